Source: an optimization exercise on an open RTL-to-GDS flow (aim: small area, a short achievable clock period and few clock cycles per item). Production flows keep margins and buffers that such runs may drop.
RTL that was checked went through simulation tests only; none was proved equivalent to the original.
Order is by start time. A run may have started before the one above it ended, and the first run may already hold edits.
Not every run is shown, and edits may drop behaviour that the tests do not exercise.
No functional check of the RTL was part of runs 7 and 8.
Power figures rest on the tool's default switching activity, not on a simulated workload.

[design/flow/design.v]
`timescale 1ns / 1ps
module reg_shift
    #(parameter WIDTH = 16,
      parameter SIZE = 32)
      (input   logic   signed     [WIDTH-1:0] sh_in,
       input   logic   [SIZE-1:0][WIDTH-1:0] p_in,
       output  logic   signed     [WIDTH-1:0] sh_out,
       output  logic   [SIZE-1:0][WIDTH-1:0] p_out,
       input   logic   unsigned   sh_en,
       input   logic   unsigned   pi_en,
       input   logic   unsigned   rst,
       input   logic   unsigned   clk
      );
    localparam [WIDTH-1:0] RESET_VAL = 'd0;
    logic   [SIZE-1:0][WIDTH-1:0] internal_data;
    always_ff @(posedge(clk) or posedge(rst)) begin : SEQ
        integer idx;
        if(rst == 1'b1) begin
           for (idx = 0; idx < SIZE; idx++) begin
              internal_data[idx] <= RESET_VAL;
           end
       end else begin
           if(pi_en == 1'b1) begin
               for (idx = 0; idx < SIZE; idx++) begin
                  internal_data[idx] <= p_in[idx];
               end
           end else if(sh_en == 1'b1) begin
               internal_data[SIZE-1] <= sh_in;
               for(idx = 1; idx < SIZE; idx++) begin
                   internal_data[SIZE-1-idx] <= internal_data[SIZE-idx];
               end
           end
       end 
    end
    assign sh_out = internal_data[0];
    assign p_out = internal_data;
endmodule
`timescale 1ns / 1ps
module mul_fix
    #(parameter w=4)
    (input   logic   signed  [w-1:0]   a,
     input   logic   signed  [w-1:0]   b,
     output  logic   signed  [w-1:0]   o
    );
    localparam  ARG_WIDTH = w;
    localparam  MUL_WIDTH = w*2-1;
    always_comb begin : COMB
        logic   signed  [MUL_WIDTH-1:0]   buffer;
        buffer  =  a*b;
        o = buffer[MUL_WIDTH-1:ARG_WIDTH-1];
    end
endmodule
`timescale 1ns / 1ps
module add_fix
    #(parameter w=4)
    (input   logic   signed  [w-1:0]   a,
     input   logic   signed  [w-1:0]   b,
     output  logic   signed  [w-1:0]   o
    );
    localparam logic signed [w*2-1:0] MIN_EXT = -(2**(w-1)) + 1;
    localparam logic signed [w*2-1:0] MAX_EXT = (2**(w-1)) - 1;
    localparam logic signed [w-1:0]   MIN_V   = -(2**(w-1)) + 1;
    localparam logic signed [w-1:0]   MAX_V   = (2**(w-1)) - 1;
    always_comb begin : COMB
        logic   signed  [w*2-1:0]   buffer;
        logic   signed  [w-1:0]   result;
        buffer  =  a+b;
        if(buffer < MIN_EXT) begin
            result = MIN_V;
        end else if(buffer > MAX_EXT) begin
            result = MAX_V;
        end else begin
            result = buffer;
        end
        o = result;
    end
endmodule
`timescale 1ns / 1ps
module mac_fix
    #(parameter w=4)
    (input   logic   clk,
     input   logic   en,
     input   logic   rst,
     input   logic   clr,
     input   logic   signed  [w-1:0]   x,
     input   logic   signed  [w-1:0]   c,
     output  logic   signed  [w-1:0]   o
    );
logic   signed  [w-1:0]   mem;
logic   signed  [w-1:0]   U0_o;
mul_fix     #(.w(w)) U0(.a(x),
           .b(c),
           .o(U0_o));
logic   signed  [w-1:0]   U1_o;
add_fix     #(.w(w)) U1(.a(mem),
           .b(U0_o),
           .o(U1_o));
always_ff @(posedge(clk) or posedge(rst)) begin : SEQ
    if( rst == 1'b1) begin
        mem <= 'd0;
    end else begin
        if(clr == 1'b1) begin
            mem <= 'd0;
        end else  if(en == 1'b1) begin
            mem <= U1_o;
        end else begin
            mem <= mem;
        end
    end
end
assign o = mem;
endmodule
`timescale 1ns / 1ps
module scaler_mul_fix
    #(parameter WIDTH = 16,
      parameter SCALE = 2)
    (input  logic   signed  [WIDTH-1:0] in,
     output logic   signed  [WIDTH-1:0] out
    );
    localparam IN_MSB_IDX = WIDTH-1;
    localparam SHAMT = $clog2(SCALE);
    localparam IN_LSB_IDX = ((IN_MSB_IDX - SHAMT) < 0) ? 0 : (IN_MSB_IDX - SHAMT);
    localparam logic signed [WIDTH-1:0] MAX_POS = (2**(WIDTH-1)) - 1;
    logic   signed  [WIDTH-1:0] sig_out;
    always_comb begin : COMB
        automatic logic unsigned [WIDTH-1:0] tmp;
        if ( in == 0 ) begin
            sig_out = in;
        end else begin
            if ( in[IN_MSB_IDX] == 1'b1) begin
                tmp = -in;
            end else begin
                tmp = in;
            end
           if ((WIDTH-1) <= SHAMT) begin
               if (tmp == 0) begin
                   tmp = 0;
               end else begin
                   tmp = MAX_POS;
               end
           end else if ( tmp[IN_MSB_IDX:IN_LSB_IDX] == 0) begin
               tmp = tmp << SHAMT;
           end else begin
               tmp = MAX_POS;
           end
           if (tmp == 0 || in[IN_MSB_IDX] == 1'b0) begin
                tmp = tmp;  
           end else begin  
                tmp = -tmp;
           end
           sig_out = tmp;
        end
    end
    assign out = sig_out;
endmodule
`timescale 1ns / 1ps
module scaler_div_fix
    #(parameter WIDTH = 16,
      parameter SCALE = 2)
    (input  logic   signed  [WIDTH-1:0] in,
     output logic   signed  [WIDTH-1:0] out
    );
    localparam IN_MSB_IDX = WIDTH-1;
    localparam SHAMT = $clog2(SCALE);
    localparam logic signed [WIDTH-1:0] MAX_POS = (2**(WIDTH-1)) - 1;
    logic   signed  [WIDTH-1:0] sig_out;
    always_comb begin : COMB
        automatic logic unsigned [WIDTH-1:0] tmp;
        if ( in == 0 ) begin
            sig_out = in;
        end else begin
            if ( in[IN_MSB_IDX] == 1'b1) begin
                tmp = -in;
            end else begin
                tmp = in;
            end
            if(((WIDTH-1) <= SHAMT)) begin
                if (tmp == 0) begin
                    tmp = 0;
                end else begin
                    tmp = 1;
                end
            end else begin
                tmp = tmp >> SHAMT;
                if(tmp == 0) begin
                    tmp = 1;
                end
            end
            if (in[IN_MSB_IDX] == 1'b0) begin
                tmp = tmp;  
            end else begin  
                tmp = -tmp;
            end
            sig_out = tmp;
        end
    end
    assign out = sig_out;
endmodule
`timescale 1ns / 1ps
module relu_fix
    #(WIDTH = 16)
    (input  logic   signed  [WIDTH-1:0] in,
     output logic   signed  [WIDTH-1:0] out
    );
    localparam [WIDTH-1:0] ZERO_VAL = 'd0;
    logic   signed  [WIDTH-1:0] sig_out;
    always_comb begin : COMB
        if(in[WIDTH-1] == 1'b0) begin
            sig_out = in;
        end else begin
            sig_out = ZERO_VAL;
        end
    end
    assign out = sig_out;
endmodule
`timescale 1ns / 1ps
module sm_relu
    #(parameter DATA_WIDTH = 8,
      parameter ADDR_WIDTH = 16,
      parameter ADDR_BASE_A = 0,
      parameter ADDR_BASE_W = 0,
      parameter ADDR_BASE_REG = 0)
    (input  logic   clk,
     input  logic   rst,
     input  logic                                   start,
     input  logic                                   reset,
     output logic   unsigned                        done,
     output logic   unsigned    [ADDR_WIDTH-1:0]    mem_addr,
     output logic   unsigned    [2:0]               r_sh_en,
     input  logic                                   arg_zero,
     output logic   unsigned    [1:0]               mac_en,
     output logic   unsigned    [1:0]               mac_clr);
    typedef enum integer {
                SI_IDLE          = 0,
                S1_L1_LD_A       = 1,
                S2_L1_LD_W       = 2,
                S3_L1_MAC_CYCLE  = 3,
                S4_L2_LA_W       = 4,
                S5_L2_MAC_CYCLE  = 5,
                S6_FINISHED      = 6
               } state_t;
    localparam  L1_NEURON_COUNT = 25;
    localparam  L2_NEURON_COUNT = 10;
    localparam  L1_A_COUNT = 401;
    localparam  L2_A_COUNT = 26;
    state_t state;
    integer a_counter;
    integer w_counter;
    logic   unsigned    [ADDR_WIDTH-1:0]     a_addr_offset;
    logic   unsigned    [ADDR_WIDTH-1:0]     w_addr_offset;
    state_t state_next;
    integer a_counter_next;
    integer w_counter_next;
    logic   unsigned    [ADDR_WIDTH-1:0]     a_addr_offset_next;
    logic   unsigned    [ADDR_WIDTH-1:0]     w_addr_offset_next;
    always_ff @(posedge(clk) or posedge(rst)) begin: SM_SEQ
        if(rst == 1'b1) begin
            a_counter <= 0;
            a_addr_offset <= 0;
            w_counter <= 0;
            w_addr_offset <= 0;
            state <= SI_IDLE;
        end else begin
            a_counter <= a_counter_next;
            a_addr_offset <= a_addr_offset_next;
            w_counter <= w_counter_next;
            w_addr_offset <= w_addr_offset_next;
            state <= state_next;
        end
    end
    always_comb begin: SM_NEXT
        a_counter_next = a_counter;
        w_counter_next = w_counter;
        a_addr_offset_next = a_addr_offset;
        w_addr_offset_next = w_addr_offset;
        state_next = state;
        case(state)
            SI_IDLE: begin
                if(start == 1'b1) begin
                   a_counter_next = 0;
                   w_counter_next = 0;
                   a_addr_offset_next = 0;
                   w_addr_offset_next = 0;
                   state_next = S1_L1_LD_A;
                end else begin 
                   state_next = SI_IDLE;
                end
            end
            S1_L1_LD_A: begin
                a_counter_next = a_counter + 1;
                a_addr_offset_next = a_addr_offset + 1;
                w_counter_next = 0;
                if(a_counter < L1_A_COUNT) begin
                    state_next = S2_L1_LD_W;
                end else begin
                    state_next = S4_L2_LA_W;
                    a_counter_next = 0;
                end
            end
            S2_L1_LD_W: begin
                if(arg_zero == 1'b1) begin
                    w_counter_next = w_counter + L1_NEURON_COUNT;
                    w_addr_offset_next = w_addr_offset_next + L1_NEURON_COUNT;
                    state_next = S1_L1_LD_A;
                end else if(w_counter < L1_NEURON_COUNT) begin
                    w_counter_next = w_counter + 1;
                    w_addr_offset_next = w_addr_offset + 1;
                    state_next = S2_L1_LD_W;
                end else begin
                    state_next = S3_L1_MAC_CYCLE;
                end
            end
            S3_L1_MAC_CYCLE: begin
                state_next = S1_L1_LD_A;
            end
            S4_L2_LA_W: begin
                if(w_counter < L2_NEURON_COUNT) begin
                    w_counter_next = w_counter + 1;
                    w_addr_offset_next = w_addr_offset + 1;
                    state_next = S4_L2_LA_W;
                end else begin
                    state_next = S5_L2_MAC_CYCLE;
                end
            end
            S5_L2_MAC_CYCLE: begin
                a_counter_next = a_counter + 1;
                if(a_counter_next < L2_A_COUNT) begin
                    w_counter_next = 0;
                    state_next = S4_L2_LA_W;
                end else begin
                    state_next = S6_FINISHED;
                end
            end
            S6_FINISHED: begin
                if(reset == 1'b0) begin
                    state_next = S6_FINISHED;
                end else begin
                    state_next = SI_IDLE;
                end
            end
        endcase
    end
    always_comb begin: SM_OUT
        done = 1'b0;
        mem_addr = {ADDR_WIDTH{1'b0}};
        r_sh_en = 3'b000;
        mac_en = 2'b00;
        mac_clr = 2'b00;
        case(state)
            SI_IDLE: begin
                mac_clr = 2'b11;
            end
            S1_L1_LD_A: begin
                mem_addr = ADDR_BASE_A + a_addr_offset;
                r_sh_en = 3'b001;
            end
            S2_L1_LD_W: begin
                mem_addr = ADDR_BASE_W + w_addr_offset;
                if(w_counter < L1_NEURON_COUNT) begin
                    r_sh_en = 3'b010;
                end
            end
            S3_L1_MAC_CYCLE: begin
                mac_en = 2'b01;
            end
            S4_L2_LA_W: begin
                mem_addr = ADDR_BASE_W + w_addr_offset;
                if(w_counter < L2_NEURON_COUNT) begin
                    r_sh_en = 3'b100;
                end
            end
            S5_L2_MAC_CYCLE: begin
                    mac_en = 2'b10;
                    mem_addr = ADDR_BASE_REG + a_counter;
            end
            S6_FINISHED: begin
                done = 1'b1;
            end
        endcase
    end
endmodule
`timescale 1ns / 1ps
module datapath_relu_fix
    #(parameter WIDTH=8,
      parameter ADDR_WIDTH = 16,
      parameter SM1_SCALE = 1,
      parameter SD1_SCALE = 1,
      parameter SM2_SCALE = 1,
      parameter L2_ONE_BIAS_VAL = 0)
    (input  logic   clk,
     input  logic   rst,
     input  logic   signed      [WIDTH-1:0]         mem_data,
     input  logic   unsigned    [ADDR_WIDTH-1:0]    l2_src_addr,
     input  logic   unsigned    [2:0]               r_sh_en,
     input  logic   unsigned    [1:0]               mac_en,
     input  logic   unsigned    [1:0]               mac_clr,
     output logic                                   arg_zero,
     output logic   [9:0][WIDTH-1:0]                out);
    logic   [0:0][WIDTH-1:0] R_ARG_p_out;
    reg_shift   #(.WIDTH(WIDTH),
                  .SIZE(1))
    R_ARG   (.sh_in(mem_data),
             .p_out(R_ARG_p_out),
             .p_in(R_ARG_p_out),
             .pi_en(1'b0),
             .sh_en(r_sh_en[0]),
             .rst(rst),
             .clk(clk));
    assign arg_zero = R_ARG_p_out[0] == 0;
    logic   [24:0][WIDTH-1:0] R1_p_out;
    reg_shift   #(.WIDTH(WIDTH),
                  .SIZE(25))
    R1  (.sh_in(mem_data),
         .p_out(R1_p_out),
         .p_in(R1_p_out),
         .pi_en(1'b0),
         .sh_en(r_sh_en[1]),
         .rst(rst),
         .clk(clk));
    logic   [24:0][WIDTH-1:0] M1_o;
    logic   [24:0][WIDTH-1:0] SM1_out;
    logic   [24:0][WIDTH-1:0] RELU1_out;
    logic   [24:0][WIDTH-1:0] SD1_out;
    generate begin : GEN_L1
        genvar gi;
        for(gi = 0; gi<25; gi=gi+1) begin
            mac_fix #(.w(WIDTH))
            MAC (.clk(clk),
                 .en(mac_en[0]),
                 .rst(rst),
                 .clr(mac_clr[0]),
                 .x(R_ARG_p_out[0]),
                 .c(R1_p_out[gi]),
                 .o(M1_o[gi]));
            scaler_mul_fix  #(.WIDTH(WIDTH),
                              .SCALE(SM1_SCALE))
            SCALER_MUL (.in(M1_o[gi]),
                 .out(SM1_out[gi]));
            relu_fix  #(.WIDTH(WIDTH))
            RELU (.in(SM1_out[gi]),
                 .out(RELU1_out[gi]));
            scaler_div_fix  #(.WIDTH(WIDTH),
                              .SCALE(SD1_SCALE))
            SCALER_DIV (.in(RELU1_out[gi]),
                 .out(SD1_out[gi]));
        end
    end
    endgenerate
    logic   [9:0][WIDTH-1:0] R2_p_out;
    reg_shift   #(.WIDTH(WIDTH),
                  .SIZE(10))
    R2  (.sh_in(mem_data),
         .p_out(R2_p_out),
         .p_in(R2_p_out),
         .pi_en(1'b0),
         .sh_en(r_sh_en[2]),
         .rst(rst),
         .clk(clk));
    logic   signed  [WIDTH-1:0] mac2_a;
    always_comb begin : MAC2_INPUT
        if(l2_src_addr == 0) begin
            mac2_a = L2_ONE_BIAS_VAL;
        end else if(l2_src_addr > 25) begin
            mac2_a = 0;
        end else begin
            mac2_a = SD1_out[l2_src_addr-1];
        end 
    end
    logic   [9:0][WIDTH-1:0] M2_o;
    logic   [9:0][WIDTH-1:0] SM2_out;
    logic   [9:0][WIDTH-1:0] RELU2_out;
    logic   [9:0][WIDTH-1:0] SD2_out;
    generate begin : GEN_L2
        genvar gi;
        for(gi = 0; gi<10; gi=gi+1)begin
            mac_fix #(.w(WIDTH))
            MAC    (.clk(clk),
                 .en(mac_en[1]),
                 .rst(rst),
                 .clr(mac_clr[1]),
                 .x(mac2_a),
                 .c(R2_p_out[gi]),
                 .o(M2_o[gi]));
            scaler_mul_fix  #(.WIDTH(WIDTH),
                              .SCALE(SM2_SCALE))
            SCALER_MUL    (.in(M2_o[gi]),
                 .out(SM2_out[gi]));
            relu_fix  #(.WIDTH(WIDTH))
            RELU    (.in(SM2_out[gi]),
                 .out(out[gi]));
        end
    end
    endgenerate
 endmodule
`timescale 1ns / 1ps
module dnn_relu_fix
    #(parameter DATA_WIDTH = 8,
      parameter ADDR_WIDTH = 16,
      parameter ADDR_BASE_A = 0,
      parameter ADDR_BASE_W = 0,
      parameter SM1_SCALE = 1,
      parameter SD1_SCALE = 1,
      parameter SM2_SCALE = 1,
      parameter L2_ONE_BIAS_VAL = 0)
     (input     logic   clk,
      input     logic   rst,
      input     logic   start,
      input     logic   reset,
      output    logic   done,
      output    logic   unsigned    [ADDR_WIDTH-1:0]    mem_addr,
      input     logic   signed      [DATA_WIDTH-1:0]    mem_data,
      output    logic   [9:0][DATA_WIDTH-1:0]    out);
    localparam ADDR_BASE_REG = 0;
    logic   unsigned    [ADDR_WIDTH-1:0]    SM_mem_addr;
    logic   unsigned    [2:0]               SM_r_sh_en;
    logic   unsigned    [1:0]               SM_mac_en;
    logic   unsigned    [1:0]               SM_mac_clr;
    logic                                   D_PATH_arg_zero;
    sm_relu #(.DATA_WIDTH(DATA_WIDTH),
              .ADDR_WIDTH(ADDR_WIDTH),
              .ADDR_BASE_A(ADDR_BASE_A),
              .ADDR_BASE_W(ADDR_BASE_W),
              .ADDR_BASE_REG(ADDR_BASE_REG))
        SM (.clk(clk),
            .rst(rst),
            .start(start),
            .reset(reset),
            .done(done),
            .mem_addr(SM_mem_addr),
            .r_sh_en(SM_r_sh_en),
            .arg_zero(D_PATH_arg_zero),
            .mac_en(SM_mac_en),
            .mac_clr(SM_mac_clr));
    assign mem_addr = SM_mem_addr;
    datapath_relu_fix   #(.WIDTH(DATA_WIDTH),
                          .ADDR_WIDTH(ADDR_WIDTH),
                          .SM1_SCALE(SM1_SCALE),
                          .SD1_SCALE(SD1_SCALE),
                          .SM2_SCALE(SM2_SCALE),
                          .L2_ONE_BIAS_VAL(L2_ONE_BIAS_VAL))
        D_PATH (.clk(clk),
                .rst(rst),
                .mem_data(mem_data),
                .l2_src_addr(SM_mem_addr),
                .r_sh_en(SM_r_sh_en),
                .arg_zero(D_PATH_arg_zero),
                .mac_en(SM_mac_en),
                .mac_clr(SM_mac_clr),
                .out(out));
 endmodule
`timescale 1ns / 1ps
module dnn_relu_fix12
     (input     logic                       clk,
      input     logic                       rst,
      input     logic                       start,
      input     logic                       reset,
      input     logic   signed      [11:0]  mem_data,
      output    logic   unsigned    [15:0]  mem_addr,
      output    logic                       done,
      output    logic               [119:0] out);
    logic   [9:0][11:0]  out_arr;
    assign out = out_arr;
    dnn_relu_fix   #(.DATA_WIDTH(12),
                     .ADDR_WIDTH(16),
                     .ADDR_BASE_A(16'h0000),
                     .ADDR_BASE_W(16'h0191),
                     .SM1_SCALE(4),
                     .SD1_SCALE(2),
                     .SM2_SCALE(16),
                     .L2_ONE_BIAS_VAL(12'b010000000000))
    DNN             (.clk(clk),
                     .rst(rst),
                     .start(start),
                     .reset(reset),
                     .done(done),
                     .mem_addr(mem_addr),
                     .mem_data(mem_data),
                     .out(out_arr)
                    );
endmodule
[design/flow/run.sh]
#!/bin/bash
# synth_recipe.tcl (not shown) runs the flow's synth.tcl, then flattens the netlist and writes it again
# the make line also repeats each setting of config.mk as NAME=value (left out here)
make -C /OpenROAD-flow-scripts/flow DESIGN_CONFIG=/design/flow/config.mk WORK_HOME=/design/flow/orfs CLKGATE_MAP_FILE= SYNTH_SCRIPT=/design/flow/synth_recipe.tcl finish
[design/flow/config.mk]
export PLATFORM = sky130hd
export DESIGN_NAME = dnn_relu_fix12
export DESIGN_NICKNAME = dnn_relu_fix12
export VERILOG_FILES = /design/flow/design.v
export SDC_FILE = /design/flow/constraint.sdc
export NUM_CORES = 4
export LEC_CHECK = 0
export CAP_MARGIN = 20
export CORE_MARGIN = 2
export CORE_UTILIZATION = 40
export SLEW_MARGIN = 20
[design/flow/constraint.sdc]
create_clock -name core_clock -period 14.0 [get_ports {clk}]
set_input_delay 2.8000 -clock core_clock [delete_from_list [all_inputs] [get_ports {clk}]]
set_output_delay 2.8000 -clock core_clock [all_outputs]
set_load 0.01 [all_outputs]
==> load_flow_metrics.sql, run 1 <==
INSERT INTO impl_metrics (metric_group, metric, value, unit) VALUES
('status', 'run_status', 'complete, no violations', ''),
('setup_path', 'worst-path-max-fanout', '23', ''),
('final_layout', 'fin_area', '0.274', 'sq mm'),
('synth', 'synth_area', '0.257', 'sq mm'),
('floorplanning', 'fp.dieW', '806', 'um'),
('synth', 'yosysWarnings', '12', ''),
('sta', 'worst_hold_check_slack', '0.517', 'ns'),
('grt', 'globalRouteOverflowTotal', '0', ''),
('setup_path', 'critical_path_class', 'reg -> reg', ''),
('min_path', 'hold_class', 'reg -> reg', ''),
('synth', 'synth.ff_latch_count', '951', ''),
('synth', 'post_synth_num_cell_types', '104', ''),
('setup_path', 'critical-path-slowest-cell', 'fa_1', ''),
('placement', 'placement.cell_area', '0.268', 'sq mm'),
('sta', 'remaining_max_slew_budget_at_the_tightest_pin', '24.8', '%'),
('cts', 'cts.sinks', '951', ''),
('detailed_routing', 'via_density_per_instance', '5.42', ''),
('setup_path', 'timing.critical_path.to_type', 'register', ''),
('min_path', 'min_delay_path_depth', '1', ''),
('final_layout', 'commonest_non_fill_non_tap_cell_in_the_layout', 'inv_1', ''),
('placement', 'dpl.cell_count', '37500', ''),
('min_path', 'min-delay-start', 'DNN.SM.w_counter[28]', ''),
('cts', 'clkTransAtPathRegs', '0.05', 'ns'),
('min_path', 'hold_end', 'DNN.SM.w_counter[28]', ''),
('cts', 'clock_insertion_delay_worst_skew', '0.94', 'ns'),
('synth', 'synth_enable_flop_cells', '0', ''),
('run', 'drv.max_cap_violation_count', '0', ''),
('cts', 'cts.htree.levels', '4', ''),
('sta', 'skew', '0.0919', 'ns'),
('setup_path', 'r2r_cells', '57', ''),
('grt', 'grt_util_all_layers', '24.0', '%'),
('setup_path', 'reg_to_reg_end', 'DNN.D_PATH.GEN_L2.genblk1[2].MAC.mem[8]', ''),
('setup_path', 'crit_arrival', '14.29', 'ns'),
('floorplanning', 'floorplan.initialDensity', '40.2', '%'),
('final_layout', 'area.growth.synth_to_final', '6.60', '%'),
('floorplanning', 'floorplan.io_pins', '153', ''),
('sta', 'finalSetupViolations', '0', ''),
('floorplanning', 'core_region_area', '0.641', 'sq mm'),
('floorplanning', 'die_area', '0.650', 'sq mm'),
('synth', 'synthesis.instances', '29900', ''),
('grt', 'grt_first_pass_wirelength', '1240000', 'um'),
('setup_path', 'reg2reg_slack', '0.49', 'ns'),
('cts', 'cts-buffers-inserted', '152', ''),
('detailed_routing', 'remaining_drc_errors', '0', ''),
('synth', 'synthFlopType', 'dfrtp_1', ''),
('detailed_routing', 'drt-initial-drc-count', '15200', ''),
('sta', 'tns', '0', 'ns'),
('setup_path', 'worst_path_required', '14.78', 'ns'),
('floorplanning', 'die_height', '806', 'um'),
('placement', 'routabilityCongestion', '1.00', ''),
('sta', 'final_max_slew_viol_count', '0', ''),
('synth', 'synth_sequential_area_ratio', '9.24', '%'),
('final_layout', 'final_layout_size_suffix_gt1_share', '5.44', '%'),
('placement', 'place_hpwl', '586000', 'um'),
('grt', 'largest_net_degree_at_the_start_of_global_routing', '131', ''),
('detailed_routing', 'drt-total-wl', '778000', 'um'),
('final_layout', 'finalNetCount', '35900', ''),
('detailed_routing', 'detail_route.wl_per_cell', '20.6', 'um'),
('detailed_routing', 'detailedRoute.firstPassIterationCount', '9', ''),
('synth', 'ys_async_sr_fraction', '100', '%'),
('final_layout', 'commonest_non_fill_non_tap_cells_in_the_layout', '5205 x inv_1, 4655 x fa_1, 4147 x nand2_1', ''),
('sta', 'finalHoldViolations', '0', ''),
('floorplanning', 'floorplan.rows', '294', ''),
('sta', 'achievable-frequency', '74.0', 'MHz'),
('setup_path', 'startpoint_type', 'register', ''),
('detailed_routing', 'via_count', '205000', ''),
('cts', 'tritoncts', 'done', ''),
('detailed_routing', 'drt.antenna.violating_nets', '0', ''),
('setup_path', 'regToRegStartpoint', 'DNN.SM.w_addr_offset[0]', ''),
('grt', 'number_of_global_route_vias_before_repair', '215000', ''),
('synth', 'synthesis.area_per_instance', '8.61', 'sq um'),
('setup_path', 'cp_slowest_stage_delay', '0.54', 'ns'),
('grt', 'antenna_violations_before_repair', '43', ''),
('final_layout', 'layout.cells.non_filler', '37800', ''),
('sta', 'post-route-min-period', '13.51', 'ns'),
('placement', 'numPortBuffers', '142', ''),
('sta', 'finalCritPeriodShare', '96.5', '%'),
('cts', 'cts_max_path_buffers', '4', ''),
('cts', 'cts-root-buf', 'clkbuf_16', ''),
('sta', 'worst_max_slew_pin_slew', '1.12', 'ns');
==> kinds of logic after synthesis <==
family | Yosys count | synth area share (%)
fa+ha+maj | 6771 | 46.5
buf+inv | 6844 | 10.1
compound gates | 4047 | 10.2
xor+xnor | 1172 | 3.99
mux | 554 | 2.39
flops | 951 | 9.24
simple gates | 9566 | 17.6
other cells | 1 | 0.00146
==> stage by stage <==
stage	util [%]	setup slack, ns
after floorplan	-	-1.89
after global placement	41.8	-0.485
after detailed placement	41.8	-0.686
after CTS	42.7	0.00139
after global routing	42.8	-0.0250
final	42.8	0.492
==> worst max-delay path by stage <==
stage,startpoint,end,depth (start not counted)
6_report,DNN.SM.w_addr_offset[0],DNN.D_PATH.GEN_L2.genblk1[2].MAC.mem[8],57
5_1_grt,DNN.SM.w_addr_offset[0],DNN.D_PATH.GEN_L2.genblk1[6].MAC.mem[6],55
4_1_cts,DNN.SM.w_addr_offset[0],DNN.D_PATH.GEN_L2.genblk1[9].MAC.mem[10],56
3_5_place_dp,DNN.SM.w_addr_offset[0],DNN.D_PATH.GEN_L2.genblk1[7].MAC.mem[10],58
3_3_place_gp,DNN.SM.w_addr_offset[0],DNN.D_PATH.GEN_L2.genblk1[7].MAC.mem[8],58
2_1_floorplan,rst,DNN.D_PATH.GEN_L1.genblk1[0].MAC.mem[0],1
==> sequential cells by signal, indices dropped and copies added (netlist names) <==
name / flops
DNN.D_PATH.GEN_L1.genblk1.MAC.mem: 300
DNN.D_PATH.R_ARG.internal_data: 12
DNN.D_PATH.R1.internal_data: 300
DNN.SM.state: 3
DNN.SM.a_addr_offset: 16
DNN.SM.w_addr_offset: 16
DNN.SM.a_counter: 32
DNN.D_PATH.GEN_L2.genblk1.MAC.mem: 120
DNN.D_PATH.R2.internal_data: 120
DNN.SM.w_counter: 32
==> Yosys cell counts, types with 105 or more instances <==
library cell / number / area share (%)
ha_1: 2115 / 10
nor3_1: 405 / 0.79
dfrtp_1: 951 / 9.2
o21ai_0: 1198 / 2.3
o21bai_1: 164 / 0.48
inv_1: 5210 / 7.6
and3_1: 182 / 0.44
mux2_2: 444 / 1.9
mux2i_1: 105 / 0.41
nand2_1: 4154 / 6.1
nand3_1: 308 / 0.60
xnor2_1: 842 / 2.9
or3_1: 162 / 0.39
a31oi_1: 149 / 0.36
nand2b_1: 416 / 1.0
o31ai_1: 114 / 0.33
nor2b_1: 178 / 0.43
nor2_1: 1485 / 2.2
fa_1: 4656 / 36
clkbuf_1: 1464 / 2.1
a21o_1: 269 / 0.78
a21oi_1: 812 / 1.6
a21boi_0: 124 / 0.36
a211oi_1: 117 / 0.34
nor4_1: 130 / 0.32
o21a_1: 124 / 0.36
xor2_1: 330 / 1.1
and2_1: 1672 / 4.1
==> cell type report <==
class                   instances  area [sq um]
repair buffers                663          6260
flip-flops and latches        951         23800
well taps                    8584         10700
clock buffers                 193          4140
fillers                     63000        367000
diodes                         17          42.5
multi-input cells           22100        209000
clock inverters                79          1060
inverters                    5222         19600
==> layer usage <==
layer | track usage (%) | vias up | wire length [um] | part of all wire, %
li1 | - | 92700 | - | -
met1 | 33.5 | 105000 | 344000 | 44
met2 | 38.9 | 6043 | 359000 | 46
met3 | 3.86 | 1067 | 54300 | 7.0
met4 | 5.82 | 20 | 21700 | 2.8
met5 | 0 | - | 382 | 0.049
==> repair_timing <==
action,in CTS,in global routing
resized for setup,9,159
hold endpoints to repair,0,0
endpoints found under the setup margin,109,120
pin swaps,2,21
hold buffers,0,0
setup buffers,2,19
cloned,1,6
==> critical path, delay by kind of cell (launching register included) <==
kind | cells | cell delay, ns
compound gates | 22 | 4.42
fa+ha+maj | 10 | 3.72
simple gates | 10 | 1.97
xor+xnor | 5 | 1.00
flops | 1 | 0.38
mux | 1 | 0.27
buf+inv | 9 | 1.48
Testbench counts, summed over its fixed seeds: cycles 172,436, items 48.
Power of run 1 is left out: the tool's default activity adds up to more than one toggle a clock period on the data nets, which glitch-free logic cannot reach.
==> run 2, diff against run 1 <==
--- a/design/flow/design.v
+++ b/design/flow/design.v
@@ -558,23 +558,185 @@
       output    logic   unsigned    [15:0]  mem_addr,
       output    logic                       done,
       output    logic               [119:0] out);
-    logic   [9:0][11:0]  out_arr;
-    assign out = out_arr;
-    dnn_relu_fix   #(.DATA_WIDTH(12),
-                     .ADDR_WIDTH(16),
-                     .ADDR_BASE_A(16'h0000),
-                     .ADDR_BASE_W(16'h0191),
-                     .SM1_SCALE(4),
-                     .SD1_SCALE(2),
-                     .SM2_SCALE(16),
-                     .L2_ONE_BIAS_VAL(12'b010000000000))
-    DNN             (.clk(clk),
-                     .rst(rst),
-                     .start(start),
-                     .reset(reset),
-                     .done(done),
-                     .mem_addr(mem_addr),
-                     .mem_data(mem_data),
-                     .out(out_arr)
-                    );
+    localparam logic [15:0] BASE_W2 = 16'd10426;
+    localparam logic [2:0] M_IDLE  = 3'd0,
+                           M_L1A   = 3'd1,
+                           M_L1W   = 3'd2,
+                           M_BIAS  = 3'd3,
+                           M_L2    = 3'd4,
+                           M_FLUSH = 3'd5,
+                           M_DONE  = 3'd6;
+    function automatic logic signed [11:0] f_mul(input logic signed [11:0] a,
+                                                 input logic signed [11:0] b);
+        logic signed [23:0] p;
+        p = a * b;
+        f_mul = p[22:11];
+    endfunction
+    function automatic logic signed [11:0] f_add(input logic signed [11:0] a,
+                                                 input logic signed [11:0] b);
+        logic signed [12:0] s;
+        s = a + b;
+        if (s < -13'sd2047)     f_add = -12'sd2047;
+        else if (s > 13'sd2047) f_add = 12'sd2047;
+        else                    f_add = s[11:0];
+    endfunction
+    function automatic logic [11:0] f_hid(input logic [11:0] v);
+        if (v[11])              f_hid = 12'd0;
+        else if (v[10] | v[9])  f_hid = 12'd1023;
+        else                    f_hid = {v[10:0], 1'b0};
+    endfunction
+    function automatic logic [11:0] f_out(input logic [11:0] v);
+        if (v[11])              f_out = 12'd0;
+        else if (v[10:7] != 0)  f_out = 12'd2047;
+        else                    f_out = {v[7:0], 4'b0};
+    endfunction
+    logic [2:0]  mode;
+    logic [8:0]  n;         
+    logic [13:0] wrow;      
+    logic [4:0]  wcnt;      
+    logic [4:0]  ph;        
+    logic [4:0]  jn;        
+    logic        clr;       
+    logic [3:0]  kcnt;      
+    logic [15:0] addr_q;
+    logic        wv_d, wv_p;           
+    logic        bv_d;                 
+    logic        l2v_d, l2v_p;         
+    logic        l2f_d, l2f_p;         
+    logic        fin_d, fin_p, fin_a;  
+    logic signed [11:0] d_q;     
+    logic signed [11:0] na;      
+    logic signed [11:0] cur_a;   
+    logic signed [11:0] p_q;     
+    logic signed [11:0] acc2;
+    logic [24:0][11:0]  ring;
+    logic [9:0][11:0]   ob;
+    assign mem_addr = addr_q;
+    assign out = ob;
+    wire        pend   = (n != 9'd0) && (na != 12'sd0);
+    wire [4:0]  ph_inc = (ph == 5'd24) ? 5'd0 : ph + 5'd1;
+    wire [4:0]  jn_inc = (jn == 5'd24) ? 5'd0 : jn + 5'd1;
+    wire [15:0] waddr  = {2'b00, wrow} + {11'd0, jn};
+    always_ff @(posedge clk or posedge rst) begin : CTRL
+        if (rst) begin
+            mode  <= M_IDLE;
+            done  <= 1'b0;
+            wv_d  <= 1'b0;
+            wv_p  <= 1'b0;
+            bv_d  <= 1'b0;
+            l2v_d <= 1'b0;
+            l2v_p <= 1'b0;
+            l2f_d <= 1'b0;
+            l2f_p <= 1'b0;
+            fin_d <= 1'b0;
+            fin_p <= 1'b0;
+            fin_a <= 1'b0;
+        end else begin
+            wv_d  <= (mode == M_L1W);
+            wv_p  <= wv_d;
+            bv_d  <= (mode == M_BIAS) && (wcnt < 5'd10);
+            l2v_d <= (mode == M_L2);
+            l2v_p <= l2v_d;
+            l2f_d <= (mode == M_L2) && (ph == 5'd0);
+            l2f_p <= l2f_d;
+            fin_d <= (mode == M_L2) && (ph == 5'd24) && (kcnt == 4'd9);
+            fin_p <= fin_d;
+            fin_a <= fin_p;
+            case (mode)
+                M_IDLE:  if (start) mode <= M_L1A;
+                M_L1A:   if (pend) mode <= M_L1W;
+                         else if (n == 9'd401) mode <= M_BIAS;
+                M_L1W:   if (wcnt == 5'd24) mode <= (n == 9'd401) ? M_BIAS : M_L1A;
+                M_BIAS:  if (wcnt >= 5'd9 && ph == 5'd24) mode <= M_L2;
+                M_L2:    if (ph == 5'd24 && kcnt == 4'd9) mode <= M_FLUSH;
+                M_FLUSH: if (fin_a) begin
+                             mode <= M_DONE;
+                             done <= 1'b1;
+                         end
+                M_DONE:  if (reset) begin
+                             mode <= M_IDLE;
+                             done <= 1'b0;
+                         end
+                default: mode <= M_IDLE;
+            endcase
+        end
+    end
+    always_ff @(posedge clk) begin : CNT
+        ph <= ph_inc;
+        jn <= jn_inc;
+        if (ph == 5'd24) clr <= 1'b0;
+        case (mode)
+            M_IDLE: begin
+                n      <= 9'd0;
+                wrow   <= 14'd376;
+                addr_q <= 16'd0;
+                ph     <= 5'd0;
+                jn     <= 5'd3;
+                clr    <= 1'b1;
+            end
+            M_L1A: begin
+                wcnt <= 5'd0;
+                if (pend) begin
+                    addr_q <= waddr;
+                end else if (n == 9'd401) begin
+                    addr_q <= BASE_W2;
+                end else begin
+                    n      <= n + 9'd1;
+                    wrow   <= wrow + 14'd25;
+                    addr_q <= {7'd0, n + 9'd1};
+                end
+            end
+            M_L1W: begin
+                wcnt <= wcnt + 5'd1;
+                if (wcnt == 5'd24) begin
+                    wcnt <= 5'd0;
+                    if (n == 9'd401) begin
+                        addr_q <= BASE_W2;
+                    end else begin
+                        n      <= n + 9'd1;
+                        wrow   <= wrow + 14'd25;
+                        addr_q <= {7'd0, n + 9'd1};
+                    end
+                end else begin
+                    addr_q <= waddr;
+                end
+            end
+            M_BIAS: begin
+                kcnt <= 4'd0;
+                if (wcnt < 5'd10) wcnt <= wcnt + 5'd1;
+                if (wcnt >= 5'd9 && ph == 5'd24) addr_q <= BASE_W2 + 16'd10;
+                else if (wcnt < 5'd9) addr_q <= addr_q + 16'd1;
+            end
+            M_L2: begin
+                if (ph == 5'd24) begin
+                    kcnt   <= kcnt + 4'd1;
+                    addr_q <= addr_q - 16'd239;
+                end else begin
+                    addr_q <= addr_q + 16'd10;
+                end
+            end
+            default: ;
+        endcase
+    end
+    wire signed [11:0] prod = f_mul(cur_a, d_q);
+    wire signed [11:0] head = ring[0];
+    wire signed [11:0] ring_in = f_add(clr ? 12'sd0 : head, wv_p ? p_q : 12'sd0);
+    wire signed [11:0] acc2_in = f_add(l2f_p ? ob[0] : acc2, p_q);
+    always_ff @(posedge clk) begin : DP
+        d_q <= mem_data;
+        if (mode == M_L1A) na <= mem_data;
+        if (mode == M_L1A && pend) cur_a <= na;
+        else if (mode == M_L2) cur_a <= f_hid(head);
+        p_q <= prod;
+        ring[23:0] <= ring[24:1];
+        ring[24]   <= ring_in;
+        if (l2v_p) acc2 <= acc2_in;
+        if (bv_d) begin
+            ob[8:0] <= ob[9:1];
+            ob[9]   <= {d_q[11], d_q[11:1]};
+        end else if ((l2v_p && l2f_p) || fin_a) begin
+            ob[8:0] <= ob[9:1];
+            ob[9]   <= f_out(acc2);
+        end
+    end
 endmodule
==> run 2 against run 1 <==
  * First-iteration DRC count is 94% lower
  * Flip-flop and latch count is 398 lower
  * Fmax is 130% higher
  * Count of clock-buffer cells in the layout is 123 lower
  * Cell count is 93% lower
  * Sequential share of layout area is 40 points higher
  * Utilization is 5.0 points higher
  * Highest routed layer is now met4
==> load_flow_metrics.sql, run 2 <==
INSERT INTO impl_metrics (metric_group, metric, value, unit) VALUES
('grt', 'largest_net_degree_at_the_start_of_global_routing', '74', ''),
('placement', 'placement.cell_area', '0.0252', 'sq mm'),
('cts', 'cts-buffers-inserted', '55', ''),
('min_path', 'min-delay-start', 'ring[96]', ''),
('final_layout', 'largest_register_ff_count', '300', ''),
('final_layout', 'reg.largest.list', 'ring: 300 flops, ob: 120 flops, addr_q: 16 flops', ''),
('final_layout', 'commonest_non_fill_non_tap_cell_in_the_layout', 'dfxtp_1', ''),
('synth', 'synth_top_cells_by_area', 'dfxtp_1 29%, edfxtp_1 27%, fa_1 12%, ha_1 5.0%, inv_1 3.2%', ''),
('final_layout', 'footprint_of_the_multi_input_gates', '0.00874', 'sq mm'),
('synth', 'synth.ff_latch_count', '553', ''),
('detailed_routing', 'drt-initial-drc-count', '904', ''),
('final_layout', 'commonest_non_fill_non_tap_cells_in_the_layout', '335 x dfxtp_1, 204 x edfxtp_1, 197 x inv_1', ''),
('setup_path', 'worst_path_required', '14.47', 'ns'),
('power', 'pwr_density_cell', '131', 'mW/mm^2'),
('grt', 'number_of_global_route_vias_before_repair', '13900', ''),
('synth', 'yosysWarnings', '1', ''),
('synth', 'synthFlopType', 'dfxtp_1', ''),
('floorplanning', 'floorplan.io_pins', '153', ''),
('synth', 'synthesis.area_per_instance', '12.4', 'sq um'),
('setup_path', 'regToRegStartpoint', 'd_q[11]', ''),
('placement', 'place_hpwl', '35000', 'um'),
('setup_path', 'reg_to_reg_end', 'p_q[11]', ''),
('grt', 'grt_util_all_layers', '16.2', '%'),
('cts', 'tritoncts', 'done', ''),
('detailed_routing', 'wire_length_on_met3', '2890', 'um'),
('detailed_routing', 'remaining_drc_errors', '0', ''),
('floorplanning', 'core_region_area', '0.0565', 'sq mm'),
('cts', 'setup_fix_bufs_post_cts', '0', ''),
('sta', 'final_max_slew_viol_count', '0', ''),
('sta', 'post-route-min-period', '5.91', 'ns'),
('setup_path', 'crit_arrival', '6.38', 'ns'),
('cts', 'clkTransAtPathRegs', '0.06', 'ns'),
('cts', 'cts.sinks', '553', ''),
('final_layout', 'sequential_area', '0.0132', 'sq mm'),
('sta', 'remaining_max_slew_budget_at_the_tightest_pin', '35.1', '%'),
('setup_path', 'startpoint_type', 'register', ''),
('detailed_routing', 'dr_wl_met2', '21700', 'um'),
('placement', 'numPortBuffers', '152', ''),
('synth', 'synth_top_family_by_area', 'adder cells', ''),
('sta', 'achievable-frequency', '169', 'MHz'),
('cts', 'cts.htree.levels', '2', ''),
('final_layout', 'antenna_cells', '0', ''),
('grt', 'antenna_violations_before_repair', '1', ''),
('floorplanning', 'die_area', '0.0591', 'sq mm'),
('sta', 'finalHoldViolations', '0', ''),
('final_layout', 'final_layout_size_suffix_gt1_share', '6.15', '%'),
('detailed_routing', 'detailedRoute.firstPassIterationCount', '7', ''),
('synth', 'xor_xnor_share_of_the_synthesized_area', '3.06', '%'),
('synth', 'netlist.top_cell.by_area', 'dfxtp_1', ''),
('detailed_routing', 'via_density_per_instance', '4.91', ''),
('synth', 'synthesis.instances', '1852', ''),
('final_layout', 'n_fill_cell', '4960', ''),
('synth', 'synth_mux_area_share', '0.591', '%'),
('grt', 'grt_first_pass_wirelength', '75800', 'um'),
('cts', 'cts_resized', '0', ''),
('final_layout', 'finalNetCount', '2248', ''),
('synth', 'synth_sequential_area_ratio', '57.6', '%'),
('sta', 'finalCritPeriodShare', '42.2', '%'),
('final_layout', 'max_flop_register', 'ring', ''),
('setup_path', 'critical_path_class', 'reg -> reg', ''),
('synth', 'synthDominantCellAreaShare', '29.3', '%'),
('setup_path', 'reg2reg_slack', '8.09', 'ns'),
('synth', 'synth.top_cells.by_count', '335 x dfxtp_1, 204 x edfxtp_1, 197 x inv_1, 148 x nand2_1, 135 x fa_1', ''),
('synth', 'ys_async_sr_fraction', '2.53', '%'),
('sta', 'tns', '0', 'ns'),
('final_layout', 'final_core_util', '47.8', '%'),
('detailed_routing', 'via_count', '13800', ''),
('detailed_routing', 'drt.antenna.violating_nets', '0', ''),
('sta', 'finalSetupViolations', '0', ''),
('cts', 'postCtsHoldBufs', '0', ''),
('setup_path', 'timing.critical_path.to_type', 'register', ''),
('run', 'drv.max_cap_violation_count', '0', ''),
('synth', 'synth_area', '0.0229', 'sq mm'),
('floorplanning', 'fp.dieW', '243', 'um'),
('cts', 'cts_max_path_buffers', '3', ''),
('setup_path', 'worst-path-max-fanout', '9', ''),
('synth', 'post_synthesis_adder_cell_area_fraction', '17.3', '%'),
('sta', 'skew', '0.0442', 'ns'),
('synth', 'post_synth_and_or_nand_nor_area_fraction', '9.81', '%'),
('power', 'cellLeakagePower', '11.0', 'nW'),
('cts', 'clock_insertion_delay_worst_skew', '0.61', 'ns'),
('min_path', 'hold_end', 'ring[84]', ''),
('detailed_routing', 'highest_layer', 'met4', ''),
('synth', 'post_synthesis_compound_gate_area_fraction', '7.37', '%'),
('sta', 'unrepaired_setup_endpoints_after_global_routing', 'no', ''),
('power', 'irDropWorstVdd', '104', 'uV'),
('synth', 'synthMostInstantiatedCell', 'dfxtp_1', ''),
('floorplanning', 'floorplan.initialDensity', '40.5', '%'),
('detailed_routing', 'met1_length', '22000', 'um'),
('grt', 'globalRouteOverflowTotal', '0', ''),
('final_layout', 'fin_area', '0.0270', 'sq mm'),
('floorplanning', 'die_height', '243', 'um'),
('sta', 'worst_max_slew_pin_slew', '0.972', 'ns'),
('cts', 'cts-root-buf', 'clkbuf_16', ''),
('min_path', 'min_delay_path_depth', '0', ''),
('synth', 'post_synth_num_cell_types', '68', ''),
('min_path', 'hold_class', 'reg -> reg', ''),
('setup_path', 'r2r_cells', '17', ''),
('synth', 'synth_enable_flop_cells', '204', ''),
('detailed_routing', 'detail_route.wl_per_cell', '17.0', 'um'),
('floorplanning', 'floorplan.rows', '87', ''),
('final_layout', 'area.growth.synth_to_final', '18.1', '%'),
('detailed_routing', 'drt-total-wl', '47700', 'um'),
('status', 'run_status', 'complete, no violations', ''),
('placement', 'routabilityCongestion', '0.842', '');
-- run 2: final cells by class --
cell class / instances / area share, %
clock buffer: 70 / 5.68
clock inverter: 29 / 1.13
inverter: 198 / 2.75
multi-input combinational: 1041 / 32.4
sequential: 553 / 48.8
tap: 756 / 3.50
timing repair buffer: 157 / 5.77
-- run 2: stage by stage --
stage,std cells,hold WS (ns),total power [mW],worst slack [ns]
global route,2804,0.308,3.68,7.86
floorplan,1852,0.310,2.01,8.86
CTS,2804,0.306,3.58,8.10
finish,2804,0.304,3.54,8.09
detailed placement,2705,0.312,2.10,8.17
global placement,2705,0.310,2.10,8.32
-- run 2: worst max path at each step --
stage,from,to,slack [ns],cells past startpoint
after floorplan,cur_a[11],p_q[11],8.86,20
after global placement,d_q[11],p_q[11],8.32,17
after detailed placement,d_q[11],p_q[11],8.17,17
after CTS,d_q[11],p_q[11],8.10,17
after global routing,d_q[11],p_q[11],7.86,17
final,d_q[11],p_q[11],8.09,17
-- run 2: kinds of logic after synthesis --
group                    after synthesis
AO/OA/AOI/OAI                        254
XOR/XNOR                              80
adder cells (fa/ha/maj)              238
buffers and inverters                258
flip-flops                           553
multiplexers                          12
AND/OR/NAND/NOR                      457
-- run 2: where the power goes --
part / internal (mW) / switching [mW]
Clock: 0.853 / 0.617
Sequential: 1.72 / 0.0285
Combinational: 0.138 / 0.181
-- run 2: worst max-delay path, cell delays in order (launching register included) --
cell and delay (ns):
dfxtp_1 0.50, clkinv_1 0.40, nor2_1 0.26, fa_1 0.45, fa_1 0.55, fa_1 0.53
fa_1 0.55, inv_1 0.05, fa_1 0.53, inv_1 0.04, ha_1 0.33, a21o_1 0.20
o21ai_0 0.17, or3_1 0.16, nand3_1 0.18, o31a_1 0.36, a311oi_1 0.37, xnor2_1 0.13
-- run 2: layer usage --
metal  GRT usage, %  vias up
li1               -     6533
met4           5.21        0
met3           3.14       72
met2           25.6      383
met1           22.4     6777
met5              0        -
Testbench counts for the RTL of run 2, summed over its fixed seeds: cycles 146,890, items 48.
==> run 3, diff against run 2 <==
--- a/design/flow/design.v
+++ b/design/flow/design.v
@@ -566,12 +566,6 @@
                            M_L2    = 3'd4,
                            M_FLUSH = 3'd5,
                            M_DONE  = 3'd6;
-    function automatic logic signed [11:0] f_mul(input logic signed [11:0] a,
-                                                 input logic signed [11:0] b);
-        logic signed [23:0] p;
-        p = a * b;
-        f_mul = p[22:11];
-    endfunction
     function automatic logic signed [11:0] f_add(input logic signed [11:0] a,
                                                  input logic signed [11:0] b);
         logic signed [12:0] s;
@@ -599,11 +593,11 @@
     logic        clr;       
     logic [3:0]  kcnt;      
     logic [15:0] addr_q;
-    logic        wv_d, wv_p;           
-    logic        bv_d;                 
-    logic        l2v_d, l2v_p;         
-    logic        l2f_d, l2f_p;         
-    logic        fin_d, fin_p, fin_a;  
+    logic        wv_d, wv_m, wv_p;             
+    logic        bv_d;                         
+    logic        l2v_d, l2v_m, l2v_p;          
+    logic        l2f_d, l2f_m, l2f_p;          
+    logic        fin_d, fin_m, fin_p, fin_a;   
     logic signed [11:0] d_q;     
     logic signed [11:0] na;      
     logic signed [11:0] cur_a;   
@@ -622,25 +616,33 @@
             mode  <= M_IDLE;
             done  <= 1'b0;
             wv_d  <= 1'b0;
+            wv_m  <= 1'b0;
             wv_p  <= 1'b0;
             bv_d  <= 1'b0;
             l2v_d <= 1'b0;
+            l2v_m <= 1'b0;
             l2v_p <= 1'b0;
             l2f_d <= 1'b0;
+            l2f_m <= 1'b0;
             l2f_p <= 1'b0;
             fin_d <= 1'b0;
+            fin_m <= 1'b0;
             fin_p <= 1'b0;
             fin_a <= 1'b0;
         end else begin
             wv_d  <= (mode == M_L1W);
-            wv_p  <= wv_d;
+            wv_m  <= wv_d;
+            wv_p  <= wv_m;
             bv_d  <= (mode == M_BIAS) && (wcnt < 5'd10);
             l2v_d <= (mode == M_L2);
-            l2v_p <= l2v_d;
+            l2v_m <= l2v_d;
+            l2v_p <= l2v_m;
             l2f_d <= (mode == M_L2) && (ph == 5'd0);
-            l2f_p <= l2f_d;
+            l2f_m <= l2f_d;
+            l2f_p <= l2f_m;
             fin_d <= (mode == M_L2) && (ph == 5'd24) && (kcnt == 4'd9);
-            fin_p <= fin_d;
+            fin_m <= fin_d;
+            fin_p <= fin_m;
             fin_a <= fin_p;
             case (mode)
                 M_IDLE:  if (start) mode <= M_L1A;
@@ -662,6 +664,7 @@
         end
     end
     always_ff @(posedge clk) begin : CNT
+        addr_q <= addr_q + 16'd1;
         ph <= ph_inc;
         jn <= jn_inc;
         if (ph == 5'd24) clr <= 1'b0;
@@ -671,7 +674,7 @@
                 wrow   <= 14'd376;
                 addr_q <= 16'd0;
                 ph     <= 5'd0;
-                jn     <= 5'd3;
+                jn     <= 5'd4;
                 clr    <= 1'b1;
             end
             M_L1A: begin
@@ -705,7 +708,6 @@
                 kcnt <= 4'd0;
                 if (wcnt < 5'd10) wcnt <= wcnt + 5'd1;
                 if (wcnt >= 5'd9 && ph == 5'd24) addr_q <= BASE_W2 + 16'd10;
-                else if (wcnt < 5'd9) addr_q <= addr_q + 16'd1;
             end
             M_L2: begin
                 if (ph == 5'd24) begin
@@ -718,7 +720,13 @@
             default: ;
         endcase
     end
-    wire signed [11:0] prod = f_mul(cur_a, d_q);
+    wire signed [5:0]  w_hi = d_q[11:6];
+    wire signed [6:0]  w_lo = {1'b0, d_q[5:0]};
+    wire signed [17:0] pm_hi = cur_a * w_hi;
+    wire signed [17:0] pm_lo = cur_a * w_lo;
+    logic signed [16:0] m_hi;
+    logic signed [11:0] m_lo;
+    wire signed [16:0] m_sum = m_hi + {{5{m_lo[11]}}, m_lo};
     wire signed [11:0] head = ring[0];
     wire signed [11:0] ring_in = f_add(clr ? 12'sd0 : head, wv_p ? p_q : 12'sd0);
     wire signed [11:0] acc2_in = f_add(l2f_p ? ob[0] : acc2, p_q);
@@ -727,7 +735,9 @@
         if (mode == M_L1A) na <= mem_data;
         if (mode == M_L1A && pend) cur_a <= na;
         else if (mode == M_L2) cur_a <= f_hid(head);
-        p_q <= prod;
+        m_hi <= pm_hi[16:0];
+        m_lo <= pm_lo[17:6];
+        p_q  <= m_sum[16:5];
         ring[23:0] <= ring[24:1];
         ring[24]   <= ring_in;
         if (l2v_p) acc2 <= acc2_in;
==> run 3 against run 2 <==
  * Still clean
  * Flip-flop and latch count up 33
  * Worst hold slack better by 0.0075 ns
  * Via count up 2.9%
  * Setup slack better by 0.84 ns
  * First-iteration DRC count down 7.3%
  * Sequential power up 3%
  * Clock skew down 0.0046 ns
  * Combinational power up 1%
  * Wire length about the same
  * Register-to-register slack better by 0.84 ns
  * Utilization down 0.10 points
  * Cell count up 2.7%
  * Largest power group unchanged
  * Highest routed layer unchanged
==> load_flow_metrics.sql, run 3 <==
INSERT INTO impl_metrics (metric_group, metric, value, unit) VALUES
('synth', 'post_synth_num_cell_types', '75', ''),
('detailed_routing', 'via_density_per_instance', '4.92', ''),
('floorplanning', 'die_height', '247', 'um'),
('placement', 'numPortBuffers', '152', ''),
('sta', 'post-route-min-period', '5.08', 'ns'),
('synth', 'post_synth_and_or_nand_nor_area_fraction', '10.9', '%'),
('synth', 'ys_async_sr_fraction', '3.07', '%'),
('cts', 'clkTransAtPathRegs', '0.06', 'ns'),
('synth', 'synth_area', '0.0236', 'sq mm'),
('power', 'cellLeakagePower', '11.4', 'nW'),
('synth', 'synthesis.instances', '1896', ''),
('power', 'cell_internal_pwr', '2.88', 'mW'),
('synth', 'synthMostInstantiatedCell', 'dfxtp_1', ''),
('detailed_routing', 'remaining_drc_errors', '0', ''),
('synth', 'synth_top_cells_by_area', 'dfxtp_1 32%, edfxtp_1 24%, fa_1 8.4%, ha_1 6.5%, and2_1 3.3%', ''),
('placement', 'place_hpwl', '34900', 'um'),
('setup_path', 'crit_arrival', '5.56', 'ns'),
('synth', 'synth.ff_latch_count', '586', ''),
('setup_path', 'critical_path_class', 'reg -> reg', ''),
('cts', 'cts.htree.levels', '2', ''),
('power', 'sequentialPowerShare', '48.5', '%'),
('grt', 'largest_net_degree_at_the_start_of_global_routing', '70', ''),
('final_layout', 'commonest_non_fill_non_tap_cell_in_the_layout', 'dfxtp_1', ''),
('setup_path', 'worst-path-max-fanout', '13', ''),
('placement', 'routabilityCongestion', '0.875', ''),
('final_layout', 'commonest_non_fill_non_tap_cells_in_the_layout', '379 x dfxtp_1, 189 x edfxtp_1, 152 x clkdlybuf4s50_1', ''),
('cts', 'cts-root-buf', 'clkbuf_16', ''),
('synth', 'synthFlopType', 'dfxtp_1', ''),
('sta', 'unrepaired_setup_endpoints_after_global_routing', 'no', ''),
('sta', 'finalSetupViolations', '0', ''),
('grt', 'globalRouteOverflowTotal', '0', ''),
('cts', 'setup_fix_bufs_post_cts', '0', ''),
('final_layout', 'finalNetCount', '2297', ''),
('detailed_routing', 'via_count', '14200', ''),
('status', 'run_status', 'complete, no violations', ''),
('synth', 'post_synthesis_adder_cell_area_fraction', '15.5', '%'),
('power', 'swShare', '23.0', '%'),
('sta', 'tns', '0', 'ns'),
('floorplanning', 'floorplan.io_pins', '153', ''),
('detailed_routing', 'detail_route.wl_per_cell', '16.6', 'um'),
('synth', 'synth_enable_flop_cells', '189', ''),
('setup_path', 'startpoint_type', 'register', ''),
('final_layout', 'final_layout_size_suffix_gt1_share', '6.45', '%'),
('detailed_routing', 'drt-total-wl', '47700', 'um'),
('synth', 'post_synthesis_compound_gate_area_fraction', '7.71', '%'),
('detailed_routing', 'drt-initial-drc-count', '838', ''),
('final_layout', 'area.growth.synth_to_final', '18.5', '%'),
('grt', 'number_of_global_route_vias_before_repair', '14200', ''),
('min_path', 'hold_class', 'reg -> reg', ''),
('synth', 'netlist.top_cell.by_area', 'dfxtp_1', ''),
('setup_path', 'worst_path_required', '14.48', 'ns'),
('power', 'power.share.clock', '42.9', '%'),
('floorplanning', 'floorplan.initialDensity', '40.2', '%'),
('run', 'drv.max_cap_violation_count', '0', ''),
('power', 'pwr_density_cell', '133', 'mW/mm^2'),
('synth', 'synth_mux_area_share', '0.789', '%'),
('cts', 'cts_resized', '0', ''),
('final_layout', 'reg.largest.list', 'ring: 300 flops, ob: 120 flops, m_hi: 17 flops', ''),
('power', 'p_switching', '0.859', 'mW'),
('synth', 'xor_xnor_share_of_the_synthesized_area', '4.08', '%'),
('grt', 'antenna_violations_before_repair', '0', ''),
('placement', 'dpl.cell_count', '2771', ''),
('cts', 'clock_insertion_delay_worst_skew', '0.63', 'ns'),
('grt', 'grt_first_pass_wirelength', '75900', 'um'),
('cts', 'cts_max_path_buffers', '3', ''),
('final_layout', 'max_flop_register', 'ring', ''),
('floorplanning', 'floorplan.rows', '89', ''),
('sta', 'remaining_max_slew_budget_at_the_tightest_pin', '34.6', '%'),
('synth', 'synthDominantCellAreaShare', '32.1', '%'),
('grt', 'grt_util_all_layers', '15.8', '%'),
('sta', 'worst_max_slew_pin_slew', '0.971', 'ns'),
('sta', 'finalCritPeriodShare', '36.3', '%'),
('sta', 'skew', '0.0396', 'ns'),
('synth', 'synth.top_cells.by_count', '379 x dfxtp_1, 189 x edfxtp_1, 129 x inv_1, 125 x and2_1, 123 x ha_1', ''),
('floorplanning', 'die_area', '0.0610', 'sq mm'),
('final_layout', 'antenna_cells', '0', ''),
('sta', 'worst_hold_check_slack', '0.311', 'ns'),
('power', 'combinational_fraction_of_design_power', '8.6', '%'),
('cts', 'cts.sinks', '586', ''),
('final_layout', 'layout.cells.non_filler', '2881', ''),
('detailed_routing', 'detailedRoute.firstPassIterationCount', '5', ''),
('synth', 'synth_sequential_area_ratio', '58.1', '%'),
('cts', 'cts-buffers-inserted', '59', ''),
('cts', 'tritoncts', 'done', ''),
('power', 'irDropWorstVdd', '122', 'uV'),
('detailed_routing', 'drt.antenna.violating_nets', '0', ''),
('floorplanning', 'core_region_area', '0.0587', 'sq mm'),
('sta', 'finalHoldViolations', '0', ''),
('synth', 'synthesis.area_per_instance', '12.5', 'sq um'),
('power', 'design_power_total', '3.74', 'mW'),
('final_layout', 'largest_register_ff_count', '300', ''),
('synth', 'yosysWarnings', '1', ''),
('floorplanning', 'fp.dieW', '247', 'um'),
('synth', 'synth_top_family_by_area', 'adder cells', ''),
('sta', 'achievable-frequency', '197', 'MHz'),
('sta', 'final_max_slew_viol_count', '0', ''),
('cts', 'postCtsHoldBufs', '0', ''),
('setup_path', 'timing.critical_path.to_type', 'register', '');
run 3: metal layers:
metal | wire length [um] | share of wire [%] | vias to the layer above | global-route usage, %
met1 | 21600 | 45 | 6904 | 20.8
met5 | 0 | 0 | - | 0
li1 | - | - | 6844 | -
met3 | 2570 | 5.4 | 71 | 3.01
met4 | 1200 | 2.5 | 0 | 4.91
met2 | 22400 | 47 | 350 | 26.3
run 3: final timing paths:
kind | startpoint | slack [ns] | end | cells past startpoint
setup / recovery | d_q[3] | 8.92 | m_lo[11] | 16
hold / removal | ring[170] | 0.31 | ring[158] | 0
setup reg to reg | d_q[3] | 8.92 | m_lo[11] | 16
hold reg to reg | ring[170] | 0.31 | ring[158] | 0
max in group asynchronous | rst | 10.94 | wv_m | 2
min in group asynchronous | rst | 2.60 | fin_d | 2
run 3: worst max-delay path, stage by stage, from the launching register on:
cell,delay [ns]
dfxtp_1,0.57
nand2_1,0.14
fa_1,0.56
inv_1,0.05
fa_1,0.46
fa_1,0.54
inv_1,0.06
fa_1,0.52
inv_1,0.04
ha_1,0.21
or3_1,0.40
or4_1,0.43
a21oi_2,0.18
o31ai_2,0.14
o31ai_4,0.25
mux2i_1,0.11
a221o_1,0.26
run 3: stage by stage:
step / util [%] / worst slack, ns / area (sq um)
6_report: 47.7 / 8.92 / 28000
5_1_grt: 47.7 / 8.67 / 28000
4_1_cts: 47.7 / 8.93 / 28000
3_5_place_dp: 44.2 / 8.98 / 26000
3_3_place_gp: 44.2 / 9.06 / 26000
2_1_floorplan: - / 9.23 / 23600
run 3: logic make-up after synthesis:
group	count (synthesis)
AO/OA/AOI/OAI	273
XOR/XNOR	110
adder cells (fa/ha/maj)	236
buffers and inverters	185
flip-flops	586
multiplexers	17
AND/OR/NAND/NOR	489
run 3: final cells by class:
| cell class | instances | area, sq um |
|---|---|---|
| clock buffer | 82 | 1760 |
| clock inverter | 28 | 285 |
| fill | 5122 | 30700 |
| tap | 773 | 967 |
| multi-input combinational | 1125 | 9230 |
| sequential | 586 | 13700 |
| timing repair buffer | 157 | 1560 |
| inverter | 130 | 488 |
run 3: power by group through the flow:
stage / clock (mW) / sequential, mW / combinational (mW)
final: 1.60 / 1.81 / 0.322
after CTS: 1.65 / 1.81 / 0.322
after global placement: 0 / 1.85 / 0.316
after global routing: 1.72 / 1.81 / 0.354
after detailed placement: 0 / 1.85 / 0.319
after floorplan: 0 / 1.84 / 0.250
Testbench counts for the RTL of run 3, summed over its fixed seeds: cycles 146,938, items 48.
==> run 4, diff against run 3 <==
==> design/flow/flow/run.sh (new file) <==
#!/bin/bash
set -euo pipefail
export BUFFER_PORTS_ARGS="-buffer_cell sky130_fd_sc_hd__buf_2"
bash standard.sh finish > flow_make.log 2>&1
==> design/flow/standard.sh (new file) <==
#!/bin/bash
# synth_recipe.tcl (not shown) runs the flow's synth.tcl, then flattens the netlist and writes it again
# the make line also repeats each setting of config.mk as NAME=value (left out here)
make -C /OpenROAD-flow-scripts/flow DESIGN_CONFIG=/design/flow/config.mk WORK_HOME=/design/flow/orfs CLKGATE_MAP_FILE= SYNTH_SCRIPT=/design/flow/synth_recipe.tcl "${@:-finish}"
removed: design/flow/run.sh
==> run 4 against run 3 <==
  * Still clean on timing, DRC and antenna
  * Sequential share of layout area up 1.6 points
  * Clock skew shrank 0.022 ns
  * Count of clock-buffer cells in the layout is 1 lower
  * Synthesized cell count stayed put
  * Global-route usage decreased by 0.14 points
  * Critical path depth unchanged
  * Sequential power hardly changed
  * Cell count about the same
  * Fmax barely moved
  * Largest power group unchanged
==> load_flow_metrics.sql, run 4 <==
INSERT INTO impl_metrics (metric_group, metric, value, unit) VALUES
('floorplanning', 'fp.dieW', '247', 'um'),
('grt', 'number_of_global_route_vias_before_repair', '14100', ''),
('power', 'cellLeakagePower', '11.3', 'nW'),
('cts', 'cts_resized', '0', ''),
('setup_path', 'critical-path-slowest-cell', 'dfxtp_1', ''),
('floorplanning', 'die_height', '247', 'um'),
('min_path', 'min-delay-start', 'ring[62]', ''),
('setup_path', 'timing.critical_path.to_type', 'register', ''),
('sta', 'tns', '0', 'ns'),
('placement', 'routabilityCongestion', '0.861', ''),
('cts', 'cts_max_path_buffers', '3', ''),
('setup_path', 'reg_to_reg_end', 'm_lo[11]', ''),
('grt', 'grt_util_all_layers', '15.7', '%'),
('synth', 'synth_sequential_area_ratio', '58.1', '%'),
('cts', 'tritoncts', 'done', ''),
('synth', 'synth_enable_flop_cells', '189', ''),
('placement', 'numPortBuffers', '152', ''),
('final_layout', 'fin_area', '0.0271', 'sq mm'),
('final_layout', 'reg.largest.list', 'ring: 300 flops, ob: 120 flops, m_hi: 17 flops', ''),
('sta', 'post-route-min-period', '5.08', 'ns'),
('detailed_routing', 'detail_route.wl_per_cell', '16.5', 'um'),
('power', 'design_power_total', '3.66', 'mW'),
('synth', 'synth_top_cells_by_area', 'dfxtp_1 32%, edfxtp_1 24%, fa_1 8.4%, ha_1 6.5%, and2_1 3.3%', ''),
('cts', 'clock_insertion_delay_worst_skew', '0.62', 'ns'),
('detailed_routing', 'drt-initial-drc-count', '820', ''),
('synth', 'netlist.top_cell.by_area', 'dfxtp_1', ''),
('setup_path', 'critical_path.cell_chain', 'nand2_1 -> fa_1 -> inv_1 -> fa_1 -> fa_1 -> inv_1 -> fa_1 -> inv_1 -> ha_1 -> or3_1 -> or4_1 -> a21oi_2 -> o31ai_2 -> o31ai_4 -> mux2i_1 -> a221o_1', ''),
('setup_path', 'cp_slowest_stage_delay', '0.63', 'ns'),
('final_layout', 'commonest_non_fill_non_tap_cells_in_the_layout', '379 x dfxtp_1, 189 x edfxtp_1, 152 x buf_2', ''),
('cts', 'cts-buffers-inserted', '58', ''),
('floorplanning', 'die_area', '0.0610', 'sq mm'),
('setup_path', 'cp_common_cell', 'fa_1', ''),
('sta', 'remaining_max_slew_budget_at_the_tightest_pin', '28.4', '%'),
('grt', 'grt_first_pass_wirelength', '75600', 'um'),
('setup_path', 'r2r_cells', '16', ''),
('final_layout', 'commonest_non_fill_non_tap_cell_in_the_layout', 'dfxtp_1', ''),
('cts', 'cts.sinks', '586', ''),
('setup_path', 'critical_path_class', 'reg -> reg', ''),
('sta', 'worst_slack', '8.92', 'ns'),
('run', 'drv.max_cap_violation_count', '0', ''),
('setup_path', 'crit_arrival', '5.58', 'ns'),
('sta', 'worst_hold_check_slack', '0.316', 'ns'),
('sta', 'worst_max_slew_pin_slew', '1.06', 'ns'),
('floorplanning', 'floorplan.initialDensity', '40.2', '%'),
('detailed_routing', 'remaining_drc_errors', '0', ''),
('sta', 'finalCritPeriodShare', '36.3', '%'),
('floorplanning', 'floorplan.rows', '89', ''),
('cts', 'clkTransAtPathRegs', '0.06', 'ns'),
('setup_path', 'startpoint_type', 'register', ''),
('synth', 'ys_async_sr_fraction', '3.07', '%'),
('setup_path', 'regToRegStartpoint', 'd_q[2]', ''),
('synth', 'synthesis.area_per_instance', '12.5', 'sq um'),
('grt', 'largest_net_degree_at_the_start_of_global_routing', '70', ''),
('sta', 'finalHoldViolations', '0', ''),
('grt', 'antenna_violations_before_repair', '2', ''),
('min_path', 'min_delay_path_depth', '0', ''),
('setup_path', 'reg2reg_slack', '8.92', 'ns'),
('sta', 'skew', '0.0177', 'ns'),
('placement', 'post-place-ws', '8.94', 'ns'),
('floorplanning', 'core_region_area', '0.0587', 'sq mm'),
('status', 'run_status', 'complete, no violations', ''),
('detailed_routing', 'drt.antenna.violating_nets', '0', ''),
('sta', 'finalSetupViolations', '0', ''),
('synth', 'synth.top_cells.by_count', '379 x dfxtp_1, 189 x edfxtp_1, 129 x inv_1, 125 x and2_1, 123 x ha_1', ''),
('cts', 'cts.htree.levels', '2', ''),
('synth', 'post_synth_num_cell_types', '75', ''),
('final_layout', 'largest_register_ff_count', '300', ''),
('sta', 'unrepaired_setup_endpoints_after_global_routing', 'no', ''),
('final_layout', 'max_flop_register', 'ring', ''),
('synth', 'synth.ff_latch_count', '586', ''),
('final_layout', 'finalNetCount', '2295', ''),
('power', 'irDropWorstVdd', '113', 'uV'),
('synth', 'synthesis.instances', '1896', ''),
('setup_path', 'worst-path-max-fanout', '13', ''),
('min_path', 'hold_end', 'ring[50]', ''),
('final_layout', 'antenna_cells', '0', ''),
('floorplanning', 'floorplan.io_pins', '153', ''),
('cts', 'postCtsHoldBufs', '0', ''),
('detailed_routing', 'via_count', '14200', ''),
('cts', 'cts-root-buf', 'clkbuf_16', ''),
('synth', 'synthFlopType', 'dfxtp_1', ''),
('sta', 'final_max_slew_viol_count', '0', ''),
('final_layout', 'final_layout_size_suffix_gt1_share', '13.5', '%'),
('min_path', 'hold_class', 'reg -> reg', ''),
('placement', 'placement.cell_area', '0.0252', 'sq mm'),
('cts', 'setup_fix_bufs_post_cts', '0', ''),
('final_layout', 'area.growth.synth_to_final', '14.9', '%'),
('setup_path', 'worst_path_required', '14.50', 'ns'),
('grt', 'globalRouteOverflowTotal', '0', ''),
('detailed_routing', 'detailedRoute.firstPassIterationCount', '5', ''),
('synth', 'synthDominantCellAreaShare', '32.1', '%'),
('synth', 'synthMostInstantiatedCell', 'dfxtp_1', ''),
('placement', 'place_hpwl', '34900', 'um'),
('synth', 'yosysWarnings', '1', ''),
('sta', 'achievable-frequency', '197', 'MHz'),
('synth', 'synth_area', '0.0236', 'sq mm'),
('power', 'pwr_density_cell', '135', 'mW/mm^2'),
('detailed_routing', 'via_density_per_instance', '4.93', ''),
('detailed_routing', 'drt-total-wl', '47500', 'um');
==> run 4: cell counts after synthesis <==
No cell type changed its count.
==> run 4: worst max-delay path, delay by kind of cell, from the launching register on <==
kind	cells	cell delay [ns]
compound gates	4	0.85
fa+ha+maj	5	2.26
buf+inv	3	0.14
flops	1	0.63
mux	1	0.12
simple gates	3	0.96
==> run 4: worst max path at each step <==
stage	startpoint	endpoint	slack [ns]	cells past startpoint
2_1_floorplan	cur_a[6]	m_lo[11]	9.23	17
5_1_grt	d_q[2]	m_lo[11]	8.70	16
6_report	d_q[2]	m_lo[11]	8.92	16
3_5_place_dp	d_q[2]	m_lo[11]	8.94	16
4_1_cts	d_q[2]	m_lo[11]	8.92	16
3_3_place_gp	d_q[3]	m_lo[11]	9.00	16
==> run 4: cell families after synthesis <==
kind of cell / share of synthesized area [%]
muxes: 0.789
and+or+nand+nor: 10.9
DFF: 58.1
AOI/OAI and AO/OA: 7.71
buffers and inverters: 2.95
xor gates and xnor gates: 4.08
adders and majority gates: 15.5
==> run 4: layer usage <==
layer	wire (um)	part of all wire [%]	global-route usage (%)
met3	2490	5.2	3.39
met2	22400	47	26.1
met1	21500	45	20.6
met5	11	0.023	0
met4	1170	2.5	4.25
==> run 4: metrics by stage <==
step | std cells | util [%]
6_report | 2879 | 46.2
2_1_floorplan | 1896 | -
3_5_place_dp | 2770 | 42.9
4_1_cts | 2879 | 46.2
3_3_place_gp | 2770 | 42.9
5_1_grt | 2879 | 46.2
==> run 4: final cells by class <==
type,count,area [sq um]
fillers,5269,31600
well taps,773,967
multi-input cells,1125,9230
clock inverters,28,262
repair buffers,156,791
inverters,130,488
clock buffers,81,1680
flip-flops and latches,586,13700
==> run 4: power by group <==
group,total [mW],internal [mW],switching [mW]
logic,0.315,0.141,0.173
registers,1.81,1.79,0.0223
clock network,1.53,0.883,0.651
==> run 5, diff against run 4 <==
--- a/design/flow/design.v
+++ b/design/flow/design.v
@@ -593,6 +593,7 @@
     logic        clr;       
     logic [3:0]  kcnt;      
     logic [15:0] addr_q;
+    logic        start_q, reset_q;
     logic        wv_d, wv_m, wv_p;             
     logic        bv_d;                         
     logic        l2v_d, l2v_m, l2v_p;          
@@ -615,6 +616,8 @@
         if (rst) begin
             mode  <= M_IDLE;
             done  <= 1'b0;
+            start_q <= 1'b0;
+            reset_q <= 1'b0;
             wv_d  <= 1'b0;
             wv_m  <= 1'b0;
             wv_p  <= 1'b0;
@@ -630,6 +633,9 @@
             fin_p <= 1'b0;
             fin_a <= 1'b0;
         end else begin
+            start_q <= start;
+            reset_q <= reset;
+            if (reset) done <= 1'b0;
             wv_d  <= (mode == M_L1W);
             wv_m  <= wv_d;
             wv_p  <= wv_m;
@@ -645,7 +651,7 @@
             fin_p <= fin_m;
             fin_a <= fin_p;
             case (mode)
-                M_IDLE:  if (start) mode <= M_L1A;
+                M_IDLE:  if (start_q) mode <= M_L1A;
                 M_L1A:   if (pend) mode <= M_L1W;
                          else if (n == 9'd401) mode <= M_BIAS;
                 M_L1W:   if (wcnt == 5'd24) mode <= (n == 9'd401) ? M_BIAS : M_L1A;
@@ -655,10 +661,7 @@
                              mode <= M_DONE;
                              done <= 1'b1;
                          end
-                M_DONE:  if (reset) begin
-                             mode <= M_IDLE;
-                             done <= 1'b0;
-                         end
+                M_DONE:  if (reset_q) mode <= M_IDLE;
                 default: mode <= M_IDLE;
             endcase
         end
@@ -720,13 +723,16 @@
             default: ;
         endcase
     end
-    wire signed [5:0]  w_hi = d_q[11:6];
-    wire signed [6:0]  w_lo = {1'b0, d_q[5:0]};
-    wire signed [17:0] pm_hi = cur_a * w_hi;
-    wire signed [17:0] pm_lo = cur_a * w_lo;
-    logic signed [16:0] m_hi;
-    logic signed [11:0] m_lo;
-    wire signed [16:0] m_sum = m_hi + {{5{m_lo[11]}}, m_lo};
+    wire signed [4:0]  w_0 = {1'b0, d_q[3:0]};
+    wire signed [4:0]  w_1 = {1'b0, d_q[7:4]};
+    wire signed [3:0]  w_2 = d_q[11:8];
+    wire signed [15:0] pm_0 = cur_a * w_0;
+    wire signed [15:0] pm_1 = cur_a * w_1;
+    wire signed [15:0] pm_2 = cur_a * w_2;
+    logic signed [11:0] m_0;
+    logic signed [15:0] m_1;
+    logic signed [14:0] m_2;
+    wire signed [18:0] m_sum = {{7{m_0[11]}}, m_0} + {{3{m_1[15]}}, m_1} + {m_2, 4'b0};
     wire signed [11:0] head = ring[0];
     wire signed [11:0] ring_in = f_add(clr ? 12'sd0 : head, wv_p ? p_q : 12'sd0);
     wire signed [11:0] acc2_in = f_add(l2f_p ? ob[0] : acc2, p_q);
@@ -735,9 +741,10 @@
         if (mode == M_L1A) na <= mem_data;
         if (mode == M_L1A && pend) cur_a <= na;
         else if (mode == M_L2) cur_a <= f_hid(head);
-        m_hi <= pm_hi[16:0];
-        m_lo <= pm_lo[17:6];
-        p_q  <= m_sum[16:5];
+        m_0  <= pm_0[15:4];
+        m_1  <= pm_1;
+        m_2  <= pm_2[14:0];
+        p_q  <= m_sum[18:7];
         ring[23:0] <= ring[24:1];
         ring[24]   <= ring_in;
         if (l2v_p) acc2 <= acc2_in;
==> run 5 against run 4 <==
  * Fmax increased by 16%
  * Critical path type unchanged
  * First-iteration DRC count decreased by 6.1%
  * Setup slack improved by 0.68 ns
==> load_flow_metrics.sql, run 5 <==
INSERT INTO impl_metrics (metric_group, metric, value, unit) VALUES
('final_layout', 'n_fill_cell', '5437', ''),
('status', 'run_status', 'complete, no violations', ''),
('min_path', 'hold_class', 'reg -> reg', ''),
('detailed_routing', 'remaining_drc_errors', '0', ''),
('cts', 'cts_resized', '0', ''),
('cts', 'cts-buffers-inserted', '60', ''),
('min_path', 'min-delay-start', 'ring[230]', ''),
('sta', 'final_max_slew_viol_count', '0', ''),
('floorplanning', 'die_height', '252', 'um'),
('detailed_routing', 'wire_length_on_met3', '2450', 'um'),
('floorplanning', 'core_region_area', '0.0605', 'sq mm'),
('detailed_routing', 'drt.antenna.violating_nets', '0', ''),
('sta', 'worst_hold_check_slack', '0.312', 'ns'),
('grt', 'globalRouteOverflowTotal', '0', ''),
('final_layout', 'sequential_area', '0.0140', 'sq mm'),
('detailed_routing', 'via_count', '15100', ''),
('synth', 'synth_top_cells_by_area', 'dfxtp_1 32%, edfxtp_1 23%, ha_1 8.0%, fa_1 6.0%, and2_1 3.1%', ''),
('setup_path', 'timing.critical_path.to_type', 'register', ''),
('sta', 'unrepaired_setup_endpoints_after_global_routing', 'no', ''),
('synth', 'synthDominantCellAreaShare', '32.1', '%'),
('detailed_routing', 'met1_length', '23100', 'um'),
('final_layout', 'reg.largest.list', 'ring: 300 flops, ob: 120 flops', ''),
('grt', 'grt_first_pass_wirelength', '81300', 'um'),
('grt', 'antenna_violations_before_repair', '1', ''),
('cts', 'cts-root-buf', 'clkbuf_16', ''),
('final_layout', 'finalNetCount', '2446', ''),
('cts', 'postCtsHoldBufs', '0', ''),
('final_layout', 'antenna_cells', '0', ''),
('synth', 'post_synthesis_compound_gate_area_fraction', '8.90', '%'),
('final_layout', 'area.growth.synth_to_final', '15.2', '%'),
('placement', 'place_hpwl', '36700', 'um'),
('final_layout', 'commonest_non_fill_non_tap_cell_in_the_layout', 'dfxtp_1', ''),
('placement', 'numPortBuffers', '152', ''),
('grt', 'largest_net_degree_at_the_start_of_global_routing', '74', ''),
('grt', 'number_of_global_route_vias_before_repair', '15500', ''),
('synth', 'synthesis.area_per_instance', '12.1', 'sq um'),
('synth', 'synth_enable_flop_cells', '189', ''),
('cts', 'setup_fix_bufs_post_cts', '0', ''),
('synth', 'synth_area', '0.0245', 'sq mm'),
('detailed_routing', 'drt-total-wl', '50100', 'um'),
('sta', 'skew', '0.0233', 'ns'),
('sta', 'tns', '0', 'ns'),
('setup_path', 'critical_path_class', 'reg -> reg', ''),
('detailed_routing', 'via_density_per_instance', '4.98', ''),
('detailed_routing', 'detail_route.wl_per_cell', '16.5', 'um'),
('detailed_routing', 'highest_layer', 'met5', ''),
('final_layout', 'footprint_of_the_multi_input_gates', '0.00969', 'sq mm'),
('floorplanning', 'floorplan.io_pins', '153', ''),
('detailed_routing', 'drt-initial-drc-count', '770', ''),
('sta', 'finalHoldViolations', '0', ''),
('floorplanning', 'fp.dieW', '252', 'um'),
('final_layout', 'final_layout_size_suffix_gt1_share', '13.6', '%'),
('synth', 'netlist.top_cell.by_area', 'dfxtp_1', ''),
('synth', 'ys_async_sr_fraction', '3.32', '%'),
('synth', 'synthesis.instances', '2035', ''),
('sta', 'finalSetupViolations', '0', ''),
('setup_path', 'startpoint_type', 'register', ''),
('sta', 'finalCritPeriodShare', '31.4', '%'),
('synth', 'synth.ff_latch_count', '602', ''),
('grt', 'grt_util_all_layers', '16.0', '%'),
('setup_path', 'regToRegStartpoint', 'd_q[10]', ''),
('cts', 'cts.htree.levels', '2', ''),
('setup_path', 'worst_setup_path_startpoint', 'd_q[10]', ''),
('cts', 'cts_max_path_buffers', '3', ''),
('cts', 'clock_insertion_delay_worst_skew', '0.63', 'ns'),
('cts', 'cts.sinks', '602', ''),
('synth', 'synth_top_family_by_area', 'adder cells', ''),
('setup_path', 'worst_path_required', '14.50', 'ns'),
('final_layout', 'commonest_non_fill_non_tap_cells_in_the_layout', '393 x dfxtp_1, 189 x edfxtp_1, 160 x inv_1', ''),
('cts', 'clkTransAtPathRegs', '0.06', 'ns'),
('synth', 'synthMostInstantiatedCell', 'dfxtp_1', ''),
('sta', 'achievable-frequency', '227', 'MHz'),
('floorplanning', 'die_area', '0.0633', 'sq mm'),
('synth', 'post_synth_num_cell_types', '78', ''),
('setup_path', 'worst-path-max-fanout', '14', ''),
('floorplanning', 'floorplan.rows', '90', ''),
('floorplanning', 'floorplan.initialDensity', '40.6', '%'),
('synth', 'post_synthesis_adder_cell_area_fraction', '14.3', '%'),
('run', 'drv.max_cap_violation_count', '0', ''),
('setup_path', 'crit_arrival', '4.90', 'ns'),
('detailed_routing', 'detailedRoute.firstPassIterationCount', '5', ''),
('synth', 'yosysWarnings', '1', ''),
('synth', 'synthFlopType', 'dfxtp_1', ''),
('synth', 'xor_xnor_share_of_the_synthesized_area', '4.59', '%'),
('cts', 'tritoncts', 'done', ''),
('placement', 'routabilityCongestion', '0.863', ''),
('sta', 'remaining_max_slew_budget_at_the_tightest_pin', '34.6', '%'),
('final_layout', 'largest_register_ff_count', '300', ''),
('synth', 'synth.top_cells.by_count', '393 x dfxtp_1, 189 x edfxtp_1, 160 x inv_1, 156 x ha_1, 120 x and2_1', ''),
('detailed_routing', 'dr_wl_met2', '23000', 'um'),
('synth', 'post_synth_and_or_nand_nor_area_fraction', '11.0', '%'),
('sta', 'post-route-min-period', '4.40', 'ns'),
('synth', 'synth_sequential_area_ratio', '57.3', '%'),
('final_layout', 'max_flop_register', 'ring', ''),
('sta', 'worst_max_slew_pin_slew', '0.977', 'ns'),
('synth', 'synth_mux_area_share', '0.638', '%');
[run 5: cell type report]
class,count,area share [%]
well taps,782,3.46
multi-input cells,1218,34.3
inverters,161,2.14
clock inverters,36,1.46
flip-flops and latches,602,49.7
repair buffers,157,2.83
clock buffers,77,6.12
[run 5: kinds of logic (layout without fill, tap and decap cells)]
kind of cell	Yosys count	after routing
muxes	14	14
AOI/OAI and AO/OA	323	323
and+or+nand+nor	516	516
adders and majority gates	238	238
buffers and inverters	215	431
DFF	602	602
xor gates and xnor gates	127	127
[run 5: worst max-delay path, cell delays in order (launching register included)]
cell and delay (ns):
dfxtp_1 0.62, nand2_1 0.14, fa_1 0.52, fa_1 0.53, fa_1 0.53, inv_1 0.05
ha_1 0.21, fa_1 0.40, a21o_1 0.17, a21oi_1 0.21, o21bai_1 0.09, a21oi_1 0.22
o21bai_1 0.09, a21oi_1 0.25, nand4b_1 0.16, nand3_1 0.07
[run 5: worst paths after layout]
kind / endpoint / slack (ns) / cells after the start
max: m_2[13] / 9.60 / 15
min: ring[218] / 0.31 / 0
max reg2reg: m_2[13] / 9.60 / 15
min reg2reg: ring[218] / 0.31 / 0
max in group asynchronous: fin_a / 11.19 / 2
min in group asynchronous: done / 2.31 / 2
[run 5: per-layer routing]
| metal | track usage, % | vias to the layer above |
|---|---|---|
| met2 | 26.4 | 321 |
| met5 | 0 | - |
| met1 | 21.0 | 7312 |
| met4 | 5.73 | 2 |
| met3 | 3.04 | 92 |
| li1 | - | 7379 |
[run 5: through the flow]
stage                     std cells  utilization (%)  cell area (sq um)  worst slack [ns]
after floorplan                2035                -              24500              9.92
after global placement         2919             43.2              26100              9.70
after detailed placement       2920             43.2              26100              9.62
after CTS                      3033             46.7              28300              9.62
after global routing           3033             46.7              28300              9.39
final                          3033             46.7              28300              9.60
Testbench counts for the RTL of run 5, summed over its fixed seeds: cycles 146,986, items 48.
Power of run 5 is not shown: the default activity estimate is doubtful for this run.
==> run 6, diff against run 5 <==
--- a/design/flow/design.v
+++ b/design/flow/design.v
@@ -723,16 +723,41 @@
             default: ;
         endcase
     end
-    wire signed [4:0]  w_0 = {1'b0, d_q[3:0]};
-    wire signed [4:0]  w_1 = {1'b0, d_q[7:4]};
-    wire signed [3:0]  w_2 = d_q[11:8];
-    wire signed [15:0] pm_0 = cur_a * w_0;
-    wire signed [15:0] pm_1 = cur_a * w_1;
-    wire signed [15:0] pm_2 = cur_a * w_2;
-    logic signed [11:0] m_0;
-    logic signed [15:0] m_1;
-    logic signed [14:0] m_2;
-    wire signed [18:0] m_sum = {{7{m_0[11]}}, m_0} + {{3{m_1[15]}}, m_1} + {m_2, 4'b0};
+    logic [22:0] pp [0:12];
+    always_comb begin : PPGEN
+        integer r, c;
+        for (r = 0; r < 13; r = r + 1) pp[r] = 23'd0;
+        for (r = 0; r < 11; r = r + 1) begin
+            for (c = 0; c < 11; c = c + 1) pp[r][r + c] = cur_a[c] & d_q[r];
+            pp[r][r + 11] = ~(cur_a[11] & d_q[r]);
+        end
+        for (c = 0; c < 11; c = c + 1) pp[11][11 + c] = ~(cur_a[c] & d_q[11]);
+        pp[11][22] = cur_a[11] & d_q[11];
+        pp[12][12] = 1'b1;
+    end
+    function automatic logic [22:0] csa_s(input logic [22:0] x, input logic [22:0] y,
+                                          input logic [22:0] z);
+        csa_s = x ^ y ^ z;
+    endfunction
+    function automatic logic [22:0] csa_c(input logic [22:0] x, input logic [22:0] y,
+                                          input logic [22:0] z);
+        logic [22:0] m;
+        m = (x & y) | (x & z) | (y & z);
+        csa_c = {m[21:0], 1'b0};
+    endfunction
+    wire [22:0] l1s0 = csa_s(pp[0], pp[1], pp[2]),  l1c0 = csa_c(pp[0], pp[1], pp[2]);
+    wire [22:0] l1s1 = csa_s(pp[3], pp[4], pp[5]),  l1c1 = csa_c(pp[3], pp[4], pp[5]);
+    wire [22:0] l1s2 = csa_s(pp[6], pp[7], pp[8]),  l1c2 = csa_c(pp[6], pp[7], pp[8]);
+    wire [22:0] l1s3 = csa_s(pp[9], pp[10], pp[11]), l1c3 = csa_c(pp[9], pp[10], pp[11]);
+    wire [22:0] l2s0 = csa_s(l1s0, l1c0, l1s1),  l2c0 = csa_c(l1s0, l1c0, l1s1);
+    wire [22:0] l2s1 = csa_s(l1c1, l1s2, l1c2),  l2c1 = csa_c(l1c1, l1s2, l1c2);
+    wire [22:0] l2s2 = csa_s(l1s3, l1c3, pp[12]), l2c2 = csa_c(l1s3, l1c3, pp[12]);
+    wire [22:0] l3s0 = csa_s(l2s0, l2c0, l2s1),  l3c0 = csa_c(l2s0, l2c0, l2s1);
+    wire [22:0] l3s1 = csa_s(l2c1, l2s2, l2c2),  l3c1 = csa_c(l2c1, l2s2, l2c2);
+    wire [22:0] l4s0 = csa_s(l3s0, l3c0, l3s1),  l4c0 = csa_c(l3s0, l3c0, l3s1);
+    wire [22:0] l5s0 = csa_s(l4s0, l4c0, l3c1),  l5c0 = csa_c(l4s0, l4c0, l3c1);
+    logic [22:0] m_a, m_b;
+    wire  [22:0] m_sum = m_a + m_b;
     wire signed [11:0] head = ring[0];
     wire signed [11:0] ring_in = f_add(clr ? 12'sd0 : head, wv_p ? p_q : 12'sd0);
     wire signed [11:0] acc2_in = f_add(l2f_p ? ob[0] : acc2, p_q);
@@ -741,10 +766,9 @@
         if (mode == M_L1A) na <= mem_data;
         if (mode == M_L1A && pend) cur_a <= na;
         else if (mode == M_L2) cur_a <= f_hid(head);
-        m_0  <= pm_0[15:4];
-        m_1  <= pm_1;
-        m_2  <= pm_2[14:0];
-        p_q  <= m_sum[18:7];
+        m_a  <= l5s0;
+        m_b  <= l5c0;
+        p_q  <= m_sum[22:11];
         ring[23:0] <= ring[24:1];
         ring[24]   <= ring_in;
         if (l2v_p) acc2 <= acc2_in;
==> run 6 against run 5 <==
  * Setup slack improved by 0.18 ns
  * Synthesized cell count fell by 9.3%
  * Area after synthesis fell by 5.4%
  * Critical path depth fell by 14
  * Highest routed layer unchanged
==> load_flow_metrics.sql, run 6 <==
INSERT INTO impl_metrics (metric_group, metric, value, unit) VALUES
('grt', 'grt_util_all_layers', '15.3', '%'),
('detailed_routing', 'highest_layer', 'met5', ''),
('sta', 'remaining_max_slew_budget_at_the_tightest_pin', '36.5', '%'),
('synth', 'yosysWarnings', '2', ''),
('run', 'drv.max_cap_violation_count', '0', ''),
('floorplanning', 'die_area', '0.0599', 'sq mm'),
('grt', 'largest_net_degree_at_the_start_of_global_routing', '64', ''),
('sta', 'final_max_slew_viol_count', '0', ''),
('floorplanning', 'floorplan.initialDensity', '40.4', '%'),
('final_layout', 'final_layout_size_suffix_gt1_share', '14.5', '%'),
('cts', 'clkTransAtPathRegs', '0.06', 'ns'),
('synth', 'synth_top_cells_by_area', 'dfxtp_1 33%, edfxtp_1 24%, fa_1 9.0%, ha_1 5.3%, and2_1 2.8%', ''),
('min_path', 'hold_class', 'reg -> reg', ''),
('cts', 'tritoncts', 'done', ''),
('status', 'run_status', 'complete, no violations', ''),
('final_layout', 'final_core_util', '46.7', '%'),
('grt', 'number_of_global_route_vias_before_repair', '13900', ''),
('detailed_routing', 'drt-initial-drc-count', '755', ''),
('detailed_routing', 'detail_route.wl_per_cell', '16.1', 'um'),
('placement', 'place_hpwl', '32600', 'um'),
('sta', 'finalCritPeriodShare', '30.1', '%'),
('final_layout', 'finalNetCount', '2225', ''),
('setup_path', 'path_depth', '1', ''),
('final_layout', 'max_flop_register', 'ring', ''),
('floorplanning', 'fp.dieW', '245', 'um'),
('cts', 'cts-buffers-inserted', '59', ''),
('detailed_routing', 'drt.antenna.violating_nets', '0', ''),
('synth', 'synthMostInstantiatedCell', 'dfxtp_1', ''),
('setup_path', 'critical_path.cell_chain', 'buf_2', ''),
('sta', 'skew', '0.0376', 'ns'),
('sta', 'worst_slack', '9.78', 'ns'),
('detailed_routing', 'remaining_drc_errors', '0', ''),
('synth', 'synth.top_cells.by_count', '384 x dfxtp_1, 189 x edfxtp_1, 166 x inv_1, 112 x nand2_1, 104 x fa_1', ''),
('setup_path', 'cp_slowest_stage_delay', '0.57', 'ns'),
('setup_path', 'crit_arrival', '1.42', 'ns'),
('floorplanning', 'core_region_area', '0.0575', 'sq mm'),
('grt', 'globalRouteOverflowTotal', '0', ''),
('cts', 'clock_insertion_delay_worst_skew', '0.63', 'ns'),
('sta', 'unrepaired_setup_endpoints_after_global_routing', 'no', ''),
('placement', 'numPortBuffers', '152', ''),
('synth', 'synth.ff_latch_count', '593', ''),
('synth', 'synthFlopType', 'dfxtp_1', ''),
('final_layout', 'fin_area', '0.0269', 'sq mm'),
('sta', 'achievable-frequency', '237', 'MHz'),
('detailed_routing', 'detailedRoute.firstPassIterationCount', '5', ''),
('min_path', 'min-delay-start', 'ring[277]', ''),
('detailed_routing', 'met1_length', '21100', 'um'),
('cts', 'cts.htree.levels', '2', ''),
('synth', 'post_synth_num_cell_types', '87', ''),
('synth', 'synth_enable_flop_cells', '189', ''),
('detailed_routing', 'dr_wl_met2', '20700', 'um'),
('cts', 'cts_max_path_buffers', '3', ''),
('synth', 'synth_area', '0.0232', 'sq mm'),
('final_layout', 'area.growth.synth_to_final', '15.8', '%'),
('floorplanning', 'floorplan.io_pins', '153', ''),
('sta', 'finalHoldViolations', '0', ''),
('cts', 'cts.sinks', '593', ''),
('sta', 'tns', '0', 'ns'),
('synth', 'synthesis.instances', '1845', ''),
('setup_path', 'critical_path_class', 'reg -> out', ''),
('floorplanning', 'die_height', '245', 'um'),
('synth', 'synthesis.area_per_instance', '12.6', 'sq um'),
('final_layout', 'commonest_non_fill_non_tap_cells_in_the_layout', '384 x dfxtp_1, 189 x edfxtp_1, 166 x inv_1', ''),
('detailed_routing', 'wire_length_on_met3', '2420', 'um'),
('synth', 'synthDominantCellAreaShare', '33.1', '%'),
('synth', 'ys_async_sr_fraction', '3.37', '%'),
('setup_path', 'worst_path_required', '11.20', 'ns'),
('setup_path', 'worst_path_dominant_cell_family', 'flip-flops', ''),
('sta', 'worst_max_slew_pin_slew', '0.949', 'ns'),
('detailed_routing', 'via_density_per_instance', '4.88', ''),
('sta', 'post-route-min-period', '4.22', 'ns'),
('final_layout', 'reg.largest.list', 'ring: 300 flops, ob: 120 flops', ''),
('setup_path', 'worst-path-buf-inv', '1', ''),
('floorplanning', 'floorplan.rows', '88', ''),
('placement', 'post-place-ws', '10.20', 'ns'),
('setup_path', 'worst-path-max-fanout', '13', ''),
('setup_path', 'r2r_cells', '9', ''),
('grt', 'grt_first_pass_wirelength', '73700', 'um'),
('min_path', 'min_delay_path_depth', '0', ''),
('setup_path', 'timing.critical_path.to_type', 'output port', ''),
('cts', 'setup_fix_bufs_post_cts', '0', ''),
('sta', 'finalSetupViolations', '0', ''),
('setup_path', 'critical-path-slowest-cell', 'dfxtp_1', ''),
('final_layout', 'commonest_non_fill_non_tap_cell_in_the_layout', 'dfxtp_1', ''),
('placement', 'placement.cell_area', '0.0247', 'sq mm'),
('cts', 'postCtsHoldBufs', '0', ''),
('setup_path', 'startpoint_type', 'register', ''),
('setup_path', 'regToRegStartpoint', 'l2f_p', ''),
('final_layout', 'largest_register_ff_count', '300', ''),
('placement', 'routabilityCongestion', '0.828', ''),
('synth', 'synth_sequential_area_ratio', '59.8', '%'),
('grt', 'antenna_violations_before_repair', '4', ''),
('synth', 'netlist.top_cell.by_area', 'dfxtp_1', ''),
('cts', 'cts-root-buf', 'clkbuf_16', ''),
('cts', 'cts_resized', '0', ''),
('detailed_routing', 'via_count', '13800', ''),
('detailed_routing', 'drt-total-wl', '45500', 'um'),
('setup_path', 'worst_setup_path_startpoint', 'addr_q[4]', '');
==> run 6: cell types whose count changed after synthesis, sizes merged, moves of 7 or more <==
cell and delta:
ha -57, xnor2 -43, a21oi -30, fa +30, nand2 +25, and2 -18
nor2 -14, o21ai -11, dfxtp -9, and3 -8, xor2 -8, nor2b -7
nor3 -7
==> run 6: path summary, 6_finish.rpt <==
kind	slack (ns)	endpoint
worst min-delay path	0.30	ring[265]
max in group asynchronous	11.10	l2f_m
worst min register to register	0.30	ring[265]
worst max register to register	10.12	acc2[0]
worst max-delay path	9.78	mem_addr[4]
min in group asynchronous	2.35	fin_m
==> run 6: routing by layer <==
layer | vias up | track usage [%]
li1 | 6631 | -
met1 | 6766 | 20.8
met2 | 288 | 24.5
met3 | 74 | 3.33
met4 | 4 | 4.82
met5 | - | 0
==> run 6: kinds of logic after synthesis <==
logic type	Yosys count	synth area share, %
adder cells (fa/ha/maj)	209	14.6
AO/OA/AOI/OAI	254	7.76
multiplexers	16	0.755
AND/OR/NAND/NOR	474	10.6
flip-flops	593	59.8
buffers and inverters	224	3.68
XOR/XNOR	75	2.83
==> run 6: area by class of cell <==
class	count	area, sq um
fill	5205	30600
sequential	593	13900
multi-input combinational	1028	8490
clock buffer	80	1760
tap	765	957
timing repair buffer	157	798
inverter	167	627
clock inverter	31	360
antenna	1	2.50
==> run 6: through the flow <==
stage,cells,hold WS (ns)
6_report,2822,0.302
5_1_grt,2821,0.309
4_1_cts,2821,0.304
3_5_place_dp,2710,0.312
3_3_place_gp,2710,0.310
2_1_floorplan,1845,0.310
Testbench counts for the RTL of run 6, summed over its fixed seeds: cycles 146,986, items 48.
Power of run 6 is not shown: the default activity estimate is doubtful for this run.
==> run 7, diff against run 6 <==
--- a/design/flow/design.v
+++ b/design/flow/design.v
@@ -592,7 +592,8 @@
     logic [4:0]  jn;        
     logic        clr;       
     logic [3:0]  kcnt;      
-    logic [15:0] addr_q;
+    logic [15:0] ma_q;      
+    logic [15:0] la;        
     logic        start_q, reset_q;
     logic        wv_d, wv_m, wv_p;             
     logic        bv_d;                         
@@ -606,7 +607,7 @@
     logic signed [11:0] acc2;
     logic [24:0][11:0]  ring;
     logic [9:0][11:0]   ob;
-    assign mem_addr = addr_q;
+    assign mem_addr = ma_q;
     assign out = ob;
     wire        pend   = (n != 9'd0) && (na != 12'sd0);
     wire [4:0]  ph_inc = (ph == 5'd24) ? 5'd0 : ph + 5'd1;
@@ -666,8 +667,26 @@
             endcase
         end
     end
+    logic [15:0] a_next;
+    always_comb begin : ANEXT
+        a_next = la + 16'd1;
+        case (mode)
+            M_IDLE:  a_next = 16'd0;
+            M_L1A:   if (pend)              a_next = waddr;
+                     else if (n == 9'd401)  a_next = BASE_W2;
+                     else                   a_next = {7'd0, n + 9'd1};
+            M_L1W:   if (wcnt != 5'd24)     a_next = waddr;
+                     else if (n == 9'd401)  a_next = BASE_W2;
+                     else                   a_next = {7'd0, n + 9'd1};
+            M_BIAS:  if (wcnt >= 5'd9 && ph == 5'd24) a_next = BASE_W2 + 16'd10;
+            M_L2:    if (ph == 5'd24)       a_next = la - 16'd239;
+                     else                   a_next = la + 16'd10;
+            default: ;
+        endcase
+    end
     always_ff @(posedge clk) begin : CNT
-        addr_q <= addr_q + 16'd1;
+        ma_q <= a_next;
+        la   <= (mode == M_BIAS || mode == M_L2) ? a_next : BASE_W2;
         ph <= ph_inc;
         jn <= jn_inc;
         if (ph == 5'd24) clr <= 1'b0;
@@ -675,50 +694,33 @@
             M_IDLE: begin
                 n      <= 9'd0;
                 wrow   <= 14'd376;
-                addr_q <= 16'd0;
                 ph     <= 5'd0;
                 jn     <= 5'd4;
                 clr    <= 1'b1;
             end
             M_L1A: begin
                 wcnt <= 5'd0;
-                if (pend) begin
-                    addr_q <= waddr;
-                end else if (n == 9'd401) begin
-                    addr_q <= BASE_W2;
-                end else begin
+                if (!pend && n != 9'd401) begin
                     n      <= n + 9'd1;
                     wrow   <= wrow + 14'd25;
-                    addr_q <= {7'd0, n + 9'd1};
                 end
             end
             M_L1W: begin
                 wcnt <= wcnt + 5'd1;
                 if (wcnt == 5'd24) begin
                     wcnt <= 5'd0;
-                    if (n == 9'd401) begin
-                        addr_q <= BASE_W2;
-                    end else begin
+                    if (n != 9'd401) begin
                         n      <= n + 9'd1;
                         wrow   <= wrow + 14'd25;
-                        addr_q <= {7'd0, n + 9'd1};
                     end
-                end else begin
-                    addr_q <= waddr;
                 end
             end
             M_BIAS: begin
                 kcnt <= 4'd0;
                 if (wcnt < 5'd10) wcnt <= wcnt + 5'd1;
-                if (wcnt >= 5'd9 && ph == 5'd24) addr_q <= BASE_W2 + 16'd10;
             end
             M_L2: begin
-                if (ph == 5'd24) begin
-                    kcnt   <= kcnt + 4'd1;
-                    addr_q <= addr_q - 16'd239;
-                end else begin
-                    addr_q <= addr_q + 16'd10;
-                end
+                if (ph == 5'd24) kcnt <= kcnt + 4'd1;
             end
             default: ;
         endcase
--- a/design/flow/config.mk
+++ b/design/flow/config.mk
@@ -7,5 +7,5 @@
 export LEC_CHECK = 0
 export CAP_MARGIN = 20
 export CORE_MARGIN = 2
-export CORE_UTILIZATION = 40
+export CORE_UTILIZATION = 60
 export SLEW_MARGIN = 20
==> run 7 against run 6 <==
  * Still clean on timing, DRC and antenna
  * Critical path depth stayed put
  * Non-clock buffer count decreased by 2
  * Largest cell class unchanged
  * Worst hold slack improved by 0.021 ns
  * Flip-flop and latch count increased by 16
  * Critical endpoint is now out[1]
  * Critical path type unchanged
  * Utilization is 22 points higher
  * Register-to-register slack better by 0.24 ns
  * Wire length increased by 4.7%
==> load_flow_metrics.sql, run 7 <==
INSERT INTO impl_metrics (metric_group, metric, value, unit) VALUES
('synth', 'post_synth_num_cell_types', '82', ''),
('sta', 'skew', '0.0566', 'ns'),
('grt', 'grt_util_all_layers', '24.1', '%'),
('sta', 'post-route-min-period', '4.04', 'ns'),
('floorplanning', 'floorplan.initialDensity', '60.7', '%'),
('synth', 'xor_xnor_share_of_the_synthesized_area', '3.29', '%'),
('setup_path', 'startpoint_type', 'register', ''),
('cts', 'tritoncts', 'done', ''),
('final_layout', 'final_layout_size_suffix_gt1_share', '13.9', '%'),
('synth', 'yosysWarnings', '2', ''),
('sta', 'remaining_max_slew_budget_at_the_tightest_pin', '25.0', '%'),
('synth', 'synthMostInstantiatedCell', 'dfxtp_1', ''),
('synth', 'synthesis.area_per_instance', '12.7', 'sq um'),
('floorplanning', 'floorplan.io_pins', '153', ''),
('cts', 'clock_insertion_delay_worst_skew', '0.63', 'ns'),
('setup_path', 'critical-path-slowest-cell', 'edfxtp_1', ''),
('synth', 'ys_async_sr_fraction', '3.28', '%'),
('cts', 'cts-root-buf', 'clkbuf_16', ''),
('synth', 'synth.top_cells.by_count', '401 x dfxtp_1, 188 x edfxtp_1, 153 x inv_1, 126 x nand2_1, 111 x and2_1', ''),
('floorplanning', 'die_area', '0.0406', 'sq mm'),
('synth', 'post_synth_and_or_nand_nor_area_fraction', '10.3', '%'),
('synth', 'synth_area', '0.0234', 'sq mm'),
('placement', 'post-place-ws', '10.42', 'ns'),
('final_layout', 'max_flop_register', 'ring', ''),
('sta', 'achievable-frequency', '248', 'MHz'),
('final_layout', 'commonest_non_fill_non_tap_cell_in_the_layout', 'dfxtp_1', ''),
('synth', 'synth_top_cells_by_area', 'dfxtp_1 34%, edfxtp_1 24%, fa_1 8.9%, ha_1 5.2%, and2_1 3.0%', ''),
('cts', 'cts_resized', '0', ''),
('synth', 'synth.ff_latch_count', '609', ''),
('grt', 'antenna_violations_before_repair', '3', ''),
('final_layout', 'largest_register_ff_count', '300', ''),
('setup_path', 'worst_path_required', '11.20', 'ns'),
('grt', 'globalRouteOverflowTotal', '0', ''),
('synth', 'netlist.top_cell.by_area', 'dfxtp_1', ''),
('synth', 'synthFlopType', 'dfxtp_1', ''),
('detailed_routing', 'via_count', '13600', ''),
('setup_path', 'timing.critical_path.to_type', 'output port', ''),
('sta', 'tns', '0', 'ns'),
('synth', 'synth_sequential_area_ratio', '60.5', '%'),
('placement', 'routabilityCongestion', '0.901', ''),
('sta', 'final_max_slew_viol_count', '0', ''),
('grt', 'number_of_global_route_vias_before_repair', '13900', ''),
('floorplanning', 'die_height', '202', 'um'),
('cts', 'cts_max_path_buffers', '3', ''),
('final_layout', 'commonest_non_fill_non_tap_cells_in_the_layout', '401 x dfxtp_1, 188 x edfxtp_1, 153 x inv_1', ''),
('detailed_routing', 'remaining_drc_errors', '0', ''),
('synth', 'synth_top_family_by_area', 'adder cells', ''),
('final_layout', 'finalNetCount', '2220', ''),
('cts', 'cts.sinks', '609', ''),
('synth', 'post_synthesis_adder_cell_area_fraction', '14.7', '%'),
('floorplanning', 'floorplan.rows', '72', ''),
('synth', 'post_synthesis_compound_gate_area_fraction', '7.05', '%'),
('final_layout', 'area.growth.synth_to_final', '13.6', '%'),
('grt', 'grt_first_pass_wirelength', '75900', 'um'),
('grt', 'largest_net_degree_at_the_start_of_global_routing', '72', ''),
('setup_path', 'critical_path_class', 'reg -> out', ''),
('sta', 'finalCritPeriodShare', '28.8', '%'),
('synth', 'synthDominantCellAreaShare', '34.3', '%'),
('setup_path', 'critical_path.cell_chain', 'buf_2', ''),
('cts', 'clkTransAtPathRegs', '0.06', 'ns'),
('placement', 'place_hpwl', '33500', 'um'),
('cts', 'cts.htree.levels', '2', ''),
('status', 'run_status', 'complete, no violations', ''),
('run', 'drv.max_cap_violation_count', '0', ''),
('floorplanning', 'core_region_area', '0.0386', 'sq mm'),
('sta', 'finalHoldViolations', '0', ''),
('placement', 'numPortBuffers', '152', ''),
('detailed_routing', 'via_density_per_instance', '5.31', ''),
('detailed_routing', 'drt-total-wl', '47600', 'um'),
('detailed_routing', 'drt-initial-drc-count', '721', ''),
('sta', 'finalSetupViolations', '0', ''),
('detailed_routing', 'drt.antenna.violating_nets', '0', ''),
('sta', 'unrepaired_setup_endpoints_after_global_routing', 'no', ''),
('synth', 'synth_enable_flop_cells', '188', ''),
('sta', 'worst_max_slew_pin_slew', '1.12', 'ns'),
('setup_path', 'worst_path_dominant_cell_family', 'flip-flops', ''),
('setup_path', 'worst-path-buf-inv', '1', ''),
('synth', 'synthesis.instances', '1849', ''),
('setup_path', 'cp_slowest_stage_delay', '0.44', 'ns'),
('synth', 'synth_mux_area_share', '0.663', '%'),
('cts', 'postCtsHoldBufs', '0', ''),
('sta', 'worst_slack', '9.96', 'ns'),
('detailed_routing', 'detailedRoute.firstPassIterationCount', '5', ''),
('cts', 'cts-buffers-inserted', '57', ''),
('min_path', 'hold_class', 'reg -> reg', ''),
('final_layout', 'reg.largest.list', 'ring: 300 flops, ob: 120 flops', ''),
('cts', 'setup_fix_bufs_post_cts', '0', ''),
('floorplanning', 'fp.dieW', '202', 'um'),
('setup_path', 'crit_arrival', '1.24', 'ns'),
('setup_path', 'worst-path-max-fanout', '2', ''),
('detailed_routing', 'detail_route.wl_per_cell', '18.5', 'um');
-- run 7: changes by cell type after synthesis, sizes merged, moves of 7 or more --
cell / change
dfxtp: +17
nor3: -15
inv: -14
nand2: +14
o21ai: -12
a21oi: +11
nor2: -10
and2: +9
maj3: +7
xnor2: +7
-- run 7: area by class of cell --
cell class	instances	area [sq um]
Sequential cell	609	14200
Fill cell	2853	12000
Multi-Input combinational cell	1026	8440
Clock buffer	86	1750
Timing Repair Buffer	155	783
Tap cell	518	648
Inverter	153	574
Clock inverter	20	223
Antenna cell	1	2.50
-- run 7: metal layers --
layer / GRT usage [%] / vias to the layer above / part of all wire [%]
met2: 40.6 / 333 / 49
met3: 4.20 / 80 / 4.8
met1: 32.0 / 6663 / 44
li1: - / 6562 / -
met5: 0 / - / 0
met4: 7.43 / 0 / 2.5
-- run 7: per-stage QoR --
stage | hold WS, ns | util [%] | std cells | area [sq um]
after floorplan | 0.310 | - | 1849 | 23400
after global placement | 0.310 | 63.8 | 2461 | 24600
after detailed placement | 0.312 | 63.8 | 2461 | 24600
after CTS | 0.324 | 69.0 | 2567 | 26600
after global routing | 0.329 | 69.0 | 2567 | 26600
final | 0.322 | 69.0 | 2568 | 26600
-- run 7: cell families (layout without fill, tap and decap cells) --
kind of cell               count (synthesis)  count (layout)
DFF                                      609             609
and+or+nand+nor                          470             470
AOI/OAI and AO/OA                        240             240
adders and majority gates                215             215
buffers and inverters                    214             414
xor gates and xnor gates                  87              87
muxes                                     14              14
other                                      0               1
-- run 7: path summary, 6_finish.rpt --
kind	start	endpoint	depth (start not counted)	slack (ns)
max in group asynchronous	rst	start_q	2	11.20
min in group asynchronous	rst	done	2	2.31
hold / removal	ring[56]	ring[44]	0	0.32
hold reg to reg	ring[56]	ring[44]	0	0.32
setup / recovery	ob[1]	out[1]	1	9.96
setup reg to reg	d_q[5]	m_a[13]	8	10.36
Power of run 7 is not shown: the default activity estimate is doubtful for this run.
==> run 8, diff against run 7 <==
--- a/design/flow/config.mk
+++ b/design/flow/config.mk
@@ -8,4 +8,6 @@
 export CAP_MARGIN = 20
 export CORE_MARGIN = 2
 export CORE_UTILIZATION = 60
+export CTS_CLUSTER_DIAMETER = 100
+export CTS_CLUSTER_SIZE = 24
 export SLEW_MARGIN = 20
==> run 8 against run 7 <==
  * Via count down 1.6%
  * Highest routed layer unchanged
  * Clock skew decreased by 0.042 ns
  * Cell count shrank 2.4%
==> load_flow_metrics.sql, run 8 <==
INSERT INTO impl_metrics (metric_group, metric, value, unit) VALUES
('status', 'run_status', 'complete, no violations', ''),
('grt', 'globalRouteOverflowTotal', '0', ''),
('detailed_routing', 'remaining_drc_errors', '0', ''),
('grt', 'number_of_global_route_vias_before_repair', '13400', ''),
('setup_path', 'worst_path_dominant_cell_family', 'flip-flops', ''),
('final_layout', 'max_flop_register', 'ring', ''),
('synth', 'ys_async_sr_fraction', '3.28', '%'),
('synth', 'synth_area', '0.0234', 'sq mm'),
('setup_path', 'worst_path_required', '11.20', 'ns'),
('setup_path', 'crit_arrival', '1.23', 'ns'),
('cts', 'cts_max_path_buffers', '3', ''),
('synth', 'synthDominantCellAreaShare', '34.3', '%'),
('final_layout', 'largest_register_ff_count', '300', ''),
('setup_path', 'worst-path-buf-inv', '1', ''),
('setup_path', 'critical_path_class', 'reg -> out', ''),
('cts', 'tritoncts', 'done', ''),
('sta', 'unrepaired_setup_endpoints_after_global_routing', 'no', ''),
('sta', 'finalSetupViolations', '0', ''),
('sta', 'skew', '0.0144', 'ns'),
('grt', 'largest_net_degree_at_the_start_of_global_routing', '72', ''),
('cts', 'cts.htree.levels', '1', ''),
('setup_path', 'regToRegStartpoint', 'cur_a[9]', ''),
('sta', 'tns', '0', 'ns'),
('placement', 'place_hpwl', '33500', 'um'),
('sta', 'remaining_max_slew_budget_at_the_tightest_pin', '26.9', '%'),
('setup_path', 'timing.critical_path.to_type', 'output port', ''),
('synth', 'yosysWarnings', '2', ''),
('synth', 'synth.top_cells.by_count', '401 x dfxtp_1, 188 x edfxtp_1, 153 x inv_1, 126 x nand2_1, 111 x and2_1', ''),
('sta', 'achievable-frequency', '248', 'MHz'),
('final_layout', 'antenna_cells', '0', ''),
('min_path', 'hold_end', 'ring[159]', ''),
('placement', 'routabilityCongestion', '0.901', ''),
('detailed_routing', 'detail_route.wl_per_cell', '18.4', 'um'),
('floorplanning', 'floorplan.io_pins', '153', ''),
('cts', 'setup_fix_bufs_post_cts', '0', ''),
('final_layout', 'sequential_area', '0.0142', 'sq mm'),
('floorplanning', 'floorplan.initialDensity', '60.7', '%'),
('setup_path', 'startpoint_type', 'register', ''),
('grt', 'grt_first_pass_wirelength', '73800', 'um'),
('setup_path', 'cp_slowest_stage_delay', '0.45', 'ns'),
('floorplanning', 'die_area', '0.0406', 'sq mm'),
('grt', 'grt_util_all_layers', '23.1', '%'),
('final_layout', 'n_fill_cell', '2978', ''),
('cts', 'postCtsHoldBufs', '0', ''),
('detailed_routing', 'drt.antenna.violating_nets', '0', ''),
('run', 'drv.max_cap_violation_count', '0', ''),
('setup_path', 'worst-path-max-fanout', '2', ''),
('setup_path', 'critical-path-slowest-cell', 'edfxtp_1', ''),
('detailed_routing', 'drt-total-wl', '46000', 'um'),
('floorplanning', 'die_height', '202', 'um'),
('detailed_routing', 'drt-initial-drc-count', '834', ''),
('final_layout', 'commonest_non_fill_non_tap_cells_in_the_layout', '401 x dfxtp_1, 188 x edfxtp_1, 153 x inv_1', ''),
('min_path', 'hold_class', 'reg -> reg', ''),
('grt', 'antenna_violations_before_repair', '4', ''),
('setup_path', 'critical_path.cell_chain', 'buf_2', ''),
('detailed_routing', 'via_density_per_instance', '5.35', ''),
('min_path', 'min_delay_path_depth', '0', ''),
('synth', 'synth_sequential_area_ratio', '60.5', '%'),
('synth', 'synthMostInstantiatedCell', 'dfxtp_1', ''),
('synth', 'synthesis.area_per_instance', '12.7', 'sq um'),
('detailed_routing', 'via_count', '13400', ''),
('final_layout', 'reg.largest.list', 'ring: 300 flops, ob: 120 flops', ''),
('synth', 'synthesis.instances', '1849', ''),
('sta', 'post-route-min-period', '4.03', 'ns'),
('setup_path', 'reg_to_reg_end', 'm_a[12]', ''),
('sta', 'final_max_slew_viol_count', '0', ''),
('final_layout', 'final_layout_size_suffix_gt1_share', '11.2', '%'),
('final_layout', 'area.growth.synth_to_final', '8.66', '%'),
('sta', 'finalHoldViolations', '0', ''),
('cts', 'cts-buffers-inserted', '29', ''),
('cts', 'cts-root-buf', 'clkbuf_16', ''),
('floorplanning', 'floorplan.rows', '72', ''),
('setup_path', 'r2r_cells', '8', ''),
('synth', 'synth.ff_latch_count', '609', ''),
('detailed_routing', 'detailedRoute.firstPassIterationCount', '5', ''),
('sta', 'finalCritPeriodShare', '28.8', '%'),
('final_layout', 'finalNetCount', '2192', ''),
('cts', 'clkTransAtPathRegs', '0.09', 'ns'),
('floorplanning', 'core_region_area', '0.0386', 'sq mm'),
('placement', 'numPortBuffers', '152', ''),
('synth', 'post_synth_num_cell_types', '82', ''),
('setup_path', 'reg2reg_slack', '10.41', 'ns'),
('cts', 'cts_resized', '0', ''),
('synth', 'synthFlopType', 'dfxtp_1', ''),
('min_path', 'min-delay-start', 'ring[171]', ''),
('synth', 'synth_top_cells_by_area', 'dfxtp_1 34%, edfxtp_1 24%, fa_1 8.9%, ha_1 5.2%, and2_1 3.0%', ''),
('final_layout', 'footprint_of_the_multi_input_gates', '0.00844', 'sq mm'),
('final_layout', 'commonest_non_fill_non_tap_cell_in_the_layout', 'dfxtp_1', ''),
('sta', 'worst_max_slew_pin_slew', '1.09', 'ns'),
('synth', 'synth_enable_flop_cells', '188', ''),
('cts', 'clock_insertion_delay_worst_skew', '0.61', 'ns'),
('cts', 'cts.sinks', '609', ''),
('floorplanning', 'fp.dieW', '202', 'um'),
('synth', 'netlist.top_cell.by_area', 'dfxtp_1', '');
==> run 8: area by class of cell <==
class / count / area share, %
Sequential cell: 609 / 55.7
Multi-Input combinational cell: 1026 / 33.2
Clock buffer: 44 / 3.11
Timing Repair Buffer: 155 / 3.08
Tap cell: 518 / 2.55
Inverter: 153 / 2.26
Clock inverter: 2 / 0.143
==> run 8: per-layer routing <==
layer / wire, um / track usage, % / up-vias
met1: 20800 / 31.9 / 6597
met2: 22200 / 39.2 / 291
li1: - / - / 6473
met5: 0 / 0 / -
met4: 904 / 5.28 / 0
met3: 2090 / 3.08 / 57
==> run 8: worst max-delay path by stage <==
| stage | start | end | slack [ns] | depth (start not counted) |
|---|---|---|---|---|
| 5_1_grt | ob[113] | out[113] | 9.91 | 1 |
| 4_1_cts | ob[0] | out[0] | 9.93 | 1 |
| 3_3_place_gp | cur_a[7] | m_a[10] | 10.45 | 8 |
| 3_5_place_dp | cur_a[7] | m_a[10] | 10.42 | 8 |
| 6_report | ob[1] | out[1] | 9.97 | 1 |
| 2_1_floorplan | l2f_p | ob[0] | 10.26 | 2 |
==> run 8: cell families (layout without fill, tap and decap cells) <==
logic type | count (synthesis) | in the layout | synth area share (%)
AOI/OAI and AO/OA | 240 | 240 | 7.05
and+or+nand+nor | 470 | 470 | 10.3
xor gates and xnor gates | 87 | 87 | 3.29
DFF | 609 | 609 | 60.5
adders and majority gates | 215 | 215 | 14.7
muxes | 14 | 14 | 0.663
buffers and inverters | 214 | 354 | 3.51
==> run 8: stage by stage <==
stage | instance area (sq um) | instances | setup slack, ns | hold slack (ns) | util (%)
finish | 25400 | 2507 | 9.97 | 0.317 | 66.0
global route | 25400 | 2507 | 9.91 | 0.314 | 66.0
CTS | 25400 | 2507 | 9.93 | 0.319 | 66.0
detailed placement | 24600 | 2461 | 10.42 | 0.312 | 63.8
global placement | 24600 | 2461 | 10.45 | 0.310 | 63.8
floorplan | 23400 | 1849 | 10.26 | 0.310 | -
Power of run 8 is not shown: the default activity estimate is doubtful for this run.
==> run 9, diff against run 8 <==
--- a/design/flow/design.v
+++ b/design/flow/design.v
@@ -565,7 +565,8 @@
                            M_BIAS  = 3'd3,
                            M_L2    = 3'd4,
                            M_FLUSH = 3'd5,
-                           M_DONE  = 3'd6;
+                           M_DONE  = 3'd6,
+                           M_XF    = 3'd7;
     function automatic logic signed [11:0] f_add(input logic signed [11:0] a,
                                                  input logic signed [11:0] b);
         logic signed [12:0] s;
@@ -593,18 +594,16 @@
     logic        clr;       
     logic [3:0]  kcnt;      
     logic [15:0] ma_q;      
-    logic [15:0] la;        
     logic        start_q, reset_q;
     logic        wv_d, wv_m, wv_p;             
     logic        bv_d;                         
     logic        l2v_d, l2v_m, l2v_p;          
-    logic        l2f_d, l2f_m, l2f_p;          
-    logic        fin_d, fin_m, fin_p, fin_a;   
+    logic        l2l_d, l2l_m, l2l_p;          
+    logic        fin_d, fin_m, fin_p;          
     logic signed [11:0] d_q;     
     logic signed [11:0] na;      
     logic signed [11:0] cur_a;   
     logic signed [11:0] p_q;     
-    logic signed [11:0] acc2;
     logic [24:0][11:0]  ring;
     logic [9:0][11:0]   ob;
     assign mem_addr = ma_q;
@@ -626,13 +625,12 @@
             l2v_d <= 1'b0;
             l2v_m <= 1'b0;
             l2v_p <= 1'b0;
-            l2f_d <= 1'b0;
-            l2f_m <= 1'b0;
-            l2f_p <= 1'b0;
+            l2l_d <= 1'b0;
+            l2l_m <= 1'b0;
+            l2l_p <= 1'b0;
             fin_d <= 1'b0;
             fin_m <= 1'b0;
             fin_p <= 1'b0;
-            fin_a <= 1'b0;
         end else begin
             start_q <= start;
             reset_q <= reset;
@@ -644,13 +642,12 @@
             l2v_d <= (mode == M_L2);
             l2v_m <= l2v_d;
             l2v_p <= l2v_m;
-            l2f_d <= (mode == M_L2) && (ph == 5'd0);
-            l2f_m <= l2f_d;
-            l2f_p <= l2f_m;
+            l2l_d <= (mode == M_L2) && (ph == 5'd24);
+            l2l_m <= l2l_d;
+            l2l_p <= l2l_m;
             fin_d <= (mode == M_L2) && (ph == 5'd24) && (kcnt == 4'd9);
             fin_m <= fin_d;
             fin_p <= fin_m;
-            fin_a <= fin_p;
             case (mode)
                 M_IDLE:  if (start_q) mode <= M_L1A;
                 M_L1A:   if (pend) mode <= M_L1W;
@@ -658,7 +655,8 @@
                 M_L1W:   if (wcnt == 5'd24) mode <= (n == 9'd401) ? M_BIAS : M_L1A;
                 M_BIAS:  if (wcnt >= 5'd9 && ph == 5'd24) mode <= M_L2;
                 M_L2:    if (ph == 5'd24 && kcnt == 4'd9) mode <= M_FLUSH;
-                M_FLUSH: if (fin_a) begin
+                M_FLUSH: if (fin_p) mode <= M_XF;
+                M_XF:    if (wcnt == 5'd9) begin
                              mode <= M_DONE;
                              done <= 1'b1;
                          end
@@ -667,9 +665,12 @@
             endcase
         end
     end
+    wire  [3:0]  k_next = (ph == 5'd24) ? kcnt + 4'd1 : kcnt;
+    wire  [8:0]  l2_off = 9'd10 + {1'b0, ph_inc, 3'b0} + {3'b0, ph_inc, 1'b0} + {5'd0, k_next};
+    wire  [8:0]  b_off  = (wcnt >= 5'd9) ? 9'd10 : {4'd0, wcnt + 5'd1};
     logic [15:0] a_next;
     always_comb begin : ANEXT
-        a_next = la + 16'd1;
+        a_next = 16'd0;
         case (mode)
             M_IDLE:  a_next = 16'd0;
             M_L1A:   if (pend)              a_next = waddr;
@@ -678,15 +679,13 @@
             M_L1W:   if (wcnt != 5'd24)     a_next = waddr;
                      else if (n == 9'd401)  a_next = BASE_W2;
                      else                   a_next = {7'd0, n + 9'd1};
-            M_BIAS:  if (wcnt >= 5'd9 && ph == 5'd24) a_next = BASE_W2 + 16'd10;
-            M_L2:    if (ph == 5'd24)       a_next = la - 16'd239;
-                     else                   a_next = la + 16'd10;
+            M_BIAS:  a_next = BASE_W2 + {7'd0, b_off};
+            M_L2:    a_next = BASE_W2 + {7'd0, l2_off};
             default: ;
         endcase
     end
     always_ff @(posedge clk) begin : CNT
         ma_q <= a_next;
-        la   <= (mode == M_BIAS || mode == M_L2) ? a_next : BASE_W2;
         ph <= ph_inc;
         jn <= jn_inc;
         if (ph == 5'd24) clr <= 1'b0;
@@ -722,6 +721,8 @@
             M_L2: begin
                 if (ph == 5'd24) kcnt <= kcnt + 4'd1;
             end
+            M_FLUSH: wcnt <= 5'd0;
+            M_XF:    wcnt <= wcnt + 5'd1;
             default: ;
         endcase
     end
@@ -762,7 +763,7 @@
     wire  [22:0] m_sum = m_a + m_b;
     wire signed [11:0] head = ring[0];
     wire signed [11:0] ring_in = f_add(clr ? 12'sd0 : head, wv_p ? p_q : 12'sd0);
-    wire signed [11:0] acc2_in = f_add(l2f_p ? ob[0] : acc2, p_q);
+    wire signed [11:0] ob_sum = f_add(ob[0], p_q);
     always_ff @(posedge clk) begin : DP
         d_q <= mem_data;
         if (mode == M_L1A) na <= mem_data;
@@ -773,13 +774,17 @@
         p_q  <= m_sum[22:11];
         ring[23:0] <= ring[24:1];
         ring[24]   <= ring_in;
-        if (l2v_p) acc2 <= acc2_in;
         if (bv_d) begin
             ob[8:0] <= ob[9:1];
             ob[9]   <= {d_q[11], d_q[11:1]};
-        end else if ((l2v_p && l2f_p) || fin_a) begin
+        end else if (l2v_p && l2l_p) begin
             ob[8:0] <= ob[9:1];
-            ob[9]   <= f_out(acc2);
+            ob[9]   <= ob_sum;
+        end else if (l2v_p) begin
+            ob[0]   <= ob_sum;
+        end else if (mode == M_XF) begin
+            ob[8:0] <= ob[9:1];
+            ob[9]   <= f_out(ob[0]);
         end
     end
 endmodule
==> run 9 against run 8 <==
  * Still clean on timing, DRC and antenna
  * Sequential share of layout area fell by 0.47 points
  * Utilization rose by 0.35 points
  * Register-to-register slack got worse by 0.17 ns
  * Via count fell by 3.7%
  * Setup slack got worse by 0.059 ns
  * Highest routed layer is now met5
==> load_flow_metrics.sql, run 9 <==
INSERT INTO impl_metrics (metric_group, metric, value, unit) VALUES
('setup_path', 'worst-path-max-fanout', '3', ''),
('synth', 'synth_enable_flop_cells', '176', ''),
('floorplanning', 'floorplan.initialDensity', '61.0', '%'),
('final_layout', 'finalNetCount', '2146', ''),
('sta', 'remaining_max_slew_budget_at_the_tightest_pin', '33.2', '%'),
('floorplanning', 'floorplan.io_pins', '153', ''),
('placement', 'routabilityCongestion', '0.867', ''),
('synth', 'synthDominantCellAreaShare', '34.3', '%'),
('synth', 'synthFlopType', 'dfxtp_1', ''),
('setup_path', 'critical_path.cell_chain', 'buf_2', ''),
('detailed_routing', 'detailedRoute.firstPassIterationCount', '5', ''),
('setup_path', 'timing.critical_path.to_type', 'output port', ''),
('grt', 'antenna_violations_before_repair', '5', ''),
('setup_path', 'worst_path_dominant_cell_family', 'flip-flops', ''),
('sta', 'tns', '0', 'ns'),
('sta', 'unrepaired_setup_endpoints_after_global_routing', 'no', ''),
('synth', 'synth_area', '0.0224', 'sq mm'),
('synth', 'synth_mux_area_share', '0.145', '%'),
('cts', 'cts_max_path_buffers', '3', ''),
('cts', 'clkTransAtPathRegs', '0.10', 'ns'),
('grt', 'grt_first_pass_wirelength', '68800', 'um'),
('cts', 'tritoncts', 'done', ''),
('placement', 'numPortBuffers', '151', ''),
('synth', 'xor_xnor_share_of_the_synthesized_area', '2.74', '%'),
('synth', 'post_synth_num_cell_types', '84', ''),
('synth', 'synthesis.instances', '1786', ''),
('placement', 'placement.cell_area', '0.0235', 'sq mm'),
('final_layout', 'fin_area', '0.0243', 'sq mm'),
('cts', 'cts_resized', '0', ''),
('synth', 'synth_top_family_by_area', 'adder cells', ''),
('final_layout', 'max_flop_register', 'ring', ''),
('final_layout', 'area.growth.synth_to_final', '8.71', '%'),
('setup_path', 'worst-path-buf-inv', '1', ''),
('detailed_routing', 'drt.antenna.violating_nets', '0', ''),
('detailed_routing', 'drt-initial-drc-count', '708', ''),
('final_layout', 'commonest_non_fill_non_tap_cells_in_the_layout', '384 x dfxtp_1, 176 x edfxtp_1, 154 x inv_1', ''),
('synth', 'synthMostInstantiatedCell', 'dfxtp_1', ''),
('setup_path', 'worst_path_required', '11.20', 'ns'),
('cts', 'cts.sinks', '579', ''),
('sta', 'achievable-frequency', '245', 'MHz'),
('grt', 'grt_util_all_layers', '22.8', '%'),
('setup_path', 'crit_arrival', '1.29', 'ns'),
('synth', 'yosysWarnings', '2', ''),
('floorplanning', 'fp.dieW', '197', 'um'),
('synth', 'post_synthesis_adder_cell_area_fraction', '15.7', '%'),
('cts', 'cts-root-buf', 'clkbuf_16', ''),
('run', 'drv.max_cap_violation_count', '0', ''),
('final_layout', 'commonest_non_fill_non_tap_cell_in_the_layout', 'dfxtp_1', ''),
('floorplanning', 'core_region_area', '0.0367', 'sq mm'),
('setup_path', 'critical_path_class', 'reg -> out', ''),
('cts', 'setup_fix_bufs_post_cts', '0', ''),
('sta', 'finalCritPeriodShare', '29.2', '%'),
('floorplanning', 'die_area', '0.0389', 'sq mm'),
('sta', 'worst_max_slew_pin_slew', '0.989', 'ns'),
('grt', 'globalRouteOverflowTotal', '0', ''),
('synth', 'ys_async_sr_fraction', '3.28', '%'),
('synth', 'synthesis.area_per_instance', '12.5', 'sq um'),
('setup_path', 'cp_slowest_stage_delay', '0.50', 'ns'),
('cts', 'cts-buffers-inserted', '28', ''),
('final_layout', 'final_layout_size_suffix_gt1_share', '10.5', '%'),
('cts', 'clock_insertion_delay_worst_skew', '0.61', 'ns'),
('detailed_routing', 'via_count', '12900', ''),
('detailed_routing', 'drt-total-wl', '43200', 'um'),
('floorplanning', 'die_height', '197', 'um'),
('floorplanning', 'floorplan.rows', '70', ''),
('final_layout', 'largest_register_ff_count', '300', ''),
('status', 'run_status', 'complete, no violations', ''),
('detailed_routing', 'remaining_drc_errors', '0', ''),
('synth', 'synth.ff_latch_count', '579', ''),
('setup_path', 'critical-path-slowest-cell', 'edfxtp_1', ''),
('synth', 'synth.top_cells.by_count', '384 x dfxtp_1, 176 x edfxtp_1, 154 x inv_1, 120 x nor2_1, 116 x nand2_1', ''),
('cts', 'cts.htree.levels', '1', ''),
('synth', 'synth_top_cells_by_area', 'dfxtp_1 34%, edfxtp_1 24%, fa_1 9.5%, ha_1 6.0%, and2_1 3.0%', ''),
('synth', 'post_synthesis_compound_gate_area_fraction', '7.11', '%'),
('final_layout', 'reg.largest.list', 'ring: 300 flops, ob: 120 flops', ''),
('detailed_routing', 'via_density_per_instance', '5.38', ''),
('sta', 'skew', '0.0383', 'ns'),
('synth', 'synth_sequential_area_ratio', '60.0', '%'),
('sta', 'worst_hold_check_slack', '0.320', 'ns'),
('sta', 'final_max_slew_viol_count', '0', ''),
('placement', 'place_hpwl', '32500', 'um'),
('detailed_routing', 'detail_route.wl_per_cell', '18.0', 'um'),
('grt', 'number_of_global_route_vias_before_repair', '13000', ''),
('sta', 'post-route-min-period', '4.09', 'ns'),
('setup_path', 'startpoint_type', 'register', ''),
('cts', 'postCtsHoldBufs', '0', ''),
('sta', 'finalHoldViolations', '0', ''),
('min_path', 'hold_class', 'reg -> reg', ''),
('synth', 'netlist.top_cell.by_area', 'dfxtp_1', ''),
('grt', 'largest_net_degree_at_the_start_of_global_routing', '55', ''),
('synth', 'post_synth_and_or_nand_nor_area_fraction', '10.5', '%'),
('sta', 'finalSetupViolations', '0', '');
==> run 9: cells by family (layout without fill, tap and decap cells) <==
kind of cell / after synthesis / after routing
flops: 579 / 579
simple gates: 471 / 471
compound gates: 232 / 232
fa+ha+maj: 219 / 219
buf+inv: 211 / 356
xor+xnor: 70 / 70
mux: 3 / 3
other cells: 1 / 3
==> run 9: cell type report <==
type	count	area [sq um]
sequential	579	13400
fill	2751	12400
multi-input combinational	996	8130
timing repair buffer	155	786
clock buffer	42	753
inverter	156	586
tap	468	586
clock inverter	3	57.6
antenna	2	5.00
==> run 9: worst paths after layout <==
kind,cells past startpoint,slack [ns],end,from
worst max-delay path,1,9.91,out[9],ob[9]
worst min-delay path,0,0.32,ring[54],ring[66]
worst max register to register,11,10.24,ob[109],p_q[0]
worst min register to register,0,0.32,ring[54],ring[66]
max in group asynchronous,2,11.27,l2v_p,rst
min in group asynchronous,2,2.30,start_q,rst
==> run 9: routing by layer <==
layer  GRT usage [%]  vias up  wire [um]
li1                -     6229          -
met1            31.2     6296      19200
met2            37.6      327      20400
met3            3.93       68       2560
met4            6.52        2       1120
met5               0        -         13
==> run 9: metrics by stage <==
stage,worst slack [ns],instances,utilization (%)
final,9.91,2401,66.3
after global routing,9.89,2399,66.3
after CTS,9.90,2399,66.3
after detailed placement,10.39,2354,64.1
after global placement,10.39,2354,64.1
after floorplan,7.31,1786,-
Testbench counts for the RTL of run 9, summed over its fixed seeds: cycles 147,418, items 48.
Power of run 9 is not shown: the default activity estimate is doubtful for this run.
==> run 10, diff against run 9 <==
--- a/design/flow/config.mk
+++ b/design/flow/config.mk
@@ -7,7 +7,7 @@
 export LEC_CHECK = 0
 export CAP_MARGIN = 20
 export CORE_MARGIN = 2
-export CORE_UTILIZATION = 60
+export CORE_UTILIZATION = 72
 export CTS_CLUSTER_DIAMETER = 100
-export CTS_CLUSTER_SIZE = 24
+export CTS_CLUSTER_SIZE = 27
 export SLEW_MARGIN = 20
==> run 10 against run 9 <==
  * Still clean
  * Critical path depth unchanged
  * Fmax is 0.22% higher
  * First-iteration DRC count is 63% higher
  * Synthesized cell count did not move
  * Critical path type unchanged
==> load_flow_metrics.sql, run 10 <==
INSERT INTO impl_metrics (metric_group, metric, value, unit) VALUES
('status', 'run_status', 'complete, no violations', ''),
('synth', 'synthDominantCellAreaShare', '34.3', '%'),
('final_layout', 'commonest_non_fill_non_tap_cell_in_the_layout', 'dfxtp_1', ''),
('final_layout', 'largest_register_ff_count', '300', ''),
('floorplanning', 'floorplan.io_pins', '153', ''),
('final_layout', 'area.growth.synth_to_final', '7.86', '%'),
('setup_path', 'timing.critical_path.to_type', 'output port', ''),
('final_layout', 'n_fill_cell', '1852', ''),
('detailed_routing', 'remaining_drc_errors', '0', ''),
('setup_path', 'critical_path.cell_chain', 'buf_2', ''),
('final_layout', 'finalNetCount', '2143', ''),
('sta', 'unrepaired_setup_endpoints_after_global_routing', 'no', ''),
('sta', 'achievable-frequency', '245', 'MHz'),
('cts', 'cts.sinks', '579', ''),
('synth', 'synthFlopType', 'dfxtp_1', ''),
('sta', 'remaining_max_slew_budget_at_the_tightest_pin', '34.9', '%'),
('placement', 'routabilityCongestion', '0.909', ''),
('synth', 'synthMostInstantiatedCell', 'dfxtp_1', ''),
('placement', 'post-place-ws', '10.40', 'ns'),
('setup_path', 'worst-path-buf-inv', '1', ''),
('grt', 'largest_net_degree_at_the_start_of_global_routing', '75', ''),
('sta', 'final_max_slew_viol_count', '0', ''),
('grt', 'globalRouteOverflowTotal', '0', ''),
('detailed_routing', 'drt-total-wl', '45600', 'um'),
('grt', 'grt_first_pass_wirelength', '73300', 'um'),
('sta', 'finalHoldViolations', '0', ''),
('sta', 'finalCritPeriodShare', '29.1', '%'),
('detailed_routing', 'via_density_per_instance', '5.72', ''),
('placement', 'placement.cell_area', '0.0234', 'sq mm'),
('final_layout', 'footprint_of_the_multi_input_gates', '0.00813', 'sq mm'),
('min_path', 'hold_class', 'reg -> reg', ''),
('grt', 'grt_util_all_layers', '28.5', '%'),
('setup_path', 'crit_arrival', '1.28', 'ns'),
('placement', 'dpl.cell_count', '2282', ''),
('sta', 'worst_slack', '9.92', 'ns'),
('cts', 'postCtsHoldBufs', '0', ''),
('final_layout', 'final_layout_size_suffix_gt1_share', '10.3', '%'),
('cts', 'setup_fix_bufs_post_cts', '0', ''),
('placement', 'place_hpwl', '33200', 'um'),
('final_layout', 'max_flop_register', 'ring', ''),
('run', 'drv.max_cap_violation_count', '0', ''),
('floorplanning', 'core_region_area', '0.0306', 'sq mm'),
('synth', 'synth_top_cells_by_area', 'dfxtp_1 34%, edfxtp_1 24%, fa_1 9.5%, ha_1 6.0%, and2_1 3.0%', ''),
('cts', 'clkTransAtPathRegs', '0.11', 'ns'),
('synth', 'ys_async_sr_fraction', '3.28', '%'),
('synth', 'synth_enable_flop_cells', '176', ''),
('final_layout', 'sequential_area', '0.0134', 'sq mm'),
('sta', 'worst_max_slew_pin_slew', '0.964', 'ns'),
('synth', 'synth.ff_latch_count', '579', ''),
('cts', 'cts.htree.levels', '1', ''),
('detailed_routing', 'detailedRoute.firstPassIterationCount', '7', ''),
('floorplanning', 'die_area', '0.0325', 'sq mm'),
('cts', 'cts_resized', '0', ''),
('grt', 'antenna_violations_before_repair', '2', ''),
('setup_path', 'regToRegStartpoint', 'cur_a[9]', ''),
('sta', 'skew', '0.0231', 'ns'),
('setup_path', 'cp_slowest_stage_delay', '0.50', 'ns'),
('cts', 'cts-buffers-inserted', '25', ''),
('floorplanning', 'floorplan.rows', '64', ''),
('cts', 'tritoncts', 'done', ''),
('synth', 'synth_sequential_area_ratio', '60.0', '%'),
('setup_path', 'critical-path-slowest-cell', 'edfxtp_1', ''),
('final_layout', 'fin_area', '0.0242', 'sq mm'),
('synth', 'synth.top_cells.by_count', '384 x dfxtp_1, 176 x edfxtp_1, 154 x inv_1, 120 x nor2_1, 116 x nand2_1', ''),
('detailed_routing', 'detail_route.wl_per_cell', '19.6', 'um'),
('synth', 'synthesis.instances', '1786', ''),
('synth', 'netlist.top_cell.by_area', 'dfxtp_1', ''),
('sta', 'tns', '0', 'ns'),
('floorplanning', 'floorplan.initialDensity', '73.2', '%'),
('setup_path', 'critical_path_class', 'reg -> out', ''),
('setup_path', 'worst_path_required', '11.20', 'ns'),
('placement', 'numPortBuffers', '151', ''),
('final_layout', 'commonest_non_fill_non_tap_cells_in_the_layout', '384 x dfxtp_1, 176 x edfxtp_1, 154 x inv_1', ''),
('detailed_routing', 'drt.antenna.violating_nets', '0', ''),
('setup_path', 'worst-path-max-fanout', '4', ''),
('detailed_routing', 'drt-initial-drc-count', '1157', ''),
('final_layout', 'reg.largest.list', 'ring: 300 flops, ob: 120 flops', ''),
('setup_path', 'worst_path_dominant_cell_family', 'flip-flops', ''),
('synth', 'post_synth_num_cell_types', '84', ''),
('floorplanning', 'fp.dieW', '180', 'um'),
('synth', 'synthesis.area_per_instance', '12.5', 'sq um'),
('detailed_routing', 'via_count', '13300', ''),
('cts', 'cts-root-buf', 'clkbuf_16', ''),
('setup_path', 'worst_setup_path_startpoint', 'ob[11]', ''),
('cts', 'cts_max_path_buffers', '3', ''),
('sta', 'post-route-min-period', '4.08', 'ns'),
('min_path', 'min-delay-start', 'ring[32]', ''),
('synth', 'synth_area', '0.0224', 'sq mm'),
('setup_path', 'startpoint_type', 'register', ''),
('synth', 'yosysWarnings', '2', ''),
('grt', 'number_of_global_route_vias_before_repair', '13600', ''),
('cts', 'clock_insertion_delay_worst_skew', '0.58', 'ns'),
('final_layout', 'layout.cells.non_filler', '2323', ''),
('sta', 'finalSetupViolations', '0', ''),
('floorplanning', 'die_height', '180', 'um');
==> run 10: cell types whose count changed in the layout (fill, tap and decap cells not counted) <==
cell,before,now
diode_2,2,1
clkinv_2,0,1
clkinv_16,1,0
inv_8,1,0
clkbuf_1,14,12
inv_16,0,1
clkbuf_16,28,25
==> run 10: cells by family (layout without fill, tap and decap cells) <==
kind of cell	after synthesis	in the layout	synth area share, %
and+or+nand+nor	471	471	10.5
xor gates and xnor gates	70	70	2.74
buffers and inverters	211	351	3.68
AOI/OAI and AO/OA	232	232	7.11
other	1	2	0.0167
adders and majority gates	219	219	15.7
muxes	3	3	0.145
DFF	579	579	60.0
==> run 10: layer usage <==
| layer | track usage [%] | vias to the layer above | wire length, um |
|---|---|---|---|
| met5 | 0 | - | 0 |
| met3 | 4.35 | 95 | 2660 |
| li1 | - | 6216 | - |
| met1 | 37.8 | 6536 | 18700 |
| met4 | 8.81 | 0 | 1510 |
| met2 | 48.9 | 444 | 22700 |
==> run 10: metrics by stage <==
stage	utilization, %	hold WS [ns]
5_1_grt	79.0	0.320
2_1_floorplan	-	0.310
3_5_place_dp	76.6	0.312
6_report	79.0	0.318
4_1_cts	78.9	0.324
3_3_place_gp	76.6	0.310
==> run 10: area by class of cell <==
class	instances	share of cell area [%]
multi-input combinational	996	33.6
clock buffer	37	2.78
antenna	1	0.0104
tap	396	2.05
timing repair buffer	155	3.25
sequential	579	55.7
inverter	156	2.42
clock inverter	3	0.171
==> run 10: path summary, 6_finish.rpt <==
| path | depth (start not counted) | end | slack, ns |
|---|---|---|---|
| worst max-delay path | 1 | out[11] | 9.92 |
| worst min-delay path | 0 | ring[20] | 0.32 |
| worst max register to register | 8 | m_a[10] | 10.38 |
| worst min register to register | 0 | ring[20] | 0.32 |
| max in group asynchronous | 2 | l2l_m | 11.23 |
| min in group asynchronous | 2 | l2l_p | 2.31 |
Power of run 10 is not shown: the default activity estimate is doubtful for this run.
==> run 11, diff against run 10 <==
--- a/design/flow/design.v
+++ b/design/flow/design.v
@@ -565,8 +565,7 @@
                            M_BIAS  = 3'd3,
                            M_L2    = 3'd4,
                            M_FLUSH = 3'd5,
-                           M_DONE  = 3'd6,
-                           M_XF    = 3'd7;
+                           M_DONE  = 3'd6;
     function automatic logic signed [11:0] f_add(input logic signed [11:0] a,
                                                  input logic signed [11:0] b);
         logic signed [12:0] s;
@@ -605,9 +604,13 @@
     logic signed [11:0] cur_a;   
     logic signed [11:0] p_q;     
     logic [24:0][11:0]  ring;
-    logic [9:0][11:0]   ob;
+    logic [9:0][10:0]   ob;
+    logic               ob_s;
     assign mem_addr = ma_q;
-    assign out = ob;
+    always_comb begin : OUTW
+        integer q;
+        for (q = 0; q < 10; q = q + 1) out[12*q +: 12] = {1'b0, ob[q]};
+    end
     wire        pend   = (n != 9'd0) && (na != 12'sd0);
     wire [4:0]  ph_inc = (ph == 5'd24) ? 5'd0 : ph + 5'd1;
     wire [4:0]  jn_inc = (jn == 5'd24) ? 5'd0 : jn + 5'd1;
@@ -655,8 +658,7 @@
                 M_L1W:   if (wcnt == 5'd24) mode <= (n == 9'd401) ? M_BIAS : M_L1A;
                 M_BIAS:  if (wcnt >= 5'd9 && ph == 5'd24) mode <= M_L2;
                 M_L2:    if (ph == 5'd24 && kcnt == 4'd9) mode <= M_FLUSH;
-                M_FLUSH: if (fin_p) mode <= M_XF;
-                M_XF:    if (wcnt == 5'd9) begin
+                M_FLUSH: if (fin_p) begin
                              mode <= M_DONE;
                              done <= 1'b1;
                          end
@@ -721,8 +723,6 @@
             M_L2: begin
                 if (ph == 5'd24) kcnt <= kcnt + 4'd1;
             end
-            M_FLUSH: wcnt <= 5'd0;
-            M_XF:    wcnt <= wcnt + 5'd1;
             default: ;
         endcase
     end
@@ -763,7 +763,10 @@
     wire  [22:0] m_sum = m_a + m_b;
     wire signed [11:0] head = ring[0];
     wire signed [11:0] ring_in = f_add(clr ? 12'sd0 : head, wv_p ? p_q : 12'sd0);
-    wire signed [11:0] ob_sum = f_add(ob[0], p_q);
+    wire signed [11:0] ob_sum = f_add({ob_s, ob[0]}, p_q);
+    wire signed [12:0] ob_raw = {ob_s, ob_s, ob[0]} + {p_q[11], p_q};
+    wire        [10:0] ob_res = ob_raw[12] ? 11'd0 :
+                                (ob_raw[11:7] != 5'd0) ? 11'd2047 : {ob_raw[6:0], 4'b0};
     always_ff @(posedge clk) begin : DP
         d_q <= mem_data;
         if (mode == M_L1A) na <= mem_data;
@@ -776,15 +779,14 @@
         ring[24]   <= ring_in;
         if (bv_d) begin
             ob[8:0] <= ob[9:1];
-            ob[9]   <= {d_q[11], d_q[11:1]};
+            ob_s    <= ob[1][10];
+            ob[9]   <= d_q[11:1];
         end else if (l2v_p && l2l_p) begin
             ob[8:0] <= ob[9:1];
-            ob[9]   <= ob_sum;
+            ob_s    <= ob[1][10];
+            ob[9]   <= ob_res;
         end else if (l2v_p) begin
-            ob[0]   <= ob_sum;
-        end else if (mode == M_XF) begin
-            ob[8:0] <= ob[9:1];
-            ob[9]   <= f_out(ob[0]);
+            {ob_s, ob[0]} <= ob_sum;
         end
     end
 endmodule
--- a/design/flow/config.mk
+++ b/design/flow/config.mk
@@ -7,7 +7,7 @@
 export LEC_CHECK = 0
 export CAP_MARGIN = 20
 export CORE_MARGIN = 2
-export CORE_UTILIZATION = 72
+export CORE_UTILIZATION = 60
 export CTS_CLUSTER_DIAMETER = 100
-export CTS_CLUSTER_SIZE = 27
+export CTS_CLUSTER_SIZE = 24
 export SLEW_MARGIN = 20
==> run 11 against run 10 <==
  * Still clean
  * Sequential share of layout area down 0.25 points
  * Wire length down 11%
  * Synthesized cell count down 2.3%
  * Setup slack better by 0.052 ns
  * Global-route usage down 7.2 points
  * Register-to-register slack better by 0.02 ns
  * Non-clock buffer count down 9
==> load_flow_metrics.sql, run 11 <==
INSERT INTO impl_metrics (metric_group, metric, value, unit) VALUES
('final_layout', 'commonest_non_fill_non_tap_cells_in_the_layout', '384 x dfxtp_1, 167 x edfxtp_1, 157 x inv_1', ''),
('min_path', 'hold_end', 'ring[40]', ''),
('setup_path', 'worst-path-max-fanout', '3', ''),
('synth', 'netlist.top_cell.by_area', 'dfxtp_1', ''),
('final_layout', 'final_layout_size_suffix_gt1_share', '10.5', '%'),
('final_layout', 'area.growth.synth_to_final', '8.40', '%'),
('setup_path', 'regToRegStartpoint', 'cur_a[10]', ''),
('cts', 'cts-buffers-inserted', '27', ''),
('floorplanning', 'die_area', '0.0381', 'sq mm'),
('final_layout', 'antenna_cells', '0', ''),
('setup_path', 'crit_arrival', '1.23', 'ns'),
('floorplanning', 'fp.dieW', '195', 'um'),
('setup_path', 'timing.critical_path.to_type', 'output port', ''),
('placement', 'place_hpwl', '30400', 'um'),
('setup_path', 'startpoint_type', 'register', ''),
('synth', 'synthMostInstantiatedCell', 'dfxtp_1', ''),
('placement', 'dpl.cell_count', '2306', ''),
('sta', 'worst_hold_check_slack', '0.318', 'ns'),
('floorplanning', 'core_region_area', '0.0363', 'sq mm'),
('sta', 'final_max_slew_viol_count', '0', ''),
('detailed_routing', 'detail_route.wl_per_cell', '17.2', 'um'),
('detailed_routing', 'via_count', '12400', ''),
('cts', 'cts-root-buf', 'clkbuf_16', ''),
('setup_path', 'critical_path.cell_chain', 'buf_2', ''),
('final_layout', 'finalNetCount', '2097', ''),
('final_layout', 'reg.largest.list', 'ring: 300 flops, ob: 110 flops', ''),
('detailed_routing', 'via_density_per_instance', '5.28', ''),
('sta', 'skew', '0.0183', 'ns'),
('synth', 'synth.top_cells.by_count', '384 x dfxtp_1, 167 x edfxtp_1, 158 x inv_1, 113 x nand2_1, 108 x ha_1', ''),
('floorplanning', 'die_height', '195', 'um'),
('setup_path', 'worst_path_required', '11.20', 'ns'),
('sta', 'unrepaired_setup_endpoints_after_global_routing', 'no', ''),
('grt', 'number_of_global_route_vias_before_repair', '12100', ''),
('detailed_routing', 'drt.antenna.violating_nets', '0', ''),
('synth', 'synthFlopType', 'dfxtp_1', ''),
('final_layout', 'max_flop_register', 'ring', ''),
('detailed_routing', 'remaining_drc_errors', '0', ''),
('setup_path', 'worst_path_dominant_cell_family', 'flip-flops', ''),
('synth', 'synth_sequential_area_ratio', '60.1', '%'),
('detailed_routing', 'drt-total-wl', '40400', 'um'),
('cts', 'clkTransAtPathRegs', '0.10', 'ns'),
('synth', 'synth.ff_latch_count', '570', ''),
('synth', 'post_synth_num_cell_types', '71', ''),
('cts', 'clock_insertion_delay_worst_skew', '0.59', 'ns'),
('run', 'drv.max_cap_violation_count', '0', ''),
('sta', 'finalHoldViolations', '0', ''),
('min_path', 'min-delay-start', 'ring[52]', ''),
('setup_path', 'worst-path-buf-inv', '1', ''),
('setup_path', 'reg2reg_slack', '10.40', 'ns'),
('setup_path', 'path_depth', '1', ''),
('status', 'run_status', 'complete, no violations', ''),
('grt', 'grt_util_all_layers', '21.3', '%'),
('sta', 'finalCritPeriodShare', '28.8', '%'),
('cts', 'tritoncts', 'done', ''),
('synth', 'synthesis.area_per_instance', '12.6', 'sq um'),
('sta', 'remaining_max_slew_budget_at_the_tightest_pin', '39.0', '%'),
('min_path', 'min_delay_path_depth', '0', ''),
('final_layout', 'largest_register_ff_count', '300', ''),
('setup_path', 'cp_slowest_stage_delay', '0.46', 'ns'),
('placement', 'routabilityCongestion', '0.855', ''),
('final_layout', 'commonest_non_fill_non_tap_cell_in_the_layout', 'dfxtp_1', ''),
('final_layout', 'layout.cells.non_filler', '2349', ''),
('synth', 'ys_async_sr_fraction', '3.33', '%'),
('detailed_routing', 'drt-initial-drc-count', '772', ''),
('cts', 'cts.htree.levels', '1', ''),
('sta', 'achievable-frequency', '248', 'MHz'),
('synth', 'synthDominantCellAreaShare', '35.1', '%'),
('synth', 'synth_area', '0.0219', 'sq mm'),
('cts', 'postCtsHoldBufs', '0', ''),
('grt', 'globalRouteOverflowTotal', '0', ''),
('sta', 'post-route-min-period', '4.03', 'ns'),
('sta', 'worst_max_slew_pin_slew', '0.890', 'ns'),
('setup_path', 'reg_to_reg_end', 'm_a[10]', ''),
('placement', 'numPortBuffers', '141', ''),
('sta', 'finalSetupViolations', '0', ''),
('floorplanning', 'floorplan.io_pins', '153', ''),
('cts', 'setup_fix_bufs_post_cts', '0', ''),
('cts', 'cts.sinks', '570', ''),
('synth', 'synth_top_cells_by_area', 'dfxtp_1 35%, edfxtp_1 23%, fa_1 9.7%, ha_1 6.2%, and2_1 3.1%', ''),
('cts', 'cts_max_path_buffers', '3', ''),
('min_path', 'hold_class', 'reg -> reg', ''),
('setup_path', 'r2r_cells', '8', ''),
('synth', 'yosysWarnings', '2', ''),
('detailed_routing', 'detailedRoute.firstPassIterationCount', '7', ''),
('grt', 'antenna_violations_before_repair', '2', ''),
('synth', 'synth_enable_flop_cells', '167', ''),
('floorplanning', 'floorplan.rows', '70', ''),
('synth', 'synthesis.instances', '1745', ''),
('sta', 'tns', '0', 'ns'),
('setup_path', 'critical_path_class', 'reg -> out', ''),
('grt', 'largest_net_degree_at_the_start_of_global_routing', '60', ''),
('cts', 'cts_resized', '0', ''),
('grt', 'grt_first_pass_wirelength', '64200', 'um'),
('floorplanning', 'floorplan.initialDensity', '60.5', '%'),
('setup_path', 'critical-path-slowest-cell', 'edfxtp_1', '');
-- run 11: cell count changes after synthesis, sizes merged, moves of 7 or more --
cell    before  now
o21a        23   14
edfxtp     176  167
nand2b      16    7
a21oi       49   57
or2          3   10
nor2       122   90
o31ai       18    8
-- run 11: logic make-up (layout without fill, tap and decap cells) --
kind of cell    count (synthesis)  after routing  synth area share, %
fa+ha+maj                     220            220                 16.1
other cells                     1             11               0.0171
xor+xnor                       70             70                 2.80
mux                             6              6                0.274
flops                         570            570                 60.1
buf+inv                       222            348                 4.03
compound gates                217            217                 6.55
simple gates                  439            439                 10.1
-- run 11: cell type report --
cell class,count,area (sq um)
fill,2848,12500
timing repair buffer,146,743
clock inverter,3,30.0
inverter,159,599
clock buffer,40,724
sequential,570,13200
multi-input combinational,963,7910
tap,468,586
-- run 11: metal layers --
| layer | GRT usage [%] | part of all wire [%] |
|---|---|---|
| met5 | 0 | 0 |
| met4 | 4.86 | 1.8 |
| met1 | 31.4 | 47 |
| met2 | 33.9 | 46 |
| met3 | 2.76 | 5.1 |
-- run 11: how the worst max path moves through the flow --
| stage | from | end | slack [ns] |
|---|---|---|---|
| final | ob[1] | out[1] | 9.97 |
| after global routing | ob[1] | out[1] | 9.91 |
| after CTS | ob[1] | out[1] | 9.93 |
| after detailed placement | cur_a[10] | m_a[10] | 10.42 |
| after global placement | cur_a[10] | m_a[10] | 10.45 |
| after floorplan | bv_d | ob_s | 9.79 |
-- run 11: per-stage QoR --
stage	setup WS, ns	util (%)	area, sq um
floorplan	9.79	-	22000
global placement	10.45	63.5	23000
detailed placement	10.42	63.5	23000
CTS	9.93	65.6	23800
global route	9.91	65.6	23800
finish	9.97	65.6	23800
Testbench counts for the RTL of run 11, summed over its fixed seeds: cycles 146,938, items 48.
Power of run 11 is not shown: the default activity estimate is doubtful for this run.
==> run 12, diff against run 11 <==
==> design/flow/flow/run.sh (replaced) <==
#!/bin/bash
set -euo pipefail
export BUFFER_PORTS_ARGS="-buffer_cell sky130_fd_sc_hd__buf_2"
export CTS_ARGS="-sink_clustering_enable -repair_clock_nets -sink_clustering_size 24 -sink_clustering_max_diameter 100 -dont_use_dummy_load"
bash standard.sh finish > flow_make.log 2>&1
--- a/design/flow/config.mk
+++ b/design/flow/config.mk
@@ -7,7 +7,7 @@
 export LEC_CHECK = 0
 export CAP_MARGIN = 20
 export CORE_MARGIN = 2
-export CORE_UTILIZATION = 60
+export CORE_UTILIZATION = 70
 export CTS_CLUSTER_DIAMETER = 100
 export CTS_CLUSTER_SIZE = 24
 export SLEW_MARGIN = 20
==> run 12 against run 11 <==
  * Synthesized cell count unchanged
  * Die area fell by 14%
  * Sequential share of layout area is 0.43 points higher
  * Critical path type unchanged
  * Global-route usage increased by 5.4 points
  * Wire length increased by 7.4%
  * Non-clock buffer count is 3 lower
  * Via count up 3.5%
  * Largest cell class unchanged
  * Setup slack worse by 0.015 ns
  * Clock skew is 0.037 ns higher
  * Utilization increased by 11 points
  * Flip-flop and latch count unchanged
==> load_flow_metrics.sql, run 12 <==
INSERT INTO impl_metrics (metric_group, metric, value, unit) VALUES
('floorplanning', 'floorplan.rows', '64', ''),
('detailed_routing', 'drt-total-wl', '43400', 'um'),
('setup_path', 'reg2reg_slack', '10.36', 'ns'),
('detailed_routing', 'drt.antenna.violating_nets', '0', ''),
('sta', 'unrepaired_setup_endpoints_after_global_routing', 'no', ''),
('synth', 'synth_enable_flop_cells', '167', ''),
('grt', 'largest_net_degree_at_the_start_of_global_routing', '89', ''),
('sta', 'worst_max_slew_pin_slew', '1.04', 'ns'),
('run', 'drv.max_cap_violation_count', '0', ''),
('setup_path', 'regToRegStartpoint', 'cur_a[6]', ''),
('synth', 'synth.ff_latch_count', '570', ''),
('grt', 'grt_first_pass_wirelength', '68900', 'um'),
('floorplanning', 'die_area', '0.0328', 'sq mm'),
('floorplanning', 'fp.dieW', '181', 'um'),
('setup_path', 'worst_path_required', '11.20', 'ns'),
('cts', 'cts-buffers-inserted', '27', ''),
('detailed_routing', 'detailedRoute.firstPassIterationCount', '5', ''),
('setup_path', 'critical_path_class', 'reg -> out', ''),
('synth', 'ys_async_sr_fraction', '3.33', '%'),
('synth', 'synth_sequential_area_ratio', '60.1', '%'),
('setup_path', 'reg_to_reg_end', 'm_a[12]', ''),
('final_layout', 'area.growth.synth_to_final', '7.57', '%'),
('cts', 'tritoncts', 'done', ''),
('sta', 'finalCritPeriodShare', '28.9', '%'),
('detailed_routing', 'remaining_drc_errors', '0', ''),
('sta', 'achievable-frequency', '247', 'MHz'),
('grt', 'number_of_global_route_vias_before_repair', '12900', ''),
('setup_path', 'r2r_cells', '8', ''),
('setup_path', 'worst_path_dominant_cell_family', 'flip-flops', ''),
('detailed_routing', 'via_count', '12800', ''),
('floorplanning', 'floorplan.initialDensity', '71.3', '%'),
('min_path', 'min-delay-start', 'ring[29]', ''),
('cts', 'clock_insertion_delay_worst_skew', '0.59', 'ns'),
('synth', 'synth_top_cells_by_area', 'dfxtp_1 35%, edfxtp_1 23%, fa_1 9.7%, ha_1 6.2%, and2_1 3.1%', ''),
('final_layout', 'max_flop_register', 'ring', ''),
('setup_path', 'worst-path-max-fanout', '2', ''),
('setup_path', 'critical-path-slowest-cell', 'edfxtp_1', ''),
('sta', 'post-route-min-period', '4.04', 'ns'),
('cts', 'cts_max_path_buffers', '3', ''),
('sta', 'remaining_max_slew_budget_at_the_tightest_pin', '30.4', '%'),
('final_layout', 'reg.largest.list', 'ring: 300 flops, ob: 110 flops', ''),
('final_layout', 'n_fill_cell', '1942', ''),
('cts', 'cts_resized', '0', ''),
('final_layout', 'largest_register_ff_count', '300', ''),
('synth', 'synth.top_cells.by_count', '384 x dfxtp_1, 167 x edfxtp_1, 158 x inv_1, 113 x nand2_1, 108 x ha_1', ''),
('floorplanning', 'floorplan.io_pins', '153', ''),
('final_layout', 'antenna_cells', '0', ''),
('setup_path', 'crit_arrival', '1.24', 'ns'),
('floorplanning', 'core_region_area', '0.0307', 'sq mm'),
('min_path', 'min_delay_path_depth', '0', ''),
('setup_path', 'worst_setup_path_startpoint', 'ob[10]', ''),
('final_layout', 'finalNetCount', '2094', ''),
('cts', 'cts.htree.levels', '1', ''),
('sta', 'tns', '0', 'ns'),
('grt', 'grt_util_all_layers', '26.7', '%'),
('final_layout', 'commonest_non_fill_non_tap_cells_in_the_layout', '384 x dfxtp_1, 167 x edfxtp_1, 157 x inv_1', ''),
('final_layout', 'commonest_non_fill_non_tap_cell_in_the_layout', 'dfxtp_1', ''),
('synth', 'synthDominantCellAreaShare', '35.1', '%'),
('setup_path', 'startpoint_type', 'register', ''),
('setup_path', 'critical_path.cell_chain', 'buf_2', ''),
('synth', 'post_synth_num_cell_types', '71', ''),
('setup_path', 'timing.critical_path.to_type', 'output port', ''),
('final_layout', 'final_layout_size_suffix_gt1_share', '10.4', '%'),
('status', 'run_status', 'complete, no violations', ''),
('cts', 'cts-root-buf', 'clkbuf_16', ''),
('min_path', 'hold_end', 'ring[17]', ''),
('sta', 'finalHoldViolations', '0', ''),
('synth', 'synth_area', '0.0219', 'sq mm'),
('cts', 'clkTransAtPathRegs', '0.09', 'ns'),
('synth', 'synthesis.instances', '1745', ''),
('sta', 'skew', '0.0555', 'ns'),
('synth', 'yosysWarnings', '2', ''),
('detailed_routing', 'detail_route.wl_per_cell', '19.2', 'um'),
('placement', 'place_hpwl', '31500', 'um'),
('placement', 'numPortBuffers', '141', ''),
('floorplanning', 'die_height', '181', 'um'),
('placement', 'routabilityCongestion', '0.918', ''),
('cts', 'cts.sinks', '570', ''),
('synth', 'synthMostInstantiatedCell', 'dfxtp_1', ''),
('setup_path', 'cp_slowest_stage_delay', '0.47', 'ns'),
('cts', 'postCtsHoldBufs', '0', ''),
('min_path', 'hold_class', 'reg -> reg', ''),
('setup_path', 'worst-path-buf-inv', '1', ''),
('cts', 'setup_fix_bufs_post_cts', '0', ''),
('synth', 'netlist.top_cell.by_area', 'dfxtp_1', ''),
('synth', 'synthesis.area_per_instance', '12.6', 'sq um'),
('sta', 'final_max_slew_viol_count', '0', ''),
('grt', 'antenna_violations_before_repair', '2', ''),
('sta', 'finalSetupViolations', '0', ''),
('detailed_routing', 'via_density_per_instance', '5.68', ''),
('grt', 'globalRouteOverflowTotal', '0', ''),
('synth', 'synthFlopType', 'dfxtp_1', ''),
('detailed_routing', 'drt-initial-drc-count', '941', '');
[run 12: worst max-delay path by stage]
stage          cells after the start  slack (ns)  endpoint
3_5_place_dp                       8       10.34   m_a[10]
4_1_cts                            1        9.96   out[10]
3_3_place_gp                       8       10.41   m_a[10]
2_1_floorplan                      5        9.79      ob_s
6_report                           1        9.96   out[10]
5_1_grt                            1        9.95   out[10]
[run 12: metrics by stage]
stage | setup slack [ns] | util, % | hold slack [ns] | cells | instance area [sq um]
global route | 9.95 | 76.7 | 0.300 | 2258 | 23600
detailed placement | 10.34 | 74.5 | 0.312 | 2231 | 22900
floorplan | 9.79 | - | 0.310 | 1755 | 22000
global placement | 10.41 | 74.5 | 0.310 | 2231 | 22900
finish | 9.96 | 76.7 | 0.293 | 2258 | 23600
CTS | 9.96 | 76.7 | 0.291 | 2258 | 23600
[run 12: logic make-up (layout without fill, tap and decap cells)]
logic type,after synthesis,in the layout,synth area share [%]
DFF,570,570,60.1
and+or+nand+nor,439,439,10.1
buffers and inverters,222,329,4.03
adders and majority gates,220,220,16.1
AOI/OAI and AO/OA,217,217,6.55
xor gates and xnor gates,70,70,2.80
muxes,6,6,0.274
other,1,11,0.0171
[run 12: routing by layer]
metal | part of all wire (%) | track usage, % | vias to the layer above | wire length, um
li1 | - | - | 5976 | -
met1 | 43 | 36.6 | 6313 | 18500
met2 | 49 | 45.7 | 468 | 21100
met3 | 6.2 | 3.25 | 70 | 2710
met4 | 2.5 | 7.09 | 4 | 1100
met5 | 0.060 | 0 | - | 26
[run 12: final cells by class]
cell class | instances | area [sq um] | area share [%]
clock buffer | 27 | 676 | 2.86
tap | 396 | 495 | 2.10
sequential | 570 | 13200 | 55.9
inverter | 159 | 599 | 2.54
multi-input combinational | 963 | 7920 | 33.6
timing repair buffer | 143 | 721 | 3.05
Power of run 12 is not shown: the default activity estimate is doubtful for this run.
==> run 13, diff against run 12 <==
--- a/design/flow/design.v
+++ b/design/flow/design.v
@@ -589,7 +589,6 @@
     logic [13:0] wrow;      
     logic [4:0]  wcnt;      
     logic [4:0]  ph;        
-    logic [4:0]  jn;        
     logic        clr;       
     logic [3:0]  kcnt;      
     logic [15:0] ma_q;      
@@ -598,7 +597,6 @@
     logic        bv_d;                         
     logic        l2v_d, l2v_m, l2v_p;          
     logic        l2l_d, l2l_m, l2l_p;          
-    logic        fin_d, fin_m, fin_p;          
     logic signed [11:0] d_q;     
     logic signed [11:0] na;      
     logic signed [11:0] cur_a;   
@@ -613,7 +611,7 @@
     end
     wire        pend   = (n != 9'd0) && (na != 12'sd0);
     wire [4:0]  ph_inc = (ph == 5'd24) ? 5'd0 : ph + 5'd1;
-    wire [4:0]  jn_inc = (jn == 5'd24) ? 5'd0 : jn + 5'd1;
+    wire [4:0]  jn     = (ph >= 5'd21) ? ph - 5'd21 : ph + 5'd4;
     wire [15:0] waddr  = {2'b00, wrow} + {11'd0, jn};
     always_ff @(posedge clk or posedge rst) begin : CTRL
         if (rst) begin
@@ -631,9 +629,6 @@
             l2l_d <= 1'b0;
             l2l_m <= 1'b0;
             l2l_p <= 1'b0;
-            fin_d <= 1'b0;
-            fin_m <= 1'b0;
-            fin_p <= 1'b0;
         end else begin
             start_q <= start;
             reset_q <= reset;
@@ -648,9 +643,6 @@
             l2l_d <= (mode == M_L2) && (ph == 5'd24);
             l2l_m <= l2l_d;
             l2l_p <= l2l_m;
-            fin_d <= (mode == M_L2) && (ph == 5'd24) && (kcnt == 4'd9);
-            fin_m <= fin_d;
-            fin_p <= fin_m;
             case (mode)
                 M_IDLE:  if (start_q) mode <= M_L1A;
                 M_L1A:   if (pend) mode <= M_L1W;
@@ -658,7 +650,7 @@
                 M_L1W:   if (wcnt == 5'd24) mode <= (n == 9'd401) ? M_BIAS : M_L1A;
                 M_BIAS:  if (wcnt >= 5'd9 && ph == 5'd24) mode <= M_L2;
                 M_L2:    if (ph == 5'd24 && kcnt == 4'd9) mode <= M_FLUSH;
-                M_FLUSH: if (fin_p) begin
+                M_FLUSH: if (l2l_p) begin
                              mode <= M_DONE;
                              done <= 1'b1;
                          end
@@ -689,14 +681,12 @@
     always_ff @(posedge clk) begin : CNT
         ma_q <= a_next;
         ph <= ph_inc;
-        jn <= jn_inc;
         if (ph == 5'd24) clr <= 1'b0;
         case (mode)
             M_IDLE: begin
                 n      <= 9'd0;
                 wrow   <= 14'd376;
                 ph     <= 5'd0;
-                jn     <= 5'd4;
                 clr    <= 1'b1;
             end
             M_L1A: begin
==> design/flow/flow/run.sh (replaced) <==
#!/bin/bash
set -euo pipefail
export BUFFER_PORTS_ARGS="-buffer_cell sky130_fd_sc_hd__buf_2"
bash standard.sh finish > flow_make.log 2>&1
--- a/design/flow/config.mk
+++ b/design/flow/config.mk
@@ -7,7 +7,7 @@
 export LEC_CHECK = 0
 export CAP_MARGIN = 20
 export CORE_MARGIN = 2
-export CORE_UTILIZATION = 70
+export CORE_UTILIZATION = 60
 export CTS_CLUSTER_DIAMETER = 100
 export CTS_CLUSTER_SIZE = 24
 export SLEW_MARGIN = 20
==> run 13 against run 12 <==
  * Still clean on timing, DRC and antenna
  * Utilization shrank 10 points
  * Design area grew 0.41%
  * First-iteration DRC count shrank 47%
  * Die area grew 16%
  * Setup slack lost 0.023 ns
  * Cell count grew 4.2%
  * Sequential share of layout area shrank 0.97 points
  * Worst hold slack gained 0.015 ns
  * Via count shrank 3.6%
  * Non-clock buffer count grew 4
  * Largest cell class unchanged
  * Highest routed layer is now met4
==> load_flow_metrics.sql, run 13 <==
INSERT INTO impl_metrics (metric_group, metric, value, unit) VALUES
('sta', 'worst_hold_check_slack', '0.308', 'ns'),
('floorplanning', 'floorplan.initialDensity', '61.1', '%'),
('final_layout', 'layout.cells.non_filler', '2352', ''),
('synth', 'synthMostInstantiatedCell', 'dfxtp_1', ''),
('final_layout', 'finalNetCount', '2109', ''),
('min_path', 'hold_end', 'ring[0]', ''),
('final_layout', 'largest_register_ff_count', '300', ''),
('setup_path', 'worst-path-buf-inv', '1', ''),
('cts', 'postCtsHoldBufs', '0', ''),
('setup_path', 'worst-path-max-fanout', '2', ''),
('detailed_routing', 'detailedRoute.firstPassIterationCount', '5', ''),
('sta', 'finalHoldViolations', '0', ''),
('sta', 'worst_max_slew_pin_slew', '0.959', 'ns'),
('final_layout', 'max_flop_register', 'ring', ''),
('synth', 'synth_area', '0.0219', 'sq mm'),
('sta', 'achievable-frequency', '246', 'MHz'),
('detailed_routing', 'via_count', '12400', ''),
('floorplanning', 'fp.dieW', '195', 'um'),
('detailed_routing', 'drt-initial-drc-count', '500', ''),
('grt', 'grt_first_pass_wirelength', '65000', 'um'),
('setup_path', 'critical_path_class', 'reg -> out', ''),
('grt', 'antenna_violations_before_repair', '2', ''),
('grt', 'largest_net_degree_at_the_start_of_global_routing', '75', ''),
('detailed_routing', 'remaining_drc_errors', '0', ''),
('grt', 'globalRouteOverflowTotal', '0', ''),
('cts', 'tritoncts', 'done', ''),
('setup_path', 'startpoint_type', 'register', ''),
('detailed_routing', 'detail_route.wl_per_cell', '17.1', 'um'),
('floorplanning', 'core_region_area', '0.0357', 'sq mm'),
('detailed_routing', 'drt.antenna.violating_nets', '0', ''),
('floorplanning', 'die_area', '0.0380', 'sq mm'),
('cts', 'clock_insertion_delay_worst_skew', '0.61', 'ns'),
('setup_path', 'r2r_cells', '10', ''),
('run', 'drv.max_cap_violation_count', '0', ''),
('setup_path', 'reg2reg_slack', '10.37', 'ns'),
('synth', 'netlist.top_cell.by_area', 'dfxtp_1', ''),
('sta', 'post-route-min-period', '4.06', 'ns'),
('setup_path', 'worst_setup_path_startpoint', 'ob[12]', ''),
('sta', 'finalCritPeriodShare', '29.0', '%'),
('synth', 'synthesis.area_per_instance', '12.4', 'sq um'),
('cts', 'cts.htree.levels', '1', ''),
('detailed_routing', 'drt-total-wl', '40300', 'um'),
('placement', 'place_hpwl', '29700', 'um'),
('setup_path', 'worst_path_dominant_cell_family', 'flip-flops', ''),
('sta', 'finalSetupViolations', '0', ''),
('synth', 'synthFlopType', 'dfxtp_1', ''),
('placement', 'numPortBuffers', '141', ''),
('setup_path', 'reg_to_reg_end', 'ring[291]', ''),
('floorplanning', 'floorplan.rows', '69', ''),
('sta', 'remaining_max_slew_budget_at_the_tightest_pin', '36.1', '%'),
('setup_path', 'timing.critical_path.to_type', 'output port', ''),
('cts', 'cts_resized', '0', ''),
('synth', 'synth_top_cells_by_area', 'dfxtp_1 35%, edfxtp_1 23%, fa_1 9.6%, ha_1 6.4%, and2_1 3.0%', ''),
('synth', 'ys_async_sr_fraction', '2.85', '%'),
('synth', 'synth.ff_latch_count', '562', ''),
('placement', 'routabilityCongestion', '0.869', ''),
('min_path', 'hold_class', 'reg -> reg', ''),
('final_layout', 'area.growth.synth_to_final', '8.39', '%'),
('setup_path', 'crit_arrival', '1.26', 'ns'),
('synth', 'yosysWarnings', '2', ''),
('cts', 'cts_max_path_buffers', '3', ''),
('sta', 'skew', '0.0251', 'ns'),
('cts', 'clkTransAtPathRegs', '0.10', 'ns'),
('synth', 'synth.top_cells.by_count', '379 x dfxtp_1, 167 x edfxtp_1, 150 x inv_1, 135 x nand2_1, 112 x ha_1', ''),
('setup_path', 'critical_path.cell_chain', 'buf_2', ''),
('cts', 'setup_fix_bufs_post_cts', '0', ''),
('final_layout', 'reg.largest.list', 'ring: 300 flops, ob: 110 flops', ''),
('setup_path', 'critical-path-slowest-cell', 'edfxtp_1', ''),
('cts', 'cts-buffers-inserted', '27', ''),
('synth', 'synthesis.instances', '1759', ''),
('final_layout', 'commonest_non_fill_non_tap_cells_in_the_layout', '379 x dfxtp_1, 167 x edfxtp_1, 149 x inv_1', ''),
('synth', 'synth_sequential_area_ratio', '59.5', '%'),
('sta', 'tns', '0', 'ns'),
('sta', 'final_max_slew_viol_count', '0', ''),
('placement', 'dpl.cell_count', '2308', ''),
('min_path', 'min-delay-start', 'ring[12]', ''),
('status', 'run_status', 'complete, no violations', ''),
('setup_path', 'regToRegStartpoint', 'wv_p', ''),
('final_layout', 'commonest_non_fill_non_tap_cell_in_the_layout', 'dfxtp_1', ''),
('setup_path', 'worst_path_required', '11.20', 'ns'),
('grt', 'grt_util_all_layers', '21.5', '%'),
('synth', 'post_synth_num_cell_types', '72', ''),
('floorplanning', 'die_height', '195', 'um'),
('cts', 'cts.sinks', '562', ''),
('floorplanning', 'floorplan.io_pins', '153', ''),
('final_layout', 'final_layout_size_suffix_gt1_share', '10.4', '%'),
('sta', 'unrepaired_setup_endpoints_after_global_routing', 'no', ''),
('synth', 'synthDominantCellAreaShare', '34.7', '%'),
('grt', 'number_of_global_route_vias_before_repair', '12400', ''),
('cts', 'cts-root-buf', 'clkbuf_16', ''),
('detailed_routing', 'via_density_per_instance', '5.26', ''),
('synth', 'synth_enable_flop_cells', '167', ''),
('setup_path', 'cp_slowest_stage_delay', '0.48', 'ns'),
('min_path', 'min_delay_path_depth', '0', '');
[run 13: changes by cell type in the layout (fill, tap and decap cells not counted), moves of 6 or more]
| cell | delta |
|---|---|
| a211oi_1 | -6 |
| clkbuf_1 | +13 |
| inv_1 | -8 |
| mux2i_1 | -6 |
| nand2_1 | +22 |
| nand3_1 | +21 |
| o21ai_0 | -18 |
| or3_1 | -7 |
| xnor2_1 | +13 |
[run 13: routing by layer]
layer	vias to the layer above	track usage [%]	routed length, um
li1	6057	-	-
met1	5991	30.6	18900
met2	278	35.5	18500
met3	48	2.71	2030
met4	0	5.40	883
met5	-	0	0
[run 13: layout make-up]
type	instances	area, sq um
repair buffers	147	751
diodes	2	5.00
clock inverters	2	36.3
inverters	151	569
fillers	2783	12100
clock buffers	40	724
well taps	461	577
flip-flops and latches	562	13000
multi-input cells	987	8030
[run 13: logic make-up (layout without fill, tap and decap cells)]
| kind of cell | Yosys count | in the layout | share of synthesized area, % |
|---|---|---|---|
| other | 1 | 13 | 0.0172 |
| adder cells (fa/ha/maj) | 221 | 221 | 16.2 |
| flip-flops | 562 | 562 | 59.5 |
| XOR/XNOR | 80 | 80 | 3.21 |
| buffers and inverters | 220 | 340 | 4.01 |
| AND/OR/NAND/NOR | 467 | 467 | 10.6 |
| AO/OA/AOI/OAI | 208 | 208 | 6.44 |
[run 13: through the flow]
stage,utilization [%],area [sq um],setup WS [ns]
global placement,64.1,22900,10.33
floorplan,-,21900,10.03
CTS,66.3,23700,9.88
detailed placement,64.1,22900,10.15
finish,66.3,23700,9.94
global route,66.3,23700,9.90
[run 13: worst max path at each step]
stage | to | slack [ns] | depth (start not counted)
after floorplan | ob_s | 10.03 | 4
after detailed placement | ob[108] | 10.15 | 9
after global routing | out[1] | 9.90 | 1
after global placement | ob[108] | 10.33 | 9
after CTS | out[13] | 9.88 | 1
final | out[13] | 9.94 | 1
Testbench counts for the RTL of run 13, summed over its fixed seeds: cycles 146,938, items 48.
Power of run 13 is not shown: the default activity estimate is doubtful for this run.
==> run 14, diff against run 13 <==
==> design/flow/flow/run.sh (replaced) <==
#!/bin/bash
set -euo pipefail
export BUFFER_PORTS_ARGS="-buffer_cell sky130_fd_sc_hd__buf_2"
export CTS_ARGS="-sink_clustering_enable -repair_clock_nets -sink_clustering_size 24 -sink_clustering_max_diameter 100 -dont_use_dummy_load"
bash standard.sh finish > flow_make.log 2>&1
--- a/design/flow/config.mk
+++ b/design/flow/config.mk
@@ -7,7 +7,7 @@
 export LEC_CHECK = 0
 export CAP_MARGIN = 20
 export CORE_MARGIN = 2
-export CORE_UTILIZATION = 60
+export CORE_UTILIZATION = 70
 export CTS_CLUSTER_DIAMETER = 100
 export CTS_CLUSTER_SIZE = 24
 export SLEW_MARGIN = 20
==> run 14 against run 13 <==
  * Critical path type unchanged
  * Die area down 14%
  * Critical endpoint unchanged
  * Worst hold slack got worse by 0.017 ns
  * Still clean
  * Non-clock buffer count stayed put
  * Flip-flop and latch count did not move
  * Area after synthesis is the same
  * Sequential share of layout area is 0.41 points higher
==> load_flow_metrics.sql, run 14 <==
INSERT INTO impl_metrics (metric_group, metric, value, unit) VALUES
('floorplanning', 'floorplan.io_pins', '153', ''),
('detailed_routing', 'drt-initial-drc-count', '1016', ''),
('sta', 'remaining_max_slew_budget_at_the_tightest_pin', '43.9', '%'),
('final_layout', 'n_fill_cell', '1947', ''),
('setup_path', 'critical-path-slowest-cell', 'edfxtp_1', ''),
('synth', 'synth_enable_flop_cells', '167', ''),
('sta', 'unrepaired_setup_endpoints_after_global_routing', 'no', ''),
('cts', 'cts-buffers-inserted', '27', ''),
('cts', 'clock_insertion_delay_worst_skew', '0.58', 'ns'),
('setup_path', 'timing.critical_path.to_type', 'output port', ''),
('placement', 'numPortBuffers', '141', ''),
('final_layout', 'largest_register_ff_count', '300', ''),
('floorplanning', 'floorplan.initialDensity', '71.3', '%'),
('setup_path', 'worst_path_required', '11.20', 'ns'),
('run', 'drv.max_cap_violation_count', '0', ''),
('grt', 'globalRouteOverflowTotal', '0', ''),
('synth', 'synth_top_cells_by_area', 'dfxtp_1 35%, edfxtp_1 23%, fa_1 9.6%, ha_1 6.4%, and2_1 3.0%', ''),
('status', 'run_status', 'complete, no violations', ''),
('final_layout', 'finalNetCount', '2109', ''),
('placement', 'routabilityCongestion', '0.914', ''),
('floorplanning', 'fp.dieW', '181', 'um'),
('final_layout', 'final_layout_size_suffix_gt1_share', '10.4', '%'),
('cts', 'clkTransAtPathRegs', '0.09', 'ns'),
('placement', 'place_hpwl', '32300', 'um'),
('sta', 'finalCritPeriodShare', '28.8', '%'),
('synth', 'synthMostInstantiatedCell', 'dfxtp_1', ''),
('synth', 'post_synth_num_cell_types', '72', ''),
('setup_path', 'crit_arrival', '1.24', 'ns'),
('floorplanning', 'die_height', '181', 'um'),
('min_path', 'hold_class', 'reg -> reg', ''),
('sta', 'worst_max_slew_pin_slew', '0.835', 'ns'),
('synth', 'yosysWarnings', '2', ''),
('synth', 'synthDominantCellAreaShare', '34.7', '%'),
('final_layout', 'max_flop_register', 'ring', ''),
('setup_path', 'startpoint_type', 'register', ''),
('setup_path', 'critical_path.cell_chain', 'buf_2', ''),
('sta', 'achievable-frequency', '248', 'MHz'),
('cts', 'cts-root-buf', 'clkbuf_16', ''),
('sta', 'finalSetupViolations', '0', ''),
('detailed_routing', 'detail_route.wl_per_cell', '19.3', 'um'),
('detailed_routing', 'drt-total-wl', '43900', 'um'),
('synth', 'synthesis.instances', '1759', ''),
('grt', 'grt_util_all_layers', '27.5', '%'),
('detailed_routing', 'remaining_drc_errors', '0', ''),
('setup_path', 'critical_path_class', 'reg -> out', ''),
('cts', 'cts_max_path_buffers', '3', ''),
('sta', 'finalHoldViolations', '0', ''),
('cts', 'tritoncts', 'done', ''),
('cts', 'cts_resized', '0', ''),
('detailed_routing', 'via_density_per_instance', '5.64', ''),
('sta', 'tns', '0', 'ns'),
('synth', 'synth.ff_latch_count', '562', ''),
('grt', 'largest_net_degree_at_the_start_of_global_routing', '72', ''),
('grt', 'antenna_violations_before_repair', '0', ''),
('grt', 'use_met3', '4.03', '%'),
('cts', 'postCtsHoldBufs', '0', ''),
('synth', 'synthesis.area_per_instance', '12.4', 'sq um'),
('sta', 'final_max_slew_viol_count', '0', ''),
('final_layout', 'area.growth.synth_to_final', '7.58', '%'),
('sta', 'worst_hold_check_slack', '0.291', 'ns'),
('sta', 'post-route-min-period', '4.04', 'ns'),
('grt', 'grt_first_pass_wirelength', '71200', 'um'),
('final_layout', 'antenna_cells', '0', ''),
('grt', 'grt_util_met1', '37.5', '%'),
('cts', 'setup_fix_bufs_post_cts', '0', ''),
('setup_path', 'worst-path-max-fanout', '2', ''),
('final_layout', 'commonest_non_fill_non_tap_cells_in_the_layout', '379 x dfxtp_1, 167 x edfxtp_1, 149 x inv_1', ''),
('grt', 'number_of_global_route_vias_before_repair', '13000', ''),
('setup_path', 'worst-path-buf-inv', '1', ''),
('detailed_routing', 'drt.antenna.violating_nets', '0', ''),
('floorplanning', 'die_area', '0.0327', 'sq mm'),
('setup_path', 'cp_slowest_stage_delay', '0.48', 'ns'),
('grt', 'groute.layer.met2.usage', '46.1', '%'),
('final_layout', 'reg.largest.list', 'ring: 300 flops, ob: 110 flops', ''),
('synth', 'synthFlopType', 'dfxtp_1', ''),
('synth', 'ys_async_sr_fraction', '2.85', '%'),
('sta', 'skew', '0.0519', 'ns'),
('synth', 'synth_area', '0.0219', 'sq mm'),
('grt', 'grt.busiest_layer', 'met2', ''),
('synth', 'synth.top_cells.by_count', '379 x dfxtp_1, 167 x edfxtp_1, 150 x inv_1, 135 x nand2_1, 112 x ha_1', ''),
('final_layout', 'commonest_non_fill_non_tap_cell_in_the_layout', 'dfxtp_1', ''),
('detailed_routing', 'detailedRoute.firstPassIterationCount', '5', ''),
('setup_path', 'worst_path_dominant_cell_family', 'flip-flops', ''),
('floorplanning', 'floorplan.rows', '64', ''),
('synth', 'netlist.top_cell.by_area', 'dfxtp_1', ''),
('synth', 'synth_sequential_area_ratio', '59.5', '%'),
('floorplanning', 'core_region_area', '0.0307', 'sq mm'),
('cts', 'cts.htree.levels', '1', ''),
('detailed_routing', 'via_count', '12800', ''),
('cts', 'cts.sinks', '562', '');
==> run 14: worst paths after layout <==
check / startpoint / depth (start not counted) / slack [ns] / end
worst min-delay path: ring[145] / 0 / 0.29 / ring[133]
min in group asynchronous: rst / 2 / 2.29 / start_q
worst max register to register: cur_a[10] / 8 / 10.31 / m_a[10]
max in group asynchronous: rst / 2 / 11.24 / bv_d
worst max-delay path: ob[12] / 1 / 9.96 / out[13]
worst min register to register: ring[145] / 0 / 0.29 / ring[133]
==> run 14: layout make-up <==
| class | instances | area [sq um] | share of cell area, % |
|---|---|---|---|
| Inverter | 151 | 569 | 2.42 |
| Sequential cell | 562 | 13000 | 55.3 |
| Timing Repair Buffer | 147 | 751 | 3.19 |
| Multi-Input combinational cell | 987 | 8020 | 34.1 |
| Clock buffer | 27 | 676 | 2.87 |
| Tap cell | 396 | 495 | 2.11 |
==> run 14: routing by layer <==
metal	vias to the layer above	part of all wire [%]
met4	0	2.9
met3	86	6.1
li1	6024	-
met5	-	0
met2	463	48
met1	6219	43
==> run 14: per-stage QoR <==
stage / setup WS (ns) / cell area [sq um] / utilization (%) / cells
after floorplan: 10.03 / 21900 / - / 1769
after global placement: 10.39 / 22800 / 74.5 / 2243
after detailed placement: 10.20 / 22800 / 74.5 / 2243
after CTS: 9.93 / 23500 / 76.7 / 2270
after global routing: 9.94 / 23500 / 76.7 / 2270
final: 9.96 / 23500 / 76.7 / 2270
==> run 14: logic make-up after synthesis <==
logic type	Yosys count	synth area share (%)
flip-flops	562	59.5
AND/OR/NAND/NOR	467	10.6
adder cells (fa/ha/maj)	221	16.2
buffers and inverters	220	4.01
AO/OA/AOI/OAI	208	6.44
XOR/XNOR	80	3.21
other	1	0.0172
Power of run 14 is not shown: the default activity estimate is doubtful for this run.
==> run 15, diff against run 14 <==
--- a/design/flow/design.v
+++ b/design/flow/design.v
@@ -681,12 +681,12 @@
     always_ff @(posedge clk) begin : CNT
         ma_q <= a_next;
         ph <= ph_inc;
-        if (ph == 5'd24) clr <= 1'b0;
+        if (ph == 5'd12) clr <= 1'b0;
         case (mode)
             M_IDLE: begin
                 n      <= 9'd0;
                 wrow   <= 14'd376;
-                ph     <= 5'd0;
+                ph     <= 5'd13;
                 clr    <= 1'b1;
             end
             M_L1A: begin
==> run 15 against run 14 <==
  * Still clean on timing, DRC and antenna
  * First-iteration DRC count down 26%
  * Via count decreased by 0.70%
  * Setup slack lost 0.0031 ns
  * Fmax hardly changed
  * Count of clock-buffer cells in the layout stayed put
  * Cell count fell by 0.57%
  * Die area hardly changed
  * Wire length is 2.5% lower
  * Largest cell class unchanged
  * Highest routed layer unchanged
==> load_flow_metrics.sql, run 15 <==
INSERT INTO impl_metrics (metric_group, metric, value, unit) VALUES
('detailed_routing', 'via_density_per_instance', '5.63', ''),
('setup_path', 'regToRegStartpoint', 'ob[0]', ''),
('detailed_routing', 'remaining_drc_errors', '0', ''),
('sta', 'worst_hold_check_slack', '0.297', 'ns'),
('placement', 'routabilityCongestion', '0.911', ''),
('sta', 'finalHoldViolations', '0', ''),
('synth', 'post_synthesis_compound_gate_area_fraction', '6.72', '%'),
('detailed_routing', 'drt-initial-drc-count', '754', ''),
('sta', 'final_max_slew_viol_count', '0', ''),
('setup_path', 'cp_slowest_stage_delay', '0.47', 'ns'),
('final_layout', 'largest_register_ff_count', '300', ''),
('floorplanning', 'floorplan.io_pins', '153', ''),
('grt', 'number_of_global_route_vias_before_repair', '12700', ''),
('synth', 'synth_top_family_by_area', 'adder cells', ''),
('setup_path', 'critical_path_class', 'reg -> out', ''),
('min_path', 'hold_class', 'reg -> reg', ''),
('synth', 'synthesis.instances', '1746', ''),
('sta', 'achievable-frequency', '247', 'MHz'),
('cts', 'postCtsHoldBufs', '0', ''),
('min_path', 'min_delay_path_depth', '0', ''),
('min_path', 'hold_end', 'ring[140]', ''),
('cts', 'cts-root-buf', 'clkbuf_16', ''),
('synth', 'synth_enable_flop_cells', '167', ''),
('synth', 'post_synth_num_cell_types', '73', ''),
('synth', 'yosysWarnings', '2', ''),
('cts', 'cts.htree.levels', '1', ''),
('detailed_routing', 'detail_route.wl_per_cell', '19.0', 'um'),
('synth', 'post_synth_and_or_nand_nor_area_fraction', '10.3', '%'),
('sta', 'finalSetupViolations', '0', ''),
('final_layout', 'finalNetCount', '2096', ''),
('synth', 'xor_xnor_share_of_the_synthesized_area', '2.97', '%'),
('final_layout', 'footprint_of_the_multi_input_gates', '0.00806', 'sq mm'),
('floorplanning', 'die_height', '181', 'um'),
('setup_path', 'worst-path-buf-inv', '1', ''),
('sta', 'skew', '0.0619', 'ns'),
('floorplanning', 'floorplan.rows', '64', ''),
('setup_path', 'worst_path_required', '11.20', 'ns'),
('synth', 'synthMostInstantiatedCell', 'dfxtp_1', ''),
('final_layout', 'max_flop_register', 'ring', ''),
('synth', 'post_synthesis_adder_cell_area_fraction', '16.5', '%'),
('grt', 'largest_net_degree_at_the_start_of_global_routing', '98', ''),
('setup_path', 'reg_to_reg_end', 'ob[105]', ''),
('setup_path', 'critical_path.cell_chain', 'buf_2', ''),
('run', 'drv.max_cap_violation_count', '0', ''),
('floorplanning', 'fp.dieW', '181', 'um'),
('floorplanning', 'floorplan.initialDensity', '71.3', '%'),
('setup_path', 'critical-path-slowest-cell', 'edfxtp_1', ''),
('synth', 'synthDominantCellAreaShare', '34.7', '%'),
('grt', 'antenna_violations_before_repair', '1', ''),
('sta', 'worst_max_slew_pin_slew', '1.01', 'ns'),
('setup_path', 'startpoint_type', 'register', ''),
('grt', 'grt_first_pass_wirelength', '69000', 'um'),
('cts', 'tritoncts', 'done', ''),
('cts', 'cts_resized', '0', ''),
('cts', 'setup_fix_bufs_post_cts', '0', ''),
('synth', 'synthesis.area_per_instance', '12.5', 'sq um'),
('final_layout', 'sequential_area', '0.0130', 'sq mm'),
('synth', 'synth.top_cells.by_count', '379 x dfxtp_1, 167 x edfxtp_1, 146 x inv_1, 129 x nand2_1, 112 x ha_1', ''),
('final_layout', 'antenna_cells', '0', ''),
('cts', 'clock_insertion_delay_worst_skew', '0.59', 'ns'),
('placement', 'numPortBuffers', '141', ''),
('synth', 'synth_top_cells_by_area', 'dfxtp_1 35%, edfxtp_1 23%, fa_1 9.6%, ha_1 6.4%, and2_1 3.1%', ''),
('status', 'run_status', 'complete, no violations', ''),
('sta', 'finalCritPeriodShare', '28.9', '%'),
('setup_path', 'timing.critical_path.to_type', 'output port', ''),
('final_layout', 'final_core_util', '76.7', '%'),
('final_layout', 'final_layout_size_suffix_gt1_share', '10.2', '%'),
('setup_path', 'crit_arrival', '1.24', 'ns'),
('sta', 'post-route-min-period', '4.04', 'ns'),
('synth', 'synth_area', '0.0219', 'sq mm'),
('placement', 'dpl.cell_count', '2230', ''),
('floorplanning', 'die_area', '0.0326', 'sq mm'),
('synth', 'netlist.top_cell.by_area', 'dfxtp_1', ''),
('min_path', 'min-delay-start', 'ring[152]', ''),
('sta', 'unrepaired_setup_endpoints_after_global_routing', 'no', ''),
('final_layout', 'layout.cells.non_filler', '2257', ''),
('final_layout', 'reg.largest.list', 'ring: 300 flops, ob: 110 flops', ''),
('final_layout', 'n_fill_cell', '1948', ''),
('cts', 'cts_max_path_buffers', '3', ''),
('cts', 'cts.sinks', '562', ''),
('floorplanning', 'core_region_area', '0.0307', 'sq mm'),
('synth', 'synth.ff_latch_count', '562', ''),
('final_layout', 'commonest_non_fill_non_tap_cells_in_the_layout', '379 x dfxtp_1, 167 x edfxtp_1, 145 x inv_1', ''),
('detailed_routing', 'drt.antenna.violating_nets', '0', ''),
('synth', 'synth_sequential_area_ratio', '59.5', '%'),
('detailed_routing', 'via_count', '12700', ''),
('final_layout', 'area.growth.synth_to_final', '7.61', '%'),
('cts', 'clkTransAtPathRegs', '0.10', 'ns'),
('final_layout', 'commonest_non_fill_non_tap_cell_in_the_layout', 'dfxtp_1', ''),
('setup_path', 'worst-path-max-fanout', '2', ''),
('synth', 'synthFlopType', 'dfxtp_1', ''),
('setup_path', 'reg2reg_slack', '10.41', 'ns'),
('grt', 'globalRouteOverflowTotal', '0', ''),
('synth', 'ys_async_sr_fraction', '2.85', '%'),
('synth', 'synth_mux_area_share', '0.143', '%'),
('placement', 'place_hpwl', '30900', 'um'),
('sta', 'tns', '0', 'ns'),
('detailed_routing', 'detailedRoute.firstPassIterationCount', '5', ''),
('setup_path', 'r2r_cells', '9', ''),
('cts', 'cts-buffers-inserted', '27', ''),
('sta', 'remaining_max_slew_budget_at_the_tightest_pin', '32.4', '%'),
('setup_path', 'worst_path_dominant_cell_family', 'flip-flops', ''),
('detailed_routing', 'drt-total-wl', '42800', 'um'),
('grt', 'grt_util_all_layers', '26.6', '%');
run 15: cell types whose count changed after synthesis, moves of 7 or more:
cell / delta
a21oi_1: -9
o21ai_0: +11
a211oi_1: +9
nand3_1: -23
xor2_1: -7
o21ai_1: +8
run 15: routing by layer:
metal	up-vias	routed length, um	global-route usage [%]	part of all wire [%]
met5	-	0	0	0
met4	0	1050	6.13	2.5
met3	67	3180	5.22	7.4
met2	449	20100	43.8	47
met1	6177	18500	37.2	43
li1	6009	-	-	-
run 15: cell families after synthesis:
| family | count (synthesis) |
|---|---|
| adders and majority gates | 227 |
| buffers and inverters | 212 |
| other | 1 |
| DFF | 562 |
| and+or+nand+nor | 445 |
| AOI/OAI and AO/OA | 222 |
| muxes | 3 |
| xor gates and xnor gates | 74 |
run 15: area by class of cell:
type | instances | share of cell area (%)
Inverter | 146 | 2.34
Clock buffer | 27 | 2.87
Tap cell | 396 | 2.11
Sequential cell | 562 | 55.3
Multi-Input combinational cell | 982 | 34.3
Timing Repair Buffer | 144 | 3.11
run 15: per-stage QoR:
| stage | area (sq um) | setup WS [ns] |
|---|---|---|
| 4_1_cts | 23500 | 9.93 |
| 3_5_place_dp | 22800 | 10.38 |
| 6_report | 23500 | 9.96 |
| 3_3_place_gp | 22800 | 10.20 |
| 5_1_grt | 23500 | 9.93 |
| 2_1_floorplan | 21900 | 9.78 |
run 15: how the worst max path moves through the flow:
stage              from        to  slack (ns)  cells after the start
6_report        ob[109]  out[118]        9.96                      1
5_1_grt         ob[103]  out[112]        9.93                      1
3_3_place_gp      ob[0]   ob[107]       10.20                      9
3_5_place_dp   cur_a[9]   m_a[10]       10.38                      8
2_1_floorplan      bv_d      ob_s        9.78                      5
4_1_cts          ob[99]  out[108]        9.93                      1
Testbench counts for the RTL of run 15, summed over its fixed seeds: cycles 146,314, items 48.
Power of run 15 is not shown: the default activity estimate is doubtful for this run.
==> run 16, diff against run 15 <==
--- a/design/flow/config.mk
+++ b/design/flow/config.mk
@@ -7,7 +7,7 @@
 export LEC_CHECK = 0
 export CAP_MARGIN = 20
 export CORE_MARGIN = 2
-export CORE_UTILIZATION = 70
+export CORE_UTILIZATION = 80
 export CTS_CLUSTER_DIAMETER = 100
 export CTS_CLUSTER_SIZE = 24
 export SLEW_MARGIN = 20
==> run 16 against run 15 <==
  * Still clean on timing, DRC and antenna
  * Via count rose by 7.5%
  * Sequential share of layout area rose by 0.16 points
  * Design area fell by 0.29%
  * Global-route usage rose by 8.3 points
  * Setup slack improved by 0.031 ns
  * Register-to-register slack got worse by 0.27 ns
  * Fmax rose by 0.78%
  * Cell count fell by 2.4%
  * Non-clock buffer count rose by 1
  * Critical endpoint unchanged
  * Highest routed layer is now met5
==> load_flow_metrics.sql, run 16 <==
INSERT INTO impl_metrics (metric_group, metric, value, unit) VALUES
('detailed_routing', 'dr_wl_met2', '25000', 'um'),
('sta', 'worst_slack', '9.99', 'ns'),
('cts', 'clkTransAtPathRegs', '0.09', 'ns'),
('synth', 'synthMostInstantiatedCell', 'dfxtp_1', ''),
('run', 'drv.max_cap_violation_count', '0', ''),
('final_layout', 'reg.largest.list', 'ring: 300 flops, ob: 110 flops', ''),
('placement', 'place_hpwl', '34100', 'um'),
('detailed_routing', 'via_count', '13700', ''),
('setup_path', 'r2r_cells', '14', ''),
('min_path', 'hold_class', 'reg -> reg', ''),
('grt', 'globalRouteOverflowTotal', '0', ''),
('detailed_routing', 'met1_length', '17800', 'um'),
('setup_path', 'cp_slowest_stage_delay', '0.45', 'ns'),
('floorplanning', 'die_height', '169', 'um'),
('final_layout', 'finalNetCount', '2097', ''),
('final_layout', 'area.growth.synth_to_final', '7.30', '%'),
('cts', 'cts_max_path_buffers', '3', ''),
('min_path', 'hold_end', 'ring[215]', ''),
('placement', 'routabilityCongestion', '0.908', ''),
('cts', 'cts-buffers-inserted', '27', ''),
('sta', 'remaining_max_slew_budget_at_the_tightest_pin', '30.3', '%'),
('final_layout', 'antenna_cells', '0', ''),
('final_layout', 'max_flop_register', 'ring', ''),
('final_layout', 'fin_area', '0.0234', 'sq mm'),
('setup_path', 'worst-path-buf-inv', '1', ''),
('grt', 'largest_net_degree_at_the_start_of_global_routing', '98', ''),
('synth', 'synthFlopType', 'dfxtp_1', ''),
('cts', 'tritoncts', 'done', ''),
('grt', 'number_of_global_route_vias_before_repair', '14200', ''),
('sta', 'finalSetupViolations', '0', ''),
('floorplanning', 'floorplan.initialDensity', '81.3', '%'),
('synth', 'synthDominantCellAreaShare', '34.7', '%'),
('cts', 'clock_insertion_delay_worst_skew', '0.56', 'ns'),
('detailed_routing', 'remaining_drc_errors', '0', ''),
('synth', 'synth.ff_latch_count', '562', ''),
('cts', 'cts.sinks', '562', ''),
('placement', 'post-place-ws', '9.93', 'ns'),
('synth', 'synth_enable_flop_cells', '167', ''),
('synth', 'synth.top_cells.by_count', '379 x dfxtp_1, 167 x edfxtp_1, 146 x inv_1, 129 x nand2_1, 112 x ha_1', ''),
('cts', 'postCtsHoldBufs', '0', ''),
('cts', 'cts.htree.levels', '1', ''),
('synth', 'synth_top_cells_by_area', 'dfxtp_1 35%, edfxtp_1 23%, fa_1 9.6%, ha_1 6.4%, and2_1 3.1%', ''),
('setup_path', 'critical_path_class', 'reg -> out', ''),
('synth', 'post_synth_num_cell_types', '73', ''),
('setup_path', 'critical-path-slowest-cell', 'edfxtp_1', ''),
('synth', 'synth_sequential_area_ratio', '59.5', '%'),
('sta', 'final_max_slew_viol_count', '0', ''),
('final_layout', 'n_fill_cell', '1194', ''),
('synth', 'synth_area', '0.0219', 'sq mm'),
('sta', 'finalHoldViolations', '0', ''),
('grt', 'antenna_violations_before_repair', '4', ''),
('setup_path', 'startpoint_type', 'register', ''),
('min_path', 'min-delay-start', 'ring[227]', ''),
('sta', 'tns', '0', 'ns'),
('setup_path', 'critical_path.cell_chain', 'buf_2', ''),
('floorplanning', 'die_area', '0.0287', 'sq mm'),
('setup_path', 'reg2reg_slack', '10.14', 'ns'),
('detailed_routing', 'drt.antenna.violating_nets', '0', ''),
('setup_path', 'reg_to_reg_end', 'ma_q[7]', ''),
('setup_path', 'crit_arrival', '1.21', 'ns'),
('floorplanning', 'core_region_area', '0.0269', 'sq mm'),
('synth', 'synthesis.area_per_instance', '12.5', 'sq um'),
('final_layout', 'commonest_non_fill_non_tap_cell_in_the_layout', 'dfxtp_1', ''),
('setup_path', 'timing.critical_path.to_type', 'output port', ''),
('final_layout', 'largest_register_ff_count', '300', ''),
('grt', 'grt_first_pass_wirelength', '76900', 'um'),
('setup_path', 'regToRegStartpoint', 'ph[0]', ''),
('final_layout', 'commonest_non_fill_non_tap_cells_in_the_layout', '379 x dfxtp_1, 167 x edfxtp_1, 145 x inv_1', ''),
('cts', 'cts_resized', '0', ''),
('setup_path', 'worst_path_dominant_cell_family', 'flip-flops', ''),
('synth', 'synthesis.instances', '1746', ''),
('sta', 'finalCritPeriodShare', '28.6', '%'),
('detailed_routing', 'highest_layer', 'met5', ''),
('sta', 'worst_max_slew_pin_slew', '1.04', 'ns'),
('detailed_routing', 'detail_route.wl_per_cell', '22.5', 'um'),
('placement', 'numPortBuffers', '141', ''),
('setup_path', 'worst-path-max-fanout', '2', ''),
('floorplanning', 'floorplan.io_pins', '153', ''),
('placement', 'placement.cell_area', '0.0228', 'sq mm'),
('detailed_routing', 'wire_length_on_met3', '4140', 'um'),
('synth', 'netlist.top_cell.by_area', 'dfxtp_1', ''),
('sta', 'skew', '0.0325', 'ns'),
('floorplanning', 'fp.dieW', '169', 'um'),
('detailed_routing', 'via_density_per_instance', '6.20', ''),
('grt', 'grt_util_all_layers', '35.0', '%'),
('detailed_routing', 'detailedRoute.firstPassIterationCount', '8', ''),
('min_path', 'min_delay_path_depth', '0', ''),
('sta', 'achievable-frequency', '249', 'MHz'),
('detailed_routing', 'drt-initial-drc-count', '1459', ''),
('sta', 'post-route-min-period', '4.01', 'ns'),
('sta', 'unrepaired_setup_endpoints_after_global_routing', 'no', ''),
('floorplanning', 'floorplan.rows', '60', ''),
('status', 'run_status', 'complete, no violations', ''),
('cts', 'setup_fix_bufs_post_cts', '0', ''),
('final_layout', 'final_layout_size_suffix_gt1_share', '10.2', '%'),
('synth', 'yosysWarnings', '2', ''),
('setup_path', 'worst_path_required', '11.20', 'ns'),
('detailed_routing', 'drt-total-wl', '49500', 'um'),
('synth', 'ys_async_sr_fraction', '2.85', '%'),
('cts', 'cts-root-buf', 'clkbuf_16', '');
## run 16: layout make-up
type	count	area [sq um]	share of cell area [%]
multi-input combinational	982	8050	34.3
timing repair buffer	145	739	3.15
clock buffer	27	676	2.88
tap	341	427	1.82
sequential	562	13000	55.5
inverter	146	551	2.35
## run 16: metal layers
layer  up-vias  GRT usage [%]
li1       6000              -
met1      6651           42.6
met2       788           60.9
met3       217           6.32
met4         2           16.5
met5         -              0
## run 16: worst reg2reg max path, delay by kind of cell (launching register included)
kind,cells,cell delay (ns)
fa+ha+maj,3,0.91
flops,1,0.45
buf+inv,1,0.19
simple gates,2,0.62
xor+xnor,2,0.45
compound gates,6,1.10
## run 16: stage by stage
| stage | utilization [%] | hold slack (ns) | cells |
|---|---|---|---|
| 2_1_floorplan | - | 0.310 | 1756 |
| 3_3_place_gp | 84.7 | 0.310 | 2176 |
| 3_5_place_dp | 84.7 | 0.312 | 2176 |
| 4_1_cts | 87.2 | 0.300 | 2203 |
| 5_1_grt | 87.2 | 0.300 | 2203 |
| 6_report | 87.2 | 0.294 | 2203 |
## run 16: worst max-delay path by stage
stage,start,endpoint,slack [ns],depth (start not counted)
global route,ob[1],out[1],9.93,1
finish,ob[109],out[118],9.99,1
global placement,ob[0],ob[103],10.28,9
floorplan,bv_d,ob_s,9.78,5
CTS,ob[0],ob[104],9.92,9
detailed placement,ob[0],ob[104],9.93,9
## run 16: logic make-up after synthesis
family / after synthesis / synth area share (%)
buf+inv: 212 / 3.84
compound gates: 222 / 6.72
fa+ha+maj: 227 / 16.5
mux: 3 / 0.143
flops: 562 / 59.5
simple gates: 445 / 10.3
other cells: 1 / 0.0172
xor+xnor: 74 / 2.97
Power of run 16 is not shown: the default activity estimate is doubtful for this run.
==> run 17, diff against run 16 <==
--- a/design/flow/design.v
+++ b/design/flow/design.v
@@ -716,39 +716,400 @@
             default: ;
         endcase
     end
-    logic [22:0] pp [0:12];
-    always_comb begin : PPGEN
-        integer r, c;
-        for (r = 0; r < 13; r = r + 1) pp[r] = 23'd0;
-        for (r = 0; r < 11; r = r + 1) begin
-            for (c = 0; c < 11; c = c + 1) pp[r][r + c] = cur_a[c] & d_q[r];
-            pp[r][r + 11] = ~(cur_a[11] & d_q[r]);
-        end
-        for (c = 0; c < 11; c = c + 1) pp[11][11 + c] = ~(cur_a[c] & d_q[11]);
-        pp[11][22] = cur_a[11] & d_q[11];
-        pp[12][12] = 1'b1;
-    end
-    function automatic logic [22:0] csa_s(input logic [22:0] x, input logic [22:0] y,
-                                          input logic [22:0] z);
-        csa_s = x ^ y ^ z;
-    endfunction
-    function automatic logic [22:0] csa_c(input logic [22:0] x, input logic [22:0] y,
-                                          input logic [22:0] z);
-        logic [22:0] m;
-        m = (x & y) | (x & z) | (y & z);
-        csa_c = {m[21:0], 1'b0};
-    endfunction
-    wire [22:0] l1s0 = csa_s(pp[0], pp[1], pp[2]),  l1c0 = csa_c(pp[0], pp[1], pp[2]);
-    wire [22:0] l1s1 = csa_s(pp[3], pp[4], pp[5]),  l1c1 = csa_c(pp[3], pp[4], pp[5]);
-    wire [22:0] l1s2 = csa_s(pp[6], pp[7], pp[8]),  l1c2 = csa_c(pp[6], pp[7], pp[8]);
-    wire [22:0] l1s3 = csa_s(pp[9], pp[10], pp[11]), l1c3 = csa_c(pp[9], pp[10], pp[11]);
-    wire [22:0] l2s0 = csa_s(l1s0, l1c0, l1s1),  l2c0 = csa_c(l1s0, l1c0, l1s1);
-    wire [22:0] l2s1 = csa_s(l1c1, l1s2, l1c2),  l2c1 = csa_c(l1c1, l1s2, l1c2);
-    wire [22:0] l2s2 = csa_s(l1s3, l1c3, pp[12]), l2c2 = csa_c(l1s3, l1c3, pp[12]);
-    wire [22:0] l3s0 = csa_s(l2s0, l2c0, l2s1),  l3c0 = csa_c(l2s0, l2c0, l2s1);
-    wire [22:0] l3s1 = csa_s(l2c1, l2s2, l2c2),  l3c1 = csa_c(l2c1, l2s2, l2c2);
-    wire [22:0] l4s0 = csa_s(l3s0, l3c0, l3s1),  l4c0 = csa_c(l3s0, l3c0, l3s1);
-    wire [22:0] l5s0 = csa_s(l4s0, l4c0, l3c1),  l5c0 = csa_c(l4s0, l4c0, l3c1);
+    wire pp0 = (cur_a[0] & d_q[0]);
+    wire pp1 = (cur_a[1] & d_q[0]);
+    wire pp2 = (cur_a[2] & d_q[0]);
+    wire pp3 = (cur_a[3] & d_q[0]);
+    wire pp4 = (cur_a[4] & d_q[0]);
+    wire pp5 = (cur_a[5] & d_q[0]);
+    wire pp6 = (cur_a[6] & d_q[0]);
+    wire pp7 = (cur_a[7] & d_q[0]);
+    wire pp8 = (cur_a[8] & d_q[0]);
+    wire pp9 = (cur_a[9] & d_q[0]);
+    wire pp10 = (cur_a[10] & d_q[0]);
+    wire pp11 = ~(cur_a[11] & d_q[0]);
+    wire pp12 = (cur_a[0] & d_q[1]);
+    wire pp13 = (cur_a[1] & d_q[1]);
+    wire pp14 = (cur_a[2] & d_q[1]);
+    wire pp15 = (cur_a[3] & d_q[1]);
+    wire pp16 = (cur_a[4] & d_q[1]);
+    wire pp17 = (cur_a[5] & d_q[1]);
+    wire pp18 = (cur_a[6] & d_q[1]);
+    wire pp19 = (cur_a[7] & d_q[1]);
+    wire pp20 = (cur_a[8] & d_q[1]);
+    wire pp21 = (cur_a[9] & d_q[1]);
+    wire pp22 = (cur_a[10] & d_q[1]);
+    wire pp23 = ~(cur_a[11] & d_q[1]);
+    wire pp24 = (cur_a[0] & d_q[2]);
+    wire pp25 = (cur_a[1] & d_q[2]);
+    wire pp26 = (cur_a[2] & d_q[2]);
+    wire pp27 = (cur_a[3] & d_q[2]);
+    wire pp28 = (cur_a[4] & d_q[2]);
+    wire pp29 = (cur_a[5] & d_q[2]);
+    wire pp30 = (cur_a[6] & d_q[2]);
+    wire pp31 = (cur_a[7] & d_q[2]);
+    wire pp32 = (cur_a[8] & d_q[2]);
+    wire pp33 = (cur_a[9] & d_q[2]);
+    wire pp34 = (cur_a[10] & d_q[2]);
+    wire pp35 = ~(cur_a[11] & d_q[2]);
+    wire pp36 = (cur_a[0] & d_q[3]);
+    wire pp37 = (cur_a[1] & d_q[3]);
+    wire pp38 = (cur_a[2] & d_q[3]);
+    wire pp39 = (cur_a[3] & d_q[3]);
+    wire pp40 = (cur_a[4] & d_q[3]);
+    wire pp41 = (cur_a[5] & d_q[3]);
+    wire pp42 = (cur_a[6] & d_q[3]);
+    wire pp43 = (cur_a[7] & d_q[3]);
+    wire pp44 = (cur_a[8] & d_q[3]);
+    wire pp45 = (cur_a[9] & d_q[3]);
+    wire pp46 = (cur_a[10] & d_q[3]);
+    wire pp47 = ~(cur_a[11] & d_q[3]);
+    wire pp48 = (cur_a[0] & d_q[4]);
+    wire pp49 = (cur_a[1] & d_q[4]);
+    wire pp50 = (cur_a[2] & d_q[4]);
+    wire pp51 = (cur_a[3] & d_q[4]);
+    wire pp52 = (cur_a[4] & d_q[4]);
+    wire pp53 = (cur_a[5] & d_q[4]);
+    wire pp54 = (cur_a[6] & d_q[4]);
+    wire pp55 = (cur_a[7] & d_q[4]);
+    wire pp56 = (cur_a[8] & d_q[4]);
+    wire pp57 = (cur_a[9] & d_q[4]);
+    wire pp58 = (cur_a[10] & d_q[4]);
+    wire pp59 = ~(cur_a[11] & d_q[4]);
+    wire pp60 = (cur_a[0] & d_q[5]);
+    wire pp61 = (cur_a[1] & d_q[5]);
+    wire pp62 = (cur_a[2] & d_q[5]);
+    wire pp63 = (cur_a[3] & d_q[5]);
+    wire pp64 = (cur_a[4] & d_q[5]);
+    wire pp65 = (cur_a[5] & d_q[5]);
+    wire pp66 = (cur_a[6] & d_q[5]);
+    wire pp67 = (cur_a[7] & d_q[5]);
+    wire pp68 = (cur_a[8] & d_q[5]);
+    wire pp69 = (cur_a[9] & d_q[5]);
+    wire pp70 = (cur_a[10] & d_q[5]);
+    wire pp71 = ~(cur_a[11] & d_q[5]);
+    wire pp72 = (cur_a[0] & d_q[6]);
+    wire pp73 = (cur_a[1] & d_q[6]);
+    wire pp74 = (cur_a[2] & d_q[6]);
+    wire pp75 = (cur_a[3] & d_q[6]);
+    wire pp76 = (cur_a[4] & d_q[6]);
+    wire pp77 = (cur_a[5] & d_q[6]);
+    wire pp78 = (cur_a[6] & d_q[6]);
+    wire pp79 = (cur_a[7] & d_q[6]);
+    wire pp80 = (cur_a[8] & d_q[6]);
+    wire pp81 = (cur_a[9] & d_q[6]);
+    wire pp82 = (cur_a[10] & d_q[6]);
+    wire pp83 = ~(cur_a[11] & d_q[6]);
+    wire pp84 = (cur_a[0] & d_q[7]);
+    wire pp85 = (cur_a[1] & d_q[7]);
+    wire pp86 = (cur_a[2] & d_q[7]);
+    wire pp87 = (cur_a[3] & d_q[7]);
+    wire pp88 = (cur_a[4] & d_q[7]);
+    wire pp89 = (cur_a[5] & d_q[7]);
+    wire pp90 = (cur_a[6] & d_q[7]);
+    wire pp91 = (cur_a[7] & d_q[7]);
+    wire pp92 = (cur_a[8] & d_q[7]);
+    wire pp93 = (cur_a[9] & d_q[7]);
+    wire pp94 = (cur_a[10] & d_q[7]);
+    wire pp95 = ~(cur_a[11] & d_q[7]);
+    wire pp96 = (cur_a[0] & d_q[8]);
+    wire pp97 = (cur_a[1] & d_q[8]);
+    wire pp98 = (cur_a[2] & d_q[8]);
+    wire pp99 = (cur_a[3] & d_q[8]);
+    wire pp100 = (cur_a[4] & d_q[8]);
+    wire pp101 = (cur_a[5] & d_q[8]);
+    wire pp102 = (cur_a[6] & d_q[8]);
+    wire pp103 = (cur_a[7] & d_q[8]);
+    wire pp104 = (cur_a[8] & d_q[8]);
+    wire pp105 = (cur_a[9] & d_q[8]);
+    wire pp106 = (cur_a[10] & d_q[8]);
+    wire pp107 = ~(cur_a[11] & d_q[8]);
+    wire pp108 = (cur_a[0] & d_q[9]);
+    wire pp109 = (cur_a[1] & d_q[9]);
+    wire pp110 = (cur_a[2] & d_q[9]);
+    wire pp111 = (cur_a[3] & d_q[9]);
+    wire pp112 = (cur_a[4] & d_q[9]);
+    wire pp113 = (cur_a[5] & d_q[9]);
+    wire pp114 = (cur_a[6] & d_q[9]);
+    wire pp115 = (cur_a[7] & d_q[9]);
+    wire pp116 = (cur_a[8] & d_q[9]);
+    wire pp117 = (cur_a[9] & d_q[9]);
+    wire pp118 = (cur_a[10] & d_q[9]);
+    wire pp119 = ~(cur_a[11] & d_q[9]);
+    wire pp120 = (cur_a[0] & d_q[10]);
+    wire pp121 = (cur_a[1] & d_q[10]);
+    wire pp122 = (cur_a[2] & d_q[10]);
+    wire pp123 = (cur_a[3] & d_q[10]);
+    wire pp124 = (cur_a[4] & d_q[10]);
+    wire pp125 = (cur_a[5] & d_q[10]);
+    wire pp126 = (cur_a[6] & d_q[10]);
+    wire pp127 = (cur_a[7] & d_q[10]);
+    wire pp128 = (cur_a[8] & d_q[10]);
+    wire pp129 = (cur_a[9] & d_q[10]);
+    wire pp130 = (cur_a[10] & d_q[10]);
+    wire pp131 = ~(cur_a[11] & d_q[10]);
+    wire pp132 = ~(cur_a[0] & d_q[11]);
+    wire pp133 = ~(cur_a[1] & d_q[11]);
+    wire pp134 = ~(cur_a[2] & d_q[11]);
+    wire pp135 = ~(cur_a[3] & d_q[11]);
+    wire pp136 = ~(cur_a[4] & d_q[11]);
+    wire pp137 = ~(cur_a[5] & d_q[11]);
+    wire pp138 = ~(cur_a[6] & d_q[11]);
+    wire pp139 = ~(cur_a[7] & d_q[11]);
+    wire pp140 = ~(cur_a[8] & d_q[11]);
+    wire pp141 = ~(cur_a[9] & d_q[11]);
+    wire pp142 = ~(cur_a[10] & d_q[11]);
+    wire pp143 = (cur_a[11] & d_q[11]);
+    wire t0 = pp1 ^ pp12;
+    wire t1 = pp1 & pp12;
+    wire t2 = pp2 ^ pp13 ^ pp24;
+    wire t3 = (pp2 & pp13) | (pp2 & pp24) | (pp13 & pp24);
+    wire t4 = pp3 ^ pp14 ^ pp25;
+    wire t5 = (pp3 & pp14) | (pp3 & pp25) | (pp14 & pp25);
+    wire t6 = pp4 ^ pp15 ^ pp26;
+    wire t7 = (pp4 & pp15) | (pp4 & pp26) | (pp15 & pp26);
+    wire t8 = pp37 ^ pp48;
+    wire t9 = pp37 & pp48;
+    wire t10 = pp5 ^ pp16 ^ pp27;
+    wire t11 = (pp5 & pp16) | (pp5 & pp27) | (pp16 & pp27);
+    wire t12 = pp38 ^ pp49 ^ pp60;
+    wire t13 = (pp38 & pp49) | (pp38 & pp60) | (pp49 & pp60);
+    wire t14 = pp6 ^ pp17 ^ pp28;
+    wire t15 = (pp6 & pp17) | (pp6 & pp28) | (pp17 & pp28);
+    wire t16 = pp39 ^ pp50 ^ pp61;
+    wire t17 = (pp39 & pp50) | (pp39 & pp61) | (pp50 & pp61);
+    wire t18 = pp7 ^ pp18 ^ pp29;
+    wire t19 = (pp7 & pp18) | (pp7 & pp29) | (pp18 & pp29);
+    wire t20 = pp40 ^ pp51 ^ pp62;
+    wire t21 = (pp40 & pp51) | (pp40 & pp62) | (pp51 & pp62);
+    wire t22 = pp73 ^ pp84;
+    wire t23 = pp73 & pp84;
+    wire t24 = pp8 ^ pp19 ^ pp30;
+    wire t25 = (pp8 & pp19) | (pp8 & pp30) | (pp19 & pp30);
+    wire t26 = pp41 ^ pp52 ^ pp63;
+    wire t27 = (pp41 & pp52) | (pp41 & pp63) | (pp52 & pp63);
+    wire t28 = pp74 ^ pp85 ^ pp96;
+    wire t29 = (pp74 & pp85) | (pp74 & pp96) | (pp85 & pp96);
+    wire t30 = pp9 ^ pp20 ^ pp31;
+    wire t31 = (pp9 & pp20) | (pp9 & pp31) | (pp20 & pp31);
+    wire t32 = pp42 ^ pp53 ^ pp64;
+    wire t33 = (pp42 & pp53) | (pp42 & pp64) | (pp53 & pp64);
+    wire t34 = pp75 ^ pp86 ^ pp97;
+    wire t35 = (pp75 & pp86) | (pp75 & pp97) | (pp86 & pp97);
+    wire t36 = pp10 ^ pp21 ^ pp32;
+    wire t37 = (pp10 & pp21) | (pp10 & pp32) | (pp21 & pp32);
+    wire t38 = pp43 ^ pp54 ^ pp65;
+    wire t39 = (pp43 & pp54) | (pp43 & pp65) | (pp54 & pp65);
+    wire t40 = pp76 ^ pp87 ^ pp98;
+    wire t41 = (pp76 & pp87) | (pp76 & pp98) | (pp87 & pp98);
+    wire t42 = pp109 ^ pp120;
+    wire t43 = pp109 & pp120;
+    wire t44 = pp11 ^ pp22 ^ pp33;
+    wire t45 = (pp11 & pp22) | (pp11 & pp33) | (pp22 & pp33);
+    wire t46 = pp44 ^ pp55 ^ pp66;
+    wire t47 = (pp44 & pp55) | (pp44 & pp66) | (pp55 & pp66);
+    wire t48 = pp77 ^ pp88 ^ pp99;
+    wire t49 = (pp77 & pp88) | (pp77 & pp99) | (pp88 & pp99);
+    wire t50 = pp110 ^ pp121 ^ pp132;
+    wire t51 = (pp110 & pp121) | (pp110 & pp132) | (pp121 & pp132);
+    wire t52 = pp23 ^ pp34 ^ pp45;
+    wire t53 = (pp23 & pp34) | (pp23 & pp45) | (pp34 & pp45);
+    wire t54 = pp56 ^ pp67 ^ pp78;
+    wire t55 = (pp56 & pp67) | (pp56 & pp78) | (pp67 & pp78);
+    wire t56 = pp89 ^ pp100 ^ pp111;
+    wire t57 = (pp89 & pp100) | (pp89 & pp111) | (pp100 & pp111);
+    wire t58 = pp122 ^ pp133 ^ 1'b1;
+    wire t59 = (pp122 & pp133) | (pp122 & 1'b1) | (pp133 & 1'b1);
+    wire t60 = pp35 ^ pp46 ^ pp57;
+    wire t61 = (pp35 & pp46) | (pp35 & pp57) | (pp46 & pp57);
+    wire t62 = pp68 ^ pp79 ^ pp90;
+    wire t63 = (pp68 & pp79) | (pp68 & pp90) | (pp79 & pp90);
+    wire t64 = pp101 ^ pp112 ^ pp123;
+    wire t65 = (pp101 & pp112) | (pp101 & pp123) | (pp112 & pp123);
+    wire t66 = pp47 ^ pp58 ^ pp69;
+    wire t67 = (pp47 & pp58) | (pp47 & pp69) | (pp58 & pp69);
+    wire t68 = pp80 ^ pp91 ^ pp102;
+    wire t69 = (pp80 & pp91) | (pp80 & pp102) | (pp91 & pp102);
+    wire t70 = pp113 ^ pp124 ^ pp135;
+    wire t71 = (pp113 & pp124) | (pp113 & pp135) | (pp124 & pp135);
+    wire t72 = pp59 ^ pp70 ^ pp81;
+    wire t73 = (pp59 & pp70) | (pp59 & pp81) | (pp70 & pp81);
+    wire t74 = pp92 ^ pp103 ^ pp114;
+    wire t75 = (pp92 & pp103) | (pp92 & pp114) | (pp103 & pp114);
+    wire t76 = pp71 ^ pp82 ^ pp93;
+    wire t77 = (pp71 & pp82) | (pp71 & pp93) | (pp82 & pp93);
+    wire t78 = pp104 ^ pp115 ^ pp126;
+    wire t79 = (pp104 & pp115) | (pp104 & pp126) | (pp115 & pp126);
+    wire t80 = pp83 ^ pp94 ^ pp105;
+    wire t81 = (pp83 & pp94) | (pp83 & pp105) | (pp94 & pp105);
+    wire t82 = pp116 ^ pp127 ^ pp138;
+    wire t83 = (pp116 & pp127) | (pp116 & pp138) | (pp127 & pp138);
+    wire t84 = pp95 ^ pp106 ^ pp117;
+    wire t85 = (pp95 & pp106) | (pp95 & pp117) | (pp106 & pp117);
+    wire t86 = pp107 ^ pp118 ^ pp129;
+    wire t87 = (pp107 & pp118) | (pp107 & pp129) | (pp118 & pp129);
+    wire t88 = pp119 ^ pp130 ^ pp141;
+    wire t89 = (pp119 & pp130) | (pp119 & pp141) | (pp130 & pp141);
+    wire t90 = t1 ^ t2;
+    wire t91 = t1 & t2;
+    wire t92 = t3 ^ t4 ^ pp36;
+    wire t93 = (t3 & t4) | (t3 & pp36) | (t4 & pp36);
+    wire t94 = t5 ^ t6 ^ t8;
+    wire t95 = (t5 & t6) | (t5 & t8) | (t6 & t8);
+    wire t96 = t7 ^ t9 ^ t10;
+    wire t97 = (t7 & t9) | (t7 & t10) | (t9 & t10);
+    wire t98 = t11 ^ t13 ^ t14;
+    wire t99 = (t11 & t13) | (t11 & t14) | (t13 & t14);
+    wire t100 = t16 ^ pp72;
+    wire t101 = t16 & pp72;
+    wire t102 = t15 ^ t17 ^ t18;
+    wire t103 = (t15 & t17) | (t15 & t18) | (t17 & t18);
+    wire t104 = t20 ^ t22;
+    wire t105 = t20 & t22;
+    wire t106 = t19 ^ t21 ^ t23;
+    wire t107 = (t19 & t21) | (t19 & t23) | (t21 & t23);
+    wire t108 = t24 ^ t26 ^ t28;
+    wire t109 = (t24 & t26) | (t24 & t28) | (t26 & t28);
+    wire t110 = t25 ^ t27 ^ t29;
+    wire t111 = (t25 & t27) | (t25 & t29) | (t27 & t29);
+    wire t112 = t30 ^ t32 ^ t34;
+    wire t113 = (t30 & t32) | (t30 & t34) | (t32 & t34);
+    wire t114 = t31 ^ t33 ^ t35;
+    wire t115 = (t31 & t33) | (t31 & t35) | (t33 & t35);
+    wire t116 = t36 ^ t38 ^ t40;
+    wire t117 = (t36 & t38) | (t36 & t40) | (t38 & t40);
+    wire t118 = t37 ^ t39 ^ t41;
+    wire t119 = (t37 & t39) | (t37 & t41) | (t39 & t41);
+    wire t120 = t43 ^ t44 ^ t46;
+    wire t121 = (t43 & t44) | (t43 & t46) | (t44 & t46);
+    wire t122 = t45 ^ t47 ^ t49;
+    wire t123 = (t45 & t47) | (t45 & t49) | (t47 & t49);
+    wire t124 = t51 ^ t52 ^ t54;
+    wire t125 = (t51 & t52) | (t51 & t54) | (t52 & t54);
+    wire t126 = t53 ^ t55 ^ t57;
+    wire t127 = (t53 & t55) | (t53 & t57) | (t55 & t57);
+    wire t128 = t59 ^ t60 ^ t62;
+    wire t129 = (t59 & t60) | (t59 & t62) | (t60 & t62);
+    wire t130 = t61 ^ t63 ^ t65;
+    wire t131 = (t61 & t63) | (t61 & t65) | (t63 & t65);
+    wire t132 = t66 ^ t68 ^ t70;
+    wire t133 = (t66 & t68) | (t66 & t70) | (t68 & t70);
+    wire t134 = t67 ^ t69 ^ t71;
+    wire t135 = (t67 & t69) | (t67 & t71) | (t69 & t71);
+    wire t136 = t72 ^ t74 ^ pp125;
+    wire t137 = (t72 & t74) | (t72 & pp125) | (t74 & pp125);
+    wire t138 = t73 ^ t75 ^ t76;
+    wire t139 = (t73 & t75) | (t73 & t76) | (t75 & t76);
+    wire t140 = t77 ^ t79 ^ t80;
+    wire t141 = (t77 & t79) | (t77 & t80) | (t79 & t80);
+    wire t142 = t81 ^ t83 ^ t84;
+    wire t143 = (t81 & t83) | (t81 & t84) | (t83 & t84);
+    wire t144 = t85 ^ t86 ^ pp140;
+    wire t145 = (t85 & t86) | (t85 & pp140) | (t86 & pp140);
+    wire t146 = t89 ^ pp131 ^ pp142;
+    wire t147 = (t89 & pp131) | (t89 & pp142) | (pp131 & pp142);
+    wire t148 = t91 ^ t92;
+    wire t149 = t91 & t92;
+    wire t150 = t93 ^ t94;
+    wire t151 = t93 & t94;
+    wire t152 = t95 ^ t96 ^ t12;
+    wire t153 = (t95 & t96) | (t95 & t12) | (t96 & t12);
+    wire t154 = t97 ^ t98 ^ t100;
+    wire t155 = (t97 & t98) | (t97 & t100) | (t98 & t100);
+    wire t156 = t99 ^ t101 ^ t102;
+    wire t157 = (t99 & t101) | (t99 & t102) | (t101 & t102);
+    wire t158 = t103 ^ t105 ^ t106;
+    wire t159 = (t103 & t105) | (t103 & t106) | (t105 & t106);
+    wire t160 = t107 ^ t109 ^ t110;
+    wire t161 = (t107 & t109) | (t107 & t110) | (t109 & t110);
+    wire t162 = t112 ^ pp108;
+    wire t163 = t112 & pp108;
+    wire t164 = t111 ^ t113 ^ t114;
+    wire t165 = (t111 & t113) | (t111 & t114) | (t113 & t114);
+    wire t166 = t116 ^ t42;
+    wire t167 = t116 & t42;
+    wire t168 = t115 ^ t117 ^ t118;
+    wire t169 = (t115 & t117) | (t115 & t118) | (t117 & t118);
+    wire t170 = t120 ^ t48 ^ t50;
+    wire t171 = (t120 & t48) | (t120 & t50) | (t48 & t50);
+    wire t172 = t119 ^ t121 ^ t122;
+    wire t173 = (t119 & t121) | (t119 & t122) | (t121 & t122);
+    wire t174 = t124 ^ t56 ^ t58;
+    wire t175 = (t124 & t56) | (t124 & t58) | (t56 & t58);
+    wire t176 = t123 ^ t125 ^ t126;
+    wire t177 = (t123 & t125) | (t123 & t126) | (t125 & t126);
+    wire t178 = t128 ^ t64 ^ pp134;
+    wire t179 = (t128 & t64) | (t128 & pp134) | (t64 & pp134);
+    wire t180 = t127 ^ t129 ^ t130;
+    wire t181 = (t127 & t129) | (t127 & t130) | (t129 & t130);
+    wire t182 = t131 ^ t133 ^ t134;
+    wire t183 = (t131 & t133) | (t131 & t134) | (t133 & t134);
+    wire t184 = t135 ^ t137 ^ t138;
+    wire t185 = (t135 & t137) | (t135 & t138) | (t137 & t138);
+    wire t186 = t139 ^ t140 ^ t82;
+    wire t187 = (t139 & t140) | (t139 & t82) | (t140 & t82);
+    wire t188 = t141 ^ t142 ^ pp128;
+    wire t189 = (t141 & t142) | (t141 & pp128) | (t142 & pp128);
+    wire t190 = t145 ^ t87 ^ t88;
+    wire t191 = (t145 & t87) | (t145 & t88) | (t87 & t88);
+    wire t192 = t149 ^ t150;
+    wire t193 = t149 & t150;
+    wire t194 = t151 ^ t152;
+    wire t195 = t151 & t152;
+    wire t196 = t153 ^ t154;
+    wire t197 = t153 & t154;
+    wire t198 = t155 ^ t156 ^ t104;
+    wire t199 = (t155 & t156) | (t155 & t104) | (t156 & t104);
+    wire t200 = t157 ^ t158 ^ t108;
+    wire t201 = (t157 & t158) | (t157 & t108) | (t158 & t108);
+    wire t202 = t159 ^ t160 ^ t162;
+    wire t203 = (t159 & t160) | (t159 & t162) | (t160 & t162);
+    wire t204 = t161 ^ t163 ^ t164;
+    wire t205 = (t161 & t163) | (t161 & t164) | (t163 & t164);
+    wire t206 = t165 ^ t167 ^ t168;
+    wire t207 = (t165 & t167) | (t165 & t168) | (t167 & t168);
+    wire t208 = t169 ^ t171 ^ t172;
+    wire t209 = (t169 & t171) | (t169 & t172) | (t171 & t172);
+    wire t210 = t173 ^ t175 ^ t176;
+    wire t211 = (t173 & t175) | (t173 & t176) | (t175 & t176);
+    wire t212 = t177 ^ t179 ^ t180;
+    wire t213 = (t177 & t179) | (t177 & t180) | (t179 & t180);
+    wire t214 = t181 ^ t182 ^ t136;
+    wire t215 = (t181 & t182) | (t181 & t136) | (t182 & t136);
+    wire t216 = t183 ^ t184 ^ t78;
+    wire t217 = (t183 & t184) | (t183 & t78) | (t184 & t78);
+    wire t218 = t187 ^ t188 ^ pp139;
+    wire t219 = (t187 & t188) | (t187 & pp139) | (t188 & pp139);
+    wire t220 = t189 ^ t143 ^ t144;
+    wire t221 = (t189 & t143) | (t189 & t144) | (t143 & t144);
+    wire t222 = t193 ^ t194;
+    wire t223 = t193 & t194;
+    wire t224 = t195 ^ t196;
+    wire t225 = t195 & t196;
+    wire t226 = t197 ^ t198;
+    wire t227 = t197 & t198;
+    wire t228 = t199 ^ t200;
+    wire t229 = t199 & t200;
+    wire t230 = t201 ^ t202;
+    wire t231 = t201 & t202;
+    wire t232 = t203 ^ t204 ^ t166;
+    wire t233 = (t203 & t204) | (t203 & t166) | (t204 & t166);
+    wire t234 = t205 ^ t206 ^ t170;
+    wire t235 = (t205 & t206) | (t205 & t170) | (t206 & t170);
+    wire t236 = t207 ^ t208 ^ t174;
+    wire t237 = (t207 & t208) | (t207 & t174) | (t208 & t174);
+    wire t238 = t209 ^ t210 ^ t178;
+    wire t239 = (t209 & t210) | (t209 & t178) | (t210 & t178);
+    wire t240 = t211 ^ t212 ^ t132;
+    wire t241 = (t211 & t212) | (t211 & t132) | (t212 & t132);
+    wire t242 = t213 ^ t214 ^ pp136;
+    wire t243 = (t213 & t214) | (t213 & pp136) | (t214 & pp136);
+    wire t244 = t215 ^ t216 ^ pp137;
+    wire t245 = (t215 & t216) | (t215 & pp137) | (t216 & pp137);
+    wire t246 = t217 ^ t185 ^ t186;
+    wire t247 = (t217 & t185) | (t217 & t186) | (t185 & t186);
+    wire [22:0] red_s = {t147, t191, t221, t219, t247, t245, t243, t241, t239, t237, t235, t233, t231, t229, t227, t225, t223, t222, t192, t148, t90, t0, pp0};
+    wire [22:0] red_c = {pp143, t146, t190, t220, t218, t246, t244, t242, t240, t238, t236, t234, t232, t230, t228, t226, t224, 1'b0, 1'b0, 1'b0, 1'b0, 1'b0, 1'b0};
     logic [22:0] m_a, m_b;
     wire  [22:0] m_sum = m_a + m_b;
     wire signed [11:0] head = ring[0];
@@ -762,8 +1123,8 @@
         if (mode == M_L1A) na <= mem_data;
         if (mode == M_L1A && pend) cur_a <= na;
         else if (mode == M_L2) cur_a <= f_hid(head);
-        m_a  <= l5s0;
-        m_b  <= l5c0;
+        m_a  <= red_s;
+        m_b  <= red_c;
         p_q  <= m_sum[22:11];
         ring[23:0] <= ring[24:1];
         ring[24]   <= ring_in;
--- a/design/flow/config.mk
+++ b/design/flow/config.mk
@@ -7,7 +7,7 @@
 export LEC_CHECK = 0
 export CAP_MARGIN = 20
 export CORE_MARGIN = 2
-export CORE_UTILIZATION = 80
+export CORE_UTILIZATION = 70
 export CTS_CLUSTER_DIAMETER = 100
 export CTS_CLUSTER_SIZE = 24
 export SLEW_MARGIN = 20
==> run 17 against run 16 <==
  * Still clean
  * Worst hold slack gained 0.016 ns
  * Sequential share of layout area grew 1.2 points
  * Count of clock-buffer cells in the layout is the same
  * Clock skew shrank 0.011 ns
  * Area after synthesis shrank 2.6%
  * Design area shrank 2.1%
  * Global-route usage shrank 8.4 points
  * Setup slack lost 0.015 ns
  * Critical path depth is the same
  * Flip-flop and latch count is the same
  * Register-to-register slack gained 0.16 ns
  * Utilization shrank 10 points
  * Critical endpoint is now out[1]
  * Largest cell class unchanged
==> load_flow_metrics.sql, run 17 <==
INSERT INTO impl_metrics (metric_group, metric, value, unit) VALUES
('synth', 'synth.ff_latch_count', '562', ''),
('setup_path', 'crit_arrival', '1.22', 'ns'),
('final_layout', 'commonest_non_fill_non_tap_cells_in_the_layout', '379 x dfxtp_1, 167 x edfxtp_1, 141 x buf_2', ''),
('cts', 'setup_fix_bufs_post_cts', '0', ''),
('sta', 'worst_slack', '9.98', 'ns'),
('sta', 'final_max_slew_viol_count', '0', ''),
('floorplanning', 'floorplan.io_pins', '153', ''),
('placement', 'post-place-ws', '10.10', 'ns'),
('synth', 'synth_enable_flop_cells', '167', ''),
('cts', 'cts.sinks', '562', ''),
('detailed_routing', 'detailedRoute.firstPassIterationCount', '5', ''),
('synth', 'xor_xnor_share_of_the_synthesized_area', '2.80', '%'),
('sta', 'finalCritPeriodShare', '28.7', '%'),
('synth', 'post_synthesis_adder_cell_area_fraction', '15.4', '%'),
('setup_path', 'worst_path_dominant_cell_family', 'flip-flops', ''),
('synth', 'netlist.top_cell.by_area', 'dfxtp_1', ''),
('sta', 'achievable-frequency', '248', 'MHz'),
('synth', 'synth_top_cells_by_area', 'dfxtp_1 36%, edfxtp_1 24%, fa_1 10%, ha_1 5.1%, and2_1 2.6%', ''),
('synth', 'synth_top_family_by_area', 'adder cells', ''),
('synth', 'synth_mux_area_share', '0.147', '%'),
('final_layout', 'finalNetCount', '2019', ''),
('detailed_routing', 'drt.antenna.violating_nets', '0', ''),
('final_layout', 'final_layout_size_suffix_gt1_share', '10.9', '%'),
('grt', 'largest_net_degree_at_the_start_of_global_routing', '77', ''),
('sta', 'skew', '0.0219', 'ns'),
('sta', 'finalSetupViolations', '0', ''),
('cts', 'clock_insertion_delay_worst_skew', '0.57', 'ns'),
('grt', 'globalRouteOverflowTotal', '0', ''),
('cts', 'tritoncts', 'done', ''),
('grt', 'grt_util_all_layers', '26.5', '%'),
('detailed_routing', 'via_density_per_instance', '5.59', ''),
('synth', 'synthesis.area_per_instance', '12.6', 'sq um'),
('detailed_routing', 'remaining_drc_errors', '0', ''),
('final_layout', 'area.growth.synth_to_final', '7.84', '%'),
('setup_path', 'startpoint_type', 'register', ''),
('sta', 'remaining_max_slew_budget_at_the_tightest_pin', '34.2', '%'),
('sta', 'worst_max_slew_pin_slew', '0.985', 'ns'),
('cts', 'cts_max_path_buffers', '3', ''),
('floorplanning', 'core_region_area', '0.0298', 'sq mm'),
('cts', 'cts.htree.levels', '1', ''),
('detailed_routing', 'via_count', '12300', ''),
('final_layout', 'largest_register_ff_count', '300', ''),
('synth', 'post_synth_and_or_nand_nor_area_fraction', '10.7', '%'),
('cts', 'cts_resized', '0', ''),
('cts', 'cts-root-buf', 'clkbuf_16', ''),
('sta', 'finalHoldViolations', '0', ''),
('final_layout', 'commonest_non_fill_non_tap_cell_in_the_layout', 'dfxtp_1', ''),
('synth', 'yosysWarnings', '1', ''),
('setup_path', 'critical_path_class', 'reg -> out', ''),
('grt', 'antenna_violations_before_repair', '1', ''),
('sta', 'post-route-min-period', '4.02', 'ns'),
('cts', 'cts-buffers-inserted', '27', ''),
('detailed_routing', 'drt-initial-drc-count', '984', ''),
('synth', 'synth.top_cells.by_count', '379 x dfxtp_1, 167 x edfxtp_1, 134 x nand2_1, 133 x inv_1, 109 x fa_1', ''),
('synth', 'post_synth_num_cell_types', '77', ''),
('synth', 'synth_area', '0.0213', 'sq mm'),
('min_path', 'hold_class', 'reg -> reg', ''),
('synth', 'ys_async_sr_fraction', '2.85', '%'),
('final_layout', 'max_flop_register', 'ring', ''),
('synth', 'synthMostInstantiatedCell', 'dfxtp_1', ''),
('status', 'run_status', 'complete, no violations', ''),
('placement', 'place_hpwl', '30200', 'um'),
('detailed_routing', 'drt-total-wl', '41400', 'um'),
('floorplanning', 'floorplan.initialDensity', '71.4', '%'),
('final_layout', 'reg.largest.list', 'ring: 300 flops, ob: 110 flops', ''),
('grt', 'number_of_global_route_vias_before_repair', '12300', ''),
('sta', 'unrepaired_setup_endpoints_after_global_routing', 'no', ''),
('synth', 'synthesis.instances', '1686', ''),
('floorplanning', 'die_height', '178', 'um'),
('setup_path', 'worst-path-buf-inv', '1', ''),
('sta', 'tns', '0', 'ns'),
('setup_path', 'timing.critical_path.to_type', 'output port', ''),
('synth', 'synthDominantCellAreaShare', '35.7', '%'),
('synth', 'post_synthesis_compound_gate_area_fraction', '6.16', '%'),
('setup_path', 'cp_slowest_stage_delay', '0.48', 'ns'),
('setup_path', 'worst_path_required', '11.20', 'ns'),
('placement', 'numPortBuffers', '141', ''),
('setup_path', 'worst-path-max-fanout', '3', ''),
('setup_path', 'critical-path-slowest-cell', 'edfxtp_1', ''),
('floorplanning', 'fp.dieW', '178', 'um'),
('final_layout', 'antenna_cells', '0', ''),
('cts', 'postCtsHoldBufs', '0', ''),
('grt', 'grt_first_pass_wirelength', '64900', 'um'),
('synth', 'synthFlopType', 'dfxtp_1', ''),
('synth', 'synth_sequential_area_ratio', '61.1', '%'),
('floorplanning', 'floorplan.rows', '63', ''),
('detailed_routing', 'detail_route.wl_per_cell', '18.9', 'um'),
('placement', 'routabilityCongestion', '0.909', ''),
('floorplanning', 'die_area', '0.0318', 'sq mm'),
('cts', 'clkTransAtPathRegs', '0.09', 'ns'),
('setup_path', 'critical_path.cell_chain', 'buf_2', ''),
('run', 'drv.max_cap_violation_count', '0', '');
-- run 17: area by class of cell --
cell class,instances,area [sq um]
repair buffers,145,736
well taps,390,488
flip-flops and latches,562,13000
multi-input cells,937,7540
fillers,1849,6850
inverters,134,505
clock buffers,27,676
-- run 17: final timing paths --
path	from	endpoint	slack [ns]	cells past startpoint
min reg2reg	ring[160]	ring[148]	0.31	0
min	ring[160]	ring[148]	0.31	0
max reg2reg	ph[3]	ma_q[6]	10.30	15
max	ob[1]	out[1]	9.98	1
max in group asynchronous	rst	l2v_d	11.31	2
min in group asynchronous	rst	wv_d	2.28	2
-- run 17: per-stage QoR --
step	utilization, %	instance area (sq um)	std cells	hold WS, ns
floorplan	-	21300	1696	0.310
global placement	74.7	22300	2167	0.310
detailed placement	74.7	22300	2168	0.312
CTS	77.0	22900	2195	0.311
global route	77.0	23000	2195	0.317
finish	77.0	23000	2195	0.310
-- run 17: logic make-up (layout without fill, tap and decap cells) --
kind of cell | after synthesis | after routing
and+or+nand+nor | 454 | 454
DFF | 562 | 562
adders and majority gates | 197 | 197
muxes | 3 | 3
xor gates and xnor gates | 68 | 68
other | 1 | 11
AOI/OAI and AO/OA | 204 | 204
buffers and inverters | 197 | 306
-- run 17: per-layer routing --
| metal | part of all wire, % | track usage (%) | wire length, um |
|---|---|---|---|
| met5 | 0 | 0 | 0 |
| met4 | 2.7 | 7.76 | 1130 |
| met3 | 6.7 | 3.62 | 2770 |
| met2 | 50 | 45.7 | 20700 |
| met1 | 41 | 35.4 | 16900 |
Testbench counts for the RTL of run 17, summed over its fixed seeds: cycles 146,314, items 48.
Power of run 17 is not shown: the default activity estimate is doubtful for this run.
==> run 18, diff against run 17 <==
--- a/design/flow/config.mk
+++ b/design/flow/config.mk
@@ -7,7 +7,7 @@
 export LEC_CHECK = 0
 export CAP_MARGIN = 20
 export CORE_MARGIN = 2
-export CORE_UTILIZATION = 70
+export CORE_UTILIZATION = 80
 export CTS_CLUSTER_DIAMETER = 100
 export CTS_CLUSTER_SIZE = 24
 export SLEW_MARGIN = 20
==> run 18 against run 17 <==
  * Worst hold slack got worse by 0.0065 ns
  * Register-to-register slack got worse by 0.75 ns
  * Non-clock buffer count decreased by 1
  * Global-route usage increased by 9.7 points
  * First-iteration DRC count increased by 65%
  * Still clean on timing, DRC and antenna
  * Design area decreased by 0.28%
  * Critical path depth increased by 14
  * Sequential share of layout area increased by 0.16 points
  * Highest routed layer unchanged
  * Die area decreased by 12%
  * Utilization increased by 11 points
  * Flip-flop and latch count unchanged
  * Wire length increased by 20%
  * Critical endpoint is now ma_q[6]
==> load_flow_metrics.sql, run 18 <==
INSERT INTO impl_metrics (metric_group, metric, value, unit) VALUES
('status', 'run_status', 'complete, no violations', ''),
('synth', 'synthMostInstantiatedCell', 'dfxtp_1', ''),
('setup_path', 'worst_path_dominant_cell_family', 'compound AO/OA/AOI/OAI gates', ''),
('sta', 'finalHoldViolations', '0', ''),
('synth', 'synth_area', '0.0213', 'sq mm'),
('synth', 'synth.top_cells.by_count', '379 x dfxtp_1, 167 x edfxtp_1, 134 x nand2_1, 133 x inv_1, 109 x fa_1', ''),
('setup_path', 'cp_slowest_stage_delay', '0.58', 'ns'),
('placement', 'routabilityCongestion', '0.895', ''),
('sta', 'achievable-frequency', '225', 'MHz'),
('cts', 'setup_fix_bufs_post_cts', '0', ''),
('sta', 'finalCritPeriodShare', '31.8', '%'),
('final_layout', 'commonest_non_fill_non_tap_cells_in_the_layout', '379 x dfxtp_1, 167 x edfxtp_1, 141 x buf_2', ''),
('synth', 'synth_top_cells_by_area', 'dfxtp_1 36%, edfxtp_1 24%, fa_1 10%, ha_1 5.1%, and2_1 2.6%', ''),
('detailed_routing', 'drt-initial-drc-count', '1620', ''),
('setup_path', 'worst-path-buf-inv', '2', ''),
('detailed_routing', 'drt-total-wl', '49900', 'um'),
('detailed_routing', 'via_density_per_instance', '6.26', ''),
('detailed_routing', 'met1_length', '17100', 'um'),
('sta', 'worst_max_slew_pin_slew', '1.03', 'ns'),
('floorplanning', 'floorplan.initialDensity', '81.7', '%'),
('cts', 'clkTransAtPathRegs', '0.10', 'ns'),
('cts', 'cts-buffers-inserted', '27', ''),
('synth', 'synthFlopType', 'dfxtp_1', ''),
('run', 'drv.max_cap_violation_count', '0', ''),
('final_layout', 'area.growth.synth_to_final', '7.54', '%'),
('setup_path', 'worst_path_required', '14.45', 'ns'),
('synth', 'post_synth_num_cell_types', '77', ''),
('floorplanning', 'core_region_area', '0.0261', 'sq mm'),
('floorplanning', 'fp.dieW', '167', 'um'),
('final_layout', 'final_layout_size_suffix_gt1_share', '10.9', '%'),
('cts', 'postCtsHoldBufs', '0', ''),
('cts', 'cts.sinks', '562', ''),
('detailed_routing', 'via_count', '13400', ''),
('placement', 'dpl.cell_count', '2112', ''),
('detailed_routing', 'wire_length_on_met3', '4610', 'um'),
('final_layout', 'layout.cells.non_filler', '2141', ''),
('setup_path', 'critical-path-slowest-cell', 'a21oi_1', ''),
('sta', 'finalSetupViolations', '0', ''),
('cts', 'tritoncts', 'done', ''),
('placement', 'placement.cell_area', '0.0222', 'sq mm'),
('detailed_routing', 'remaining_drc_errors', '0', ''),
('synth', 'synth_enable_flop_cells', '167', ''),
('final_layout', 'reg.largest.list', 'ring: 300 flops, ob: 110 flops', ''),
('sta', 'remaining_max_slew_budget_at_the_tightest_pin', '31.3', '%'),
('sta', 'skew', '0.0511', 'ns'),
('grt', 'largest_net_degree_at_the_start_of_global_routing', '98', ''),
('setup_path', 'worst-path-max-fanout', '5', ''),
('setup_path', 'crit_arrival', '4.90', 'ns'),
('min_path', 'hold_class', 'reg -> reg', ''),
('placement', 'numPortBuffers', '141', ''),
('cts', 'cts-root-buf', 'clkbuf_16', ''),
('sta', 'final_max_slew_viol_count', '0', ''),
('sta', 'tns', '0', 'ns'),
('sta', 'unrepaired_setup_endpoints_after_global_routing', 'no', ''),
('final_layout', 'n_fill_cell', '1101', ''),
('setup_path', 'startpoint_type', 'register', ''),
('synth', 'netlist.top_cell.by_area', 'dfxtp_1', ''),
('synth', 'yosysWarnings', '1', ''),
('cts', 'clock_insertion_delay_worst_skew', '0.59', 'ns'),
('synth', 'synth.ff_latch_count', '562', ''),
('synth', 'synthesis.area_per_instance', '12.6', 'sq um'),
('cts', 'cts.htree.levels', '1', ''),
('setup_path', 'critical_path.cell_chain', 'inv_1 -> ha_1 -> a21oi_1 -> nand2_1 -> and2_0 -> xnor2_1 -> ha_1 -> fa_1 -> a21o_1 -> a21oi_1 -> inv_1 -> a21oi_1 -> nor2b_1 -> xnor2_1 -> o221ai_1', ''),
('detailed_routing', 'highest_layer', 'met4', ''),
('detailed_routing', 'detailedRoute.firstPassIterationCount', '6', ''),
('synth', 'synthDominantCellAreaShare', '35.7', '%'),
('synth', 'synth_sequential_area_ratio', '61.1', '%'),
('cts', 'cts_max_path_buffers', '3', ''),
('setup_path', 'critical_path_class', 'reg -> reg', ''),
('grt', 'number_of_global_route_vias_before_repair', '13800', ''),
('placement', 'place_hpwl', '33300', 'um'),
('detailed_routing', 'detail_route.wl_per_cell', '23.3', 'um'),
('final_layout', 'largest_register_ff_count', '300', ''),
('setup_path', 'cp_common_cell', 'a21oi_1', ''),
('final_layout', 'max_flop_register', 'ring', ''),
('floorplanning', 'die_area', '0.0279', 'sq mm'),
('final_layout', 'footprint_of_the_multi_input_gates', '0.00755', 'sq mm'),
('grt', 'antenna_violations_before_repair', '6', ''),
('detailed_routing', 'drt.antenna.violating_nets', '0', ''),
('final_layout', 'finalNetCount', '2018', ''),
('final_layout', 'fin_area', '0.0229', 'sq mm'),
('floorplanning', 'floorplan.rows', '59', ''),
('sta', 'post-route-min-period', '4.45', 'ns'),
('final_layout', 'commonest_non_fill_non_tap_cell_in_the_layout', 'dfxtp_1', ''),
('floorplanning', 'floorplan.io_pins', '153', ''),
('detailed_routing', 'dr_wl_met2', '24900', 'um'),
('floorplanning', 'die_height', '167', 'um'),
('setup_path', 'timing.critical_path.to_type', 'register', ''),
('synth', 'synthesis.instances', '1686', ''),
('grt', 'grt_first_pass_wirelength', '77800', 'um'),
('cts', 'cts_resized', '0', ''),
('grt', 'grt_util_all_layers', '36.2', '%'),
('grt', 'globalRouteOverflowTotal', '0', ''),
('final_layout', 'sequential_area', '0.0130', 'sq mm'),
('synth', 'ys_async_sr_fraction', '2.85', '%');
==> run 18: worst paths after layout <==
path	endpoint	slack, ns	startpoint	cells after the start
setup / recovery	ma_q[6]	9.55	ph[1]	15
hold / removal	ring[34]	0.30	ring[46]	0
setup reg to reg	ma_q[6]	9.55	ph[1]	15
hold reg to reg	ring[34]	0.30	ring[46]	0
max in group asynchronous	l2l_d	11.28	rst	2
min in group asynchronous	done	2.27	rst	2
==> run 18: layout make-up <==
type / instances / share of cell area [%]
Inverter: 134 / 2.21
Multi-Input combinational cell: 937 / 33.0
Timing Repair Buffer: 144 / 3.20
Tap cell: 335 / 1.83
Sequential cell: 562 / 56.8
Clock buffer: 27 / 2.95
Antenna cell: 2 / 0.0219
==> run 18: cell families (layout without fill, tap and decap cells) <==
group                    Yosys count  in the layout  share of synthesized area (%)
flip-flops                       562            562                           61.1
AND/OR/NAND/NOR                  454            454                           10.7
AO/OA/AOI/OAI                    204            204                           6.16
adder cells (fa/ha/maj)          197            197                           15.4
buffers and inverters            197            305                           3.71
XOR/XNOR                          68             68                           2.80
multiplexers                       3              3                          0.147
other                              1             13                         0.0176
==> run 18: per-stage QoR <==
step	utilization, %	hold slack, ns	worst slack, ns
floorplan	-	0.310	9.76
global placement	85.1	0.310	10.26
detailed placement	85.1	0.312	10.11
CTS	87.7	0.317	9.81
global route	87.8	0.320	9.63
finish	87.8	0.304	9.55
==> run 18: routing by layer <==
metal | global-route usage, % | up-vias
met2 | 62.6 | 924
met1 | 43.5 | 6446
met4 | 18.7 | 0
met5 | 0 | -
met3 | 7.11 | 265
li1 | - | 5775
==> run 18: worst reg2reg max path, stage by stage, from the launching register on <==
cell,delay [ns]
dfxtp_1,0.48
inv_1,0.19
ha_1,0.24
a21oi_1,0.20
nand2_1,0.15
and2_0,0.37
xnor2_1,0.25
ha_1,0.27
fa_1,0.42
a21o_1,0.18
a21oi_1,0.25
inv_1,0.14
a21oi_1,0.58
nor2b_1,0.20
xnor2_1,0.25
o221ai_1,0.15
Power of run 18 is not shown: the default activity estimate is doubtful for this run.
==> run 19, diff against run 18 <==
--- a/design/flow/design.v
+++ b/design/flow/design.v
@@ -566,24 +566,11 @@
                            M_L2    = 3'd4,
                            M_FLUSH = 3'd5,
                            M_DONE  = 3'd6;
-    function automatic logic signed [11:0] f_add(input logic signed [11:0] a,
-                                                 input logic signed [11:0] b);
-        logic signed [12:0] s;
-        s = a + b;
-        if (s < -13'sd2047)     f_add = -12'sd2047;
-        else if (s > 13'sd2047) f_add = 12'sd2047;
-        else                    f_add = s[11:0];
-    endfunction
     function automatic logic [11:0] f_hid(input logic [11:0] v);
         if (v[11])              f_hid = 12'd0;
         else if (v[10] | v[9])  f_hid = 12'd1023;
         else                    f_hid = {v[10:0], 1'b0};
     endfunction
-    function automatic logic [11:0] f_out(input logic [11:0] v);
-        if (v[11])              f_out = 12'd0;
-        else if (v[10:7] != 0)  f_out = 12'd2047;
-        else                    f_out = {v[7:0], 4'b0};
-    endfunction
     logic [2:0]  mode;
     logic [8:0]  n;         
     logic [13:0] wrow;      
@@ -619,30 +606,10 @@
             done  <= 1'b0;
             start_q <= 1'b0;
             reset_q <= 1'b0;
-            wv_d  <= 1'b0;
-            wv_m  <= 1'b0;
-            wv_p  <= 1'b0;
-            bv_d  <= 1'b0;
-            l2v_d <= 1'b0;
-            l2v_m <= 1'b0;
-            l2v_p <= 1'b0;
-            l2l_d <= 1'b0;
-            l2l_m <= 1'b0;
-            l2l_p <= 1'b0;
         end else begin
             start_q <= start;
             reset_q <= reset;
             if (reset) done <= 1'b0;
-            wv_d  <= (mode == M_L1W);
-            wv_m  <= wv_d;
-            wv_p  <= wv_m;
-            bv_d  <= (mode == M_BIAS) && (wcnt < 5'd10);
-            l2v_d <= (mode == M_L2);
-            l2v_m <= l2v_d;
-            l2v_p <= l2v_m;
-            l2l_d <= (mode == M_L2) && (ph == 5'd24);
-            l2l_m <= l2l_d;
-            l2l_p <= l2l_m;
             case (mode)
                 M_IDLE:  if (start_q) mode <= M_L1A;
                 M_L1A:   if (pend) mode <= M_L1W;
@@ -678,6 +645,18 @@
             default: ;
         endcase
     end
+    always_ff @(posedge clk) begin : TAGS
+        wv_d  <= (mode == M_L1W);
+        wv_m  <= wv_d;
+        wv_p  <= wv_m;
+        bv_d  <= (mode == M_BIAS) && (wcnt < 5'd10);
+        l2v_d <= (mode == M_L2);
+        l2v_m <= l2v_d;
+        l2v_p <= l2v_m;
+        l2l_d <= (mode == M_L2) && (ph == 5'd24);
+        l2l_m <= l2l_d;
+        l2l_p <= l2l_m;
+    end
     always_ff @(posedge clk) begin : CNT
         ma_q <= a_next;
         ph <= ph_inc;
@@ -1112,12 +1091,14 @@
     wire [22:0] red_c = {pp143, t146, t190, t220, t218, t246, t244, t242, t240, t238, t236, t234, t232, t230, t228, t226, t224, 1'b0, 1'b0, 1'b0, 1'b0, 1'b0, 1'b0};
     logic [22:0] m_a, m_b;
     wire  [22:0] m_sum = m_a + m_b;
-    wire signed [11:0] head = ring[0];
-    wire signed [11:0] ring_in = f_add(clr ? 12'sd0 : head, wv_p ? p_q : 12'sd0);
-    wire signed [11:0] ob_sum = f_add({ob_s, ob[0]}, p_q);
-    wire signed [12:0] ob_raw = {ob_s, ob_s, ob[0]} + {p_q[11], p_q};
-    wire        [10:0] ob_res = ob_raw[12] ? 11'd0 :
-                                (ob_raw[11:7] != 5'd0) ? 11'd2047 : {ob_raw[6:0], 4'b0};
+    wire signed [11:0] head     = ring[0];
+    wire signed [11:0] head_eff = clr ? 12'sd0 : head;
+    wire signed [11:0] acc_op   = l2v_p ? {ob_s, ob[0]} : head_eff;
+    wire signed [12:0] acc_raw  = {acc_op[11], acc_op} + {p_q[11], p_q};
+    wire signed [11:0] acc_sat  = (acc_raw < -13'sd2047) ? -12'sd2047 :
+                                  (acc_raw > 13'sd2047)  ? 12'sd2047 : acc_raw[11:0];
+    wire        [10:0] ob_res   = acc_raw[12] ? 11'd0 :
+                                  (acc_raw[11:7] != 5'd0) ? 11'd2047 : {acc_raw[6:0], 4'b0};
     always_ff @(posedge clk) begin : DP
         d_q <= mem_data;
         if (mode == M_L1A) na <= mem_data;
@@ -1127,7 +1108,7 @@
         m_b  <= red_c;
         p_q  <= m_sum[22:11];
         ring[23:0] <= ring[24:1];
-        ring[24]   <= ring_in;
+        ring[24]   <= wv_p ? acc_sat : head_eff;
         if (bv_d) begin
             ob[8:0] <= ob[9:1];
             ob_s    <= ob[1][10];
@@ -1137,7 +1118,7 @@
             ob_s    <= ob[1][10];
             ob[9]   <= ob_res;
         end else if (l2v_p) begin
-            {ob_s, ob[0]} <= ob_sum;
+            {ob_s, ob[0]} <= acc_sat;
         end
     end
 endmodule
--- a/design/flow/config.mk
+++ b/design/flow/config.mk
@@ -7,7 +7,7 @@
 export LEC_CHECK = 0
 export CAP_MARGIN = 20
 export CORE_MARGIN = 2
-export CORE_UTILIZATION = 80
+export CORE_UTILIZATION = 70
 export CTS_CLUSTER_DIAMETER = 100
 export CTS_CLUSTER_SIZE = 24
 export SLEW_MARGIN = 20
==> run 19 against run 18 <==
  * Clock skew up 0.0030 ns
  * Via count down 9.7%
  * Wire length down 14%
==> load_flow_metrics.sql, run 19 <==
INSERT INTO impl_metrics (metric_group, metric, value, unit) VALUES
('cts', 'clock_insertion_delay_worst_skew', '0.58', 'ns'),
('grt', 'grt_first_pass_wirelength', '67300', 'um'),
('setup_path', 'worst_path_required', '14.26', 'ns'),
('sta', 'post-route-min-period', '4.42', 'ns'),
('synth', 'synthFlopType', 'dfxtp_1', ''),
('detailed_routing', 'remaining_drc_errors', '0', ''),
('placement', 'numPortBuffers', '141', ''),
('sta', 'skew', '0.0541', 'ns'),
('synth', 'yosysWarnings', '1', ''),
('setup_path', 'critical_path_class', 'reg -> reg', ''),
('synth', 'synth.top_cells.by_count', '389 x dfxtp_1, 167 x edfxtp_1, 156 x inv_1, 137 x nand2_1, 110 x and2_1', ''),
('cts', 'setup_fix_bufs_post_cts', '0', ''),
('final_layout', 'final_core_util', '76.6', '%'),
('synth', 'netlist.top_cell.by_area', 'dfxtp_1', ''),
('synth', 'synth_area', '0.0210', 'sq mm'),
('setup_path', 'worst-path-max-fanout', '26', ''),
('sta', 'tns', '0', 'ns'),
('placement', 'place_hpwl', '30400', 'um'),
('sta', 'unrepaired_setup_endpoints_after_global_routing', 'no', ''),
('final_layout', 'max_flop_register', 'ring', ''),
('setup_path', 'worst_path_dominant_cell_family', 'compound AO/OA/AOI/OAI gates', ''),
('cts', 'cts.sinks', '562', ''),
('detailed_routing', 'drt.antenna.violating_nets', '0', ''),
('grt', 'number_of_global_route_vias_before_repair', '12300', ''),
('synth', 'ys_async_sr_fraction', '1.07', '%'),
('final_layout', 'area.growth.synth_to_final', '7.90', '%'),
('sta', 'remaining_max_slew_budget_at_the_tightest_pin', '24.9', '%'),
('floorplanning', 'floorplan.initialDensity', '71.0', '%'),
('sta', 'finalSetupViolations', '0', ''),
('synth', 'synthesis.instances', '1651', ''),
('synth', 'synth.ff_latch_count', '562', ''),
('sta', 'final_max_slew_viol_count', '0', ''),
('floorplanning', 'die_height', '177', 'um'),
('detailed_routing', 'detail_route.wl_per_cell', '19.8', 'um'),
('synth', 'post_synth_num_cell_types', '70', ''),
('setup_path', 'startpoint_type', 'register', ''),
('detailed_routing', 'drt-total-wl', '42800', 'um'),
('final_layout', 'finalNetCount', '1973', ''),
('floorplanning', 'floorplan.rows', '63', ''),
('final_layout', 'final_layout_size_suffix_gt1_share', '10.7', '%'),
('setup_path', 'cp_slowest_stage_delay', '0.99', 'ns'),
('sta', 'achievable-frequency', '226', 'MHz'),
('floorplanning', 'floorplan.io_pins', '153', ''),
('grt', 'grt_util_all_layers', '28.0', '%'),
('placement', 'placement.cell_area', '0.0220', 'sq mm'),
('setup_path', 'critical-path-slowest-cell', 'nor4_2', ''),
('sta', 'finalHoldViolations', '0', ''),
('min_path', 'hold_class', 'reg -> reg', ''),
('run', 'drv.max_cap_violation_count', '0', ''),
('synth', 'synthesis.area_per_instance', '12.7', 'sq um'),
('detailed_routing', 'via_count', '12100', ''),
('placement', 'dpl.cell_count', '2134', ''),
('synth', 'synth_top_cells_by_area', 'dfxtp_1 37%, edfxtp_1 24%, fa_1 10%, ha_1 4.5%, and2_1 3.3%', ''),
('synth', 'synth_sequential_area_ratio', '61.7', '%'),
('setup_path', 'critical_path.cell_chain', 'o21ai_0 -> ha_1 -> fa_1 -> a211o_1 -> a21boi_0 -> o211ai_1 -> a21oi_1 -> a21oi_1 -> nor4_2 -> a22oi_1', ''),
('final_layout', 'layout.cells.non_filler', '2161', ''),
('setup_path', 'crit_arrival', '4.68', 'ns'),
('floorplanning', 'fp.dieW', '177', 'um'),
('cts', 'cts_max_path_buffers', '3', ''),
('final_layout', 'antenna_cells', '0', ''),
('setup_path', 'worst-path-buf-inv', '0', ''),
('cts', 'cts.htree.levels', '1', ''),
('placement', 'routabilityCongestion', '0.877', ''),
('cts', 'postCtsHoldBufs', '0', ''),
('detailed_routing', 'detailedRoute.firstPassIterationCount', '8', ''),
('floorplanning', 'core_region_area', '0.0296', 'sq mm'),
('synth', 'synthDominantCellAreaShare', '37.1', '%'),
('cts', 'cts_resized', '0', ''),
('sta', 'finalCritPeriodShare', '31.6', '%'),
('detailed_routing', 'via_density_per_instance', '5.60', ''),
('sta', 'worst_max_slew_pin_slew', '1.12', 'ns'),
('final_layout', 'largest_register_ff_count', '300', ''),
('synth', 'synthMostInstantiatedCell', 'dfxtp_1', ''),
('final_layout', 'commonest_non_fill_non_tap_cells_in_the_layout', '389 x dfxtp_1, 167 x edfxtp_1, 155 x inv_1', ''),
('synth', 'synth_enable_flop_cells', '167', ''),
('cts', 'cts-buffers-inserted', '27', ''),
('cts', 'cts-root-buf', 'clkbuf_16', ''),
('final_layout', 'reg.largest.list', 'ring: 300 flops, ob: 110 flops', ''),
('floorplanning', 'die_area', '0.0314', 'sq mm'),
('cts', 'clkTransAtPathRegs', '0.10', 'ns'),
('setup_path', 'cp_common_cell', 'a21oi_1', ''),
('cts', 'tritoncts', 'done', ''),
('detailed_routing', 'drt-initial-drc-count', '1226', ''),
('grt', 'globalRouteOverflowTotal', '0', ''),
('status', 'run_status', 'complete, no violations', ''),
('grt', 'largest_net_degree_at_the_start_of_global_routing', '69', ''),
('grt', 'antenna_violations_before_repair', '0', ''),
('final_layout', 'commonest_non_fill_non_tap_cell_in_the_layout', 'dfxtp_1', ''),
('final_layout', 'fin_area', '0.0226', 'sq mm'),
('setup_path', 'timing.critical_path.to_type', 'register', '');
## run 19: per-layer routing
metal	track usage [%]	vias up	part of all wire [%]
met5	0	-	0
met4	7.09	0	2.3
met2	45.9	483	48
li1	-	5619	-
met1	39.5	5933	43
met3	4.25	75	7.1
## run 19: worst register-to-register path: cells and delay by family, from the launching register on
kind / cells / cell delay [ns]
AOI/OAI and AO/OA: 7 / 1.56
adders and majority gates: 2 / 0.69
DFF: 1 / 0.89
and+or+nand+nor: 1 / 0.99
## run 19: final timing paths
kind                                 from   endpoint  slack [ns]  cells after the start
worst min-delay path            ring[295]  ring[283]        0.31                      0
min in group asynchronous             rst    start_q        2.12                      2
worst max-delay path                l2v_p    ob[109]        9.58                     10
worst max register to register      l2v_p    ob[109]        9.58                     10
max in group asynchronous             rst    mode[0]       11.69                      2
worst min register to register  ring[295]  ring[283]        0.31                      0
## run 19: per-stage QoR
step | worst slack [ns] | hold WS, ns
final | 9.58 | 0.312
after global routing | 9.31 | 0.329
after CTS | 9.68 | 0.322
after detailed placement | 9.73 | 0.312
after global placement | 9.81 | 0.311
after floorplan | 9.78 | 0.310
## run 19: logic make-up after synthesis
logic type | after synthesis | synth area share, %
mux | 7 | 0.334
fa+ha+maj | 190 | 15.1
flops | 562 | 61.7
other cells | 1 | 0.0179
xor+xnor | 65 | 2.80
buf+inv | 217 | 4.11
simple gates | 417 | 9.86
compound gates | 192 | 6.02
## run 19: layout make-up
type / count / area, sq um
tap: 390 / 488
timing repair buffer: 144 / 728
inverter: 156 / 588
fill: 1841 / 6920
multi-input combinational: 882 / 7210
sequential: 562 / 13000
clock buffer: 27 / 676
Testbench counts for the RTL of run 19, summed over its fixed seeds: cycles 146,314, items 48.
Power of run 19 is not shown: the default activity estimate is doubtful for this run.
==> run 20, diff against run 19 <==
--- a/design/flow/design.v
+++ b/design/flow/design.v
@@ -584,6 +584,7 @@
     logic        bv_d;                         
     logic        l2v_d, l2v_m, l2v_p;          
     logic        l2l_d, l2l_m, l2l_p;          
+    logic        acc_l2;                       
     logic signed [11:0] d_q;     
     logic signed [11:0] na;      
     logic signed [11:0] cur_a;   
@@ -656,6 +657,7 @@
         l2l_d <= (mode == M_L2) && (ph == 5'd24);
         l2l_m <= l2l_d;
         l2l_p <= l2l_m;
+        acc_l2 <= (mode == M_L2) || (mode == M_FLUSH);
     end
     always_ff @(posedge clk) begin : CNT
         ma_q <= a_next;
@@ -1093,7 +1095,7 @@
     wire  [22:0] m_sum = m_a + m_b;
     wire signed [11:0] head     = ring[0];
     wire signed [11:0] head_eff = clr ? 12'sd0 : head;
-    wire signed [11:0] acc_op   = l2v_p ? {ob_s, ob[0]} : head_eff;
+    wire signed [11:0] acc_op   = acc_l2 ? {ob_s, ob[0]} : head_eff;
     wire signed [12:0] acc_raw  = {acc_op[11], acc_op} + {p_q[11], p_q};
     wire signed [11:0] acc_sat  = (acc_raw < -13'sd2047) ? -12'sd2047 :
                                   (acc_raw > 13'sd2047)  ? 12'sd2047 : acc_raw[11:0];
==> run 20 against run 19 <==
  * Still clean on timing, DRC and antenna
  * Setup slack got worse by 0.083 ns
  * Die area barely moved
  * Via count rose by 0.40%
  * Utilization barely moved
  * First-iteration DRC count fell by 23%
  * Worst hold slack barely moved
  * Cell count rose by 0.23%
  * Highest routed layer unchanged
  * Count of clock-buffer cells in the layout did not move
  * Flip-flop and latch count rose by 1
  * Sequential share of layout area rose by 0.063 points
  * Critical path type unchanged
  * Wire length rose by 1.6%
==> load_flow_metrics.sql, run 20 <==
INSERT INTO impl_metrics (metric_group, metric, value, unit) VALUES
('status', 'run_status', 'complete, no violations', ''),
('detailed_routing', 'dr_wl_met2', '20400', 'um'),
('final_layout', 'max_flop_register', 'ring', ''),
('synth', 'ys_async_sr_fraction', '1.07', '%'),
('floorplanning', 'core_region_area', '0.0296', 'sq mm'),
('detailed_routing', 'drt.antenna.violating_nets', '0', ''),
('setup_path', 'timing.critical_path.to_type', 'register', ''),
('floorplanning', 'die_height', '177', 'um'),
('cts', 'cts.htree.levels', '1', ''),
('detailed_routing', 'highest_layer', 'met4', ''),
('detailed_routing', 'drt-initial-drc-count', '945', ''),
('setup_path', 'regToRegStartpoint', 'acc_l2', ''),
('sta', 'remaining_max_slew_budget_at_the_tightest_pin', '35.8', '%'),
('synth', 'synthesis.instances', '1656', ''),
('floorplanning', 'floorplan.io_pins', '153', ''),
('setup_path', 'reg2reg_slack', '9.49', 'ns'),
('synth', 'netlist.top_cell.by_area', 'dfxtp_1', ''),
('detailed_routing', 'drt-total-wl', '43500', 'um'),
('setup_path', 'worst-path-max-fanout', '23', ''),
('synth', 'synth.top_cells.by_count', '390 x dfxtp_1, 167 x edfxtp_1, 145 x inv_1, 115 x nand2_1, 109 x and2_1', ''),
('final_layout', 'area.growth.synth_to_final', '7.87', '%'),
('sta', 'post-route-min-period', '4.51', 'ns'),
('synth', 'synthDominantCellAreaShare', '37.2', '%'),
('final_layout', 'finalNetCount', '1976', ''),
('final_layout', 'sequential_area', '0.0130', 'sq mm'),
('sta', 'finalCritPeriodShare', '32.2', '%'),
('placement', 'post-place-ws', '9.64', 'ns'),
('cts', 'cts-buffers-inserted', '27', ''),
('detailed_routing', 'via_density_per_instance', '5.61', ''),
('cts', 'cts-root-buf', 'clkbuf_16', ''),
('detailed_routing', 'via_count', '12200', ''),
('min_path', 'min-delay-start', 'ring[288]', ''),
('final_layout', 'fin_area', '0.0226', 'sq mm'),
('synth', 'synthFlopType', 'dfxtp_1', ''),
('grt', 'largest_net_degree_at_the_start_of_global_routing', '63', ''),
('min_path', 'hold_class', 'reg -> reg', ''),
('setup_path', 'critical_path_class', 'reg -> reg', ''),
('setup_path', 'r2r_cells', '11', ''),
('sta', 'unrepaired_setup_endpoints_after_global_routing', 'no', ''),
('sta', 'finalHoldViolations', '0', ''),
('sta', 'tns', '0', 'ns'),
('final_layout', 'final_layout_size_suffix_gt1_share', '10.9', '%'),
('final_layout', 'layout.cells.non_filler', '2166', ''),
('cts', 'cts_max_path_buffers', '3', ''),
('grt', 'number_of_global_route_vias_before_repair', '12300', ''),
('min_path', 'min_delay_path_depth', '0', ''),
('grt', 'antenna_violations_before_repair', '1', ''),
('setup_path', 'critical-path-slowest-cell', 'dfxtp_1', ''),
('cts', 'cts.sinks', '563', ''),
('detailed_routing', 'met1_length', '18400', 'um'),
('sta', 'achievable-frequency', '222', 'MHz'),
('setup_path', 'worst_path_required', '14.34', 'ns'),
('sta', 'skew', '0.0351', 'ns'),
('grt', 'globalRouteOverflowTotal', '0', ''),
('setup_path', 'startpoint_type', 'register', ''),
('final_layout', 'footprint_of_the_multi_input_gates', '0.00724', 'sq mm'),
('synth', 'synth.ff_latch_count', '563', ''),
('detailed_routing', 'detailedRoute.firstPassIterationCount', '5', ''),
('synth', 'post_synth_num_cell_types', '67', ''),
('cts', 'cts_resized', '0', ''),
('grt', 'grt_util_all_layers', '28.4', '%'),
('placement', 'placement.cell_area', '0.0220', 'sq mm'),
('sta', 'final_max_slew_viol_count', '0', ''),
('grt', 'grt_first_pass_wirelength', '68100', 'um'),
('synth', 'synth_sequential_area_ratio', '61.8', '%'),
('setup_path', 'critical_path.cell_chain', 'mux2_2 -> ha_1 -> fa_1 -> a211oi_2 -> o21ai_1 -> a31o_1 -> a41oi_1 -> a31oi_1 -> nor2_1 -> a21oi_1 -> mux2_2', ''),
('floorplanning', 'floorplan.initialDensity', '71.0', '%'),
('run', 'drv.max_cap_violation_count', '0', ''),
('placement', 'routabilityCongestion', '0.898', ''),
('detailed_routing', 'detail_route.wl_per_cell', '20.1', 'um'),
('final_layout', 'largest_register_ff_count', '300', ''),
('placement', 'dpl.cell_count', '2138', ''),
('synth', 'yosysWarnings', '1', ''),
('synth', 'synth_enable_flop_cells', '167', ''),
('detailed_routing', 'remaining_drc_errors', '0', ''),
('placement', 'numPortBuffers', '141', ''),
('final_layout', 'reg.largest.list', 'ring: 300 flops, ob: 110 flops', ''),
('final_layout', 'commonest_non_fill_non_tap_cells_in_the_layout', '390 x dfxtp_1, 167 x edfxtp_1, 144 x inv_1', ''),
('final_layout', 'commonest_non_fill_non_tap_cell_in_the_layout', 'dfxtp_1', ''),
('synth', 'synthesis.area_per_instance', '12.7', 'sq um'),
('setup_path', 'cp_common_cell', 'mux2_2', ''),
('setup_path', 'cp_slowest_stage_delay', '0.85', 'ns'),
('sta', 'worst_max_slew_pin_slew', '0.959', 'ns'),
('cts', 'setup_fix_bufs_post_cts', '0', ''),
('floorplanning', 'die_area', '0.0314', 'sq mm'),
('cts', 'clock_insertion_delay_worst_skew', '0.58', 'ns'),
('detailed_routing', 'wire_length_on_met3', '3560', 'um'),
('synth', 'synth_area', '0.0210', 'sq mm'),
('sta', 'finalSetupViolations', '0', ''),
('cts', 'clkTransAtPathRegs', '0.09', 'ns'),
('placement', 'place_hpwl', '30800', 'um'),
('cts', 'postCtsHoldBufs', '0', ''),
('floorplanning', 'floorplan.rows', '63', ''),
('floorplanning', 'fp.dieW', '177', 'um'),
('setup_path', 'worst_setup_path_startpoint', 'acc_l2', ''),
('cts', 'tritoncts', 'done', ''),
('synth', 'synthMostInstantiatedCell', 'dfxtp_1', ''),
('sta', 'worst_slack', '9.49', 'ns'),
('final_layout', 'n_fill_cell', '1844', ''),
('setup_path', 'crit_arrival', '4.84', 'ns'),
('synth', 'synth_top_cells_by_area', 'dfxtp_1 37%, edfxtp_1 24%, fa_1 10%, ha_1 4.5%, and2_1 3.2%', '');
## run 20: cell types whose count changed in the layout (fill, tap and decap cells not counted), moves of 8 or more
cell	delta
a21oi_1	+20
nand2b_1	+11
inv_1	-11
a22oi_1	-8
nor2_1	+10
nand2_1	-22
## run 20: kinds of logic after synthesis
family | Yosys count | synth area share (%)
flops | 563 | 61.8
buf+inv | 207 | 3.92
simple gates | 419 | 10.0
compound gates | 203 | 6.03
other cells | 1 | 0.0179
xor+xnor | 67 | 2.83
fa+ha+maj | 186 | 14.9
mux | 10 | 0.512
## run 20: final cells by class
cell class | count | area share [%]
timing repair buffer | 143 | 3.18
antenna | 1 | 0.0110
clock buffer | 27 | 2.98
multi-input combinational | 896 | 32.0
inverter | 146 | 2.43
tap | 390 | 2.15
sequential | 563 | 57.3
## run 20: final timing paths
path	end
setup / recovery	ob[7]
setup reg to reg	ob[7]
hold reg to reg	ring[276]
hold / removal	ring[276]
min in group asynchronous	done
max in group asynchronous	start_q
## run 20: per-layer routing
metal  vias up  global-route usage, %
met2       537                   45.8
met5         -                      0
li1       5619                      -
met3        89                   4.81
met4         0                   8.64
met1      5913                   40.0
## run 20: critical path, delay by kind of cell, from the launching register on
family	cells	cell delay, ns
AOI/OAI and AO/OA	6	1.60
muxes	2	0.72
DFF	1	0.85
adders and majority gates	2	0.71
and+or+nand+nor	1	0.39
## run 20: stage by stage
stage               utilization (%)  hold slack (ns)
floorplan                         -            0.310
global placement               74.3            0.311
detailed placement             74.3            0.312
CTS                            76.6            0.311
global route                   76.6            0.316
finish                         76.6            0.312
Testbench counts for the RTL of run 20, summed over its fixed seeds: cycles 146,314, items 48.
Power of run 20 is not shown: the default activity estimate is doubtful for this run.

static timing again, ports no longer ideal:
In the flow no input, the clock included, has a driving cell. The finished layouts below were timed again as built, in two steps.
Step 1, drivers: a clkbuf_16 drives clk and a buf_2 each remaining input, both assumed.
Step 2, shift: input delay + t, output delay - t, t = (earliest + latest rising clock arrival at the registers) / 2. This alone moves slack from input paths to output paths.
Slacks: ideal ports / drivers / drivers and shift; pairs: ideal ports / drivers.
run	t, ns	setup slack, ns	worst setup path at the end
run 1	1.026	0.492 / 0.492 / 0.492	register to register
run 2	0.653	8.086 / 8.086 / 8.086	register to register
run 3	0.668	8.922 / 8.922 / 8.922	register to register
run 4	0.672	8.920 / 8.920 / 8.920	register to register
run 5	0.678	9.603 / 9.603 / 9.603	register to register
run 6	0.671	9.784 / 9.723 / 10.115	register to register
run 7	0.660	9.963 / 9.908 / 10.365	register to register
run 8	0.656	9.971 / 9.914 / 10.413	register to register
run 9	0.653	9.912 / 9.854 / 10.241	register to register
run 10	0.617	9.921 / 9.871 / 10.375	register to register
run 11	0.640	9.973 / 9.918 / 10.404	register to register
run 12	0.621	9.959 / 9.904 / 10.361	register to register
run 13	0.645	9.936 / 9.883 / 10.374	register to register
run 14	0.607	9.962 / 9.908 / 10.309	register to register
run 15	0.611	9.959 / 9.906 / 10.409	register to register
run 16	0.611	9.990 / 9.934 / 10.143	register to register
run 17	0.615	9.975 / 9.922 / 10.297	register to register
run 18	0.613	9.548 / 9.548 / 9.548	register to register
run 19	0.609	9.577 / 9.577 / 9.577	register to register
run 20	0.613	9.494 / 9.494 / 9.494	register to register
After both steps every run listed still meets setup and hold.
